From an optimization exercise on the open Yosys and OpenROAD flow, aimed at small area; shortcuts taken in it are not production practice. Where RTL was checked, it was by simulation tests only, not by an equivalence proof against the original. The runs stand in the order in which they began. Some may have run side by side, so a run need not build on the results above it, and the first need not be the original design. Some runs may be left out. An edit can pass the tests and still lose a function that they never use. The RTL of runs 4 to 6, 9, 10, 18 and 19 was laid out without a check of its function. In runs 8, 9 and 11 to 21 the design's own scripts or RTL, not TritonCTS, make the clock network. The flow treats the clock pin as an ideal source. Dropping or thinning the clock tree relies on that and would not hold on a real chip. Power figures rest on the tool's default switching activity, not on a simulated workload.

==> flow/design.v <==
`timescale 1ns / 1ps
module pcie_cq_engine_64_dword(
  input                               CLK                   ,
  input                               RST_N                 ,
  input      [64-1:0]   M_AXIS_CQ_TDATA       ,
  input                               M_AXIS_CQ_TLAST       ,
  input                               M_AXIS_CQ_TVALID      ,
  input  [88-1:0]   M_AXIS_CQ_TUSER       ,
  input      [64 / 32-1:0]   M_AXIS_CQ_TKEEP       ,
  output                              M_AXIS_CQ_TREADY      ,
  input                       [5:0]   PCIE_CQ_NP_REQ_COUNT  ,
  output                              PCIE_CQ_NO_REQ        ,
  input                               MEM_WR_BUSY           ,
  output     [64-1:0]   MEM_WR_DATA           ,
  output     [32-1:0]   MEM_WR_ADDR           ,
  output     [64 / 8-1:0]   MEM_WR_KEEP           ,
  output                              MEM_WR_VALD           ,
  output                              MEM_WR_ERRO           ,
  output                              MEM_WR_LAST           ,
  output                    [7:0]     st_test             
);
assign st_test = st_current ;
localparam BAR_ID_SELECT = ( 64 == 64 ) ? 48 : 112 ;
reg   [63:0]    rDescHdrQw0       ;
reg   [63:0]    rDescHdrQw1       ;
reg   [64-1:0]    rMemWrData        ;
reg   [32-1:0]    rMemWrAddr        ;
reg   [64 / 8-1:0]    rMemWrKeep        ;
reg                             rMemWrVald        ;
reg                             rMemWrErro        ;
reg                             rMemWrLast        ;
reg                   [10:0]    rWrLenLeft        ;
reg                             rMemWrBusy        ;
reg                             _rMemWrBusy       ;
reg                    [7:0]    st_current  ;
reg                    [7:0]    st_next     ;
wire                            wMAxisCqEn      ;
wire                            wSop            ;
wire                            wRequestType    ;
wire                            wMemWrBusyNeg   ;
assign M_AXIS_CQ_TREADY = 1'b1                                  ;
assign PCIE_CQ_NO_REQ   = 1'b0                                  ;
assign wMAxisCqEn       = M_AXIS_CQ_TVALID && M_AXIS_CQ_TREADY  ;
assign wSop             = wMAxisCqEn && M_AXIS_CQ_TUSER[40]     ;
assign wRequestType     = rDescHdrQw1[14:11]                    ;
assign wMemWrBusyNeg    = (~rMemWrBusy) && _rMemWrBusy          ;
assign MEM_WR_DATA      = rMemWrData                            ;
assign MEM_WR_ADDR      = rMemWrAddr                            ;
assign MEM_WR_KEEP      = rMemWrKeep                            ;
assign MEM_WR_VALD      = rMemWrVald                            ;
assign MEM_WR_ERRO      = rMemWrErro                            ;
assign MEM_WR_LAST      = rMemWrLast                            ;
always @(posedge CLK) begin
  if ( !RST_N )
    st_current <= 8'b00000000  ;
  else
    st_current <= st_next     ;
end
always @(*) begin
  if ( !RST_N )
    st_next = 8'b00000000  ;
  else begin
    st_next = st_current  ;
    case(st_current)
      8'b00000000: begin
        if ( wSop )
          st_next = 8'b00000010 ;
      end  
      8'b00000010: begin
        if ( wMAxisCqEn )
          case ( M_AXIS_CQ_TDATA[14:11] )  
            4'b0001:
              if ( M_AXIS_CQ_TDATA[10:0] != 11'h000 )
                st_next = 8'b00000011 ;
              else
                st_next = 8'b00000000    ;
            default:
              st_next = 8'b00000000  ;    
          endcase  
      end  
      8'b00000011: begin
        if ( wMAxisCqEn && M_AXIS_CQ_TLAST)
            st_next = 8'b00000001   ;
      end  
      8'b00000001: begin
        case ( wRequestType )
          4'b0001:
            if ( wMemWrBusyNeg )
              st_next = 8'b00000000    ;
            else
              st_next = 8'b00000001   ;
          default:
            st_next = st_next ;
        endcase
      end  
    endcase
  end
end
always @(posedge CLK) begin
  if ( !RST_N )
    rDescHdrQw0 <= 64'd0    ;
  else if ( st_current == 8'b00000000 && wSop )
    rDescHdrQw0 <= M_AXIS_CQ_TDATA  ;
  else
    rDescHdrQw0 <= rDescHdrQw0      ;
end
always @(posedge CLK) begin
  if ( !RST_N )
    rDescHdrQw1 <= 64'd0    ;
  else if ( st_current == 8'b00000010 && wMAxisCqEn )
    rDescHdrQw1 <= M_AXIS_CQ_TDATA  ;
  else
    rDescHdrQw1 <= rDescHdrQw1      ;
end
always @(posedge CLK) begin
  if ( !RST_N )
    rWrLenLeft <= 11'd0   ;
  else if ( st_current == 8'b00000010 && M_AXIS_CQ_TDATA[14:11] == 4'b0001 && wMAxisCqEn )
    rWrLenLeft <= M_AXIS_CQ_TDATA[10:0] ;
  else if ( st_current == 8'b00000011 && rWrLenLeft > 2  && wMAxisCqEn )
    rWrLenLeft <= rWrLenLeft - 2  ;
  else if ( st_current == 8'b00000011 && rWrLenLeft <= 2 && wMAxisCqEn )
    rWrLenLeft <= 11'd0           ;
  else
    rWrLenLeft <= rWrLenLeft      ;
end
always @(posedge CLK) begin
  if ( !RST_N )
    rMemWrData <= {64{1'b0}}  ;
  else if ( st_current == 8'b00000011 && wMAxisCqEn )
    rMemWrData <= M_AXIS_CQ_TDATA           ;
  else
    rMemWrData <= rMemWrData                ;
end
always @(posedge CLK) begin
  if ( !RST_N )
    rMemWrAddr <= {32{1'b0}}  ;
  else if ( st_current == 8'b00000011 && wMAxisCqEn )
    rMemWrAddr <= ( rDescHdrQw0[31:2] + rDescHdrQw1[10:0] - rWrLenLeft )  ;
  else
    rMemWrAddr <= rMemWrAddr    ;
end
always @(posedge CLK) begin
  if ( !RST_N )
    rMemWrKeep <= {64 / 8{1'b0}}  ;
  else if ( st_current == 8'b00000011 && wMAxisCqEn )
    rMemWrKeep <= M_AXIS_CQ_TUSER[15:8]     ;
  else
    rMemWrKeep <= {64 / 8{1'b0}}  ;
end
always @(posedge CLK) begin
  if ( !RST_N )
    rMemWrVald <= 1'b0  ;
  else if ( st_current == 8'b00000011 && wMAxisCqEn )
    rMemWrVald <= 1'b1  ;
  else
    rMemWrVald <= 1'b0  ;
end
always @(posedge CLK) begin
  if ( !RST_N )
    rMemWrErro <= 1'b0  ;
  else if ( st_current == 8'b00000011 && wMAxisCqEn && M_AXIS_CQ_TLAST )
    rMemWrErro <= M_AXIS_CQ_TUSER[41] ;
  else
    rMemWrErro <= 1'b0  ;
end
always @(posedge CLK) begin
  if ( !RST_N )
    rMemWrLast <= 1'b0  ;
  else if ( st_current == 8'b00000011 && wMAxisCqEn && M_AXIS_CQ_TLAST )
    rMemWrLast <= 1'b1  ;
  else
    rMemWrLast <= 1'b0  ;
end
always @(posedge CLK) begin
  if ( !RST_N )
    {_rMemWrBusy, rMemWrBusy} <= 2'b00  ;
  else
    {_rMemWrBusy, rMemWrBusy} <= {rMemWrBusy, MEM_WR_BUSY}  ;
end
endmodule
==> flow/run.sh <==
#!/bin/bash
# synth_recipe.tcl (not shown) runs the flow's synth.tcl, then flattens the netlist and writes it again
# the make line also repeats each setting of config.mk as NAME=value (left out here)
make -C /OpenROAD-flow-scripts/flow DESIGN_CONFIG=/design/flow/config.mk WORK_HOME=/design/flow/orfs CLKGATE_MAP_FILE= SYNTH_SCRIPT=/design/flow/synth_recipe.tcl finish
==> flow/config.mk <==
export PLATFORM = sky130hd
export DESIGN_NAME = pcie_cq_engine_64_dword
export DESIGN_NICKNAME = pcie_cq_engine_64_dword
export VERILOG_FILES = /design/flow/design.v
export SDC_FILE = /design/flow/constraint.sdc
export NUM_CORES = 4
export LEC_CHECK = 0
export CAP_MARGIN = 20
export CORE_MARGIN = 2
export CORE_UTILIZATION = 40
export SLEW_MARGIN = 20
==> flow/constraint.sdc <==
create_clock -name core_clock -period 4.0 [get_ports {CLK}]
set_input_delay 0.8000 -clock core_clock [delete_from_list [all_inputs] [get_ports {CLK}]]
set_output_delay 0.8000 -clock core_clock [all_outputs]
set_load 0.01 [all_outputs]
==> results of run 1 <==
-- sequential cells by signal, indices dropped and copies added (netlist names) --
signal       flops
st_current       2
rMemWrData      64
rDescHdrQw0     30
rDescHdrQw1     12
rMemWrBusy       1
rWrLenLeft      11
rMemWrLast       1
rMemWrKeep       8
_rMemWrBusy      1
rMemWrAddr      32
rMemWrVald       1
rMemWrErro       1
-- through the flow --
step | instance area (sq um) | hold WS, ns | power (mW) | std cells
2_1_floorplan | 8160 | 0.420 | 2.20 | 1064
3_3_place_gp | 10200 | 0.440 | 2.41 | 1464
3_5_place_dp | 10200 | 0.444 | 2.41 | 1464
4_1_cts | 10800 | 0.453 | 4.04 | 1496
5_1_grt | 10800 | 0.471 | 4.19 | 1496
6_report | 10800 | 0.451 | 4.00 | 1496
-- power groups by stage --
stage | sequential (mW) | combinational (mW) | clock, mW
2_1_floorplan | 1.70 | 0.504 | 0
3_3_place_gp | 1.70 | 0.705 | 0
3_5_place_dp | 1.71 | 0.705 | 0
4_1_cts | 1.67 | 0.709 | 1.66
5_1_grt | 1.67 | 0.790 | 1.73
6_report | 1.67 | 0.710 | 1.62
-- cells by family (layout without fill, tap and decap cells) --
family / after synthesis / after routing
AO/OA/AOI/OAI: 270 / 270
flip-flops: 164 / 164
XOR/XNOR: 15 / 15
buffers and inverters: 146 / 308
multiplexers: 2 / 2
AND/OR/NAND/NOR: 415 / 415
adder cells (fa/ha/maj): 44 / 44
other: 2 / 8
-- worst register-to-register path, delay by kind of cell (launching register included) --
family | cells | cell delay [ns]
adders and majority gates | 2 | 0.97
and+or+nand+nor | 3 | 0.78
AOI/OAI and AO/OA | 5 | 1.07
DFF | 1 | 0.46
-- layer usage --
metal | up-vias | track usage [%] | wire length (microns) | part of all wire, %
li1 | 3856 | - | - | -
met1 | 3350 | 28.5 | 10900 | 49
met2 | 198 | 31.1 | 9320 | 42
met3 | 26 | 6.00 | 1470 | 6.6
met4 | 0 | 7.57 | 436 | 2.0
met5 | - | 0 | 0 | 0
-- worst min path at each step --
stage	startpoint	endpoint	slack, ns	cells past startpoint
5_1_grt	rDescHdrQw1[9]$_SDFFE_PN0P_	rDescHdrQw1[9]$_SDFFE_PN0P_	0.47	2
6_report	rMemWrAddr[14]$_SDFFE_PN0P_	rMemWrAddr[14]$_SDFFE_PN0P_	0.45	2
3_5_place_dp	rMemWrAddr[14]$_SDFFE_PN0P_	rMemWrAddr[14]$_SDFFE_PN0P_	0.44	2
3_3_place_gp	rMemWrAddr[21]$_SDFFE_PN0P_	rMemWrAddr[21]$_SDFFE_PN0P_	0.44	2
2_1_floorplan	rMemWrBusy$_SDFF_PN0_	_rMemWrBusy$_SDFF_PN0_	0.42	1
4_1_cts	rMemWrAddr[21]$_SDFFE_PN0P_	rMemWrAddr[21]$_SDFFE_PN0P_	0.45	2
-- area by class of cell --
cell class / count / area, sq um
clock buffer: 17 / 425
clock inverter: 15 / 164
fill: 1959 / 9310
inverter: 79 / 299
multi-input combinational: 754 / 4320
sequential: 164 / 3280
tap: 270 / 338
timing repair buffer: 197 / 1970
-- placed cells by master, fill, tap and decap left out, drive strengths merged, types with 11 or more instances in the layout --
master and count:
nor3 16, ha 33, and3 19, nor2 33, a21oi 162, dfxtp 164
inv 86, fa 11, clkdlybuf4s50 187, nand2 268, clkbuf 17, nand3 19
o21ai 35, a21o 11
==> impl_metrics.tcl, run 1 <==
set metrics [dict create \
    cts_resized 0 \
    core_sq_mm 0.0201 \
    drv_slew 0 \
    cellPowerDensity_mw_per_mm2 371 \
    rows 52 \
    cp_common_cell "fa_1" \
    synth-edff-count 0 \
    grt_pass1_vias 7094 \
    crit_path_max_fanout 7 \
    cts-root-buf "clkbuf_16" \
    synth_most_common_cell "nand2_1" \
    viasPerCell 4.97 \
    arrival_ns 3.69 \
    cts_max_level 4 \
    syn-cell-area_sq_mm 0.00813 \
    hold_viol 0 \
    port-buffer-count 187 \
    ys_seq_area_share_pct 40.4 \
    cap_violations 0 \
    cts_tree "yes" \
    p_int_mw 2.81 \
    status "no timing/DRC/antenna violations" \
    start_kind "register" \
    crit_buf_inv 0 \
    critical_path_depth 10 \
    path_clk_slew_ns 0.07 \
    postSynthAreaPerCell_sq_um 7.69 \
    async_reset_ff_share_pct 0 \
    drtIter0Drc 403 \
    synthTopCellsByCount "nand2_1, dfxtp_1, a21oi_1, inv_1, clkbuf_1" \
    peakVddDrop_v 0.000333 \
    slew_headroom_pct 30.6 \
    r2r-start "rWrLenLeft[1]$_SDFFE_PN0P_" \
    synth_xor_area_share_pct 1.62 \
    synthMuxAreaShare_pct 0.246 \
    worst_pin_slew_ns 1.03 \
    numClockSinks 164 \
    ys_types 71 \
    gp_congestion 0.831 \
    fin_crit_sh_pct 84.2 \
    first_pass_iters 5 \
    reg2reg_to "rMemWrAddr[30]$_SDFFE_PN0P_" \
    post_drt_wl_per_cell_microns 14.8 \
    fp.dieH_microns 147 \
    startpoint "rWrLenLeft[1]$_SDFFE_PN0P_" \
    antenna_left 0 \
    drc 0 \
    syn_inst 1058 \
    synthFlopType "dfxtp_1" \
    overflow 0 \
    synth-simple-area-share_pct 22.8 \
    io_pins 282 \
    p_switching_mw 1.19 \
    synthAdderAreaFrac_pct 7.78 \
    drive_above_1_share_pct 4.81 \
    cp_cell_sequence "fa_1 > fa_1 > nand2b_1 > a21oi_1 > o31a_2 > o22ai_2 > nor3b_4 > o2111ai_1 > and4_1 > o31a_1" \
    cts_buffers 17 \
    post-dp-hpwl_microns 15900 \
    worstSetupEndpointType "register" \
    critPathTopFamily "compound AO/OA/AOI/OAI gates" \
    post-cts-setup-buffers 0 \
    power.share.sequential_pct 41.7 \
    wl_microns 22200 \
    grt_antenna_before_repair 0 \
    cts_max_path_buffers 2 \
    yosysTopAreaCellShare_pct 40.4 \
    die-width_microns 147 \
    yosys-top-cells-area "dfxtp_1, nand2_1, a21oi_1" \
    clkPwrFrac_pct 40.6 \
    antenna_cells 0 \
    critPathCapture "rMemWrAddr[30]$_SDFFE_PN0P_" \
    critPathSlowestCell "fa_1" \
    setup_viol 0 \
    synth_top_family_by_area "simple AND/OR/NAND/NOR gates" \
    layout_setup_ws_ns 0.631 \
    grt_pass1_wl_microns 36300 \
    power.share.switching_pct 29.8 \
    area_growth_syn_to_layout_pct 32.8 \
    vias 7430 \
    start_util_pct 40.5 \
    clk_latency_ns 0.44 \
    grtUsageTotal_pct 20.8 \
    yosysTopAreaCell "dfxtp_1" \
    cp_slowest_stage_delay_ns 0.52 \
    ys_ff_latch 164 \
    reg2reg_depth 10 \
    dp_slack_ns 0.646 \
    final_core_util_pct 53.7 \
    nets 1422 \
    worstPathRequired_ns 4.32 \
    die_area_sq_mm 0.0215 \
    hold_buffers 0 \
    clock_skew_ns 0.0129 \
    fmax_mhz 297 \
    grt_setup_unrepaired "false" \
    path_class "register to register" \
    power_leakage_nw 4.05 \
    hold_class "register to register" \
    yosysWarnings 1 \
    rrSetupSlack_ns 0.63 \
    layout_min_cycle_time_ns 3.37 \
    share_comb_of_total_power_pct 17.7 \
    grt_max_degree 119 \
    synth_compound_area_share_pct 20.0 \
    tns_ns 0 \
]
==> run 2, diff against run 1 <==
==> flow/design.v (replaced) <==
`timescale 1ns / 1ps
module pcie_cq_engine_64_dword(
  input                               CLK                   ,
  input                               RST_N                 ,
  input      [64-1:0]   M_AXIS_CQ_TDATA       ,
  input                               M_AXIS_CQ_TLAST       ,
  input                               M_AXIS_CQ_TVALID      ,
  input  [88-1:0]   M_AXIS_CQ_TUSER       ,
  input      [64 / 32-1:0]   M_AXIS_CQ_TKEEP       ,
  output                              M_AXIS_CQ_TREADY      ,
  input                       [5:0]   PCIE_CQ_NP_REQ_COUNT  ,
  output                              PCIE_CQ_NO_REQ        ,
  input                               MEM_WR_BUSY           ,
  output     [64-1:0]   MEM_WR_DATA           ,
  output     [32-1:0]   MEM_WR_ADDR           ,
  output     [64 / 8-1:0]   MEM_WR_KEEP           ,
  output                              MEM_WR_VALD           ,
  output                              MEM_WR_ERRO           ,
  output                              MEM_WR_LAST           ,
  output                    [7:0]     st_test
);
reg   [1:0]   st        ;
reg   [63:0]  rData     ;
reg   [7:0]   rKeep     ;
reg           rDisc     ;    
reg           rVald     ;
reg           rBusy0    ;    
reg           rBusy1    ;    
reg   [30:0]  rAddr     ;    
reg   [10:0]  rLeft     ;    
reg           rFirst    ;    
wire beat  = M_AXIS_CQ_TVALID ;
wire sIdle = ~st[1] & ~st[0]  ;
wire sHdr  =  st[1] & ~st[0]  ;
wire sPay  =  st[1] &  st[0]  ;
wire sWait = ~st[1] &  st[0]  ;
wire hdrOk = (M_AXIS_CQ_TDATA[14:11] == 4'b0001) && (M_AXIS_CQ_TDATA[10:0] != 11'd0) ;
wire fall  = rBusy1 & ~rBusy0 ;
always @(posedge CLK) begin
  if ( !RST_N )
    st <= 2'b00 ;
  else if ( sIdle )
    st <= (beat && M_AXIS_CQ_TUSER[40]) ? 2'b10 : 2'b00 ;
  else if ( sHdr )
    st <= beat ? (hdrOk ? 2'b11 : 2'b00) : 2'b10 ;
  else if ( sPay )
    st <= (beat && M_AXIS_CQ_TLAST) ? 2'b01 : 2'b11 ;
  else
    st <= fall ? 2'b00 : 2'b01 ;
end
always @(posedge CLK) begin
  rVald <= RST_N & sPay & beat ;
end
always @(posedge CLK) begin
  rData  <= M_AXIS_CQ_TDATA        ;
  rKeep  <= M_AXIS_CQ_TUSER[15:8]  ;
  rDisc  <= M_AXIS_CQ_TUSER[41]    ;
  rBusy0 <= MEM_WR_BUSY            ;
  rBusy1 <= rBusy0                 ;
end
wire        step  = beat & ~rFirst ;
wire        left2 = |rLeft[10:1] ;
wire [1:0]  inc   = step ? (left2 ? 2'd2 : {1'b0, rLeft[0]}) : 2'd0 ;
always @(posedge CLK) begin
  if ( !st[1] )                       
    rAddr <= {1'b0, M_AXIS_CQ_TDATA[31:2]} ;
  else
    rAddr <= rAddr + inc ;
end
always @(posedge CLK) begin
  if ( !st[0] )                       
    rLeft <= M_AXIS_CQ_TDATA[10:0] ;
  else
    rLeft <= rLeft - inc ;
end
always @(posedge CLK) begin
  rFirst <= ~st[0] | (rFirst & ~beat) ;
end
assign M_AXIS_CQ_TREADY = 1'b1 ;
assign PCIE_CQ_NO_REQ   = 1'b0 ;
assign st_test          = {6'd0, st} ;
assign MEM_WR_DATA      = rData ;
assign MEM_WR_ADDR      = {1'b0, rAddr} ;
assign MEM_WR_KEEP      = rKeep ;
assign MEM_WR_VALD      = rVald ;
assign MEM_WR_LAST      = ~st[1] ;
assign MEM_WR_ERRO      = ~st[1] & rDisc ;
endmodule
==> run 2 against run 1 <==
  * Still clean
  * Worst hold slack got worse by 0.097 ns
  * Sequential cell count decreased by 43
  * First-iteration DRC count decreased by 74%
  * Global-route usage decreased by 0.42 points
  * Clock skew decreased by 0.0037 ns
  * Routed wire length decreased by 51%
  * Clock power decreased by 4%
  * Critical path type unchanged
  * Critical endpoint is now rAddr[18]$_DFF_P_
  * Largest cell class is now sequential cells
==> impl_metrics.tcl, run 2 <==
set metrics [dict create \
    slew_headroom_pct 61.0 \
    area_growth_syn_to_layout_pct 66.1 \
    startpoint "rLeft[5]$_DFF_P_" \
    final_core_util_pct 67.8 \
    port-buffer-count 186 \
    grt_pass1_vias 3198 \
    die-width_microns 103 \
    mostFrequentLayoutCells "clkdlybuf4s50_1, dfxtp_1, nor2_1" \
    viasPerCell 4.84 \
    grt_pass1_wl_microns 16300 \
    cts_max_path_buffers 2 \
    syn_inst 380 \
    grt_antenna_before_repair 0 \
    drc 0 \
    worst_pin_slew_ns 0.585 \
    wl_microns 10800 \
    fp.dieH_microns 103 \
    clock_skew_ns 0.00917 \
    rows 36 \
    yosys-top-cells-area "dfxtp_1, nor2_1, a21oi_1" \
    fmax_mhz 264 \
    fin_area_sq_mm 0.00657 \
    power_leakage_nw 2.54 \
    ys_ff_latch 121 \
    core_sq_mm 0.00968 \
    drv_slew 0 \
    path_class "register to register" \
    antenna_left 0 \
    ys_types 38 \
    reg_top3 "rData (64), rAddr (31), rLeft (11)" \
    syn-cell-area_sq_mm 0.00395 \
    worstPathRequired_ns 4.44 \
    cts_max_level 4 \
    synth_most_common_cell "dfxtp_1" \
    yosysTopAreaCellShare_pct 61.3 \
    gp_congestion 0.763 \
    peakVddDrop_v 0.000454 \
    holdWs_ns 0.355 \
    grt_setup_unrepaired "false" \
    arrival_ns 4.24 \
    synthFlopType "dfxtp_1" \
    drive_above_1_share_pct 7.48 \
    worstSetupEndpointType "register" \
    first_pass_iters 4 \
    yosysWarnings 1 \
    post-dp-hpwl_microns 7790 \
    yosysTopAreaCell "dfxtp_1" \
    die_area_sq_mm 0.0107 \
    postSynthAreaPerCell_sq_um 10.4 \
    fin_crit_sh_pct 94.8 \
    route.met2.wl_microns 5050 \
    min_from "rBusy0$_DFF_P_" \
    top_register "rData" \
    drt-met1-wl_microns 4560 \
    layout_min_cycle_time_ns 3.79 \
    cts_tree "yes" \
    cts-root-buf "clkbuf_8" \
    drtIter0Drc 104 \
    cts_buffers 17 \
    r2r-start "rLeft[5]$_DFF_P_" \
    post-cts-setup-buffers 0 \
    vias 3489 \
    path_clk_slew_ns 0.06 \
    nets 746 \
    synthTopCellsByCount "dfxtp_1, nor2_1, a21oi_1, a31oi_1, nand2_1" \
    clk_latency_ns 0.51 \
    grtUsageTotal_pct 20.4 \
    start_util_pct 40.8 \
    hold_viol 0 \
    cellPowerDensity_mw_per_mm2 495 \
    antenna_cells 0 \
    cap_violations 0 \
    dp.cells 689 \
    ys_seq_area_share_pct 61.3 \
    tns_ns 0 \
    async_reset_ff_share_pct 0 \
    top_layer_used "met4" \
    synth-edff-count 0 \
    instances_no_fill 721 \
    setup_viol 0 \
    crit_path_max_fanout 18 \
    numClockSinks 121 \
    status "no timing/DRC/antenna violations" \
    largest_reg_flops 64 \
    io_pins 282 \
    dr_wl_met3_microns 1060 \
    start_kind "register" \
    hold_class "register to register" \
    place_area_sq_mm 0.00594 \
    overflow 0 \
    layout_commonest_cell "clkdlybuf4s50_1" \
    post_drt_wl_per_cell_microns 15.0 \
    grt_max_degree 58 \
]
[run 2: changes by cell type after synthesis, sizes merged, moves of 24 or more]
cell    before  now
a21oi      162   23
clkbuf      49   12
dfxtp      164  121
ha          33    4
inv         78   11
nand2      268   15
o21ai       35   11
[run 2: cell type report]
cell class / count / area [sq um]
sequential: 121 / 2420
timing repair buffer: 194 / 1920
fill: 785 / 3120
clock buffer: 22 / 473
multi-input combinational: 230 / 1400
clock inverter: 10 / 141
tap: 133 / 166
inverter: 11 / 41.3
[run 2: report_power, final]
part,total (mW),leakage [nW],internal [mW],switching [mW]
logic,0.363,1.23,0.220,0.143
registers,1.34,1.02,1.28,0.0551
clock network,1.55,0.285,1.01,0.539
total,3.25,2.54,2.52,0.737
[run 2: worst max-delay path, stage by stage, from the launching register on]
cell and delay [ns]:
dfxtp_1 0.30, or4_1 0.61, nor4_4 0.27, and4_1 0.26, ha_1 0.18, inv_1 0.05, fa_1 0.41, nand3b_2 0.23
or4_1 0.52, buf_4 0.21, or4_1 0.51, a31oi_1 0.17
[run 2: path summary, 6_finish.rpt]
| path | to | slack, ns | cells after the start |
|---|---|---|---|
| max reg2reg | rAddr[18]$_DFF_P_ | 0.21 | 11 |
| max | rAddr[18]$_DFF_P_ | 0.21 | 11 |
| min | rBusy1$_DFF_P_ | 0.35 | 0 |
| min reg2reg | rBusy1$_DFF_P_ | 0.35 | 0 |
[run 2: kinds of logic after synthesis]
kind of cell / synth area share, %
AND/OR/NAND/NOR: 17.7
other: 0.190
flip-flops: 61.3
XOR/XNOR: 3.99
multiplexers: 0.570
adder cells (fa/ha/maj): 2.28
AO/OA/AOI/OAI: 9.65
buffers and inverters: 4.37
[run 2: metrics by stage]
stage / setup WS [ns] / total power [mW]
after floorplan: 0.319 / 1.48
after global placement: 0.0963 / 1.72
after detailed placement: 0.0854 / 1.73
after CTS: 0.0598 / 3.29
after global routing: 0.0473 / 3.38
final: 0.206 / 3.25
[run 2: what timing repair did]
item | CTS | global route
endpoints found under the setup margin | 0 | 5
gates resized for setup | 0 | 2
hold buffers | 0 | 0
[run 2: per-layer routing]
metal,vias to the layer above,GRT usage [%]
met5,-,0
met2,138,31.6
met3,14,8.87
met4,0,9.11
met1,1618,24.5
li1,1719,-
==> run 3, diff against run 2 <==
==> flow/flow/run.sh (new file) <==
#!/bin/bash
# Standard ORFS layout with smaller port buffers and a lighter clock tree.
set -euo pipefail
export BUFFER_PORTS_ARGS="-buffer_cell sky130_fd_sc_hd__buf_1"
export CTS_ARGS="-sink_clustering_enable -repair_clock_nets -dont_use_dummy_load -buf_list {sky130_fd_sc_hd__clkbuf_4 sky130_fd_sc_hd__clkbuf_8}"
bash standard.sh finish > standard_flow.log 2>&1
==> flow/standard.sh (new file) <==
#!/bin/bash
# synth_recipe.tcl (not shown) runs the flow's synth.tcl, then flattens the netlist and writes it again
# the make line also repeats each setting of config.mk as NAME=value (left out here)
make -C /OpenROAD-flow-scripts/flow DESIGN_CONFIG=/design/flow/config.mk WORK_HOME=/design/flow/orfs CLKGATE_MAP_FILE= SYNTH_SCRIPT=/design/flow/synth_recipe.tcl "${@:-finish}"
removed: flow/run.sh
==> run 3 against run 2 <==
  * Combinational power down 38%
  * Synthesized cell count is the same
  * Non-clock buffer count down 2
  * Register-to-register slack improved by 0.03 ns
  * First-iteration DRC count grew 11%
  * Largest cell class unchanged
==> impl_metrics.tcl, run 3 <==
set metrics [dict create \
    r2r-start "rLeft[7]$_DFF_P_" \
    yosysTopAreaCell "dfxtp_1" \
    arrival_ns 4.09 \
    cts_max_path_buffers 2 \
    grtUsageTotal_pct 17.1 \
    status "no timing/DRC/antenna violations" \
    place_area_sq_mm 0.00476 \
    first_pass_iters 5 \
    start_kind "register" \
    postSynthAreaPerCell_sq_um 10.4 \
    peakVddDrop_v 0.000217 \
    startpoint "rLeft[7]$_DFF_P_" \
    cts_tree "yes" \
    drtIter0Drc 115 \
    reg2reg_depth 11 \
    numClockSinks 121 \
    synth-edff-count 0 \
    worst_pin_slew_ns 0.879 \
    wl_microns 9460 \
    area_growth_syn_to_layout_pct 26.7 \
    clock_skew_ns 0.0196 \
    yosysWarnings 1 \
    cts_buffers 17 \
    multi_input_area_sq_mm 0.00140 \
    fmax_mhz 266 \
    die-width_microns 103 \
    ys_types 38 \
    worstSetupEndpointType "register" \
    drv_slew 0 \
    cap_violations 0 \
    rrSetupSlack_ns 0.24 \
    synthTopCellsByCount "dfxtp_1, nor2_1, a21oi_1, a31oi_1, nand2_1" \
    synth_most_common_cell "dfxtp_1" \
    die_area_sq_mm 0.0107 \
    crit_path_max_fanout 14 \
    ff_latch_area_sq_mm 0.00242 \
    setup_viol 0 \
    gp_congestion 0.723 \
    n_fill_cell 953 \
    worstPathRequired_ns 4.33 \
    io_pins 282 \
    instances_no_fill 704 \
    fin_area_sq_mm 0.00501 \
    start_util_pct 40.8 \
    post-dp-hpwl_microns 6990 \
    synthFlopType "dfxtp_1" \
    grt_max_degree 64 \
    top_register "rData" \
    fin_crit_sh_pct 94.1 \
    cts-root-buf "clkbuf_8" \
    critPathCapture "rAddr[18]$_DFF_P_" \
    core_sq_mm 0.00968 \
    nets 744 \
    hold_class "register to register" \
    grt_setup_unrepaired "false" \
    overflow 0 \
    largest_reg_flops 64 \
    post_drt_wl_per_cell_microns 13.4 \
    layout_commonest_cell "buf_1" \
    rows 36 \
    cts_max_level 4 \
    grt_pass1_wl_microns 13900 \
    yosysTopAreaCellShare_pct 61.3 \
    ys_ff_latch 121 \
    hold_viol 0 \
    viasPerCell 4.80 \
    reg2reg_to "rAddr[18]$_DFF_P_" \
    drive_above_1_share_pct 4.90 \
    power_leakage_nw 1.86 \
    antenna_left 0 \
    slew_headroom_pct 41.3 \
    cellPowerDensity_mw_per_mm2 462 \
    grt_antenna_before_repair 0 \
    path_clk_slew_ns 0.06 \
    fp.dieH_microns 103 \
    clk_latency_ns 0.41 \
    syn-cell-area_sq_mm 0.00395 \
    hold_buffers 0 \
    async_reset_ff_share_pct 0 \
    mostFrequentLayoutCells "buf_1, dfxtp_1, nor2_1" \
    path_class "register to register" \
    reg_top3 "rData (64), rAddr (31), rLeft (11)" \
    yosys-top-cells-area "dfxtp_1, nor2_1, a21oi_1" \
    vias 3381 \
    dp.cells 687 \
    drc 0 \
    antenna_cells 0 \
    syn_inst 380 \
    grt_pass1_vias 2931 \
    layout_min_cycle_time_ns 3.76 \
    tns_ns 0 \
    port-buffer-count 186 \
    ys_seq_area_share_pct 61.3 \
]
-- run 3: cell types whose count changed in the layout (fill, tap and decap cells not counted), sizes merged --
cell / change
buf: +184
bufinv: -3
clkbuf: -5
clkdlybuf4s50: -186
clkinv: -2
clkinvlp: -5
-- run 3: worst max-delay path: stages, from the launching register on --
cell	delay (ns)
dfxtp_1	0.34
or4_1	0.57
nor4_4	0.21
and4_1	0.27
ha_1	0.18
inv_1	0.05
fa_1	0.41
nand3b_2	0.23
or4_1	0.54
buf_4	0.20
or4_1	0.50
a31oi_1	0.17
-- run 3: worst min-delay path by stage --
stage | from | end | cells past startpoint
after global routing | rBusy0$_DFF_P_ | rBusy1$_DFF_P_ | 0
after CTS | rBusy0$_DFF_P_ | rBusy1$_DFF_P_ | 0
after global placement | rBusy0$_DFF_P_ | rBusy1$_DFF_P_ | 0
final | rBusy0$_DFF_P_ | rBusy1$_DFF_P_ | 0
after floorplan | rBusy0$_DFF_P_ | rBusy1$_DFF_P_ | 0
after detailed placement | rBusy0$_DFF_P_ | rBusy1$_DFF_P_ | 0
-- run 3: layout make-up --
type,instances,share of cell area (%)
sequential,121,48.4
timing repair buffer,192,14.8
inverter,11,0.824
tap,133,3.32
clock buffer,17,4.67
multi-input combinational,230,28.0
-- run 3: cells by family after synthesis --
kind of cell | after synthesis | synth area share (%)
muxes | 2 | 0.570
xor gates and xnor gates | 18 | 3.99
AOI/OAI and AO/OA | 65 | 9.65
and+or+nand+nor | 130 | 17.7
DFF | 121 | 61.3
adders and majority gates | 6 | 2.28
other | 2 | 0.190
buffers and inverters | 36 | 4.37
-- run 3: through the flow --
stage                     utilization (%)  setup WS [ns]  power [mW]  hold WS, ns
final                                51.7          0.236        2.31        0.357
after global routing                 51.7         0.0293        2.44        0.362
after floorplan                         -          0.319        1.48        0.332
after CTS                            51.6          0.100        2.35        0.358
after detailed placement             49.1         0.0101        1.59        0.348
after global placement               49.1         0.0791        1.58        0.340
-- run 3: power by group --
part | switching [mW] | internal [mW] | total [mW]
Combinational | 0.139 | 0.0858 | 0.225
Sequential | 0.0537 | 1.28 | 1.34
Clock | 0.379 | 0.372 | 0.751
-- run 3: timing repair --
item	in CTS	in global routing
endpoints found under the hold margin	0	0
resized for setup	1	1
buffers inserted	0	0
gates cloned	0	0
endpoints found under the setup margin	2	7
pin swaps	0	1
-- run 3: layer usage --
metal  track usage, %  vias up  part of all wire (%)
met5                0        -                     0
met2             26.5      145                    46
met1             21.4     1533                    44
met3             7.06        9                   8.9
li1                 -     1694                     -
met4             6.68        0                   1.0
==> run 4, diff against run 3 <==
--- a/flow/design.v
+++ b/flow/design.v
@@ -60,18 +60,21 @@
 end
 wire        step  = beat & ~rFirst ;
 wire        left2 = |rLeft[10:1] ;
-wire [1:0]  inc   = step ? (left2 ? 2'd2 : {1'b0, rLeft[0]}) : 2'd0 ;
+wire        inc2  = step & left2 ;
+wire        inc1  = step & ~left2 & rLeft[0] ;
+wire        cin1  = inc2 | (inc1 & rAddr[0]) ;
+wire [29:0] upAddr = rAddr[30:1] + cin1 ;
 always @(posedge CLK) begin
   if ( !st[1] )                       
     rAddr <= {1'b0, M_AXIS_CQ_TDATA[31:2]} ;
   else
-    rAddr <= rAddr + inc ;
+    rAddr <= {upAddr, rAddr[0] ^ inc1} ;
 end
 always @(posedge CLK) begin
   if ( !st[0] )                       
     rLeft <= M_AXIS_CQ_TDATA[10:0] ;
   else
-    rLeft <= rLeft - inc ;
+    rLeft <= {rLeft[10:1] - inc2, rLeft[0] & ~(step & ~left2)} ;
 end
 always @(posedge CLK) begin
   rFirst <= ~st[0] | (rFirst & ~beat) ;
==> flow/flow/run.sh (replaced) <==
#!/bin/bash
set -euo pipefail
export BUFFER_PORTS_ARGS="-buffer_cell sky130_fd_sc_hd__buf_1"
export CTS_ARGS="-repair_clock_nets -dont_use_dummy_load -buf_list {sky130_fd_sc_hd__clkbuf_16}"
bash standard.sh finish > standard_flow.log 2>&1
==> run 4 against run 3 <==
  * Cell count shrank 2.4%
  * Combinational power is 6% lower
  * Critical path type unchanged
  * Synthesized cell count decreased by 3.9%
  * Sequential power hardly changed
  * Highest routed layer unchanged
==> impl_metrics.tcl, run 4 <==
set metrics [dict create \
    async_reset_ff_share_pct 0 \
    grt_antenna_before_repair 0 \
    drtIter0Drc 117 \
    holdWs_ns 0.348 \
    power.share.switching_pct 22.8 \
    syn-cell-area_sq_mm 0.00389 \
    clk_latency_ns 0.40 \
    worstPathRequired_ns 4.33 \
    layout_setup_ws_ns 0.342 \
    grt_max_degree 65 \
    post_drt_wl_per_cell_microns 13.4 \
    layout_min_cycle_time_ns 3.66 \
    dp.cells 670 \
    synth_most_common_cell "dfxtp_1" \
    cp_cell_sequence "or4_4 > or4_4 > nor2_1 > and2_1 > ha_1 > or2_1 > ha_1 > and4_1 > nand4_1 > or4_1 > a31oi_1" \
    cp_slowest_stage_delay_ns 0.63 \
    slew_headroom_pct 50.4 \
    place_area_sq_mm 0.00468 \
    fp.dieH_microns 103 \
    reg_top3 "rData (64), rAddr (31), rLeft (11)" \
    syn_inst 365 \
    instances_no_fill 687 \
    status "no timing/DRC/antenna violations" \
    post-dp-hpwl_microns 6700 \
    cts_tree "yes" \
    wl_microns 9230 \
    port-buffer-count 186 \
    path_class "register to register" \
    antenna_cells 0 \
    start_util_pct 40.6 \
    cts_buffers 17 \
    drv_slew 0 \
    fin_crit_sh_pct 91.5 \
    grt_pass1_wl_microns 13600 \
    p_int_mw 2.10 \
    post-cts-setup-buffers 0 \
    die-width_microns 103 \
    path_clk_slew_ns 0.05 \
    drive_above_1_share_pct 5.42 \
    hold_buffers 0 \
    core_sq_mm 0.00959 \
    setup_viol 0 \
    synth-edff-count 0 \
    hold_class "register to register" \
    tns_ns 0 \
    cts_resized 0 \
    yosys-top-cells-area "dfxtp_1, nor2_1, a31oi_1" \
    area_growth_syn_to_layout_pct 31.0 \
    power.share.sequential_pct 49.2 \
    ys_seq_area_share_pct 62.2 \
    yosysTopAreaCellShare_pct 62.2 \
    synthFlopType "dfxtp_1" \
    worstSetupEndpointType "register" \
    yosysTopAreaCell "dfxtp_1" \
    final_core_util_pct 53.2 \
    critPathSlowestCell "or4_1" \
    cts_max_level 4 \
    grt_pass1_vias 2791 \
    cellPowerDensity_mw_per_mm2 532 \
    start_kind "register" \
    yosysWarnings 1 \
    grt_setup_unrepaired "false" \
    die_area_sq_mm 0.0105 \
    power_leakage_nw 1.94 \
    fmax_mhz 273 \
    hold_viol 0 \
    viasPerCell 4.74 \
    synthTopCellsByCount "dfxtp_1, nor2_1, a21oi_1, nand2_1, a31oi_1" \
    clkPwrFrac_pct 43.0 \
    nets 727 \
    first_pass_iters 4 \
    top_register "rData" \
    mostFrequentLayoutCells "buf_1, dfxtp_1, nor2_1" \
    drc 0 \
    layout_commonest_cell "buf_1" \
    rows 36 \
    numClockSinks 121 \
    p_total_mw 2.72 \
    antenna_left 0 \
    overflow 0 \
    n_fill_cell 917 \
    postSynthAreaPerCell_sq_um 10.7 \
    p_switching_mw 0.619 \
    ys_ff_latch 121 \
    share_comb_of_total_power_pct 7.8 \
    arrival_ns 3.99 \
    largest_reg_flops 64 \
    dp_slack_ns 0.324 \
    crit_path_max_fanout 11 \
    cap_violations 0 \
    gp_congestion 0.742 \
    ys_types 40 \
    fin_area_sq_mm 0.00510 \
    grtUsageTotal_pct 17.3 \
    io_pins 282 \
    worst_pin_slew_ns 0.743 \
    peakVddDrop_v 0.000290 \
    cts_max_path_buffers 2 \
    clock_skew_ns 0.0112 \
    vias 3259 \
    cts-root-buf "clkbuf_16" \
]
-- run 4: critical path, delay by kind of cell, from the launching register on --
kind            cells  cell delay [ns]
simple gates        8             2.80
flops               1             0.35
fa+ha+maj           2             0.29
compound gates      1             0.16
-- run 4: power groups by stage --
stage	clock network (mW)	logic, mW	registers (mW)
global placement	0	0.210	1.36
detailed placement	0	0.214	1.36
floorplan	0	0.0839	1.39
finish	1.17	0.212	1.34
global route	1.25	0.239	1.35
CTS	1.19	0.216	1.34
-- run 4: cell families after synthesis --
kind of cell	Yosys count	share of synthesized area [%]
XOR/XNOR	17	3.82
adder cells (fa/ha/maj)	6	1.93
flip-flops	121	62.2
AND/OR/NAND/NOR	124	17.4
buffers and inverters	31	4.02
multiplexers	4	1.12
other	2	0.193
AO/OA/AOI/OAI	60	9.35
-- run 4: path summary, 6_finish.rpt --
kind / startpoint / end / slack [ns] / depth (start not counted)
worst max register to register: rLeft[5]$_DFF_P_ / rAddr[28]$_DFF_P_ / 0.34 / 11
worst min register to register: rBusy0$_DFF_P_ / rBusy1$_DFF_P_ / 0.35 / 0
worst max-delay path: rLeft[5]$_DFF_P_ / rAddr[28]$_DFF_P_ / 0.34 / 11
worst min-delay path: rBusy0$_DFF_P_ / rBusy1$_DFF_P_ / 0.35 / 0
-- run 4: per-layer routing --
| layer | vias to the layer above | global-route usage, % | part of all wire [%] |
|---|---|---|---|
| li1 | 1647 | - | - |
| met1 | 1463 | 19.8 | 42 |
| met2 | 136 | 27.0 | 47 |
| met3 | 13 | 7.12 | 9.4 |
| met4 | 0 | 10.5 | 1.8 |
| met5 | - | 0 | 0 |
-- run 4: cell type report --
| type | instances | area (sq um) | area share, % |
|---|---|---|---|
| clock buffer | 17 | 425 | 8.34 |
| inverter | 8 | 30.0 | 0.589 |
| multi-input combinational | 220 | 1340 | 26.3 |
| sequential | 121 | 2420 | 47.5 |
| tap | 133 | 166 | 3.26 |
| timing repair buffer | 188 | 713 | 14.0 |
==> run 5, diff against run 4 <==
==> flow/flow/run.sh (replaced) <==
#!/bin/bash
set -euo pipefail
export BUFFER_PORTS_ARGS="-buffer_cell sky130_fd_sc_hd__buf_1"
export CTS_ARGS="-sink_clustering_enable -repair_clock_nets -dont_use_dummy_load -sink_clustering_size 40 -sink_clustering_max_diameter 300 -buf_list {sky130_fd_sc_hd__clkbuf_8 sky130_fd_sc_hd__clkbuf_16}"
bash standard.sh finish > standard_flow.log 2>&1
==> run 5 against run 4 <==
  * Still clean
  * Routed wire length shrank 0.29%
  * Synthesized cell count is the same
  * Final area shrank 0.22%
  * Worst setup slack lost 0.00090 ns
  * Global-route usage shrank 0.086 points
  * Clock power is essentially flat
  * Clock-buffer cell count is the same
  * Worst hold slack is essentially flat
  * Critical path type unchanged
  * Critical endpoint unchanged
==> impl_metrics.tcl, run 5 <==
set metrics [dict create \
    yosysTopAreaCellShare_pct 62.2 \
    numClockSinks 121 \
    power_leakage_nw 1.93 \
    io_pins 282 \
    n_fill_cell 919 \
    mostFrequentLayoutCells "buf_1, dfxtp_1, nor2_1" \
    synthFlopType "dfxtp_1" \
    power.share.switching_pct 23.0 \
    layout_min_cycle_time_ns 3.66 \
    synth-edff-count 0 \
    ff_latch_area_sq_mm 0.00242 \
    multi_input_area_sq_mm 0.00134 \
    synthTopCellsByCount "dfxtp_1, nor2_1, a21oi_1, nand2_1, a31oi_1" \
    p_int_mw 2.07 \
    grt_util_met1_pct 19.8 \
    port-buffer-count 186 \
    worstSetupEndpointType "register" \
    clock_skew_ns 0.0104 \
    ys_seq_area_share_pct 62.2 \
    start_kind "register" \
    cellPowerDensity_mw_per_mm2 527 \
    fin_crit_sh_pct 91.5 \
    cap_violations 0 \
    fmax_mhz 273 \
    clkPwrFrac_pct 42.3 \
    met2_usage_pct 27.0 \
    area_growth_syn_to_layout_pct 30.7 \
    yosysWarnings 1 \
    antenna_left 0 \
    hold_viol 0 \
    setup_viol 0 \
    syn-cell-area_sq_mm 0.00389 \
    layout_commonest_cell "buf_1" \
    cts_max_path_buffers 2 \
    grtUsageTotal_pct 17.2 \
    dp_slack_ns 0.324 \
    grt_antenna_before_repair 0 \
    largest_reg_flops 64 \
    hold_buffers 0 \
    clk_latency_ns 0.51 \
    ys_types 40 \
    first_pass_iters 4 \
    grt_pass1_vias 2786 \
    fp.dieH_microns 103 \
    grt_pass1_wl_microns 13500 \
    drive_above_1_share_pct 5.42 \
    status "no timing/DRC/antenna violations" \
    die_area_sq_mm 0.0105 \
    post-cts-setup-buffers 0 \
    worstPathRequired_ns 4.43 \
    peakVddDrop_v 0.000290 \
    tns_ns 0 \
    wl_microns 9200 \
    syn_inst 365 \
    die-width_microns 103 \
    vias 3252 \
    share_comb_of_total_power_pct 7.9 \
    overflow 0 \
    synth_most_common_cell "dfxtp_1" \
    power.share.sequential_pct 49.8 \
    cts_tree "yes" \
    gp_congestion 0.742 \
    viasPerCell 4.73 \
    crit_path_max_fanout 11 \
    async_reset_ff_share_pct 0 \
    yosys-top-cells-area "dfxtp_1, nor2_1, a31oi_1" \
    layout_setup_ws_ns 0.341 \
    hold_class "register to register" \
    slew_headroom_pct 50.1 \
    path_class "register to register" \
    cts-root-buf "clkbuf_8" \
    rows 36 \
    holdWs_ns 0.349 \
    nets 727 \
    ys_ff_latch 121 \
    start_util_pct 40.6 \
    core_sq_mm 0.00959 \
    reg_top3 "rData (64), rAddr (31), rLeft (11)" \
    post-dp-hpwl_microns 6700 \
    arrival_ns 4.09 \
    top_register "rData" \
    antenna_cells 0 \
    p_switching_mw 0.618 \
    grt_use_met3_pct 7.73 \
    path_clk_slew_ns 0.05 \
    drtIter0Drc 143 \
    drv_slew 0 \
    grt_setup_unrepaired "false" \
    drc 0 \
    yosysTopAreaCell "dfxtp_1" \
    cts_buffers 17 \
    postSynthAreaPerCell_sq_um 10.7 \
    cts_resized 0 \
    cts_max_level 4 \
    grt_max_degree 65 \
    post_drt_wl_per_cell_microns 13.4 \
    grt.busiest_layer "met2" \
    worst_pin_slew_ns 0.748 \
]
run 5: cell counts after synthesis:
Identical to the previous run, type by type.
run 5: worst paths after layout:
check / startpoint / end / slack, ns / depth (start not counted)
setup / recovery: rLeft[5]$_DFF_P_ / rAddr[28]$_DFF_P_ / 0.34 / 11
hold / removal: rBusy0$_DFF_P_ / rBusy1$_DFF_P_ / 0.35 / 0
setup reg to reg: rLeft[5]$_DFF_P_ / rAddr[28]$_DFF_P_ / 0.34 / 11
hold reg to reg: rBusy0$_DFF_P_ / rBusy1$_DFF_P_ / 0.35 / 0
run 5: metrics by stage:
step           cell area, sq um  util, %  power, mW  std cells
2_1_floorplan              3920        -       1.47        372
3_3_place_gp               4680     48.7       1.57        670
3_5_place_dp               4680     48.7       1.57        670
4_1_cts                    5090     53.1       2.72        687
5_1_grt                    5090     53.1       2.80        687
6_report                   5090     53.1       2.68        687
run 5: cell families (layout without fill, tap and decap cells):
group,count (synthesis),in the layout,share of synthesized area (%)
other,2,9,0.193
buffers and inverters,31,213,4.02
adders and majority gates,6,6,1.93
xor gates and xnor gates,17,17,3.82
DFF,121,121,62.2
muxes,4,4,1.12
AOI/OAI and AO/OA,60,60,9.35
and+or+nand+nor,124,124,17.4
run 5: routing by layer:
layer  vias to the layer above  part of all wire, %
met5                         -                    0
met2                       121                   48
met3                         8                  9.0
met1                      1477                   42
li1                       1646                    -
met4                         0                  1.3
run 5: worst max-delay path, stage by stage (launching register included):
cell and delay (ns):
dfxtp_1 0.35, or4_4 0.54, or4_4 0.50, nor2_1 0.14, and2_1 0.14, ha_1 0.12, or2_1 0.13, ha_1 0.17
and4_1 0.31, nand4_1 0.41, or4_1 0.63, a31oi_1 0.16
run 5: layout make-up:
cell class | count | area share, %
Sequential cell | 121 | 47.6
Timing Repair Buffer | 188 | 14.0
Tap cell | 133 | 3.27
Clock buffer | 17 | 8.14
Inverter | 8 | 0.590
Multi-Input combinational cell | 220 | 26.4
run 5: power by group through the flow:
| stage | sequential, mW | clock, mW | combinational [mW] |
|---|---|---|---|
| 2_1_floorplan | 1.39 | 0 | 0.0839 |
| 3_3_place_gp | 1.36 | 0 | 0.210 |
| 3_5_place_dp | 1.36 | 0 | 0.214 |
| 4_1_cts | 1.34 | 1.17 | 0.216 |
| 5_1_grt | 1.34 | 1.22 | 0.239 |
| 6_report | 1.34 | 1.14 | 0.212 |
==> run 6, diff against run 5 <==
--- a/flow/design.v
+++ b/flow/design.v
@@ -28,7 +28,6 @@
 reg           rBusy1    ;    
 reg   [30:0]  rAddr     ;    
 reg   [10:0]  rLeft     ;    
-reg           rFirst    ;    
 wire beat  = M_AXIS_CQ_TVALID ;
 wire sIdle = ~st[1] & ~st[0]  ;
 wire sHdr  =  st[1] & ~st[0]  ;
@@ -58,26 +57,31 @@
   rBusy0 <= MEM_WR_BUSY            ;
   rBusy1 <= rBusy0                 ;
 end
-wire        step  = beat & ~rFirst ;
 wire        left2 = |rLeft[10:1] ;
-wire        inc2  = step & left2 ;
-wire        inc1  = step & ~left2 & rLeft[0] ;
-wire        cin1  = inc2 | (inc1 & rAddr[0]) ;
-wire [29:0] upAddr = rAddr[30:1] + cin1 ;
+wire        inc2  = rVald & left2 ;
+wire        inc1  = rVald & ~left2 & rLeft[0] ;
+wire [30:1] ac ;
+assign ac[1] = inc2 | (inc1 & rAddr[0]) ;
+genvar i ;
+generate for (i = 2; i <= 30; i = i + 1) begin : g_ac
+  assign ac[i] = ac[i-1] & rAddr[i-1] ;
+end endgenerate
+wire [10:1] lb ;
+assign lb[1] = inc2 ;
+generate for (i = 2; i <= 10; i = i + 1) begin : g_lb
+  assign lb[i] = lb[i-1] & ~rLeft[i-1] ;
+end endgenerate
 always @(posedge CLK) begin
   if ( !st[1] )                       
     rAddr <= {1'b0, M_AXIS_CQ_TDATA[31:2]} ;
   else
-    rAddr <= {upAddr, rAddr[0] ^ inc1} ;
+    rAddr <= {rAddr[30:1] ^ ac, rAddr[0] ^ inc1} ;
 end
 always @(posedge CLK) begin
   if ( !st[0] )                       
     rLeft <= M_AXIS_CQ_TDATA[10:0] ;
   else
-    rLeft <= {rLeft[10:1] - inc2, rLeft[0] & ~(step & ~left2)} ;
-end
-always @(posedge CLK) begin
-  rFirst <= ~st[0] | (rFirst & ~beat) ;
+    rLeft <= {rLeft[10:1] ^ lb, rLeft[0] & ~inc1} ;
 end
 assign M_AXIS_CQ_TREADY = 1'b1 ;
 assign PCIE_CQ_NO_REQ   = 1'b0 ;
==> flow/flow/run.sh (replaced) <==
#!/bin/bash
# Standard ORFS layout with smaller port buffers and a lighter clock tree.
set -euo pipefail
export BUFFER_PORTS_ARGS="-buffer_cell sky130_fd_sc_hd__buf_1"
export CTS_ARGS="-sink_clustering_enable -repair_clock_nets -dont_use_dummy_load -buf_list {sky130_fd_sc_hd__clkbuf_4 sky130_fd_sc_hd__clkbuf_8}"
bash standard.sh finish > standard_flow.log 2>&1
==> run 6 against run 5 <==
  * The layout now fails its checks (setup timing)
  * Sequential power hardly changed
  * Total power is 13% lower
  * First-iteration DRC count is 79% lower
  * Clock power is 34% lower
  * Final area is 4.4% higher
  * Synthesized area is 6.0% lower
  * Worst hold slack better by 0.042 ns
  * Routed wire length is 9.7% lower
  * Non-clock buffer count is 26 higher
  * Combinational power is 15% higher
  * Synthesized cell count is 26% lower
==> impl_metrics.tcl, run 6 <==
set metrics [dict create \
    drtIter0Drc 30 \
    first_pass_iters 4 \
    power.share.sequential_pct 57.3 \
    grt_pass1_vias 2720 \
    synthTopCellsByCount "dfxtp_1, ha_1, mux2_2, nor2_1, a21oi_1" \
    syn-cell-area_sq_mm 0.00366 \
    gp_congestion 0.777 \
    rows 34 \
    ys_types 26 \
    hold_class "register to register" \
    wl_microns 8300 \
    grt_use_met3_pct 6.25 \
    tns_ns -13.79 \
    crit_buf_inv 0 \
    cp_slowest_stage_delay_ns 0.33 \
    path_class "register to register" \
    start_util_pct 41.6 \
    cap_violations 0 \
    ys_seq_area_share_pct 65.6 \
    worst_pin_slew_ns 0.856 \
    met2_usage_pct 28.5 \
    synthFlopType "dfxtp_1" \
    cts_tree "yes" \
    peakVddDrop_v 0.000219 \
    yosysTopAreaCellShare_pct 65.6 \
    share_comb_of_total_power_pct 10.5 \
    drive_above_1_share_pct 23.4 \
    cellPowerDensity_mw_per_mm2 438 \
    ys_ff_latch 120 \
    critPathTopFamily "adder cells" \
    grt_pass1_wl_microns 12600 \
    overflow 0 \
    top_register "rData" \
    worstPathRequired_ns 4.30 \
    hold_buffers 0 \
    cts-root-buf "clkbuf_8" \
    slew_headroom_pct 42.9 \
    setup_viol 14 \
    p_int_mw 1.77 \
    p_total_mw 2.33 \
    fp.dieH_microns 99.7 \
    grtUsageTotal_pct 16.9 \
    die-width_microns 99.7 \
    so_faults "setup timing" \
    arrival_ns 6.15 \
    grt_antenna_before_repair 0 \
    area_growth_syn_to_layout_pct 45.2 \
    numClockSinks 120 \
    largest_reg_flops 64 \
    power_leakage_nw 2.16 \
    drc 0 \
    status "complete, but fails checks" \
    post-dp-hpwl_microns 6390 \
    antenna_cells 0 \
    grt.busiest_layer "met2" \
    io_pins 282 \
    mostFrequentLayoutCells "buf_1, dfxtp_1, ha_4, buf_4" \
    start_kind "register" \
    n_fill_cell 747 \
    cts_max_path_buffers 2 \
    synth_most_common_cell "dfxtp_1" \
    postSynthAreaPerCell_sq_um 13.6 \
    yosysTopAreaCell "dfxtp_1" \
    fmax_mhz 171 \
    instances_no_fill 600 \
    port-buffer-count 186 \
    rrSetupSlack_ns -1.85 \
    syn_inst 270 \
    grt_util_met1_pct 19.4 \
    cts_max_level 4 \
    clkPwrFrac_pct 32.2 \
    dp_slack_ns -1.92 \
    viasPerCell 4.46 \
    vias 2674 \
    clk_latency_ns 0.42 \
    yosys-top-cells-area "dfxtp_1, ha_1, mux2_2" \
    path_clk_slew_ns 0.06 \
    layout_commonest_cell "buf_1" \
    cts_buffers 17 \
    post_drt_wl_per_cell_microns 13.8 \
    layout_min_cycle_time_ns 5.85 \
    worstSetupEndpointType "register" \
    antenna_left 0 \
    drv_slew 0 \
    fin_crit_sh_pct 146 \
    clock_skew_ns 0.0309 \
    grt_max_degree 28 \
    critPathSlowestCell "dfxtp_2" \
    async_reset_ff_share_pct 0 \
    dp.cells 566 \
    die_area_sq_mm 0.00993 \
    crit_path_max_fanout 3 \
    nets 698 \
    yosysWarnings 1 \
    hold_viol 0 \
    grt_setup_unrepaired "true" \
    synth-edff-count 0 \
    p_switching_mw 0.555 \
    cp_common_cell "ha_4" \
    layout_setup_ws_ns -1.85 \
    reg_top3 "rData (64), rAddr (31), rLeft (11)" \
    power.share.switching_pct 23.8 \
    core_sq_mm 0.00881 \
]
## run 6: what timing repair did
item	4_1_cts	5_1_grt
endpoints found under the hold margin	0	0
setup endpoints to repair	14	15
gates cloned	0	0
setup buffers	15	2
resized for setup	6	2
pin swaps	4	4
## run 6: worst paths after layout
check	start	to	cells after the start
setup / recovery	rLeft[6]$_DFF_P_	rAddr[29]$_DFF_P_	33
hold reg to reg	rBusy0$_DFF_P_	rBusy1$_DFF_P_	0
setup reg to reg	rLeft[6]$_DFF_P_	rAddr[29]$_DFF_P_	33
hold / removal	rBusy0$_DFF_P_	rBusy1$_DFF_P_	0
## run 6: power by group through the flow
| stage | clock network, mW | registers (mW) | logic, mW |
|---|---|---|---|
| global placement | 0 | 1.36 | 0.237 |
| global route | 0.839 | 1.34 | 0.273 |
| floorplan | 0 | 1.38 | 0.0967 |
| finish | 0.749 | 1.33 | 0.244 |
| CTS | 0.787 | 1.34 | 0.249 |
| detailed placement | 0 | 1.36 | 0.240 |
## run 6: layout make-up
| class | count | area, sq um | share of cell area (%) |
|---|---|---|---|
| flip-flops and latches | 120 | 2410 | 45.3 |
| multi-input cells | 130 | 1590 | 29.9 |
| repair buffers | 214 | 908 | 17.1 |
| clock buffers | 17 | 234 | 4.40 |
| well taps | 108 | 135 | 2.54 |
| inverters | 11 | 41.3 | 0.777 |
## run 6: cell families after synthesis
logic type	count (synthesis)	synth area share, %
DFF	120	65.6
AOI/OAI and AO/OA	19	3.25
buffers and inverters	27	3.83
and+or+nand+nor	31	4.03
other	2	0.205
muxes	30	9.23
adders and majority gates	39	13.3
xor gates and xnor gates	2	0.479
## run 6: through the flow
stage	hold WS, ns	cell area (sq um)	util [%]
5_1_grt	0.393	5320	60.4
3_3_place_gp	0.347	4920	55.8
3_5_place_dp	0.362	4920	55.8
4_1_cts	0.390	5290	60.1
2_1_floorplan	0.331	4100	-
6_report	0.391	5320	60.4
## run 6: per-layer routing
layer / up-vias / part of all wire (%)
met5: - / 0
met4: 0 / 1.2
met3: 10 / 5.8
li1: 1340 / -
met1: 1227 / 41
met2: 97 / 52
==> run 7, diff against run 6 <==
--- a/flow/design.v
+++ b/flow/design.v
@@ -61,11 +61,37 @@
 wire        inc2  = rVald & left2 ;
 wire        inc1  = rVald & ~left2 & rLeft[0] ;
 wire [30:1] ac ;
+genvar i ;
 assign ac[1] = inc2 | (inc1 & rAddr[0]) ;
-genvar i ;
-generate for (i = 2; i <= 30; i = i + 1) begin : g_ac
-  assign ac[i] = ac[i-1] & rAddr[i-1] ;
-end endgenerate
+assign ac[2] = ac[1] & rAddr[1] ;
+assign ac[3] = ac[2] & rAddr[2] ;
+assign ac[4] = ac[3] & rAddr[3] ;
+assign ac[5] = ac[4] & rAddr[4] ;
+assign ac[6] = ac[5] & rAddr[5] ;
+assign ac[7] = ac[6] & rAddr[6] ;
+assign ac[8] = ac[7] & rAddr[7] ;
+assign ac[9] = ac[8] & rAddr[8] ;
+assign ac[10] = ac[9] & rAddr[9] ;
+assign ac[11] = ac[1] & (&rAddr[10:1]) ;
+assign ac[12] = ac[11] & rAddr[11] ;
+assign ac[13] = ac[12] & rAddr[12] ;
+assign ac[14] = ac[13] & rAddr[13] ;
+assign ac[15] = ac[14] & rAddr[14] ;
+assign ac[16] = ac[15] & rAddr[15] ;
+assign ac[17] = ac[16] & rAddr[16] ;
+assign ac[18] = ac[17] & rAddr[17] ;
+assign ac[19] = ac[18] & rAddr[18] ;
+assign ac[20] = ac[19] & rAddr[19] ;
+assign ac[21] = ac[11] & (&rAddr[20:11]) ;
+assign ac[22] = ac[21] & rAddr[21] ;
+assign ac[23] = ac[22] & rAddr[22] ;
+assign ac[24] = ac[23] & rAddr[23] ;
+assign ac[25] = ac[24] & rAddr[24] ;
+assign ac[26] = ac[25] & rAddr[25] ;
+assign ac[27] = ac[26] & rAddr[26] ;
+assign ac[28] = ac[27] & rAddr[27] ;
+assign ac[29] = ac[28] & rAddr[28] ;
+assign ac[30] = ac[29] & rAddr[29] ;
 wire [10:1] lb ;
 assign lb[1] = inc2 ;
 generate for (i = 2; i <= 10; i = i + 1) begin : g_lb
==> run 7 against run 6 <==
  * The run now finishes clean
  * Sequential cell count did not move
  * Synthesized area grew 2.1%
  * Maximum frequency grew 72%
  * Clock power hardly changed
  * Clock skew fell by 0.0058 ns
  * Utilization shrank 8.7 points
  * Cell count down 2.0%
  * Largest cell class unchanged
==> impl_metrics.tcl, run 7 <==
set metrics [dict create \
    yosysWarnings 1 \
    post_drt_wl_per_cell_microns 13.0 \
    nets 681 \
    grt.busiest_layer "met2" \
    status "no timing/DRC/antenna violations" \
    post-cts-setup-buffers 0 \
    rrSetupSlack_ns 0.61 \
    drive_above_1_share_pct 10.9 \
    cap_violations 0 \
    hold_buffers 0 \
    reg2reg_to "rAddr[29]$_DFF_P_" \
    synthFlopType "dfxtp_1" \
    top_register "rData" \
    cp_cell_sequence "nor4_2 > nand4_1 > nor2_1 > ha_1 > o21ai_2 > nor4_2 > ha_1 > ha_1 > ha_1 > ha_1 > ha_1 > ha_1 > ha_1 > ha_1 > ha_1 > mux2_2" \
    grt_use_met3_pct 5.89 \
    post-dp-hpwl_microns 5920 \
    drtIter0Drc 62 \
    startpoint "rLeft[1]$_DFF_P_" \
    clk_latency_ns 0.41 \
    power.share.switching_pct 23.0 \
    gp_congestion 0.767 \
    cts_buffers 17 \
    die_area_sq_mm 0.0101 \
    die-width_microns 101 \
    syn_inst 283 \
    numClockSinks 120 \
    cp_slowest_stage_delay_ns 0.37 \
    core_sq_mm 0.00915 \
    grt_util_met1_pct 16.9 \
    worstPathRequired_ns 4.29 \
    worst_pin_slew_ns 0.889 \
    yosysTopAreaCell "dfxtp_1" \
    cts_resized 0 \
    reg_top3 "rData (64), rAddr (31), rLeft (11)" \
    peakVddDrop_v 0.000274 \
    io_pins 282 \
    grt_antenna_before_repair 0 \
    rows 35 \
    share_comb_of_total_power_pct 8.0 \
    slew_headroom_pct 40.7 \
    postSynthAreaPerCell_sq_um 13.2 \
    synth-edff-count 0 \
    worstSetupEndpointType "register" \
    place_area_sq_mm 0.00449 \
    grtUsageTotal_pct 15.3 \
    port-buffer-count 186 \
    fin_crit_sh_pct 84.8 \
    layout_min_cycle_time_ns 3.39 \
    start_kind "register" \
    n_fill_cell 858 \
    grt_pass1_vias 2518 \
    async_reset_ff_share_pct 0 \
    holdWs_ns 0.352 \
    ff_latch_area_sq_mm 0.00240 \
    clkPwrFrac_pct 33.4 \
    critPathCapture "rAddr[29]$_DFF_P_" \
    crit_path_max_fanout 2 \
    cellPowerDensity_mw_per_mm2 473 \
    fmax_mhz 295 \
    met2_usage_pct 25.8 \
    p_switching_mw 0.514 \
    hold_viol 0 \
    cp_common_cell "ha_1" \
    layout_commonest_cell "buf_1" \
    setup_viol 0 \
    r2r-start "rLeft[1]$_DFF_P_" \
    synth_most_common_cell "dfxtp_1" \
    cts_tree "yes" \
    fp.dieH_microns 101 \
    cts-root-buf "clkbuf_8" \
    grt_pass1_wl_microns 11700 \
    yosys-top-cells-area "dfxtp_1, ha_1, mux2_2" \
    fin_area_sq_mm 0.00473 \
    overflow 0 \
    antenna_cells 0 \
    reg2reg_depth 16 \
    grt_setup_unrepaired "false" \
    hold_class "register to register" \
    wl_microns 7620 \
    p_int_mw 1.72 \
    cts_max_level 4 \
    critPathSlowestCell "nor4_2" \
    drv_slew 0 \
    antenna_left 0 \
    largest_reg_flops 64 \
    syn-cell-area_sq_mm 0.00373 \
    first_pass_iters 4 \
    ys_types 29 \
    multi_input_area_sq_mm 0.00120 \
    area_growth_syn_to_layout_pct 26.6 \
    path_clk_slew_ns 0.07 \
    ys_seq_area_share_pct 64.3 \
    mostFrequentLayoutCells "buf_1, dfxtp_1, ha_1" \
    synthTopCellsByCount "dfxtp_1, ha_1, mux2_2, nor2_1, inv_1" \
    yosysTopAreaCellShare_pct 64.3 \
    tns_ns 0 \
    vias 2618 \
    grt_max_degree 41 \
    cts_max_path_buffers 2 \
    drc 0 \
    power.share.sequential_pct 58.6 \
    ys_ff_latch 120 \
    path_class "register to register" \
    viasPerCell 4.45 \
    start_util_pct 40.8 \
    arrival_ns 3.69 \
    clock_skew_ns 0.0251 \
    power_leakage_nw 1.99 \
]
==> run 7: cell count changes in the layout (fill, tap and decap cells not counted), moves of 3 or more <==
cell / delta
mux2_4: -13
buf_4: -28
xnor2_1: +3
dfxtp_1: +4
nor4_2: +3
ha_4: -28
nand4_1: +5
dfxtp_2: -4
inv_1: +4
o21ai_0: +3
ha_1: +27
mux2_2: +11
==> run 7: layout make-up <==
cell class / instances / share of cell area [%]
clock buffer: 17 / 4.95
inverter: 15 / 1.19
multi-input combinational: 139 / 25.3
sequential: 120 / 50.8
tap: 111 / 2.94
timing repair buffer: 186 / 14.8
==> run 7: cells by family (layout without fill, tap and decap cells) <==
| logic type | Yosys count | count (layout) | synth area share [%] |
|---|---|---|---|
| multiplexers | 28 | 28 | 8.44 |
| AND/OR/NAND/NOR | 41 | 41 | 6.13 |
| XOR/XNOR | 4 | 4 | 0.938 |
| flip-flops | 120 | 120 | 64.3 |
| AO/OA/AOI/OAI | 20 | 20 | 3.22 |
| other | 2 | 9 | 0.201 |
| adder cells (fa/ha/maj) | 37 | 37 | 12.4 |
| buffers and inverters | 31 | 218 | 4.35 |
==> run 7: worst min path at each step <==
stage | from | endpoint | slack [ns] | cells after the start
6_report | rBusy0$_DFF_P_ | rBusy1$_DFF_P_ | 0.35 | 0
5_1_grt | rBusy0$_DFF_P_ | rBusy1$_DFF_P_ | 0.37 | 0
4_1_cts | rBusy0$_DFF_P_ | rBusy1$_DFF_P_ | 0.36 | 0
3_5_place_dp | rBusy0$_DFF_P_ | rBusy1$_DFF_P_ | 0.34 | 0
3_3_place_gp | rBusy0$_DFF_P_ | rBusy1$_DFF_P_ | 0.33 | 0
2_1_floorplan | rBusy0$_DFF_P_ | rBusy1$_DFF_P_ | 0.32 | 0
==> run 7: worst max-delay path, delay by kind of cell (launching register included) <==
family	cells	cell delay [ns]
adder cells (fa/ha/maj)	10	1.64
flip-flops	1	0.32
AO/OA/AOI/OAI	1	0.10
multiplexers	1	0.25
AND/OR/NAND/NOR	4	0.97
==> run 7: power by group through the flow <==
stage | clock network, mW | registers, mW | logic [mW]
floorplan | 0 | 1.36 | 0.0683
global placement | 0 | 1.33 | 0.180
global route | 0.828 | 1.32 | 0.203
finish | 0.746 | 1.31 | 0.180
detailed placement | 0 | 1.33 | 0.184
CTS | 0.783 | 1.31 | 0.184
==> run 7: per-stage QoR <==
step	worst slack (ns)	power, mW	std cells	utilization [%]
floorplan	0.974	1.43	290	-
global placement	0.594	1.51	571	49.1
detailed placement	0.566	1.52	571	49.1
CTS	0.553	2.28	588	51.6
global route	0.274	2.35	588	51.6
finish	0.606	2.23	588	51.6
==> run 7: routing by layer <==
| metal | share of wire [%] | wire length, microns |
|---|---|---|
| met1 | 41 | 3090 |
| met2 | 51 | 3900 |
| met3 | 6.9 | 527 |
| met4 | 1.4 | 103 |
| met5 | 0 | 0 |
==> run 8, diff against run 7 <==
==> flow/flow/run.sh (replaced) <==
#!/bin/bash
# ORFS layout (standard.sh) with: 1-unit port buffers, tie cells kept as
# synthesised (one per value), and a hand-built two-level clock tree.
set -euo pipefail
here=$(pwd)
export BUFFER_PORTS_ARGS="-buffer_cell sky130_fd_sc_hd__buf_1"
export SKIP_REPAIR_TIE_FANOUT=1
export PRE_CTS_TCL=$here/flow/pre_cts.tcl
export MCTS_ROOT=sky130_fd_sc_hd__clkbuf_4
export MCTS_LEAF=sky130_fd_sc_hd__clkbuf_8
export MCTS_NLEAF=8
bash standard.sh finish > $here/standard_flow.log 2>&1
==> flow/flow/manual_cts.tcl (new file) <==
# Clock tree built by hand: the clock port drives one root buffer, which drives
# NLEAF leaf buffers; the flip-flops are split into NLEAF equal groups by
# recursive bisection of their placement, each group driven by one leaf buffer
# at its centre.
proc mcts_split {items nparts} {
  # items: list of {x y iterm}; returns list of nparts groups
  if {$nparts <= 1} { return [list $items] }
  set xs [lmap p $items {lindex $p 0}]; set ys [lmap p $items {lindex $p 1}]
  set dx [expr {[tcl::mathfunc::max {*}$xs] - [tcl::mathfunc::min {*}$xs]}]
  set dy [expr {[tcl::mathfunc::max {*}$ys] - [tcl::mathfunc::min {*}$ys]}]
  set idx [expr {$dx >= $dy ? 0 : 1}]
  set sorted [lsort -integer -index $idx $items]
  set n1 [expr {$nparts / 2}]
  set cut [expr {int(round([llength $sorted] * double($n1) / $nparts))}]
  return [concat [mcts_split [lrange $sorted 0 [expr {$cut-1}]] $n1] \
                 [mcts_split [lrange $sorted $cut end] [expr {$nparts - $n1}]]]
}

proc mcts_build {root_master leaf_master nleaf} {
  set db [ord::get_db]
  set block [ord::get_db_block]
  set clk [$block findNet CLK]
  set items {}
  foreach it [$clk getITerms] {
    set b [[$it getInst] getBBox]
    lappend items [list [expr {([$b xMin]+[$b xMax])/2}] [expr {([$b yMin]+[$b yMax])/2}] $it]
  }
  set groups [mcts_split $items $nleaf]
  set lm [$db findMaster $leaf_master]
  set centres {}
  set k 0
  foreach g $groups {
    set sx 0; set sy 0
    foreach p $g { set sx [expr {$sx + [lindex $p 0]}]; set sy [expr {$sy + [lindex $p 1]}] }
    set cx [expr {int($sx / [llength $g])}]; set cy [expr {int($sy / [llength $g])}]
    lappend centres [list $cx $cy]
    set lnet [odb::dbNet_create $block clknet_leaf_$k]
    $lnet setSigType CLOCK
    set linst [odb::dbInst_create $block $lm clkbuf_leaf_$k]
    [$linst findITerm X] connect $lnet
    $linst setLocation $cx $cy
    $linst setPlacementStatus PLACED
    foreach p $g { set it [lindex $p 2]; $it disconnect; $it connect $lnet }
    lappend leaves $linst
    incr k
  }
  if {$root_master ne ""} {
    set rnet [odb::dbNet_create $block clknet_root]
    $rnet setSigType CLOCK
    set rinst [odb::dbInst_create $block [$db findMaster $root_master] clkbuf_root]
    [$rinst findITerm A] connect $clk
    [$rinst findITerm X] connect $rnet
    set sx 0; set sy 0
    foreach c $centres { set sx [expr {$sx + [lindex $c 0]}]; set sy [expr {$sy + [lindex $c 1]}] }
    $rinst setLocation [expr {int($sx / $nleaf)}] [expr {int($sy / $nleaf)}]
    $rinst setPlacementStatus PLACED
    set drv $rnet
  } else { set drv $clk }
  foreach l $leaves { [$l findITerm A] connect $drv }
  set_propagated_clock [all_clocks]
  puts "manual clock tree: root $root_master, $nleaf x $leaf_master, groups [lmap g $groups {llength $g}]"
}
==> flow/flow/pre_cts.tcl (new file) <==
# Replace TritonCTS with a small hand-built clock tree (see manual_cts.tcl).
source [file join [file dirname [info script]] manual_cts.tcl]
rename clock_tree_synthesis tritoncts_unused
proc clock_tree_synthesis {args} {
  mcts_build $::env(MCTS_ROOT) $::env(MCTS_LEAF) $::env(MCTS_NLEAF)
}
==> run 8 against run 7 <==
  * Still clean
  * Clock skew is 0.021 ns lower
  * Maximum frequency is 0.49% higher
  * Register-to-register slack better by 0.02 ns
  * Sequential power hardly changed
  * Critical path depth stayed put
  * Die area stayed put
  * Synthesized area stayed put
  * Highest routed layer unchanged
==> impl_metrics.tcl, run 8 <==
set metrics [dict create \
    status "no timing/DRC/antenna violations" \
    vias 2566 \
    dp.cells 564 \
    dp_slack_ns 0.593 \
    worstSetupEndpointType "register" \
    clock_skew_ns 0.00447 \
    nets 666 \
    yosys-top-cells-area "dfxtp_1, ha_1, mux2_2" \
    worstPathRequired_ns 4.36 \
    postSynthAreaPerCell_sq_um 13.2 \
    clk_latency_ns 0.46 \
    viasPerCell 4.48 \
    layout_commonest_cell "buf_1" \
    start_kind "register" \
    grtUsageTotal_pct 13.9 \
    setup_viol 0 \
    first_pass_iters 4 \
    path_clk_slew_ns 0.09 \
    path_class "register to register" \
    grt_antenna_before_repair 0 \
    largest_reg_flops 64 \
    core_sq_mm 0.00915 \
    p_total_mw 2.02 \
    yosysTopAreaCell "dfxtp_1" \
    drv_slew 0 \
    die-width_microns 101 \
    drc 0 \
    arrival_ns 3.73 \
    reg_top3 "rData (64), rAddr (31), rLeft (11)" \
    fin_crit_sh_pct 84.4 \
    ys_types 29 \
    cap_violations 0 \
    cts_resized 0 \
    yosysWarnings 1 \
    area_growth_syn_to_layout_pct 22.7 \
    fin_area_sq_mm 0.00458 \
    hold_class "register to register" \
    crit_path_max_fanout 2 \
    post_drt_wl_per_cell_microns 13.1 \
    grt_pass1_wl_microns 11500 \
    port-buffer-count 186 \
    wl_microns 7520 \
    mostFrequentLayoutCells "buf_1, dfxtp_1, ha_1" \
    tns_ns 0 \
    grt_max_degree 41 \
    grt_setup_unrepaired "false" \
    layout_min_cycle_time_ns 3.38 \
    top_register "rData" \
    synth-edff-count 0 \
    slew_headroom_pct 42.4 \
    antenna_cells 0 \
    async_reset_ff_share_pct 0 \
    ys_seq_area_share_pct 64.3 \
    antenna_left 0 \
    synthFlopType "dfxtp_1" \
    syn-cell-area_sq_mm 0.00373 \
    syn_inst 283 \
    cellPowerDensity_mw_per_mm2 440 \
    power_leakage_nw 1.91 \
    rows 35 \
    gp_congestion 0.750 \
    drive_above_1_share_pct 9.52 \
    instances_no_fill 573 \
    peakVddDrop_v 0.000243 \
    layout_setup_ws_ns 0.623 \
    yosysTopAreaCellShare_pct 64.3 \
    die_area_sq_mm 0.0101 \
    grt_pass1_vias 2468 \
    overflow 0 \
    drtIter0Drc 34 \
    fmax_mhz 296 \
    start_util_pct 40.8 \
    io_pins 282 \
    synthTopCellsByCount "dfxtp_1, ha_1, mux2_2, nor2_1, inv_1" \
    fp.dieH_microns 101 \
    hold_buffers 0 \
    hold_viol 0 \
    worst_pin_slew_ns 0.864 \
    place_area_sq_mm 0.00447 \
    post-cts-setup-buffers 0 \
    ys_ff_latch 120 \
    rrSetupSlack_ns 0.62 \
    post-dp-hpwl_microns 5870 \
    synth_most_common_cell "dfxtp_1" \
]
-- run 8: cell families after synthesis --
group,count (synthesis),synth area share (%)
muxes,28,8.44
xor gates and xnor gates,4,0.938
and+or+nand+nor,41,6.13
adders and majority gates,37,12.4
DFF,120,64.3
AOI/OAI and AO/OA,20,3.22
other,2,0.201
buffers and inverters,31,4.35
-- run 8: worst paths after layout --
kind,cells past startpoint,end,start
worst max-delay path,16,rAddr[29]$_DFF_P_,rLeft[1]$_DFF_P_
worst min-delay path,0,rBusy1$_DFF_P_,rBusy0$_DFF_P_
worst max register to register,16,rAddr[29]$_DFF_P_,rLeft[1]$_DFF_P_
worst min register to register,0,rBusy1$_DFF_P_,rBusy0$_DFF_P_
-- run 8: report_power, final --
part	leakage, nW	internal [mW]	total (mW)	switching [mW]
Combinational	0.837	0.0786	0.180	0.101
Sequential	1.01	1.27	1.31	0.0393
Clock	0.0621	0.190	0.533	0.343
Total	1.91	1.53	2.02	0.484
-- run 8: critical path: stages (launching register included) --
cell and delay (ns):
dfxtp_1 0.33, nor4_2 0.37, nand4_1 0.18, nor2_1 0.12, ha_1 0.19, o21ai_2 0.10
nor4_2 0.31, ha_1 0.19, ha_1 0.14, ha_1 0.14, ha_1 0.15, ha_1 0.14
ha_1 0.14, ha_1 0.14, ha_1 0.15, ha_1 0.22, mux2_2 0.26
-- run 8: metal layers --
metal,up-vias,global-route usage (%),part of all wire [%]
met5,-,0,0
met4,0,2.32,1.9
met3,10,2.98,7.4
met2,95,26.1,51
met1,1164,16.4,40
li1,1297,-,-
-- run 8: final cells by class --
class / count / area, sq um
sequential: 120 / 2400
timing repair buffer: 186 / 698
inverter: 15 / 56.3
tap: 111 / 139
buffer: 9 / 118
fill: 867 / 4570
multi-input combinational: 132 / 1170
-- run 8: metrics by stage --
stage | hold slack (ns) | util (%)
floorplan | 0.323 | -
global placement | 0.332 | 48.8
detailed placement | 0.340 | 48.8
CTS | 0.355 | 50.1
global route | 0.372 | 50.1
finish | 0.351 | 50.1
==> run 9, diff against run 8 <==
--- a/flow/design.v
+++ b/flow/design.v
@@ -27,7 +27,7 @@
 reg           rBusy0    ;    
 reg           rBusy1    ;    
 reg   [30:0]  rAddr     ;    
-reg   [10:0]  rLeft     ;    
+reg   [10:0]  rLeftN    ;    
 wire beat  = M_AXIS_CQ_TVALID ;
 wire sIdle = ~st[1] & ~st[0]  ;
 wire sHdr  =  st[1] & ~st[0]  ;
@@ -57,9 +57,9 @@
   rBusy0 <= MEM_WR_BUSY            ;
   rBusy1 <= rBusy0                 ;
 end
-wire        left2 = |rLeft[10:1] ;
+wire        left2 = ~&rLeftN[10:1] ;
 wire        inc2  = rVald & left2 ;
-wire        inc1  = rVald & ~left2 & rLeft[0] ;
+wire        inc1  = rVald & ~left2 & ~rLeftN[0] ;
 wire [30:1] ac ;
 genvar i ;
 assign ac[1] = inc2 | (inc1 & rAddr[0]) ;
@@ -95,7 +95,7 @@
 wire [10:1] lb ;
 assign lb[1] = inc2 ;
 generate for (i = 2; i <= 10; i = i + 1) begin : g_lb
-  assign lb[i] = lb[i-1] & ~rLeft[i-1] ;
+  assign lb[i] = lb[i-1] & rLeftN[i-1] ;
 end endgenerate
 always @(posedge CLK) begin
   if ( !st[1] )                       
@@ -105,9 +105,9 @@
 end
 always @(posedge CLK) begin
   if ( !st[0] )                       
-    rLeft <= M_AXIS_CQ_TDATA[10:0] ;
+    rLeftN <= ~M_AXIS_CQ_TDATA[10:0] ;
   else
-    rLeft <= {rLeft[10:1] ^ lb, rLeft[0] & ~inc1} ;
+    rLeftN <= {rLeftN[10:1] ^ lb, rLeftN[0] | inc1} ;
 end
 assign M_AXIS_CQ_TREADY = 1'b1 ;
 assign PCIE_CQ_NO_REQ   = 1'b0 ;
==> run 9 against run 8 <==
  * Worst setup slack gained 0.097 ns
  * Still clean on timing, DRC and antenna
  * Utilization grew 0.076 points
  * Cell count shrank 1.7%
  * Clock skew grew 0.0012 ns
  * First-iteration DRC count shrank 12%
  * Sequential cell count is the same
  * Die area shrank 0.55%
  * Critical path depth grew 1
==> impl_metrics.tcl, run 9 <==
set metrics [dict create \
    largest_reg_flops 64 \
    critPathSlowestCell "dfxtp_1" \
    grt_setup_unrepaired "false" \
    cp_slowest_stage_delay_ns 0.36 \
    power.share.switching_pct 23.8 \
    post_drt_wl_per_cell_microns 13.2 \
    clock_skew_ns 0.00568 \
    reg_top3 "rData (64), rAddr (31), rLeftN (11)" \
    setup_viol 0 \
    layout_setup_ws_ns 0.720 \
    syn-cell-area_sq_mm 0.00371 \
    wl_microns 7450 \
    mostFrequentLayoutCells "buf_1, dfxtp_1, ha_1" \
    cts_resized 0 \
    fmax_mhz 305 \
    slew_headroom_pct 46.5 \
    layout_min_cycle_time_ns 3.28 \
    p_switching_mw 0.477 \
    post-dp-hpwl_microns 5870 \
    peakVddDrop_v 0.000259 \
    syn_inst 271 \
    power_leakage_nw 1.85 \
    synthFlopType "dfxtp_1" \
    ys_seq_area_share_pct 64.7 \
    post-cts-setup-buffers 0 \
    gp_congestion 0.779 \
    die_area_sq_mm 0.0101 \
    hold_class "register to register" \
    share_comb_of_total_power_pct 8.8 \
    synthTopCellsByCount "dfxtp_1, ha_1, mux2_2, nand2_1" \
    cp_cell_sequence "nand4_1 > nor3_1 > nand2_1 > nor2_1 > ha_1 > o21ai_2 > nor4_2 > ha_1 > ha_1 > ha_1 > ha_1 > ha_1 > ha_1 > ha_1 > ha_1 > ha_1 > mux2_2" \
    first_pass_iters 4 \
    clk_latency_ns 0.47 \
    path_class "register to register" \
    clkPwrFrac_pct 26.4 \
    grt_antenna_before_repair 0 \
    drive_above_1_share_pct 9.51 \
    start_util_pct 40.8 \
    grt_pass1_vias 2381 \
    io_pins 282 \
    start_kind "register" \
    cellPowerDensity_mw_per_mm2 440 \
    synth_most_common_cell "dfxtp_1" \
    drc 0 \
    fp.dieH_microns 100 \
    power.share.sequential_pct 64.8 \
    status "no timing/DRC/antenna violations" \
    yosysTopAreaCell "dfxtp_1" \
    grtUsageTotal_pct 13.5 \
    port-buffer-count 186 \
    synth-edff-count 0 \
    die-width_microns 100 \
    cp_common_cell "ha_1" \
    async_reset_ff_share_pct 0 \
    layout_commonest_cell "buf_1" \
    tns_ns 0 \
    fin_crit_sh_pct 82.0 \
    antenna_cells 0 \
    postSynthAreaPerCell_sq_um 13.7 \
    crit_path_max_fanout 2 \
    ys_ff_latch 120 \
    vias 2530 \
    overflow 0 \
    path_clk_slew_ns 0.09 \
    nets 656 \
    yosysWarnings 1 \
    grt_max_degree 28 \
    worstPathRequired_ns 4.37 \
    hold_viol 0 \
    ys_types 33 \
    arrival_ns 3.65 \
    viasPerCell 4.49 \
    hold_buffers 0 \
    core_sq_mm 0.00911 \
    yosys-top-cells-area "dfxtp_1, ha_1, mux2_2" \
    antenna_left 0 \
    rows 35 \
    grt_pass1_wl_microns 11200 \
    cap_violations 0 \
    yosysTopAreaCellShare_pct 64.7 \
    drv_slew 0 \
    drtIter0Drc 30 \
    area_growth_syn_to_layout_pct 23.0 \
    p_int_mw 1.53 \
    rrSetupSlack_ns 0.72 \
    worst_pin_slew_ns 0.801 \
    critPathTopFamily "adder cells" \
    crit_buf_inv 0 \
    worstSetupEndpointType "register" \
    dp_slack_ns 0.695 \
    top_register "rData" \
]
run 9: cell count changes in the layout (fill, tap and decap cells not counted), sizes merged:
cell   change
nor3       +1
nor2      -11
nor2b      +1
nand3      -1
o21ai      +8
o31a       +1
nor4       -2
a21oi     -10
inv       -11
nand2     +11
buf        +1
nand4      +1
mux2i      +1
run 9: cell type report:
class / instances / area (sq um)
Inverter: 4 / 15.0
Tap cell: 111 / 139
Fill cell: 883 / 4540
Sequential cell: 120 / 2400
Multi-Input combinational cell: 132 / 1190
Timing Repair Buffer: 187 / 706
Buffer: 9 / 118
run 9: final timing paths:
check	startpoint	endpoint	cells after the start
max reg2reg	rLeftN[4]$_DFF_P_	rAddr[29]$_DFF_P_	17
min	rBusy0$_DFF_P_	rBusy1$_DFF_P_	0
max	rLeftN[4]$_DFF_P_	rAddr[29]$_DFF_P_	17
min reg2reg	rBusy0$_DFF_P_	rBusy1$_DFF_P_	0
run 9: kinds of logic after synthesis:
group,share of synthesized area (%)
multiplexers,8.76
flip-flops,64.7
other,0.202
buffers and inverters,3.30
AND/OR/NAND/NOR,6.47
XOR/XNOR,0.943
AO/OA/AOI/OAI,3.17
adder cells (fa/ha/maj),12.5
run 9: layer usage:
metal | vias up | global-route usage, % | wire (microns)
met1 | 1147 | 17.6 | 3110
met2 | 97 | 22.9 | 3570
met3 | 11 | 3.34 | 620
met4 | 0 | 2.63 | 150
met5 | - | 0 | 0
li1 | 1275 | - | -
run 9: through the flow:
step	utilization, %	std cells	cell area (sq um)	power, mW	hold slack (ns)
floorplan	-	271	3710	1.42	0.323
global placement	48.9	554	4450	1.51	0.332
detailed placement	48.9	554	4450	1.51	0.333
CTS	50.2	563	4570	2.04	0.354
global route	50.2	563	4570	2.11	0.364
finish	50.2	563	4570	2.01	0.352
run 9: power groups by stage:
stage                     combinational [mW]  clock (mW)  sequential [mW]
after floorplan                       0.0650           0             1.36
after global placement                 0.176           0             1.33
after detailed placement               0.180           0             1.33
after CTS                              0.181       0.558             1.30
after global routing                   0.198       0.600             1.31
final                                  0.176       0.530             1.30
==> run 10, diff against run 9 <==
--- a/flow/config.mk
+++ b/flow/config.mk
@@ -7,5 +7,5 @@
 export LEC_CHECK = 0
 export CAP_MARGIN = 20
 export CORE_MARGIN = 2
-export CORE_UTILIZATION = 40
+export CORE_UTILIZATION = 65
 export SLEW_MARGIN = 20
==> run 10 against run 9 <==
  * Synthesized area unchanged
  * The run now fails in I/O pin placement
  * Synthesized cell count unchanged
==> impl_metrics.tcl, run 10 <==
set metrics [dict create \
    status "stopped before the end" \
    haltStage "I/O pin placement" \
    error "[ERROR PPL-0024] Number of IO pins (282) exceeds maximum number of available positions (280). Increase the die perimeter from 318.34um to 383.52um." \
    syn-cell-area_sq_mm 0.00371 \
    ys_seq_area_share_pct 64.7 \
    fp.dieH_microns 79.6 \
    syn_inst 271 \
    yosysTopAreaCell "dfxtp_1" \
    die-width_microns 79.6 \
    postSynthAreaPerCell_sq_um 13.7 \
    synth_most_common_cell "dfxtp_1" \
    async_reset_ff_share_pct 0 \
    ys_ff_latch 120 \
    yosysTopAreaCellShare_pct 64.7 \
    yosysWarnings 1 \
    start_util_pct 67.4 \
    synthFlopType "dfxtp_1" \
    yosys-top-cells-area "dfxtp_1, ha_1, mux2_2" \
    synthTopCellsByCount "dfxtp_1, ha_1, mux2_2, nand2_1" \
    ys_types 33 \
    synth-edff-count 0 \
    rows 27 \
]
## run 10: logic make-up after synthesis
kind of cell               after synthesis  share of synthesized area, %
buffers and inverters                   19                          3.30
adders and majority gates               37                          12.5
AOI/OAI and AO/OA                       19                          3.17
DFF                                    120                          64.7
muxes                                   29                          8.76
and+or+nand+nor                         41                          6.47
other                                    2                         0.202
xor gates and xnor gates                 4                         0.943
==> run 11, diff against run 10 <==
--- a/flow/design.v
+++ b/flow/design.v
@@ -70,23 +70,23 @@
 assign ac[6] = ac[5] & rAddr[5] ;
 assign ac[7] = ac[6] & rAddr[6] ;
 assign ac[8] = ac[7] & rAddr[7] ;
-assign ac[9] = ac[8] & rAddr[8] ;
+assign ac[9] = ac[1] & (&rAddr[8:1]) ;
 assign ac[10] = ac[9] & rAddr[9] ;
-assign ac[11] = ac[1] & (&rAddr[10:1]) ;
+assign ac[11] = ac[10] & rAddr[10] ;
 assign ac[12] = ac[11] & rAddr[11] ;
 assign ac[13] = ac[12] & rAddr[12] ;
 assign ac[14] = ac[13] & rAddr[13] ;
 assign ac[15] = ac[14] & rAddr[14] ;
 assign ac[16] = ac[15] & rAddr[15] ;
-assign ac[17] = ac[16] & rAddr[16] ;
+assign ac[17] = ac[9] & (&rAddr[16:9]) ;
 assign ac[18] = ac[17] & rAddr[17] ;
 assign ac[19] = ac[18] & rAddr[18] ;
 assign ac[20] = ac[19] & rAddr[19] ;
-assign ac[21] = ac[11] & (&rAddr[20:11]) ;
+assign ac[21] = ac[20] & rAddr[20] ;
 assign ac[22] = ac[21] & rAddr[21] ;
 assign ac[23] = ac[22] & rAddr[22] ;
 assign ac[24] = ac[23] & rAddr[23] ;
-assign ac[25] = ac[24] & rAddr[24] ;
+assign ac[25] = ac[17] & (&rAddr[24:17]) ;
 assign ac[26] = ac[25] & rAddr[25] ;
 assign ac[27] = ac[26] & rAddr[26] ;
 assign ac[28] = ac[27] & rAddr[27] ;
--- a/flow/flow/run.sh
+++ b/flow/flow/run.sh
@@ -6,7 +6,7 @@
 export BUFFER_PORTS_ARGS="-buffer_cell sky130_fd_sc_hd__buf_1"
 export SKIP_REPAIR_TIE_FANOUT=1
 export PRE_CTS_TCL=$here/flow/pre_cts.tcl
-export MCTS_ROOT=sky130_fd_sc_hd__clkbuf_4
-export MCTS_LEAF=sky130_fd_sc_hd__clkbuf_8
-export MCTS_NLEAF=8
+export MCTS_ROOT=
+export MCTS_LEAF=sky130_fd_sc_hd__clkbuf_16
+export MCTS_NLEAF=4
 bash standard.sh finish > $here/standard_flow.log 2>&1
--- a/flow/config.mk
+++ b/flow/config.mk
@@ -7,5 +7,6 @@
 export LEC_CHECK = 0
 export CAP_MARGIN = 20
 export CORE_MARGIN = 2
-export CORE_UTILIZATION = 65
+export CORE_UTILIZATION = 40
+export PLACE_DENSITY = 0.9
 export SLEW_MARGIN = 20
==> run 11 against run 10 <==
  * Synthesized area fell by 0.88%
  * Now clean on timing, DRC and antenna
  * Synthesized cell count rose by 1.1%
==> impl_metrics.tcl, run 11 <==
set metrics [dict create \
    status "no timing/DRC/antenna violations" \
    fin_crit_sh_pct 79.0 \
    drv_slew 0 \
    cp_slowest_stage_delay_ns 0.51 \
    critical_path_depth 14 \
    synthAdderAreaFrac_pct 12.2 \
    worstPathRequired_ns 4.07 \
    layout_setup_ws_ns 0.838 \
    peakVddDrop_v 0.000284 \
    post-dp-hpwl_microns 6440 \
    crit_path_max_fanout 3 \
    synth-edff-count 0 \
    synth_compound_area_share_pct 3.13 \
    io_pins 282 \
    slew_headroom_pct 48.5 \
    ys_seq_area_share_pct 65.3 \
    grt_max_degree 31 \
    async_reset_ff_share_pct 0 \
    cts_resized 0 \
    grt_pass1_wl_microns 12100 \
    grt_setup_unrepaired "false" \
    hold_buffers 0 \
    antenna_left 0 \
    hold_viol 0 \
    die-width_microns 99.9 \
    reg_top3 "rData (64), rAddr (31), rLeftN (11)" \
    port-buffer-count 186 \
    layout_min_cycle_time_ns 3.16 \
    cellPowerDensity_mw_per_mm2 431 \
    grt_pass1_vias 2617 \
    cp_common_cell "ha_1" \
    rows 35 \
    syn-cell-area_sq_mm 0.00368 \
    crit_buf_inv 0 \
    synth_top_family_by_area "adder cells" \
    critPathSlowestCell "or4_4" \
    core_sq_mm 0.00906 \
    clock_skew_ns 0.0136 \
    mostFrequentLayoutCells "buf_1, dfxtp_1, ha_1" \
    yosys-top-cells-area "dfxtp_1, ha_1, mux2_2" \
    cp_cell_sequence "nand4_1 > or4_4 > nor2_1 > ha_1 > o21ai_1 > nor3_1 > ha_1 > ha_1 > ha_1 > ha_1 > ha_1 > ha_1 > ha_1 > mux2_2" \
    gp_congestion 0.773 \
    tns_ns 0 \
    start_util_pct 40.6 \
    cap_violations 0 \
    synthTopCellsByCount "dfxtp_1, ha_1, mux2_2, nand2_1, o21ai_0" \
    largest_reg_flops 64 \
    post-cts-setup-buffers 0 \
    nets 653 \
    path_clk_slew_ns 0.11 \
    synthFlopType "dfxtp_1" \
    synth-simple-area-share_pct 6.29 \
    drc 0 \
    hold_class "register to register" \
    hold_depth 0 \
    area_growth_syn_to_layout_pct 23.0 \
    antenna_cells 0 \
    postSynthAreaPerCell_sq_um 13.4 \
    syn_inst 274 \
    worst_pin_slew_ns 0.772 \
    power_leakage_nw 1.83 \
    clk_latency_ns 0.17 \
    fp.dieH_microns 99.9 \
    yosysTopAreaCellShare_pct 65.3 \
    first_pass_iters 4 \
    drive_above_1_share_pct 8.22 \
    vias 2590 \
    yosysTopAreaCell "dfxtp_1" \
    setup_viol 0 \
    synthMuxAreaShare_pct 8.53 \
    yosysWarnings 1 \
    dp_slack_ns 0.772 \
    path_class "register to register" \
    synth_xor_area_share_pct 1.19 \
    grt_antenna_before_repair 0 \
    critPathTopFamily "adder cells" \
    top_register "rData" \
    grtUsageTotal_pct 14.7 \
    reg2reg_depth 14 \
    synth_most_common_cell "dfxtp_1" \
    drtIter0Drc 60 \
    viasPerCell 4.62 \
    worstSetupEndpointType "register" \
    die_area_sq_mm 0.00999 \
    wl_microns 7880 \
    place_area_sq_mm 0.00443 \
    p_total_mw 1.95 \
    ys_ff_latch 120 \
    arrival_ns 3.23 \
    ys_types 31 \
    layout_commonest_cell "buf_1" \
    start_kind "register" \
    fmax_mhz 316 \
    fin_area_sq_mm 0.00453 \
    overflow 0 \
    post_drt_wl_per_cell_microns 14.0 \
]
==> run 11: stage by stage <==
step | util (%) | cells | hold slack [ns]
5_1_grt | 50.0 | 561 | 0.370
2_1_floorplan | - | 274 | 0.323
3_3_place_gp | 48.9 | 557 | 0.332
6_report | 50.0 | 561 | 0.362
4_1_cts | 50.0 | 561 | 0.362
3_5_place_dp | 48.9 | 557 | 0.342
==> run 11: power by group <==
part	switching, mW	total (mW)	internal [mW]
clock network	0.282	0.467	0.185
registers	0.0386	1.31	1.27
logic	0.104	0.181	0.0773
total	0.424	1.95	1.53
==> run 11: final cells by class <==
type | instances | area (sq um)
fill | 808 | 4540
sequential | 120 | 2400
multi-input combinational | 134 | 1160
timing repair buffer | 187 | 706
tap | 111 | 139
buffer | 4 | 100
inverter | 5 | 18.8
==> run 11: final timing paths <==
kind | start | to | slack, ns
max reg2reg | rLeftN[2]$_DFF_P_ | rAddr[23]$_DFF_P_ | 0.84
min reg2reg | rBusy0$_DFF_P_ | rBusy1$_DFF_P_ | 0.36
min | rBusy0$_DFF_P_ | rBusy1$_DFF_P_ | 0.36
max | rLeftN[2]$_DFF_P_ | rAddr[23]$_DFF_P_ | 0.84
==> run 11: routing by layer <==
layer	part of all wire, %	global-route usage [%]	vias to the layer above
li1	-	-	1282
met1	39	17.6	1193
met2	52	27.5	99
met3	6.6	2.37	16
met4	2.3	3.58	0
met5	0	0	-
==> run 11: kinds of logic (layout without fill, tap and decap cells) <==
logic type	Yosys count	after routing
AO/OA/AOI/OAI	20	20
other	2	2
multiplexers	28	28
AND/OR/NAND/NOR	43	43
buffers and inverters	20	196
XOR/XNOR	5	5
flip-flops	120	120
adder cells (fa/ha/maj)	36	36
==> run 12, diff against run 11 <==
--- a/flow/config.mk
+++ b/flow/config.mk
@@ -8,5 +8,5 @@
 export CAP_MARGIN = 20
 export CORE_MARGIN = 2
 export CORE_UTILIZATION = 40
-export PLACE_DENSITY = 0.9
+export PLACE_DENSITY = 0.75
 export SLEW_MARGIN = 20
==> run 12 against run 11 <==
  * Critical path type unchanged
  * Critical endpoint unchanged
  * Utilization did not move
  * Worst hold slack improved by 0.0011 ns
  * Sequential cell count did not move
  * Synthesized area unchanged
  * Worst setup slack better by 0.0070 ns
  * Combinational power down 3%
  * Largest power group unchanged
==> impl_metrics.tcl, run 12 <==
set metrics [dict create \
    drv_slew 0 \
    post-cts-setup-buffers 0 \
    power.share.switching_pct 21.8 \
    grt_pass1_wl_microns 11500 \
    drc 0 \
    setup_viol 0 \
    reg2reg_depth 14 \
    min_delay_worst_endpoint "rBusy1$_DFF_P_" \
    grtUsageTotal_pct 13.9 \
    peakVddDrop_v 0.000273 \
    slew_headroom_pct 46.4 \
    layout_setup_ws_ns 0.845 \
    start_kind "register" \
    viasPerCell 4.70 \
    area_growth_syn_to_layout_pct 23.0 \
    nets 653 \
    io_pins 282 \
    p_switching_mw 0.427 \
    vias 2639 \
    fin_crit_sh_pct 78.9 \
    postSynthAreaPerCell_sq_um 13.4 \
    ys_seq_area_share_pct 65.3 \
    layout_commonest_cell "buf_1" \
    dp_slack_ns 0.878 \
    place_area_sq_mm 0.00443 \
    grt_pass1_vias 2564 \
    yosysWarnings 1 \
    power.share.sequential_pct 66.8 \
    antenna_left 0 \
    holdWs_ns 0.363 \
    hold_viol 0 \
    fin_area_sq_mm 0.00453 \
    crit_path_max_fanout 3 \
    met2_usage_pct 26.2 \
    path_clk_slew_ns 0.11 \
    share_comb_of_total_power_pct 9.0 \
    gp_congestion 0.801 \
    top_register "rData" \
    mostFrequentLayoutCells "buf_1, dfxtp_1, ha_1" \
    startpoint "rLeftN[4]$_DFF_P_" \
    clk_latency_ns 0.17 \
    tns_ns 0 \
    grt.busiest_layer "met2" \
    cellPowerDensity_mw_per_mm2 432 \
    cts_resized 0 \
    synth-edff-count 0 \
    synthTopCellsByCount "dfxtp_1, ha_1, mux2_2, nand2_1, o21ai_0" \
    async_reset_ff_share_pct 0 \
    yosysTopAreaCellShare_pct 65.3 \
    rrSetupSlack_ns 0.85 \
    reg_top3 "rData (64), rAddr (31), rLeftN (11)" \
    ys_types 31 \
    grt_use_met3_pct 3.76 \
    yosysTopAreaCell "dfxtp_1" \
    core_sq_mm 0.00906 \
    grt_util_met1_pct 15.5 \
    cap_violations 0 \
    yosys-top-cells-area "dfxtp_1, ha_1, mux2_2" \
    worst_pin_slew_ns 0.802 \
    reg2reg_to "rAddr[23]$_DFF_P_" \
    rows 35 \
    drive_above_1_share_pct 8.22 \
    synth_most_common_cell "dfxtp_1" \
    grt_setup_unrepaired "false" \
    path_class "register to register" \
    worstSetupEndpointType "register" \
    hold_buffers 0 \
    post-dp-hpwl_microns 6130 \
    arrival_ns 3.22 \
    synthFlopType "dfxtp_1" \
    syn-cell-area_sq_mm 0.00368 \
    overflow 0 \
    grt_antenna_before_repair 0 \
    min_from "rBusy0$_DFF_P_" \
    first_pass_iters 4 \
    syn_inst 274 \
    fp.dieH_microns 99.9 \
    status "no timing/DRC/antenna violations" \
    die-width_microns 99.9 \
    fmax_mhz 317 \
    power_leakage_nw 1.83 \
    antenna_cells 0 \
    drtIter0Drc 63 \
    largest_reg_flops 64 \
    wl_microns 7620 \
    die_area_sq_mm 0.00999 \
    post_drt_wl_per_cell_microns 13.6 \
    grt_max_degree 31 \
    start_util_pct 40.6 \
    clkPwrFrac_pct 24.2 \
    p_int_mw 1.53 \
    hold_depth 0 \
    hold_class "register to register" \
    clock_skew_ns 0.0127 \
    layout_min_cycle_time_ns 3.15 \
    p_total_mw 1.96 \
    port-buffer-count 186 \
    r2r-start "rLeftN[4]$_DFF_P_" \
    worstPathRequired_ns 4.06 \
    ys_ff_latch 120 \
]
==> run 12: final cells by class <==
type	instances	area, sq um
Fill cell	821	4540
Sequential cell	120	2400
Timing Repair Buffer	187	706
Buffer	4	100
Tap cell	111	139
Inverter	5	18.8
Multi-Input combinational cell	134	1160
==> run 12: cell families (layout without fill, tap and decap cells) <==
logic type,Yosys count,count (layout),synth area share (%)
compound gates,20,20,3.13
xor+xnor,5,5,1.19
fa+ha+maj,36,36,12.2
buf+inv,20,196,3.16
flops,120,120,65.3
mux,28,28,8.53
other cells,2,2,0.204
simple gates,43,43,6.29
==> run 12: layer usage <==
metal	wire (microns)	up-vias
met5	0	-
met3	704	12
met2	3860	107
met1	2900	1234
li1	-	1286
met4	158	0
==> run 12: stage by stage <==
| step | cells | utilization [%] |
|---|---|---|
| finish | 561 | 50.0 |
| global route | 561 | 50.0 |
| CTS | 561 | 50.0 |
| detailed placement | 557 | 48.9 |
| global placement | 557 | 48.9 |
| floorplan | 274 | - |
==> run 12: worst max path at each step <==
stage                                   end  slack, ns  cells past startpoint
after floorplan           rAddr[23]$_DFF_P_       1.14                     14
after global placement    rAddr[29]$_DFF_P_       0.92                     12
after detailed placement  rAddr[23]$_DFF_P_       0.88                     14
after CTS                 rAddr[23]$_DFF_P_       0.83                     14
after global routing      rAddr[23]$_DFF_P_       0.57                     14
final                     rAddr[23]$_DFF_P_       0.85                     14
==> run 12: worst max-delay path, stage by stage (launching register included) <==
cell and delay (ns):
dfxtp_1 0.37, nand4_1 0.13, or4_4 0.50, nor2_1 0.10, ha_1 0.17, o21ai_1 0.16
nor3_1 0.23, ha_1 0.18, ha_1 0.15, ha_1 0.15, ha_1 0.14, ha_1 0.15
ha_1 0.14, ha_1 0.22, mux2_2 0.25
==> run 12: power by group through the flow <==
| stage | sequential, mW | combinational, mW | clock (mW) |
|---|---|---|---|
| after floorplan | 1.36 | 0.0634 | 0 |
| after global placement | 1.33 | 0.173 | 0 |
| after detailed placement | 1.33 | 0.180 | 0 |
| after CTS | 1.31 | 0.180 | 0.489 |
| after global routing | 1.32 | 0.196 | 0.529 |
| final | 1.31 | 0.176 | 0.473 |
==> run 13, diff against run 12 <==
--- a/flow/config.mk
+++ b/flow/config.mk
@@ -8,5 +8,4 @@
 export CAP_MARGIN = 20
 export CORE_MARGIN = 2
 export CORE_UTILIZATION = 40
-export PLACE_DENSITY = 0.75
 export SLEW_MARGIN = 20
==> run 13 against run 12 <==
  * Clock skew decreased by 0.0014 ns
  * Synthesized area unchanged
  * Routed wire length decreased by 5.5%
  * Sequential power about the same
  * Largest cell class unchanged
  * Die area unchanged
  * Critical endpoint unchanged
==> impl_metrics.tcl, run 13 <==
set metrics [dict create \
    mostFrequentLayoutCells "buf_1, dfxtp_1, ha_1" \
    die_area_sq_mm 0.00999 \
    viasPerCell 4.55 \
    vias 2553 \
    instances_no_fill 561 \
    area_growth_syn_to_layout_pct 23.0 \
    port-buffer-count 186 \
    final_core_util_pct 50.0 \
    synthAdderAreaFrac_pct 12.2 \
    dp.cells 557 \
    synth-edff-count 0 \
    ys_types 31 \
    arrival_ns 3.23 \
    tns_ns 0 \
    synthTopCellsByCount "dfxtp_1, ha_1, mux2_2, nand2_1, o21ai_0" \
    critPathTopFamily "adder cells" \
    layout_min_cycle_time_ns 3.16 \
    synthFlopType "dfxtp_1" \
    grt_antenna_before_repair 0 \
    peakVddDrop_v 0.000291 \
    ff_latch_area_sq_mm 0.00240 \
    synth_top_family_by_area "adder cells" \
    worstSetupEndpointType "register" \
    post_drt_wl_per_cell_microns 12.8 \
    start_kind "register" \
    ys_seq_area_share_pct 65.3 \
    reg_top3 "rData (64), rAddr (31), rLeftN (11)" \
    cellPowerDensity_mw_per_mm2 430 \
    cp_common_cell "ha_1" \
    gp_congestion 0.838 \
    start_util_pct 40.6 \
    fin_crit_sh_pct 79.1 \
    syn-cell-area_sq_mm 0.00368 \
    synth-simple-area-share_pct 6.29 \
    hold_buffers 0 \
    hold_viol 0 \
    status "no timing/DRC/antenna violations" \
    overflow 0 \
    cp_slowest_stage_delay_ns 0.50 \
    yosys-top-cells-area "dfxtp_1, ha_1, mux2_2" \
    post-cts-setup-buffers 0 \
    cts_resized 0 \
    drtIter0Drc 26 \
    layout_commonest_cell "buf_1" \
    grt_setup_unrepaired "false" \
    grt_pass1_vias 2331 \
    cp_cell_sequence "nand4_1 > or4_4 > nor2_1 > ha_1 > o21ai_1 > nor3_1 > ha_1 > ha_1 > ha_1 > ha_1 > ha_1 > ha_1 > ha_1 > mux2_2" \
    drv_slew 0 \
    synth_compound_area_share_pct 3.13 \
    postSynthAreaPerCell_sq_um 13.4 \
    multi_input_area_sq_mm 0.00116 \
    largest_reg_flops 64 \
    fp.dieH_microns 99.9 \
    fmax_mhz 316 \
    grt_max_degree 31 \
    hold_class "register to register" \
    antenna_cells 0 \
    io_pins 282 \
    die-width_microns 99.9 \
    synthMuxAreaShare_pct 8.53 \
    wl_microns 7200 \
    core_sq_mm 0.00906 \
    crit_path_max_fanout 3 \
    worst_pin_slew_ns 0.791 \
    syn_inst 274 \
    synth_most_common_cell "dfxtp_1" \
    async_reset_ff_share_pct 0 \
    nets 653 \
    synth_xor_area_share_pct 1.19 \
    cap_violations 0 \
    holdWs_ns 0.351 \
    ys_ff_latch 120 \
    grt_pass1_wl_microns 11000 \
    yosysWarnings 1 \
    crit_buf_inv 0 \
    clock_skew_ns 0.0113 \
    slew_headroom_pct 47.2 \
    setup_viol 0 \
    top_register "rData" \
    yosysTopAreaCell "dfxtp_1" \
    antenna_left 0 \
    grtUsageTotal_pct 13.2 \
    post-dp-hpwl_microns 5770 \
    critPathSlowestCell "or4_4" \
    yosysTopAreaCellShare_pct 65.3 \
    drive_above_1_share_pct 8.22 \
    drc 0 \
    path_class "register to register" \
    path_clk_slew_ns 0.11 \
    clk_latency_ns 0.17 \
    rows 35 \
    worstPathRequired_ns 4.06 \
    n_fill_cell 883 \
    power_leakage_nw 1.83 \
    first_pass_iters 4 \
]
==> run 13: path summary, 6_finish.rpt <==
path,from,to,slack [ns],cells after the start
setup / recovery,rLeftN[2]$_DFF_P_,rAddr[23]$_DFF_P_,0.84,14
hold / removal,rBusy0$_DFF_P_,rBusy1$_DFF_P_,0.35,0
setup reg to reg,rLeftN[2]$_DFF_P_,rAddr[23]$_DFF_P_,0.84,14
hold reg to reg,rBusy0$_DFF_P_,rBusy1$_DFF_P_,0.35,0
==> run 13: power by group <==
group          leakage, nW  switching [mW]  total [mW]  internal [mW]
Combinational        0.769           0.101       0.178         0.0770
Clock               0.0493           0.282       0.468          0.185
Sequential            1.01          0.0349        1.30           1.27
==> run 13: layout make-up <==
type / instances / area share (%)
inverter: 5 / 0.414
sequential: 120 / 53.1
buffer: 4 / 2.21
tap: 111 / 3.07
timing repair buffer: 187 / 15.6
multi-input combinational: 134 / 25.7
==> run 13: kinds of logic after synthesis <==
logic type | count (synthesis)
flip-flops | 120
AND/OR/NAND/NOR | 43
adder cells (fa/ha/maj) | 36
multiplexers | 28
AO/OA/AOI/OAI | 20
buffers and inverters | 20
XOR/XNOR | 5
other | 2
==> run 13: metrics by stage <==
stage | power [mW] | area [sq um] | setup WS, ns
4_1_cts | 1.98 | 4530 | 0.814
5_1_grt | 2.04 | 4530 | 0.607
6_report | 1.95 | 4530 | 0.837
3_3_place_gp | 1.51 | 4430 | 0.871
3_5_place_dp | 1.51 | 4430 | 0.839
2_1_floorplan | 1.42 | 3680 | 1.14
==> run 13: routing by layer <==
layer | track usage, % | up-vias | part of all wire, %
met2 | 22.8 | 98 | 48
li1 | - | 1284 | -
met1 | 17.6 | 1165 | 43
met4 | 1.90 | 0 | 1.5
met5 | 0 | - | 0
met3 | 2.58 | 6 | 7.8
==> run 14, diff against run 13 <==
--- a/flow/design.v
+++ b/flow/design.v
@@ -22,10 +22,8 @@
 reg   [1:0]   st        ;
 reg   [63:0]  rData     ;
 reg   [7:0]   rKeep     ;
-reg           rDisc     ;    
 reg           rVald     ;
 reg           rBusy0    ;    
-reg           rBusy1    ;    
 reg   [30:0]  rAddr     ;    
 reg   [10:0]  rLeftN    ;    
 wire beat  = M_AXIS_CQ_TVALID ;
@@ -34,7 +32,8 @@
 wire sPay  =  st[1] &  st[0]  ;
 wire sWait = ~st[1] &  st[0]  ;
 wire hdrOk = (M_AXIS_CQ_TDATA[14:11] == 4'b0001) && (M_AXIS_CQ_TDATA[10:0] != 11'd0) ;
-wire fall  = rBusy1 & ~rBusy0 ;
+wire lastBeat = beat & M_AXIS_CQ_TLAST ;
+wire fall  = rLeftN[9] & ~rBusy0 ;
 always @(posedge CLK) begin
   if ( !RST_N )
     st <= 2'b00 ;
@@ -43,7 +42,7 @@
   else if ( sHdr )
     st <= beat ? (hdrOk ? 2'b11 : 2'b00) : 2'b10 ;
   else if ( sPay )
-    st <= (beat && M_AXIS_CQ_TLAST) ? 2'b01 : 2'b11 ;
+    st <= lastBeat ? 2'b01 : 2'b11 ;
   else
     st <= fall ? 2'b00 : 2'b01 ;
 end
@@ -53,9 +52,7 @@
 always @(posedge CLK) begin
   rData  <= M_AXIS_CQ_TDATA        ;
   rKeep  <= M_AXIS_CQ_TUSER[15:8]  ;
-  rDisc  <= M_AXIS_CQ_TUSER[41]    ;
   rBusy0 <= MEM_WR_BUSY            ;
-  rBusy1 <= rBusy0                 ;
 end
 wire        left2 = ~&rLeftN[10:1] ;
 wire        inc2  = rVald & left2 ;
@@ -106,8 +103,11 @@
 always @(posedge CLK) begin
   if ( !st[0] )                       
     rLeftN <= ~M_AXIS_CQ_TDATA[10:0] ;
-  else
-    rLeftN <= {rLeftN[10:1] ^ lb, rLeftN[0] | inc1} ;
+  else begin
+    rLeftN[8:0] <= {rLeftN[8:1] ^ lb[8:1], rLeftN[0] | inc1} ;
+    rLeftN[10]  <= lastBeat ? M_AXIS_CQ_TUSER[41] : rLeftN[10] ^ lb[10] ;
+    rLeftN[9]   <= (lastBeat | ~st[1]) ? rBusy0 : rLeftN[9] ^ lb[9] ;
+  end
 end
 assign M_AXIS_CQ_TREADY = 1'b1 ;
 assign PCIE_CQ_NO_REQ   = 1'b0 ;
@@ -117,5 +117,5 @@
 assign MEM_WR_KEEP      = rKeep ;
 assign MEM_WR_VALD      = rVald ;
 assign MEM_WR_LAST      = ~st[1] ;
-assign MEM_WR_ERRO      = ~st[1] & rDisc ;
+assign MEM_WR_ERRO      = ~st[1] & rLeftN[10] ;
 endmodule
==> run 14 against run 13 <==
  * Worst setup slack worse by 0.26 ns
  * Via count fell by 0.20%
  * Critical path depth unchanged
  * Cell count shrank 1.1%
  * Die area down 0.43%
  * Sequential share of layout area decreased by 0.59 points
  * Global-route usage is 1.1 points higher
  * Final area fell by 0.55%
  * Synthesized cell count fell by 0.73%
  * Register-to-register slack got worse by 0.26 ns
==> impl_metrics.tcl, run 14 <==
set metrics [dict create \
    status "no timing/DRC/antenna violations" \
    layout_min_cycle_time_ns 3.43 \
    path_clk_slew_ns 0.11 \
    die-width_microns 99.7 \
    worst_pin_slew_ns 0.897 \
    drv_slew 0 \
    start_util_pct 41.6 \
    cap_violations 0 \
    met2_usage_pct 25.7 \
    grt_pass1_wl_microns 11800 \
    ys_seq_area_share_pct 64.5 \
    synthTopCellsByCount "dfxtp_1, ha_1, mux2_2, nand2_1, buf_4" \
    slew_headroom_pct 40.2 \
    synth-simple-area-share_pct 4.98 \
    first_pass_iters 6 \
    area_growth_syn_to_layout_pct 22.9 \
    fin_crit_sh_pct 85.6 \
    die_area_sq_mm 0.00994 \
    grt_util_met1_pct 17.8 \
    grt_pass1_vias 2519 \
    r2r-start "rLeftN[10]$_DFF_P_" \
    crit_path_max_fanout 4 \
    layout_commonest_cell "buf_1" \
    power_leakage_nw 1.83 \
    rrSetupSlack_ns 0.57 \
    syn-cell-area_sq_mm 0.00366 \
    wl_microns 7670 \
    post-dp-hpwl_microns 6080 \
    mostFrequentLayoutCells "buf_1, dfxtp_1, ha_1" \
    synth-edff-count 0 \
    synthFlopType "dfxtp_1" \
    antenna_left 0 \
    overflow 0 \
    drive_above_1_share_pct 7.61 \
    synth_most_common_cell "dfxtp_1" \
    synthMuxAreaShare_pct 9.39 \
    synthAdderAreaFrac_pct 12.3 \
    cts_resized 0 \
    dp_slack_ns 0.542 \
    port-buffer-count 186 \
    grt_setup_unrepaired "false" \
    gp_congestion 0.764 \
    critPathCapture "rAddr[23]$_DFF_P_" \
    io_pins 282 \
    final_core_util_pct 51.2 \
    peakVddDrop_v 0.000332 \
    holdWs_ns 0.466 \
    clock_skew_ns 0.00975 \
    yosysTopAreaCell "dfxtp_1" \
    yosysTopAreaCellShare_pct 64.5 \
    path_class "register to register" \
    syn_inst 272 \
    worstSetupEndpointType "register" \
    arrival_ns 3.49 \
    start_kind "register" \
    startpoint "rLeftN[10]$_DFF_P_" \
    fp.dieH_microns 99.7 \
    fmax_mhz 292 \
    core_sq_mm 0.00881 \
    hold_viol 0 \
    grt.busiest_layer "met2" \
    worstPathRequired_ns 4.07 \
    reg_top3 "rData (64), rAddr (31), rLeftN (11)" \
    yosysWarnings 1 \
    grt_use_met3_pct 3.51 \
    grtUsageTotal_pct 14.2 \
    tns_ns 0 \
    postSynthAreaPerCell_sq_um 13.5 \
    hold_depth 2 \
    yosys-top-cells-area "dfxtp_1, ha_1, mux2_2" \
    setup_viol 0 \
    nets 650 \
    ys_ff_latch 118 \
    cellPowerDensity_mw_per_mm2 447 \
    fin_area_sq_mm 0.00450 \
    clk_latency_ns 0.17 \
    async_reset_ff_share_pct 0 \
    grt_antenna_before_repair 0 \
    synth_xor_area_share_pct 1.19 \
    reg2reg_depth 14 \
    viasPerCell 4.59 \
    post_drt_wl_per_cell_microns 13.8 \
    synth_compound_area_share_pct 4.27 \
    synth_top_family_by_area "adder cells" \
    antenna_cells 0 \
    vias 2548 \
    layout_setup_ws_ns 0.575 \
    top_register "rData" \
    drtIter0Drc 27 \
    reg2reg_to "rAddr[23]$_DFF_P_" \
    drc 0 \
    ys_types 30 \
    grt_max_degree 42 \
    largest_reg_flops 64 \
    rows 34 \
    place_area_sq_mm 0.00440 \
    post-cts-setup-buffers 0 \
    hold_class "register to register" \
    hold_buffers 0 \
]
## run 14: layout make-up
cell class | count | area, sq um
buffer | 4 | 100
fill | 825 | 4300
inverter | 6 | 22.5
multi-input combinational | 133 | 1180
sequential | 118 | 2360
tap | 108 | 135
timing repair buffer | 186 | 698
## run 14: worst min path at each step
stage | startpoint | slack (ns) | to
after floorplan | rLeftN[0]$_DFF_P_ | 0.43 | rLeftN[0]$_DFF_P_
after CTS | rLeftN[0]$_DFF_P_ | 0.47 | rLeftN[0]$_DFF_P_
after detailed placement | rLeftN[0]$_DFF_P_ | 0.45 | rLeftN[0]$_DFF_P_
after global placement | rLeftN[0]$_DFF_P_ | 0.45 | rLeftN[0]$_DFF_P_
final | rLeftN[0]$_DFF_P_ | 0.47 | rLeftN[0]$_DFF_P_
after global routing | rLeftN[0]$_DFF_P_ | 0.51 | rLeftN[0]$_DFF_P_
## run 14: per-layer routing
layer	vias up	part of all wire (%)
met4	0	1.2
met5	-	0
met3	7	9.2
met2	117	47
met1	1148	43
li1	1276	-
## run 14: worst max-delay path, stage by stage, from the launching register on
cell	delay (ns)
dfxtp_1	0.40
nand4_1	0.16
or4_1	0.45
nor2_1	0.12
ha_1	0.15
inv_1	0.09
a2111oi_0	0.51
ha_1	0.25
ha_1	0.15
ha_1	0.15
ha_1	0.14
ha_1	0.14
ha_1	0.14
ha_1	0.22
mux2_2	0.25
## run 14: logic make-up after synthesis
logic type,after synthesis
muxes,31
DFF,118
xor gates and xnor gates,5
AOI/OAI and AO/OA,23
adders and majority gates,36
and+or+nand+nor,36
buffers and inverters,21
other,2
## run 14: where the power goes
group          leakage, nW  internal [mW]  switching (mW)
Sequential           0.995           1.26          0.0598
Combinational        0.789          0.102           0.120
Clock               0.0493          0.186           0.285
Total                 1.83           1.55           0.464
## run 14: metrics by stage
step	cells	total power [mW]
finish	555	2.01
global route	555	2.10
CTS	555	2.04
detailed placement	551	1.58
global placement	551	1.57
floorplan	272	1.46
==> run 15, diff against run 14 <==
==> flow/flow/run.sh (replaced) <==
#!/bin/bash
# ORFS layout (standard.sh) with these changes:
#  - synthesis: the standard flow's synthesis script unchanged, except that ABC maps the
#    combinational logic with its area mapper (flow/abc_area_map.script),
#    and half/full adder cells are not used, so the adders are mapped by ABC
#    with the rest of the logic;
#  - 1-unit port buffers;
#  - tie cells kept as synthesised (one per value);
#  - a hand-built clock tree (flow/manual_cts.tcl) instead of TritonCTS.
# All tool output goes to standard_flow.log here (and ORFS's per-step logs
# under orfs/logs).
set -euo pipefail
here=$(pwd)

cat > "$here/own_synth.tcl" <<EOT
# synth_recipe.tcl with ABC's -script argument replaced, and no adder cells
set ::env(DONT_USE_CELLS) "\$::env(DONT_USE_CELLS) sky130_fd_sc_hd__ha_1 sky130_fd_sc_hd__ha_2 sky130_fd_sc_hd__ha_4 sky130_fd_sc_hd__fa_1 sky130_fd_sc_hd__fa_2 sky130_fd_sc_hd__fa_4"
proc abc {args} {
  set i [lsearch -exact \$args -script]
  if {\$i >= 0} { set args [lreplace \$args [expr {\$i + 1}] [expr {\$i + 1}] $here/flow/abc_area_map.script] }
  yosys abc {*}\$args
}
source $here/synth_recipe.tcl
EOT
sed "s#SYNTH_SCRIPT=[^ ]*#SYNTH_SCRIPT=$here/own_synth.tcl#" standard.sh > "$here/own_standard.sh"
grep -q "SYNTH_SCRIPT=$here/own_synth.tcl" "$here/own_standard.sh"

export BUFFER_PORTS_ARGS="-buffer_cell sky130_fd_sc_hd__buf_1"
export SKIP_REPAIR_TIE_FANOUT=1
export PRE_CTS_TCL=$here/flow/pre_cts.tcl
export MCTS_ROOT=
export MCTS_LEAF=sky130_fd_sc_hd__clkbuf_16
export MCTS_NLEAF=4
bash "$here/own_standard.sh" finish > "$here/standard_flow.log" 2>&1
==> flow/flow/abc_area_map.script (new file) <==
strash
dch -f
amap
topo
stime -c
==> run 15 against run 14 <==
  * Critical path depth rose by 16
  * Cell count rose by 14%
  * Utilization is 0.81 points higher
  * Synthesized area decreased by 5.0%
  * Sequential power about the same
  * Synthesized cell count grew 25%
  * Worst hold slack improved by 0.029 ns
  * Routed wire length is 7.8% higher
  * Clock skew increased by 0.0022 ns
  * Largest cell class unchanged
==> impl_metrics.tcl, run 15 <==
set metrics [dict create \
    status "no timing/DRC/antenna violations" \
    top_register "rData" \
    synthTopCellsByCount "dfxtp_1, nand2_1, o21ai_0, clkinv_1, nor2_1" \
    die_area_sq_mm 0.00946 \
    ys_seq_area_share_pct 67.9 \
    yosys-top-cells-area "dfxtp_1, nand2_1, o21ai_0" \
    drive_above_1_share_pct 5.12 \
    ys_ff_latch 118 \
    antenna_left 0 \
    slew_headroom_pct 63.0 \
    layout_min_cycle_time_ns 3.54 \
    arrival_ns 3.62 \
    overflow 0 \
    fp.dieH_microns 97.3 \
    tns_ns 0 \
    instances_no_fill 635 \
    layout_setup_ws_ns 0.463 \
    start_kind "register" \
    hold_viol 0 \
    route.met2.wl_microns 3860 \
    post_drt_wl_per_cell_microns 13.0 \
    vias 2986 \
    start_util_pct 40.5 \
    crit_path_max_fanout 4 \
    p_total_mw 1.99 \
    antenna_cells 0 \
    peakVddDrop_v 0.000217 \
    async_reset_ff_share_pct 0 \
    wl_microns 8270 \
    dp_slack_ns 0.0635 \
    cap_violations 0 \
    synth_most_common_cell "dfxtp_1" \
    hold_class "register to register" \
    largest_reg_flops 64 \
    grtUsageTotal_pct 15.9 \
    setup_viol 0 \
    drt-met1-wl_microns 3590 \
    post-dp-hpwl_microns 6330 \
    worstSetupEndpointType "register" \
    postSynthAreaPerCell_sq_um 10.3 \
    worstPathRequired_ns 4.09 \
    io_pins 282 \
    port-buffer-count 186 \
    grt_pass1_wl_microns 12800 \
    yosysWarnings 1 \
    drc 0 \
    ys_types 30 \
    first_pass_iters 4 \
    fmax_mhz 283 \
    area_growth_syn_to_layout_pct 28.3 \
    yosysTopAreaCell "dfxtp_1" \
    worst_pin_slew_ns 0.554 \
    clk_latency_ns 0.17 \
    grt_antenna_before_repair 0 \
    grt_setup_unrepaired "false" \
    nets 694 \
    core_sq_mm 0.00859 \
    synth-edff-count 0 \
    critPathSlowestCell "dfxtp_1" \
    grt_max_degree 60 \
    top_layer_used "met4" \
    path_clk_slew_ns 0.11 \
    dp.cells 628 \
    mostFrequentLayoutCells "buf_1, dfxtp_1, nand2_1" \
    yosysTopAreaCellShare_pct 67.9 \
    grt_pass1_vias 2650 \
    reg_top3 "rData (64), rAddr (31), rLeftN (11)" \
    viasPerCell 4.70 \
    cp_slowest_stage_delay_ns 0.36 \
    syn_inst 339 \
    fin_crit_sh_pct 88.4 \
    drtIter0Drc 71 \
    dr_wl_met3_microns 697 \
    clock_skew_ns 0.0119 \
    synthFlopType "dfxtp_1" \
    die-width_microns 97.3 \
    place_area_sq_mm 0.00428 \
    syn-cell-area_sq_mm 0.00348 \
    gp_congestion 0.755 \
    path_class "register to register" \
    drv_slew 0 \
    cp_common_cell "nand2_1" \
    rows 34 \
    cellPowerDensity_mw_per_mm2 447 \
    layout_commonest_cell "buf_1" \
    power_leakage_nw 1.72 \
    fin_area_sq_mm 0.00447 \
]
run 15: cell types whose count changed after synthesis, moves of 4 or more:
cell,change
nand2_1,+40
o21ai_0,+31
clkinv_1,+30
inv_1,-6
xnor2_1,-4
and3_1,+4
o22a_1,+5
mux2_2,-27
o31ai_1,+7
buf_2,-4
nor2_1,+11
mux2i_1,-4
o22ai_1,+9
ha_1,-36
run 15: final cells by class:
| class | instances | area, sq um |
|---|---|---|
| plain buffers | 4 | 100 |
| fillers | 843 | 4130 |
| inverters | 30 | 113 |
| multi-input cells | 182 | 1000 |
| flip-flops and latches | 118 | 2370 |
| well taps | 108 | 135 |
| repair buffers | 193 | 751 |
run 15: per-stage QoR:
step,util (%),hold WS (ns)
4_1_cts,50.9,0.503
3_3_place_gp,49.8,0.471
6_report,52.0,0.495
3_5_place_dp,49.8,0.487
5_1_grt,52.0,0.518
2_1_floorplan,-,0.477
run 15: timing repair:
action,in CTS,in global routing
hold buffers,0,0
buffers inserted,0,3
gates resized for setup,0,19
setup endpoints to repair,0,13
run 15: worst paths after layout:
| path | depth (start not counted) | startpoint | endpoint | slack [ns] |
|---|---|---|---|---|
| max reg2reg | 30 | rLeftN[6]$_DFF_P_ | rAddr[30]$_SDFF_PN0_ | 0.46 |
| max | 30 | rLeftN[6]$_DFF_P_ | rAddr[30]$_SDFF_PN0_ | 0.46 |
| min | 1 | rAddr[30]$_SDFF_PN0_ | rAddr[30]$_SDFF_PN0_ | 0.49 |
| min reg2reg | 1 | rAddr[30]$_SDFF_PN0_ | rAddr[30]$_SDFF_PN0_ | 0.49 |
run 15: kinds of logic after synthesis:
| logic type | synth area share (%) |
|---|---|
| flip-flops | 67.9 |
| AND/OR/NAND/NOR | 12.2 |
| AO/OA/AOI/OAI | 14.6 |
| buffers and inverters | 5.18 |
| other | 0.216 |
run 15: worst max-delay path: cells and delay by family (launching register included):
family	cells	cell delay [ns]
AND/OR/NAND/NOR	19	2.18
AO/OA/AOI/OAI	2	0.36
flip-flops	1	0.36
buffers and inverters	9	0.56
run 15: power breakdown:
part	leakage, nW	switching (mW)	internal [mW]
clock	0.0493	0.288	0.186
sequential	0.994	0.0500	1.26
combinational	0.673	0.132	0.0822
run 15: layer usage:
layer	global-route usage (%)	vias up
li1	-	1526
met1	20.7	1332
met2	28.0	118
met3	3.24	10
met4	2.24	0
met5	0	-
==> run 16, diff against run 15 <==
--- a/flow/flow/run.sh
+++ b/flow/flow/run.sh
@@ -1,9 +1,7 @@
 #!/bin/bash
 # ORFS layout (standard.sh) with these changes:
 #  - synthesis: the standard flow's synthesis script unchanged, except that ABC maps the
-#    combinational logic with its area mapper (flow/abc_area_map.script),
-#    and half/full adder cells are not used, so the adders are mapped by ABC
-#    with the rest of the logic;
+#    combinational logic with its area mapper (flow/abc_area_map.script);
 #  - 1-unit port buffers;
 #  - tie cells kept as synthesised (one per value);
 #  - a hand-built clock tree (flow/manual_cts.tcl) instead of TritonCTS.
@@ -13,8 +11,7 @@
 here=$(pwd)
 
 cat > "$here/own_synth.tcl" <<EOT
-# synth_recipe.tcl with ABC's -script argument replaced, and no adder cells
-set ::env(DONT_USE_CELLS) "\$::env(DONT_USE_CELLS) sky130_fd_sc_hd__ha_1 sky130_fd_sc_hd__ha_2 sky130_fd_sc_hd__ha_4 sky130_fd_sc_hd__fa_1 sky130_fd_sc_hd__fa_2 sky130_fd_sc_hd__fa_4"
+# synth_recipe.tcl with ABC's -script argument replaced
 proc abc {args} {
   set i [lsearch -exact \$args -script]
   if {\$i >= 0} { set args [lreplace \$args [expr {\$i + 1}] [expr {\$i + 1}] $here/flow/abc_area_map.script] }
==> run 16 against run 15 <==
  * Register-to-register slack gained 0.29 ns
  * Worst hold slack lost 0.0060 ns
  * Clock power decreased by 2%
  * Sequential share of layout area rose by 0.41 points
  * Critical path depth is 14 lower
  * Cell count fell by 10%
  * Combinational power is essentially flat
  * Clock skew down 0.0030 ns
  * Global-route usage fell by 1.6 points
  * Routed wire length is 9.3% lower
  * Largest cell class unchanged
  * Highest routed layer unchanged
==> impl_metrics.tcl, run 16 <==
set metrics [dict create \
    status "no timing/DRC/antenna violations" \
    vias 2646 \
    grt_pass1_vias 2537 \
    grt_max_degree 42 \
    syn-cell-area_sq_mm 0.00354 \
    synthTopCellsByCount "dfxtp_1, ha_1, o22a_1, nor2_1, a21oi_1" \
    worstPathRequired_ns 4.06 \
    grt_util_met1_pct 18.3 \
    hold_viol 0 \
    antenna_left 0 \
    hold_class "register to register" \
    ys_seq_area_share_pct 66.8 \
    synth-simple-area-share_pct 6.58 \
    min_delay_worst_endpoint "rAddr[30]$_SDFF_PN0_" \
    start_util_pct 40.9 \
    grtUsageTotal_pct 14.3 \
    worst_pin_slew_ns 0.495 \
    r2r-start "rLeftN[10]$_DFF_P_" \
    peakVddDrop_v 0.000184 \
    post-dp-hpwl_microns 5830 \
    syn_inst 277 \
    mostFrequentLayoutCells "buf_1, dfxtp_1, ha_1" \
    rows 34 \
    reg_top3 "rData (64), rAddr (31), rLeftN (11)" \
    antenna_cells 0 \
    first_pass_iters 4 \
    path_clk_slew_ns 0.11 \
    share_comb_of_total_power_pct 11.0 \
    met2_usage_pct 26.6 \
    grt_setup_unrepaired "false" \
    yosysWarnings 1 \
    area_growth_syn_to_layout_pct 25.1 \
    cp_cell_sequence "clkinv_1 > nor4_1 > nor2b_1 > ha_1 > ha_1 > ha_1 > ha_1 > ha_1 > ha_1 > ha_1 > ha_1 > ha_1 > a21oi_1 > nor2_1 > o21ai_0 > o21ai_0" \
    overflow 0 \
    fmax_mhz 308 \
    synth_xor_area_share_pct 0 \
    reg2reg_to "rLeftN[10]$_DFF_P_" \
    dp_slack_ns 0.769 \
    cp_common_cell "ha_1" \
    synth-edff-count 0 \
    clock_skew_ns 0.00886 \
    arrival_ns 3.31 \
    cap_violations 0 \
    nets 664 \
    largest_reg_flops 64 \
    layout_min_cycle_time_ns 3.25 \
    setup_viol 0 \
    wl_microns 7500 \
    ys_ff_latch 118 \
    synthFlopType "dfxtp_1" \
    die_area_sq_mm 0.00961 \
    path_class "register to register" \
    synthAdderAreaFrac_pct 12.7 \
    p_total_mw 1.98 \
    drv_slew 0 \
    layout_commonest_cell "buf_1" \
    critPathSlowestCell "nor4_1" \
    clk_latency_ns 0.17 \
    hold_buffers 0 \
    reg2reg_depth 16 \
    tns_ns 0 \
    gp_congestion 0.774 \
    yosysTopAreaCell "dfxtp_1" \
    power_leakage_nw 1.78 \
    core_sq_mm 0.00864 \
    drc 0 \
    worstSetupEndpointType "register" \
    top_register "rData" \
    yosysTopAreaCellShare_pct 66.8 \
    start_kind "register" \
    async_reset_ff_share_pct 0 \
    io_pins 282 \
    viasPerCell 4.65 \
    grt_use_met3_pct 1.65 \
    die-width_microns 98.0 \
    power.share.sequential_pct 65.5 \
    fin_crit_sh_pct 81.2 \
    n_fill_cell 829 \
    p_int_mw 1.53 \
    ys_types 21 \
    hold_depth 1 \
    drive_above_1_share_pct 1.52 \
    grt_pass1_wl_microns 11600 \
    post_drt_wl_per_cell_microns 13.2 \
    postSynthAreaPerCell_sq_um 12.8 \
    post-cts-setup-buffers 0 \
    layout_setup_ws_ns 0.754 \
    min_from "rAddr[30]$_SDFF_PN0_" \
    cellPowerDensity_mw_per_mm2 447 \
    power.share.switching_pct 22.7 \
    yosys-top-cells-area "dfxtp_1, ha_1, o22a_1" \
    rrSetupSlack_ns 0.75 \
    drtIter0Drc 32 \
    synth_most_common_cell "dfxtp_1" \
    cts_resized 0 \
    grt.busiest_layer "met2" \
    clkPwrFrac_pct 23.5 \
    port-buffer-count 186 \
    crit_path_max_fanout 4 \
    synthMuxAreaShare_pct 0 \
    slew_headroom_pct 66.8 \
    fp.dieH_microns 98.0 \
    synth_top_family_by_area "adder cells" \
    p_switching_mw 0.449 \
    cp_slowest_stage_delay_ns 0.49 \
    synth_compound_area_share_pct 10.8 \
    grt_antenna_before_repair 0 \
]
[run 16: cell types whose count changed after synthesis, moves of 3 or more]
cell / delta
a21oi_1: +3
and3_1: -3
clkinv_1: -21
ha_1: +36
nand2_1: -43
nand3_1: -3
nand4_1: +3
o21ai_0: -29
o22a_1: +21
o22ai_1: -7
o31ai_1: -6
o32ai_1: -3
[run 16: through the flow]
| stage | instance area (sq um) | instances | util (%) | hold slack, ns |
|---|---|---|---|---|
| 2_1_floorplan | 3540 | 277 | - | 0.504 |
| 3_3_place_gp | 4320 | 565 | 50.1 | 0.458 |
| 3_5_place_dp | 4320 | 565 | 50.1 | 0.473 |
| 4_1_cts | 4420 | 569 | 51.2 | 0.491 |
| 5_1_grt | 4420 | 569 | 51.2 | 0.509 |
| 6_report | 4420 | 569 | 51.2 | 0.489 |
[run 16: cells by family after synthesis]
logic type	Yosys count
other	2
AOI/OAI and AO/OA	54
DFF	118
adders and majority gates	36
buffers and inverters	18
and+or+nand+nor	49
[run 16: per-layer routing]
layer  part of all wire (%)  wire length (microns)
met5                      0                      0
met4                    1.2                     91
met3                    7.3                    551
met2                     48                   3640
met1                     43                   3220
[run 16: power groups by stage]
stage	sequential, mW	combinational (mW)	clock (mW)
2_1_floorplan	1.36	0.0784	0
3_3_place_gp	1.32	0.217	0
3_5_place_dp	1.33	0.220	0
4_1_cts	1.30	0.221	0.486
5_1_grt	1.31	0.244	0.526
6_report	1.30	0.217	0.466
[run 16: how the worst max path moves through the flow]
stage,start,end,slack (ns),depth (start not counted)
after global placement,rLeftN[9]$_DFF_P_,rLeftN[10]$_DFF_P_,0.78,16
final,rLeftN[10]$_DFF_P_,rLeftN[10]$_DFF_P_,0.75,16
after detailed placement,rLeftN[5]$_DFF_P_,rAddr[23]$_DFF_P_,0.77,17
after CTS,rLeftN[5]$_DFF_P_,rLeftN[10]$_DFF_P_,0.74,16
after floorplan,rLeftN[10]$_DFF_P_,rLeftN[10]$_DFF_P_,1.03,16
after global routing,rLeftN[9]$_DFF_P_,rAddr[24]$_DFF_P_,0.43,19
[run 16: worst max-delay path, delay by kind of cell (launching register included)]
| family | cells | cell delay, ns |
|---|---|---|
| buf+inv | 1 | 0.10 |
| flops | 1 | 0.33 |
| simple gates | 3 | 0.68 |
| compound gates | 3 | 0.37 |
| fa+ha+maj | 9 | 1.67 |
[run 16: cell type report]
class	count	area, sq um	share of cell area (%)
Buffer	4	100	2.26
Inverter	9	33.8	0.764
Multi-Input combinational cell	141	1070	24.2
Sequential cell	118	2360	53.4
Tap cell	108	135	3.05
Timing Repair Buffer	189	721	16.3
==> run 17, diff against run 16 <==
--- a/flow/config.mk
+++ b/flow/config.mk
@@ -5,7 +5,7 @@
 export SDC_FILE = /design/flow/constraint.sdc
 export NUM_CORES = 4
 export LEC_CHECK = 0
-export CAP_MARGIN = 20
+export CAP_MARGIN = 0
 export CORE_MARGIN = 2
 export CORE_UTILIZATION = 40
-export SLEW_MARGIN = 20
+export SLEW_MARGIN = 0
==> run 17 against run 16 <==
  * Still clean
  * Critical path depth is the same
  * Final area unchanged
  * Die area is the same
  * Synthesized cell count did not move
  * Via count did not move
  * Worst hold slack did not move
  * Register-to-register slack barely moved
  * Critical endpoint unchanged
  * Largest power group unchanged
==> impl_metrics.tcl, run 17 <==
set metrics [dict create \
    grt_antenna_before_repair 0 \
    power.share.switching_pct 22.7 \
    fin_crit_sh_pct 81.2 \
    synthMuxAreaShare_pct 0 \
    yosysTopAreaCell "dfxtp_1" \
    status "no timing/DRC/antenna violations" \
    p_int_mw 1.53 \
    path_class "register to register" \
    synthAdderAreaFrac_pct 12.7 \
    hold_buffers 0 \
    cts_resized 0 \
    tns_ns 0 \
    die-width_microns 98.0 \
    arrival_ns 3.31 \
    drc 0 \
    worstPathRequired_ns 4.06 \
    vias 2646 \
    antenna_left 0 \
    async_reset_ff_share_pct 0 \
    fmax_mhz 308 \
    reg2reg_depth 16 \
    largest_reg_flops 64 \
    core_sq_mm 0.00864 \
    cellPowerDensity_mw_per_mm2 447 \
    synth_most_common_cell "dfxtp_1" \
    nets 664 \
    synthTopCellsByCount "dfxtp_1, ha_1, o22a_1, nor2_1, a21oi_1" \
    yosys-top-cells-area "dfxtp_1, ha_1, o22a_1" \
    drive_above_1_share_pct 1.52 \
    path_clk_slew_ns 0.11 \
    setup_viol 0 \
    reg2reg_to "rLeftN[10]$_DFF_P_" \
    final_core_util_pct 51.2 \
    postSynthAreaPerCell_sq_um 12.8 \
    yosysTopAreaCellShare_pct 66.8 \
    area_growth_syn_to_layout_pct 25.1 \
    top_register "rData" \
    first_pass_iters 4 \
    synthFlopType "dfxtp_1" \
    hold_depth 1 \
    layout_commonest_cell "buf_1" \
    viasPerCell 4.65 \
    synth-simple-area-share_pct 6.58 \
    p_switching_mw 0.449 \
    synth_xor_area_share_pct 0 \
    min_delay_worst_endpoint "rAddr[30]$_SDFF_PN0_" \
    share_comb_of_total_power_pct 11.0 \
    grt_pass1_vias 2537 \
    worstSetupEndpointType "register" \
    syn_inst 277 \
    synth-edff-count 0 \
    ys_types 21 \
    slew_headroom_pct 66.8 \
    gp_congestion 0.774 \
    drv_slew 0 \
    reg_top3 "rData (64), rAddr (31), rLeftN (11)" \
    ys_ff_latch 118 \
    peakVddDrop_v 0.000184 \
    rows 34 \
    yosysWarnings 1 \
    synth_compound_area_share_pct 10.8 \
    wl_microns 7500 \
    min_from "rAddr[30]$_SDFF_PN0_" \
    hold_viol 0 \
    post-cts-setup-buffers 0 \
    grt_setup_unrepaired "false" \
    grt_max_degree 42 \
    hold_class "register to register" \
    grtUsageTotal_pct 14.3 \
    io_pins 282 \
    n_fill_cell 829 \
    start_util_pct 40.9 \
    crit_path_max_fanout 4 \
    synth_top_family_by_area "adder cells" \
    die_area_sq_mm 0.00961 \
    overflow 0 \
    grt_pass1_wl_microns 11600 \
    clk_latency_ns 0.17 \
    mostFrequentLayoutCells "buf_1, dfxtp_1, ha_1" \
    worst_pin_slew_ns 0.495 \
    drtIter0Drc 32 \
    post-dp-hpwl_microns 5830 \
    start_kind "register" \
    power.share.sequential_pct 65.5 \
    layout_min_cycle_time_ns 3.25 \
    rrSetupSlack_ns 0.75 \
    cap_violations 0 \
    post_drt_wl_per_cell_microns 13.2 \
    r2r-start "rLeftN[10]$_DFF_P_" \
    fp.dieH_microns 98.0 \
    syn-cell-area_sq_mm 0.00354 \
    clock_skew_ns 0.00886 \
    ys_seq_area_share_pct 66.8 \
    clkPwrFrac_pct 23.5 \
    port-buffer-count 186 \
    antenna_cells 0 \
    power_leakage_nw 1.78 \
]
==> run 17: cell counts in the layout (fill, tap and decap cells not counted) <==
No cell type changed its count.
==> run 17: through the flow <==
step                std cells  area [sq um]  setup slack [ns]  hold WS [ns]  total power, mW
floorplan                 277          3540              1.03         0.504             1.44
global placement          565          4320             0.782         0.458             1.54
detailed placement        565          4320             0.769         0.473             1.55
CTS                       569          4420             0.738         0.491             2.01
global route              569          4420             0.432         0.509             2.08
finish                    569          4420             0.754         0.489             1.98
==> run 17: layout make-up <==
| type | count | area (sq um) | area share, % |
|---|---|---|---|
| inverter | 9 | 33.8 | 0.764 |
| buffer | 4 | 100 | 2.26 |
| sequential | 118 | 2360 | 53.4 |
| timing repair buffer | 189 | 721 | 16.3 |
| multi-input combinational | 141 | 1070 | 24.2 |
| tap | 108 | 135 | 3.05 |
==> run 17: worst max-delay path, stage by stage, from the launching register on <==
cell and delay [ns]:
dfxtp_1 0.33, clkinv_1 0.10, nor4_1 0.49, nor2b_1 0.14
ha_1 0.21, ha_1 0.18, ha_1 0.18, ha_1 0.19
ha_1 0.18, ha_1 0.18, ha_1 0.18, ha_1 0.18
ha_1 0.19, a21oi_1 0.14, nor2_1 0.05, o21ai_0 0.14
o21ai_0 0.09
==> run 17: kinds of logic after synthesis <==
kind of cell / Yosys count
other: 2
and+or+nand+nor: 49
adders and majority gates: 36
buffers and inverters: 18
AOI/OAI and AO/OA: 54
DFF: 118
==> run 17: per-layer routing <==
| metal | GRT usage, % | vias to the layer above | share of wire [%] |
|---|---|---|---|
| li1 | - | 1341 | - |
| met1 | 18.3 | 1190 | 43 |
| met2 | 26.6 | 110 | 48 |
| met3 | 1.65 | 5 | 7.3 |
| met4 | 1.60 | 0 | 1.2 |
| met5 | 0 | - | 0 |
==> run 17: power by group through the flow <==
stage | registers (mW) | clock network (mW) | logic [mW]
2_1_floorplan | 1.36 | 0 | 0.0784
3_3_place_gp | 1.32 | 0 | 0.217
3_5_place_dp | 1.33 | 0 | 0.220
4_1_cts | 1.30 | 0.486 | 0.221
5_1_grt | 1.31 | 0.526 | 0.244
6_report | 1.30 | 0.466 | 0.217
==> run 17: worst max-delay path by stage <==
stage,from,end,slack [ns],depth (start not counted)
CTS,rLeftN[5]$_DFF_P_,rLeftN[10]$_DFF_P_,0.74,16
floorplan,rLeftN[10]$_DFF_P_,rLeftN[10]$_DFF_P_,1.03,16
detailed placement,rLeftN[5]$_DFF_P_,rAddr[23]$_DFF_P_,0.77,17
global route,rLeftN[9]$_DFF_P_,rAddr[24]$_DFF_P_,0.43,19
global placement,rLeftN[9]$_DFF_P_,rLeftN[10]$_DFF_P_,0.78,16
finish,rLeftN[10]$_DFF_P_,rLeftN[10]$_DFF_P_,0.75,16
==> run 18, diff against run 17 <==
--- a/flow/design.v
+++ b/flow/design.v
@@ -67,23 +67,23 @@
 assign ac[6] = ac[5] & rAddr[5] ;
 assign ac[7] = ac[6] & rAddr[6] ;
 assign ac[8] = ac[7] & rAddr[7] ;
-assign ac[9] = ac[1] & (&rAddr[8:1]) ;
+assign ac[9] = ac[8] & rAddr[8] ;
 assign ac[10] = ac[9] & rAddr[9] ;
-assign ac[11] = ac[10] & rAddr[10] ;
+assign ac[11] = ac[1] & (&rAddr[10:1]) ;
 assign ac[12] = ac[11] & rAddr[11] ;
 assign ac[13] = ac[12] & rAddr[12] ;
 assign ac[14] = ac[13] & rAddr[13] ;
 assign ac[15] = ac[14] & rAddr[14] ;
 assign ac[16] = ac[15] & rAddr[15] ;
-assign ac[17] = ac[9] & (&rAddr[16:9]) ;
+assign ac[17] = ac[16] & rAddr[16] ;
 assign ac[18] = ac[17] & rAddr[17] ;
 assign ac[19] = ac[18] & rAddr[18] ;
 assign ac[20] = ac[19] & rAddr[19] ;
-assign ac[21] = ac[20] & rAddr[20] ;
+assign ac[21] = ac[11] & (&rAddr[20:11]) ;
 assign ac[22] = ac[21] & rAddr[21] ;
 assign ac[23] = ac[22] & rAddr[22] ;
 assign ac[24] = ac[23] & rAddr[23] ;
-assign ac[25] = ac[17] & (&rAddr[24:17]) ;
+assign ac[25] = ac[24] & rAddr[24] ;
 assign ac[26] = ac[25] & rAddr[25] ;
 assign ac[27] = ac[26] & rAddr[26] ;
 assign ac[28] = ac[27] & rAddr[27] ;
--- a/flow/config.mk
+++ b/flow/config.mk
@@ -5,7 +5,7 @@
 export SDC_FILE = /design/flow/constraint.sdc
 export NUM_CORES = 4
 export LEC_CHECK = 0
-export CAP_MARGIN = 0
+export CAP_MARGIN = 20
 export CORE_MARGIN = 2
 export CORE_UTILIZATION = 40
-export SLEW_MARGIN = 0
+export SLEW_MARGIN = 20
==> run 18 against run 17 <==
  * Combinational power about the same
  * Highest routed layer unchanged
  * Routed wire length up 1.0%
  * Sequential cell count unchanged
  * Worst setup slack worse by 0.28 ns
  * Critical endpoint is now rAddr[20]$_DFF_P_
  * Sequential power about the same
  * Maximum frequency down 8.0%
  * Die area down 0.20%
  * Synthesized cell count down 1.8%
  * Global-route usage up 0.14 points
  * First-iteration DRC count up 59%
==> impl_metrics.tcl, run 18 <==
set metrics [dict create \
    status "no timing/DRC/antenna violations" \
    grt_pass1_wl_microns 11800 \
    antenna_cells 0 \
    area_growth_syn_to_layout_pct 25.6 \
    fp.dieH_microns 97.9 \
    postSynthAreaPerCell_sq_um 13.0 \
    layout_min_cycle_time_ns 3.53 \
    start_kind "register" \
    cp_common_cell "ha_1" \
    reg2reg_to "rAddr[20]$_DFF_P_" \
    worstSetupEndpointType "register" \
    syn_inst 272 \
    grtUsageTotal_pct 14.4 \
    cp_cell_sequence "clkinv_1 > nor4_4 > nor2b_1 > or2_0 > nand4_1 > clkinv_1 > ha_1 > ha_1 > ha_1 > ha_1 > ha_1 > ha_1 > ha_1 > ha_1 > ha_1 > o21ai_0 > o21ai_0" \
    post-dp-hpwl_microns 5820 \
    fmax_mhz 284 \
    gp_congestion 0.741 \
    critPathCapture "rAddr[20]$_DFF_P_" \
    post-cts-setup-buffers 0 \
    path_clk_slew_ns 0.11 \
    reg2reg_depth 17 \
    grt_pass1_vias 2531 \
    start_util_pct 40.9 \
    synth_most_common_cell "dfxtp_1" \
    crit_path_max_fanout 4 \
    die_area_sq_mm 0.00959 \
    layout_commonest_cell "buf_1" \
    ys_ff_latch 118 \
    drt-met1-wl_microns 3250 \
    top_layer_used "met4" \
    post_drt_wl_per_cell_microns 13.5 \
    tns_ns 0 \
    peakVddDrop_v 0.000235 \
    worstPathRequired_ns 4.05 \
    holdWs_ns 0.474 \
    largest_reg_flops 64 \
    arrival_ns 3.57 \
    worst_pin_slew_ns 0.560 \
    setup_viol 0 \
    critPathSlowestCell "nor4_4" \
    async_reset_ff_share_pct 0 \
    fin_crit_sh_pct 88.2 \
    clock_skew_ns 0.0144 \
    cellPowerDensity_mw_per_mm2 448 \
    grt_setup_unrepaired "false" \
    drive_above_1_share_pct 1.76 \
    rows 34 \
    slew_headroom_pct 62.6 \
    cp_slowest_stage_delay_ns 0.37 \
    synthTopCellsByCount "dfxtp_1, ha_1, o22a_1, nor2_1, a21oi_1" \
    vias 2654 \
    ys_seq_area_share_pct 67.0 \
    yosys-top-cells-area "dfxtp_1, ha_1, o22a_1" \
    drv_slew 0 \
    grt_max_degree 41 \
    core_sq_mm 0.00864 \
    startpoint "rLeftN[10]$_DFF_P_" \
    wl_microns 7580 \
    first_pass_iters 4 \
    io_pins 282 \
    hold_viol 0 \
    drtIter0Drc 51 \
    overflow 0 \
    route.met2.wl_microns 3670 \
    die-width_microns 97.9 \
    top_register "rData" \
    power_leakage_nw 1.79 \
    dr_wl_met3_microns 617 \
    mostFrequentLayoutCells "buf_1, dfxtp_1, ha_1" \
    nets 659 \
    port-buffer-count 186 \
    ys_types 22 \
    synth-edff-count 0 \
    clk_latency_ns 0.17 \
    cap_violations 0 \
    hold_class "register to register" \
    synthFlopType "dfxtp_1" \
    yosysTopAreaCell "dfxtp_1" \
    yosysTopAreaCellShare_pct 67.0 \
    viasPerCell 4.71 \
    reg_top3 "rData (64), rAddr (31), rLeftN (11)" \
    path_class "register to register" \
    yosysWarnings 1 \
    drc 0 \
    min_from "rAddr[30]$_SDFF_PN0_" \
    antenna_left 0 \
    grt_antenna_before_repair 0 \
    r2r-start "rLeftN[10]$_DFF_P_" \
    rrSetupSlack_ns 0.47 \
    syn-cell-area_sq_mm 0.00353 \
]
## run 18: critical path, delay by kind of cell, from the launching register on
kind / cells / cell delay [ns]
flip-flops: 1 / 0.33
AO/OA/AOI/OAI: 2 / 0.22
adder cells (fa/ha/maj): 9 / 1.67
buffers and inverters: 2 / 0.23
AND/OR/NAND/NOR: 4 / 0.95
## run 18: layout make-up
type	count	area, sq um
Sequential cell	118	2360
Multi-Input combinational cell	137	1090
Inverter	8	30.0
Fill cell	840	4210
Timing Repair Buffer	188	713
Buffer	4	100
Tap cell	108	135
## run 18: repair_timing
| action | CTS | global route |
|---|---|---|
| hold buffers | 0 | 0 |
| gates resized for setup | 0 | 3 |
| endpoints found under the setup margin | 0 | 2 |
| endpoints found under the hold margin | 0 | 0 |
## run 18: metrics by stage
step	util, %	power, mW	cells	area, sq um	setup WS [ns]
finish	51.3	1.98	563	4430	0.473
global route	51.3	2.07	563	4430	0.0148
CTS	51.1	2.01	563	4410	0.246
detailed placement	49.9	1.54	559	4310	0.282
global placement	49.9	1.54	559	4310	0.314
floorplan	-	1.44	272	3530	0.821
## run 18: worst min-delay path by stage
stage,endpoint,slack [ns],cells after the start
2_1_floorplan,rLeftN[0]$_DFF_P_,0.50,2
3_3_place_gp,rAddr[30]$_SDFF_PN0_,0.45,1
3_5_place_dp,rAddr[30]$_SDFF_PN0_,0.46,1
4_1_cts,rAddr[30]$_SDFF_PN0_,0.48,1
5_1_grt,rAddr[30]$_SDFF_PN0_,0.52,1
6_report,rAddr[30]$_SDFF_PN0_,0.47,1
## run 18: report_power, final
part | switching, mW | internal (mW)
Combinational | 0.127 | 0.0883
Sequential | 0.0407 | 1.26
Clock | 0.286 | 0.186
Total | 0.454 | 1.53
## run 18: logic make-up after synthesis
| group | Yosys count | share of synthesized area [%] |
|---|---|---|
| flops | 118 | 67.0 |
| simple gates | 45 | 6.17 |
| buf+inv | 17 | 2.77 |
| other cells | 2 | 0.213 |
| fa+ha+maj | 37 | 13.1 |
| compound gates | 53 | 10.8 |
## run 18: metal layers
layer  up-vias  track usage, %
met5         -               0
met4         0           0.855
met3         3            2.51
met2       107            26.9
met1      1215            18.3
li1       1329               -
==> run 19, diff against run 18 <==
--- a/flow/design.v
+++ b/flow/design.v
@@ -69,17 +69,17 @@
 assign ac[8] = ac[7] & rAddr[7] ;
 assign ac[9] = ac[8] & rAddr[8] ;
 assign ac[10] = ac[9] & rAddr[9] ;
-assign ac[11] = ac[1] & (&rAddr[10:1]) ;
+assign ac[11] = ac[10] & rAddr[10] ;
 assign ac[12] = ac[11] & rAddr[11] ;
 assign ac[13] = ac[12] & rAddr[12] ;
 assign ac[14] = ac[13] & rAddr[13] ;
 assign ac[15] = ac[14] & rAddr[14] ;
-assign ac[16] = ac[15] & rAddr[15] ;
+assign ac[16] = ac[1] & (&rAddr[15:1]) ;
 assign ac[17] = ac[16] & rAddr[16] ;
 assign ac[18] = ac[17] & rAddr[17] ;
 assign ac[19] = ac[18] & rAddr[18] ;
 assign ac[20] = ac[19] & rAddr[19] ;
-assign ac[21] = ac[11] & (&rAddr[20:11]) ;
+assign ac[21] = ac[20] & rAddr[20] ;
 assign ac[22] = ac[21] & rAddr[21] ;
 assign ac[23] = ac[22] & rAddr[22] ;
 assign ac[24] = ac[23] & rAddr[23] ;
==> run 19 against run 18 <==
  * First-iteration DRC count is 31% lower
  * Highest routed layer unchanged
  * Clock power hardly changed
  * Via count is 0.49% lower
  * Cell count is 0.71% higher
  * Synthesized area is 0.28% lower
  * Die area is 0.28% lower
  * Utilization is 4.2 points higher
  * Sequential cell count stayed put
  * Largest cell class unchanged
  * Routed wire length is 7.2% higher
==> impl_metrics.tcl, run 19 <==
set metrics [dict create \
    status "no timing/DRC/antenna violations" \
    cp_common_cell "ha_4" \
    clock_skew_ns 0.00686 \
    mostFrequentLayoutCells "buf_1, dfxtp_1, o22a_1" \
    p_total_mw 2.01 \
    worstPathRequired_ns 4.07 \
    share_comb_of_total_power_pct 11.4 \
    power_leakage_nw 1.82 \
    io_pins 282 \
    p_int_mw 1.54 \
    grt_antenna_before_repair 0 \
    hold_buffers 0 \
    peakVddDrop_v 0.000273 \
    wl_microns 8120 \
    yosys-top-cells-area "dfxtp_1, ha_1, o22a_1" \
    ff_latch_area_sq_mm 0.00237 \
    arrival_ns 3.92 \
    place_area_sq_mm 0.00437 \
    start_util_pct 40.7 \
    post_drt_wl_per_cell_microns 14.3 \
    largest_reg_flops 64 \
    die_area_sq_mm 0.00956 \
    drtIter0Drc 35 \
    worstSetupEndpointType "register" \
    post-dp-hpwl_microns 5920 \
    layout_commonest_cell "buf_1" \
    slew_headroom_pct 46.9 \
    rows 34 \
    synthTopCellsByCount "dfxtp_1, ha_1, o22a_1, nor2_1, a21oi_1" \
    path_clk_slew_ns 0.11 \
    area_growth_syn_to_layout_pct 36.3 \
    syn-cell-area_sq_mm 0.00352 \
    critPathSlowestCell "dfxtp_2" \
    cp_cell_sequence "nand4_1 > nor4_2 > buf_4 > buf_6 > nand2_1 > nor2_1 > ha_2 > nor2_4 > clkinv_2 > ha_4 > ha_4 > ha_4 > ha_4 > ha_4 > ha_4 > ha_4 > ha_4 > ha_2 > ha_2 > ha_2 > ha_2 > ha_2 > ha_2 > o22a_1" \
    gp_congestion 0.739 \
    fp.dieH_microns 97.8 \
    drive_above_1_share_pct 12.0 \
    ys_ff_latch 118 \
    syn_inst 267 \
    instances_no_fill 567 \
    yosysTopAreaCell "dfxtp_1" \
    grt_pass1_vias 2546 \
    hold_viol 0 \
    cap_violations 0 \
    setup_viol 0 \
    drv_slew 0 \
    antenna_cells 0 \
    async_reset_ff_share_pct 0 \
    multi_input_area_sq_mm 0.00138 \
    dp.cells 563 \
    clkPwrFrac_pct 23.3 \
    ys_seq_area_share_pct 67.1 \
    tns_ns 0 \
    path_class "register to register" \
    synth-edff-count 0 \
    reg_top3 "rData (64), rAddr (31), rLeftN (11)" \
    die-width_microns 97.8 \
    hold_class "register to register" \
    top_register "rData" \
    cp_slowest_stage_delay_ns 0.34 \
    overflow 0 \
    first_pass_iters 4 \
    ys_types 22 \
    yosysTopAreaCellShare_pct 67.1 \
    grtUsageTotal_pct 15.5 \
    p_switching_mw 0.466 \
    core_sq_mm 0.00864 \
    final_core_util_pct 55.5 \
    start_kind "register" \
    fin_crit_sh_pct 96.2 \
    synthFlopType "dfxtp_1" \
    vias 2641 \
    drc 0 \
    n_fill_cell 774 \
    synth_most_common_cell "dfxtp_1" \
    layout_min_cycle_time_ns 3.85 \
    postSynthAreaPerCell_sq_um 13.2 \
    worst_pin_slew_ns 0.796 \
    holdWs_ns 0.494 \
    cellPowerDensity_mw_per_mm2 419 \
    viasPerCell 4.66 \
    dp_slack_ns -0.262 \
    crit_path_max_fanout 2 \
    port-buffer-count 186 \
    yosysWarnings 1 \
    antenna_left 0 \
    power.share.sequential_pct 65.2 \
    power.share.switching_pct 23.2 \
    nets 664 \
    fmax_mhz 260 \
    layout_setup_ws_ns 0.151 \
    fin_area_sq_mm 0.00480 \
    clk_latency_ns 0.17 \
    grt_max_degree 40 \
    grt_pass1_wl_microns 12400 \
]
[run 19: cell types whose count changed in the layout (fill, tap and decap cells not counted), moves of 4 or more]
cell,delta
ha_1,-28
ha_4,+21
buf_4,+8
ha_2,+8
dfxtp_1,-4
dfxtp_2,+4
o21ai_0,-4
[run 19: worst paths after layout]
check / depth (start not counted) / slack, ns / endpoint / from
setup / recovery: 24 / 0.15 / rAddr[14]$_DFF_P_ / rLeftN[8]$_DFF_P_
hold reg to reg: 1 / 0.49 / rAddr[30]$_SDFF_PN0_ / rAddr[30]$_SDFF_PN0_
setup reg to reg: 24 / 0.15 / rAddr[14]$_DFF_P_ / rLeftN[8]$_DFF_P_
hold / removal: 1 / 0.49 / rAddr[30]$_SDFF_PN0_ / rAddr[30]$_SDFF_PN0_
[run 19: kinds of logic (layout without fill, tap and decap cells)]
| group | Yosys count | count (layout) | share of synthesized area, % |
|---|---|---|---|
| adders and majority gates | 38 | 38 | 13.5 |
| DFF | 118 | 118 | 67.1 |
| AOI/OAI and AO/OA | 52 | 52 | 10.8 |
| buffers and inverters | 17 | 209 | 2.77 |
| other | 2 | 2 | 0.213 |
| and+or+nand+nor | 40 | 40 | 5.58 |
[run 19: power groups by stage]
| stage | clock network (mW) | logic, mW | registers [mW] |
|---|---|---|---|
| final | 0.469 | 0.230 | 1.31 |
| after global routing | 0.520 | 0.259 | 1.32 |
| after CTS | 0.487 | 0.230 | 1.31 |
| after floorplan | 0 | 0.0781 | 1.36 |
| after global placement | 0 | 0.217 | 1.32 |
| after detailed placement | 0 | 0.223 | 1.33 |
[run 19: worst max-delay path, delay by kind of cell, from the launching register on]
family	cells	cell delay (ns)
AO/OA/AOI/OAI	1	0.15
adder cells (fa/ha/maj)	15	2.48
buffers and inverters	3	0.33
flip-flops	1	0.34
AND/OR/NAND/NOR	5	0.44
[run 19: timing repair]
item | CTS | global route
endpoints found under the setup margin | 6 | 6
hold endpoints to repair | 0 | 0
buffers inserted | 1 | 0
gates resized for setup | 53 | 13
pin swaps | 11 | 11
[run 19: layer usage]
layer | up-vias | GRT usage, % | part of all wire, %
li1 | 1335 | - | -
met1 | 1194 | 18.9 | 40
met2 | 104 | 29.3 | 51
met3 | 8 | 2.65 | 7.4
met4 | 0 | 2.35 | 1.6
met5 | - | 0 | 0
[run 19: layout make-up]
cell class / instances / share of cell area, %
Inverter: 8 / 0.652
Timing Repair Buffer: 197 / 16.4
Multi-Input combinational cell: 132 / 28.7
Sequential cell: 118 / 49.4
Buffer: 4 / 2.09
Tap cell: 108 / 2.82
==> run 20, diff against run 19 <==
--- a/flow/design.v
+++ b/flow/design.v
@@ -67,15 +67,15 @@
 assign ac[6] = ac[5] & rAddr[5] ;
 assign ac[7] = ac[6] & rAddr[6] ;
 assign ac[8] = ac[7] & rAddr[7] ;
-assign ac[9] = ac[8] & rAddr[8] ;
+assign ac[9] = ac[1] & (&rAddr[8:1]) ;
 assign ac[10] = ac[9] & rAddr[9] ;
 assign ac[11] = ac[10] & rAddr[10] ;
 assign ac[12] = ac[11] & rAddr[11] ;
 assign ac[13] = ac[12] & rAddr[12] ;
 assign ac[14] = ac[13] & rAddr[13] ;
 assign ac[15] = ac[14] & rAddr[14] ;
-assign ac[16] = ac[1] & (&rAddr[15:1]) ;
-assign ac[17] = ac[16] & rAddr[16] ;
+assign ac[16] = ac[15] & rAddr[15] ;
+assign ac[17] = ac[9] & (&rAddr[16:9]) ;
 assign ac[18] = ac[17] & rAddr[17] ;
 assign ac[19] = ac[18] & rAddr[18] ;
 assign ac[20] = ac[19] & rAddr[19] ;
@@ -83,7 +83,7 @@
 assign ac[22] = ac[21] & rAddr[21] ;
 assign ac[23] = ac[22] & rAddr[22] ;
 assign ac[24] = ac[23] & rAddr[23] ;
-assign ac[25] = ac[24] & rAddr[24] ;
+assign ac[25] = ac[17] & (&rAddr[24:17]) ;
 assign ac[26] = ac[25] & rAddr[25] ;
 assign ac[27] = ac[26] & rAddr[26] ;
 assign ac[28] = ac[27] & rAddr[27] ;
--- a/flow/config.mk
+++ b/flow/config.mk
@@ -8,4 +8,6 @@
 export CAP_MARGIN = 20
 export CORE_MARGIN = 2
 export CORE_UTILIZATION = 40
+export GPL_ROUTABILITY_DRIVEN = 0
+export GPL_TIMING_DRIVEN = 0
 export SLEW_MARGIN = 20
==> run 20 against run 19 <==
  * Still clean on timing, DRC and antenna
  * Global-route usage fell by 1.6 points
  * Sequential power about the same
  * Maximum frequency rose by 20%
  * Register-to-register slack gained 0.64 ns
  * Synthesized area rose by 0.50%
  * Highest routed layer unchanged
==> impl_metrics.tcl, run 20 <==
set metrics [dict create \
    status "no timing/DRC/antenna violations" \
    fmax_mhz 311 \
    port-buffer-count 186 \
    power.share.sequential_pct 65.8 \
    layout_min_cycle_time_ns 3.21 \
    clk_latency_ns 0.17 \
    hold_buffers 0 \
    reg2reg_depth 16 \
    path_clk_slew_ns 0.11 \
    die-width_microns 98.0 \
    cp_slowest_stage_delay_ns 0.46 \
    synthFlopType "dfxtp_1" \
    core_sq_mm 0.00864 \
    power.share.switching_pct 22.6 \
    worstPathRequired_ns 4.06 \
    drc 0 \
    yosys-top-cells-area "dfxtp_1, ha_1, o22a_1" \
    ys_types 21 \
    critical_path_depth 16 \
    drtIter0Drc 37 \
    clock_skew_ns 0.0139 \
    post_drt_wl_per_cell_microns 12.9 \
    overflow 0 \
    setup_viol 0 \
    critPathSlowestCell "nor4_1" \
    yosysTopAreaCellShare_pct 66.8 \
    crit_path_max_fanout 4 \
    start_util_pct 40.9 \
    drive_above_1_share_pct 3.21 \
    reg_top3 "rData (64), rAddr (31), rLeftN (11)" \
    grt_antenna_before_repair 0 \
    layout_commonest_cell "buf_1" \
    grtUsageTotal_pct 13.9 \
    first_pass_iters 4 \
    p_int_mw 1.53 \
    antenna_left 0 \
    grt_max_degree 43 \
    die_area_sq_mm 0.00961 \
    io_pins 282 \
    dp_slack_ns 0.752 \
    hold_viol 0 \
    synthTopCellsByCount "dfxtp_1, ha_1, o22a_1, nor2_1, a21oi_1" \
    cts_resized 0 \
    start_kind "register" \
    grt_pass1_wl_microns 11500 \
    antenna_cells 0 \
    grt.busiest_layer "met2" \
    p_total_mw 1.98 \
    post-dp-hpwl_microns 5680 \
    arrival_ns 3.28 \
    async_reset_ff_share_pct 0 \
    tns_ns 0 \
    slew_headroom_pct 58.4 \
    grt_use_met3_pct 1.93 \
    ys_seq_area_share_pct 66.8 \
    drv_slew 0 \
    critPathTopFamily "adder cells" \
    cp_common_cell "ha_1" \
    vias 2708 \
    wl_microns 7440 \
    rows 34 \
    share_comb_of_total_power_pct 10.9 \
    worst_pin_slew_ns 0.624 \
    postSynthAreaPerCell_sq_um 12.8 \
    power_leakage_nw 1.82 \
    holdWs_ns 0.497 \
    grt_setup_unrepaired "false" \
    grt_pass1_vias 2480 \
    fin_area_sq_mm 0.00447 \
    instances_no_fill 575 \
    cp_cell_sequence "clkinv_1 > nor4_1 > nor2b_1 > ha_1 > ha_1 > ha_1 > ha_1 > ha_1 > ha_1 > ha_1 > ha_1 > ha_1 > a21oi_1 > nor2_1 > o21ai_0 > o21ai_0" \
    cellPowerDensity_mw_per_mm2 443 \
    area_growth_syn_to_layout_pct 26.5 \
    synth_most_common_cell "dfxtp_1" \
    cap_violations 0 \
    clkPwrFrac_pct 23.4 \
    synth-edff-count 0 \
    mostFrequentLayoutCells "buf_1, dfxtp_1, ha_1" \
    hold_depth 1 \
    post-cts-setup-buffers 0 \
    met2_usage_pct 24.9 \
    fin_crit_sh_pct 80.3 \
    syn_inst 277 \
    final_core_util_pct 51.8 \
    top_register "rData" \
    grt_util_met1_pct 18.9 \
    largest_reg_flops 64 \
    fp.dieH_microns 98.0 \
    worstSetupEndpointType "register" \
    ys_ff_latch 118 \
    p_switching_mw 0.447 \
    syn-cell-area_sq_mm 0.00354 \
    dp.cells 571 \
    n_fill_cell 834 \
    peakVddDrop_v 0.000251 \
    crit_buf_inv 1 \
    nets 670 \
    place_area_sq_mm 0.00437 \
    path_class "register to register" \
    layout_setup_ws_ns 0.786 \
    viasPerCell 4.71 \
    hold_class "register to register" \
    yosysWarnings 1 \
    yosysTopAreaCell "dfxtp_1" \
]
-- run 20: cell count changes in the layout (fill, tap and decap cells not counted), sizes merged --
cell    delta
nor4       -1
nor3       +2
buf        -2
nand4      +3
nor2       +1
inv        -1
nand2      +5
o21ai      +4
clkinv     +2
ha         -2
o22a       -2
nand4b     -1
-- run 20: per-layer routing --
| layer | routed length (microns) | part of all wire (%) | up-vias |
|---|---|---|---|
| li1 | - | - | 1360 |
| met1 | 3280 | 44 | 1222 |
| met2 | 3500 | 47 | 120 |
| met3 | 603 | 8.1 | 6 |
| met4 | 61 | 0.82 | 0 |
| met5 | 0 | 0 | - |
-- run 20: final timing paths --
path	startpoint	end	slack [ns]
max reg2reg	rLeftN[10]$_DFF_P_	rLeftN[10]$_DFF_P_	0.79
min	rAddr[30]$_SDFF_PN0_	rAddr[30]$_SDFF_PN0_	0.50
min reg2reg	rAddr[30]$_SDFF_PN0_	rAddr[30]$_SDFF_PN0_	0.50
max	rLeftN[10]$_DFF_P_	rLeftN[10]$_DFF_P_	0.79
-- run 20: layout make-up --
class / instances / area [sq um] / share of cell area (%)
buffer: 13 / 168 / 3.75
inverter: 9 / 35.0 / 0.783
multi-input combinational: 141 / 1070 / 24.0
sequential: 118 / 2360 / 52.9
tap: 108 / 135 / 3.02
timing repair buffer: 186 / 698 / 15.6
-- run 20: logic make-up (layout without fill, tap and decap cells) --
family | count (synthesis) | in the layout | synth area share, %
other | 2 | 2 | 0.212
AOI/OAI and AO/OA | 54 | 54 | 10.8
adders and majority gates | 36 | 36 | 12.7
buffers and inverters | 18 | 208 | 2.87
DFF | 118 | 118 | 66.8
and+or+nand+nor | 49 | 49 | 6.58
-- run 20: worst reg2reg max path: cells and delay by family, from the launching register on --
| kind | cells | cell delay [ns] |
|---|---|---|
| adders and majority gates | 9 | 1.66 |
| and+or+nand+nor | 3 | 0.65 |
| buffers and inverters | 1 | 0.11 |
| AOI/OAI and AO/OA | 3 | 0.38 |
| DFF | 1 | 0.33 |
-- run 20: power groups by stage --
| stage | Combinational, mW | Clock (mW) | Sequential, mW |
|---|---|---|---|
| floorplan | 0.0784 | 0 | 1.36 |
| finish | 0.215 | 0.463 | 1.30 |
| global route | 0.240 | 0.529 | 1.31 |
| detailed placement | 0.217 | 0 | 1.33 |
| global placement | 0.216 | 0 | 1.33 |
| CTS | 0.218 | 0.485 | 1.30 |
==> run 21, diff against run 20 <==
--- a/flow/config.mk
+++ b/flow/config.mk
@@ -8,6 +8,5 @@
 export CAP_MARGIN = 20
 export CORE_MARGIN = 2
 export CORE_UTILIZATION = 40
-export GPL_ROUTABILITY_DRIVEN = 0
 export GPL_TIMING_DRIVEN = 0
 export SLEW_MARGIN = 20
==> run 21 against run 20 <==
  * Routed wire length stayed put
  * Combinational power is essentially flat
  * Largest cell class unchanged
  * Register-to-register slack barely moved
  * First-iteration DRC count unchanged
  * Worst setup slack stayed put
  * Sequential power barely moved
  * Sequential cell count is the same
  * Critical endpoint unchanged
  * Utilization stayed put
==> impl_metrics.tcl, run 21 <==
set metrics [dict create \
    largest_reg_flops 64 \
    status "no timing/DRC/antenna violations" \
    setup_viol 0 \
    grt_pass1_wl_microns 11500 \
    ys_seq_area_share_pct 66.8 \
    clk_latency_ns 0.17 \
    post-dp-hpwl_microns 5680 \
    cap_violations 0 \
    critPathSlowestCell "nor4_1" \
    post-cts-setup-buffers 0 \
    fmax_mhz 311 \
    yosysWarnings 1 \
    fin_area_sq_mm 0.00447 \
    fin_crit_sh_pct 80.3 \
    clock_skew_ns 0.0139 \
    synth-edff-count 0 \
    gp_congestion 0.785 \
    crit_path_max_fanout 4 \
    grt_antenna_before_repair 0 \
    fp.dieH_microns 98.0 \
    place_area_sq_mm 0.00437 \
    tns_ns 0 \
    io_pins 282 \
    cp_common_cell "ha_1" \
    power_leakage_nw 1.82 \
    post_drt_wl_per_cell_microns 12.9 \
    overflow 0 \
    peakVddDrop_v 0.000251 \
    worstSetupEndpointType "register" \
    worstPathRequired_ns 4.06 \
    layout_min_cycle_time_ns 3.21 \
    arrival_ns 3.28 \
    start_kind "register" \
    hold_viol 0 \
    rows 34 \
    antenna_left 0 \
    top_register "rData" \
    drive_above_1_share_pct 3.21 \
    layout_commonest_cell "buf_1" \
    holdWs_ns 0.497 \
    start_util_pct 40.9 \
    first_pass_iters 4 \
    grtUsageTotal_pct 13.9 \
    yosysTopAreaCellShare_pct 66.8 \
    worst_pin_slew_ns 0.624 \
    postSynthAreaPerCell_sq_um 12.8 \
    n_fill_cell 834 \
    startpoint "rLeftN[10]$_DFF_P_" \
    drtIter0Drc 37 \
    antenna_cells 0 \
    cellPowerDensity_mw_per_mm2 443 \
    cts_resized 0 \
    r2r-start "rLeftN[10]$_DFF_P_" \
    drc 0 \
    wl_microns 7440 \
    core_sq_mm 0.00864 \
    syn_inst 277 \
    grt_setup_unrepaired "false" \
    grt_pass1_vias 2480 \
    ys_types 21 \
    synth_most_common_cell "dfxtp_1" \
    grt_max_degree 43 \
    slew_headroom_pct 58.4 \
    hold_buffers 0 \
    hold_class "register to register" \
    syn-cell-area_sq_mm 0.00354 \
    yosys-top-cells-area "dfxtp_1, ha_1, o22a_1" \
    mostFrequentLayoutCells "buf_1, dfxtp_1, ha_1" \
    ys_ff_latch 118 \
    final_core_util_pct 51.8 \
    p_total_mw 1.98 \
    vias 2708 \
    reg_top3 "rData (64), rAddr (31), rLeftN (11)" \
    cp_cell_sequence "clkinv_1 > nor4_1 > nor2b_1 > ha_1 > ha_1 > ha_1 > ha_1 > ha_1 > ha_1 > ha_1 > ha_1 > ha_1 > a21oi_1 > nor2_1 > o21ai_0 > o21ai_0" \
    path_class "register to register" \
    drv_slew 0 \
    async_reset_ff_share_pct 0 \
    area_growth_syn_to_layout_pct 26.5 \
    viasPerCell 4.71 \
    synthTopCellsByCount "dfxtp_1, ha_1, o22a_1, nor2_1, a21oi_1" \
    cp_slowest_stage_delay_ns 0.46 \
    path_clk_slew_ns 0.11 \
    port-buffer-count 186 \
    nets 670 \
    die-width_microns 98.0 \
    die_area_sq_mm 0.00961 \
    yosysTopAreaCell "dfxtp_1" \
    min_from "rAddr[30]$_SDFF_PN0_" \
    synthFlopType "dfxtp_1" \
]
## run 21: cell counts in the layout (fill, tap and decap cells not counted)
No cell type changed its count.
## run 21: layout make-up
class | instances | area [sq um] | share of cell area (%)
Tap cell | 108 | 135 | 3.02
Timing Repair Buffer | 186 | 698 | 15.6
Inverter | 9 | 35.0 | 0.783
Sequential cell | 118 | 2360 | 52.9
Multi-Input combinational cell | 141 | 1070 | 24.0
Buffer | 13 | 168 | 3.75
## run 21: metal layers
| metal | track usage [%] | up-vias | wire, microns |
|---|---|---|---|
| met3 | 1.93 | 6 | 603 |
| met1 | 18.9 | 1222 | 3280 |
| li1 | - | 1360 | - |
| met2 | 24.9 | 120 | 3500 |
| met4 | 0.962 | 0 | 61 |
| met5 | 0 | - | 0 |
## run 21: logic make-up (layout without fill, tap and decap cells)
| logic type | Yosys count | in the layout | share of synthesized area (%) |
|---|---|---|---|
| AOI/OAI and AO/OA | 54 | 54 | 10.8 |
| adders and majority gates | 36 | 36 | 12.7 |
| buffers and inverters | 18 | 208 | 2.87 |
| DFF | 118 | 118 | 66.8 |
| other | 2 | 2 | 0.212 |
| and+or+nand+nor | 49 | 49 | 6.58 |
## run 21: final timing paths
path	to	slack, ns	cells after the start
min	rAddr[30]$_SDFF_PN0_	0.50	1
max	rLeftN[10]$_DFF_P_	0.79	16
min reg2reg	rAddr[30]$_SDFF_PN0_	0.50	1
max reg2reg	rLeftN[10]$_DFF_P_	0.79	16
## run 21: worst max-delay path: cells and delay by family, from the launching register on
kind	cells	cell delay, ns
AND/OR/NAND/NOR	3	0.65
AO/OA/AOI/OAI	3	0.38
adder cells (fa/ha/maj)	9	1.66
flip-flops	1	0.33
buffers and inverters	1	0.11
## run 21: stage by stage
step                setup WS [ns]  std cells
floorplan                    1.03        277
global placement            0.269        571
detailed placement          0.752        571
CTS                         0.732        575
global route                0.359        575
finish                      0.786        575
## run 21: power breakdown
group / total, mW / internal, mW / switching, mW
Sequential: 1.30 / 1.26 / 0.0465
Clock: 0.463 / 0.185 / 0.278
Combinational: 0.215 / 0.0919 / 0.123

## afterwards: timing with drivers on the ports
In the flow no input, the clock included, has a driving cell. The finished layouts below were timed again as built, in two steps. Step 1: set_driving_cell puts a clkbuf_16 on CLK and a buf_2 on each other input, an assumption about the parent block. Step 2, shift: input delay + t, output delay - t, t = (earliest + latest rising clock arrival at the registers) / 2. This alone moves slack from input paths to output paths. a / b / c = ideal / step 1 / step 2; a / b = the first two.
run	shift t [ns]	slack for setup (ns)	worst hold slack (ns)	worst register clock-pin slew, ns
run 1	0.480	0.631 / 0.631 / 0.631	0.451 / 0.451 / 0.451	0.08 / 0.08
run 2	0.540	0.206 / 0.206 / 0.069	0.355 / 0.355 / 0.355	0.06 / 0.06
run 3	0.437	0.236 / 0.236 / 0.236	0.357 / 0.357 / 0.357	0.07 / 0.07
run 4	0.437	0.342 / 0.342 / 0.342	0.348 / 0.348 / 0.348	0.05 / 0.05
run 5	0.536	0.341 / 0.341 / 0.341	0.349 / 0.349 / 0.349	0.06 / 0.06
run 6	0.436	-1.846 / -1.846 / -1.846	0.391 / 0.391 / 0.391	0.07 / 0.07
run 7	0.426	0.606 / 0.606 / 0.606	0.352 / 0.352 / 0.352	0.07 / 0.07
run 8	0.486	0.623 / 0.623 / 0.623	0.351 / 0.351 / 0.351	0.09 / 0.09
run 9	0.500	0.720 / 0.720 / 0.720	0.352 / 0.352 / 0.352	0.09 / 0.09
run 11	0.243	0.838 / 0.838 / 0.838	0.362 / 0.362 / 0.362	0.11 / 0.11
run 12	0.246	0.845 / 0.845 / 0.845	0.363 / 0.363 / 0.363	0.11 / 0.11
run 13	0.244	0.837 / 0.837 / 0.837	0.351 / 0.351 / 0.351	0.11 / 0.11
run 14	0.243	0.575 / 0.575 / 0.575	0.466 / 0.466 / 0.466	0.11 / 0.11
run 15	0.242	0.463 / 0.463 / 0.463	0.495 / 0.495 / 0.495	0.11 / 0.11
run 16	0.239	0.754 / 0.754 / 0.754	0.489 / 0.489 / 0.489	0.11 / 0.11
run 17	0.239	0.754 / 0.754 / 0.754	0.489 / 0.489 / 0.489	0.11 / 0.11
run 18	0.245	0.473 / 0.473 / 0.473	0.474 / 0.474 / 0.474	0.11 / 0.11
run 19	0.242	0.151 / 0.151 / 0.151	0.494 / 0.494 / 0.494	0.11 / 0.11
run 20	0.239	0.786 / 0.786 / 0.786	0.497 / 0.497 / 0.497	0.11 / 0.11
run 21	0.239	0.786 / 0.786 / 0.786	0.497 / 0.497 / 0.497	0.11 / 0.11
The setup slack of run 2, which loses most, moves by 0.000 ns with the drivers and by -0.137 ns with both steps.
